This is an optimization exercise on Yosys and OpenROAD, whose aim is small area, not a production implementation.
Only simulation tests tie the RTL to the original design; equivalence was not proved.
The runs stand in the order in which they began. Some may have run side by side, so a run need not build on the results above it, and the first need not be the original design.
Not every run is shown, and edits may drop behaviour that the tests do not exercise.
Power figures rest on the tool's default switching activity, not on a simulated workload.

===== flow/config.mk =====
export PLATFORM = sky130hd
export DESIGN_NAME = wbuart
export DESIGN_NICKNAME = wbuart
export VERILOG_FILES = /design/flow/design.v
export SDC_FILE = /design/flow/constraint.sdc
export NUM_CORES = 4
export LEC_CHECK = 0
export CAP_MARGIN = 20
export CORE_MARGIN = 2
export CORE_UTILIZATION = 40
export SLEW_MARGIN = 20

===== flow/constraint.sdc =====
create_clock -name core_clock -period 10.0 [get_ports {i_clk}]
set_input_delay 2.0000 -clock core_clock [delete_from_list [all_inputs] [get_ports {i_clk}]]
set_output_delay 2.0000 -clock core_clock [all_outputs]
set_load 0.01 [all_outputs]

===== flow/design.v =====
`default_nettype	none
module	wbuart(i_clk, i_rst,
		i_wb_cyc, i_wb_stb, i_wb_we, i_wb_addr, i_wb_data,
			o_wb_ack, o_wb_stall, o_wb_data,
		i_uart_rx, o_uart_tx, i_cts_n, o_rts_n,
		o_uart_rx_int, o_uart_tx_int,
		o_uart_rxfifo_int, o_uart_txfifo_int);
	parameter [30:0] INITIAL_SETUP = 31'd25;  
	parameter [3:0]	LGFLEN = 4;
	parameter [0:0]	HARDWARE_FLOW_CONTROL_PRESENT = 1'b1;
	localparam [3:0]	LCLLGFLEN = (LGFLEN > 4'ha)? 4'ha
					: ((LGFLEN < 4'h2) ? 4'h2 : LGFLEN);
	input	wire		i_clk, i_rst;
	input	wire		i_wb_cyc;	 
	input	wire		i_wb_stb, i_wb_we;
	input	wire	[1:0]	i_wb_addr;
	input	wire	[31:0]	i_wb_data;	 
	output	reg		o_wb_ack;
	output	wire		o_wb_stall;
	output	reg	[31:0]	o_wb_data;
	input	wire		i_uart_rx;
	output	wire		o_uart_tx;
	input	wire		i_cts_n;
	output	reg		o_rts_n;
	output	wire		o_uart_rx_int, o_uart_tx_int,
				o_uart_rxfifo_int, o_uart_txfifo_int;
	wire	tx_busy;
	reg	[30:0]	uart_setup;
	always @(posedge i_clk)
		if (i_rst)
			uart_setup <= INITIAL_SETUP
			| ((HARDWARE_FLOW_CONTROL_PRESENT==1'b0)? 31'h40000000 : 0);
		else
		if ((i_wb_stb)&&(i_wb_addr == 2'b00)&&(i_wb_we))
			uart_setup <= {
				(i_wb_data[30])
					||(!HARDWARE_FLOW_CONTROL_PRESENT),
				i_wb_data[29:0] };
	wire		rx_stb, rx_break, rx_perr, rx_ferr, ck_uart;
	wire	[7:0]	rx_uart_data;
	reg		rx_uart_reset;
	rxuart	#(INITIAL_SETUP) rx(i_clk, (i_rst)||(rx_uart_reset),
			uart_setup, i_uart_rx,
			rx_stb, rx_uart_data, rx_break,
			rx_perr, rx_ferr, ck_uart);
	wire		rx_empty_n, rx_fifo_err;
	wire	[7:0]	rxf_wb_data;
	wire	[15:0]	rxf_status;
	reg		rxf_wb_read;
	ufifo	#(.LGFLEN(LCLLGFLEN), .RXFIFO(1))
		rxfifo(i_clk, (i_rst)||(rx_break)||(rx_uart_reset),
			rx_stb, rx_uart_data,
			rx_empty_n,
			rxf_wb_read, rxf_wb_data,
			rxf_status, rx_fifo_err);
	assign	o_uart_rxfifo_int = rxf_status[1];
	assign	o_uart_rx_int = rxf_status[0];
	wire	[(LCLLGFLEN-1):0]	check_cutoff;
	assign	check_cutoff = -3;
	always @(posedge i_clk)
		o_rts_n <= ((HARDWARE_FLOW_CONTROL_PRESENT)
			&&(!uart_setup[30])
			&&(rxf_status[(LCLLGFLEN+1):2] > check_cutoff));
	always @(posedge i_clk)
		rxf_wb_read <= (i_wb_stb)&&(i_wb_addr[1:0]==2'b10)
				&&(!i_wb_we);
	reg	r_rx_perr, r_rx_ferr;
	always @(posedge i_clk)
		if ((rx_uart_reset)||(rx_break))
		begin
			r_rx_perr <= 1'b0;
			r_rx_ferr <= 1'b0;
		end else if ((i_wb_stb)
				&&(i_wb_addr[1:0]==2'b10)&&(i_wb_we))
		begin
			r_rx_perr <= (r_rx_perr)&&(~i_wb_data[9]);
			r_rx_ferr <= (r_rx_ferr)&&(~i_wb_data[10]);
		end else if (rx_stb)
		begin
			r_rx_perr <= (r_rx_perr)||(rx_perr);
			r_rx_ferr <= (r_rx_ferr)||(rx_ferr);
		end
	always @(posedge i_clk)
		if ((i_rst)||((i_wb_stb)&&(i_wb_addr[1:0]==2'b00)&&(i_wb_we)))
			rx_uart_reset <= 1'b1;
		else if ((i_wb_stb)&&(i_wb_addr[1:0]==2'b10)&&(i_wb_we))
			rx_uart_reset <= i_wb_data[12];
		else
			rx_uart_reset <= 1'b0;
	wire	[31:0]	wb_rx_data;
	assign	wb_rx_data = { 16'h00,
				3'h0, rx_fifo_err,
				rx_break, rx_ferr, r_rx_perr, !rx_empty_n,
				rxf_wb_data};
	wire		tx_empty_n, txf_err, tx_break;
	wire	[7:0]	tx_data;
	wire	[15:0]	txf_status;
	reg		txf_wb_write, tx_uart_reset;
	reg	[7:0]	txf_wb_data;
	always @(posedge i_clk)
	begin
		txf_wb_write <= (i_wb_stb)&&(i_wb_addr == 2'b11)
					&&(i_wb_we);
		txf_wb_data  <= i_wb_data[7:0];
	end
	ufifo	#(.LGFLEN(LGFLEN), .RXFIFO(0))
		txfifo(i_clk, (tx_break)||(tx_uart_reset),
			txf_wb_write, txf_wb_data,
			tx_empty_n,
			(!tx_busy)&&(tx_empty_n), tx_data,
			txf_status, txf_err);
	assign	o_uart_tx_int = txf_status[0];
	assign	o_uart_txfifo_int = txf_status[1];
	reg	r_tx_break;
	always @(posedge i_clk)
		if (i_rst)
			r_tx_break <= 1'b0;
		else if ((i_wb_stb)&&(i_wb_addr[1:0]==2'b11)&&(i_wb_we))
			r_tx_break <= i_wb_data[9];
	assign	tx_break = r_tx_break;
	always @(posedge i_clk)
		if((i_rst)||((i_wb_stb)&&(i_wb_addr == 2'b00)&&(i_wb_we)))
			tx_uart_reset <= 1'b1;
		else if ((i_wb_stb)&&(i_wb_addr[1:0]==2'b11)&&(i_wb_we))
			tx_uart_reset <= i_wb_data[12];
		else
			tx_uart_reset <= 1'b0;
	wire	cts_n;
	assign	cts_n = (HARDWARE_FLOW_CONTROL_PRESENT)&&(i_cts_n);
	txuart	#(INITIAL_SETUP) tx(i_clk, i_rst, uart_setup,
			r_tx_break, (tx_empty_n), tx_data,
			cts_n, o_uart_tx, tx_busy);
	wire	[31:0]	wb_tx_data;
	assign	wb_tx_data = { 16'h00, 
				i_cts_n, txf_status[1:0], txf_err,
				ck_uart, o_uart_tx, tx_break, (tx_busy|txf_status[0]),
				(tx_busy|txf_status[0])?txf_wb_data:8'b00};
	wire	[31:0]	wb_fifo_data;
	assign	wb_fifo_data = { txf_status, rxf_status };
	reg	[1:0]	r_wb_addr;
	always @(posedge i_clk)
		r_wb_addr <= i_wb_addr;
	reg	r_wb_ack;
	always @(posedge i_clk)  
		r_wb_ack <= i_wb_stb;
	always @(posedge i_clk)  
		o_wb_ack <= r_wb_ack;
	always @(posedge i_clk)
		casez(r_wb_addr)
		2'b00: o_wb_data <= { 1'b0, uart_setup };
		2'b01:  o_wb_data <= wb_fifo_data;
		2'b10: o_wb_data <= wb_rx_data;
		2'b11: o_wb_data <= wb_tx_data;
		endcase
	assign	o_wb_stall = 1'b0;
	/*verilator lint_off UNUSED*/
	wire	[33:0] unused;
	assign	unused = { i_rst, i_wb_cyc, i_wb_data };
	/*verilator lint_on UNUSED*/
endmodule
`default_nettype	none
module rxuart(i_clk, i_reset, i_setup, i_uart_rx, o_wr, o_data, o_break,
			o_parity_err, o_frame_err, o_ck_uart);
	parameter [30:0] INITIAL_SETUP = 31'd868;
	input	wire		i_clk, i_reset;
	/*verilator lint_off UNUSED*/
	input	wire	[30:0]	i_setup;
	/*verilator lint_on UNUSED*/
	input	wire		i_uart_rx;
	output	reg		o_wr;
	output	reg	[7:0]	o_data;
	output	reg		o_break;
	output	reg		o_parity_err, o_frame_err;
	output	wire		o_ck_uart;
	wire	[27:0]	clocks_per_baud, break_condition, half_baud;
	wire	[1:0]	data_bits;
	wire		use_parity, parity_even, dblstop, fixd_parity;
	reg	[29:0]	r_setup;
	reg	[3:0]	state;
	assign	clocks_per_baud = { 4'h0, r_setup[23:0] };
	assign	data_bits   = r_setup[29:28];
	assign	dblstop     = r_setup[27];
	assign	use_parity  = r_setup[26];
	assign	fixd_parity = r_setup[25];
	assign	parity_even = r_setup[24];
	assign	break_condition = { r_setup[23:0], 4'h0 };
	assign	half_baud = { 5'h00, r_setup[23:1] }-28'h1;
	reg	[27:0]	baud_counter;
	reg		zero_baud_counter;
	reg	q_uart, qq_uart, ck_uart;
	always @(posedge i_clk)
	begin
		q_uart <= i_uart_rx;
		qq_uart <= q_uart;
		ck_uart <= qq_uart;
	end
	assign	o_ck_uart = ck_uart;
	reg	[27:0]	chg_counter;
	always @(posedge i_clk)
		if (i_reset)
			chg_counter <= 28'h00;
		else if (qq_uart != ck_uart)
			chg_counter <= 28'h00;
		else if (chg_counter < break_condition)
			chg_counter <= chg_counter + 1;
	always @(posedge i_clk)
		o_break <= ((chg_counter >= break_condition)&&(~ck_uart))? 1'b1:1'b0;
	reg	line_synch;
	always @(posedge i_clk)
		line_synch <= ((chg_counter >= break_condition)&&(ck_uart));
	reg	half_baud_time;
	always @(posedge i_clk)
		half_baud_time <= (~ck_uart)&&(chg_counter >= half_baud);
	always @(posedge i_clk)
		if (state >= 4'he)
			r_setup <= i_setup[29:0];
	always @(posedge i_clk)
	begin
		if (i_reset)
			state <= 4'he;
		else if (state == 4'he)
		begin
			if (line_synch)
				state <= 4'hf;
			else  
				state <= 4'he;
		end else if (o_break)
		begin  
			state <= 4'hd;
		end else if (state == 4'hd)
		begin  
			if (ck_uart)
				state <= 4'hf;
			else
				state <= 4'hd;
		end else if (state == 4'hf)
		begin  
			if ((~ck_uart)&&(half_baud_time))
			begin
				case (data_bits)
				2'b00: state <= 4'h0;
				2'b01: state <= 4'h1;
				2'b10: state <= 4'h2;
				2'b11: state <= 4'h3;
				endcase
			end else  
				state <= 4'hf;
		end else if (zero_baud_counter)
		begin
			if (state < 4'h7)
				state <= state + 1;
			else if (state == 4'h7)
				state <= (use_parity) ? 4'h8:4'h9;
			else if (state == 4'h8)
				state <= 4'h9;
			else if (state == 4'h9)
			begin  
				if (~ck_uart)  
					state <= 4'he;
				else if (dblstop)
					state <= 4'ha;
				else
					state <= 4'hf;
			end else  
			begin
				if (~ck_uart)  
					state <= 4'he;
				else
					state <= 4'hf;
			end
		end
	end
	reg	[7:0]	data_reg;
	always @(posedge i_clk)
		if ((zero_baud_counter)&&(state != 4'h8))
			data_reg <= { ck_uart, data_reg[7:1] };
	reg		calc_parity;
	always @(posedge i_clk)
		if (state == 4'hf)
			calc_parity <= 0;
		else if (zero_baud_counter)
			calc_parity <= calc_parity ^ ck_uart;
	always @(posedge i_clk)
		if ((zero_baud_counter)&&(state == 4'h8))
		begin
			if (fixd_parity)
				o_parity_err <= (ck_uart ^ parity_even);
			else if (parity_even)
				o_parity_err <= (calc_parity != ck_uart);
			else
				o_parity_err <= (calc_parity == ck_uart);
		end else if (state >= 4'hd)
			o_parity_err <= 1'b0;
	always @(posedge i_clk)
		if ((zero_baud_counter)&&((state == 4'h9)
						||(state == 4'ha)))
			o_frame_err <= (o_frame_err)||(~ck_uart);
		else if ((zero_baud_counter)||(state >= 4'hd))
			o_frame_err <= 1'b0;
	reg	pre_wr;
	always @(posedge i_clk)
		if (i_reset)
		begin
			pre_wr <= 1'b0;
			o_data <= 8'h00;
		end else if ((zero_baud_counter)&&(state == 4'h9))
		begin
			pre_wr <= 1'b1;
			case (data_bits)
			2'b00: o_data <= data_reg;
			2'b01: o_data <= { 1'b0, data_reg[7:1] };
			2'b10: o_data <= { 2'b0, data_reg[7:2] };
			2'b11: o_data <= { 3'b0, data_reg[7:3] };
			endcase
		end else if ((zero_baud_counter)||(state == 4'hf))
			pre_wr <= 1'b0;
	always @(posedge i_clk)
		if ((zero_baud_counter)||(state == 4'hf))
			o_wr <= (pre_wr)&&(!i_reset);
		else
			o_wr <= 1'b0;
	always @(posedge i_clk)
		if (i_reset)
			baud_counter <= clocks_per_baud-28'h01;
		else if (zero_baud_counter)
			baud_counter <= clocks_per_baud-28'h01;
		else case(state)
			4'he:baud_counter <= clocks_per_baud-28'h01;
			4'hd:	baud_counter <= clocks_per_baud-28'h01;
			4'hf:	baud_counter <= clocks_per_baud-28'h01;
			default:	baud_counter <= baud_counter-28'h01;
		endcase
	always @(posedge i_clk)
		if (state == 4'hf)
			zero_baud_counter <= 1'b0;
		else
		zero_baud_counter <= (baud_counter == 28'h01);
endmodule
`default_nettype	none
module txuart(i_clk, i_reset, i_setup, i_break, i_wr, i_data,
		i_cts_n, o_uart_tx, o_busy);
	parameter	[30:0]	INITIAL_SETUP = 31'd868;
	input	wire		i_clk, i_reset;
	input	wire	[30:0]	i_setup;
	input	wire		i_break;
	input	wire		i_wr;
	input	wire	[7:0]	i_data;
	input	wire		i_cts_n;
	output	reg		o_uart_tx;
	output	wire		o_busy;
	wire	[27:0]	clocks_per_baud, break_condition;
	wire	[1:0]	data_bits;
	wire		use_parity, parity_even, dblstop, fixd_parity,
			fixdp_value, hw_flow_control;
	reg	[30:0]	r_setup;
	assign	clocks_per_baud = { 4'h0, r_setup[23:0] };
	assign	break_condition = { r_setup[23:0], 4'h0 };
	assign	hw_flow_control = !r_setup[30];
	assign	data_bits       =  r_setup[29:28];
	assign	dblstop         =  r_setup[27];
	assign	use_parity      =  r_setup[26];
	assign	fixd_parity     =  r_setup[25];
	assign	parity_even     =  r_setup[24];
	assign	fixdp_value     =  r_setup[24];
	reg	[27:0]	baud_counter;
	reg	[3:0]	state;
	reg	[7:0]	lcl_data;
	reg		calc_parity, r_busy, zero_baud_counter;
	reg	q_cts_n, qq_cts_n, ck_cts;
	always	@(posedge i_clk)
		q_cts_n <= i_cts_n;
	always	@(posedge i_clk)
		qq_cts_n <= q_cts_n;
	always	@(posedge i_clk)
		ck_cts <= (!qq_cts_n)||(!hw_flow_control);
	always @(posedge i_clk)
	begin
		if (i_reset)
		begin
			r_busy <= 1'b1;
			state <= 4'hf;
		end else if (i_break)
		begin
			state <= 4'he;
			r_busy <= 1'b1;
		end else if (!zero_baud_counter)
		begin  
			r_busy <= 1'b1;
		end else if (state == 4'he)
		begin
			state <= 4'hf;
			r_busy <= 1'b1;
		end else if (state == 4'hf)	 
		begin
			if ((i_wr)&&(!r_busy))
			begin	 
				r_busy <= 1'b1;
				case(data_bits)
				2'b00: state <= 4'h0;
				2'b01: state <= 4'h1;
				2'b10: state <= 4'h2;
				2'b11: state <= 4'h3;
				endcase
			end else begin  
				r_busy <= !ck_cts;
			end
		end else begin
			r_busy <= 1'b1;
			if (state[3] == 0)  
			begin
				if (state == 4'h7)
					state <= (use_parity)?4'h8:4'h9;
				else
					state <= state + 1;
			end else if (state == 4'h8)
			begin
				state <= 4'h9;
			end else if (state == 4'h9)
			begin  
				if (dblstop)
					state <= 4'ha;
				else
					state <= 4'hf;
			end else  
			begin
				state <= 4'hf;  
			end
		end 
	end
	assign	o_busy = (r_busy);
	always @(posedge i_clk)
		if (state == 4'hf)
			r_setup <= i_setup;
	always @(posedge i_clk)
		if (!r_busy)
			lcl_data <= i_data;
		else if (zero_baud_counter)
			lcl_data <= { 1'b0, lcl_data[7:1] };
	always @(posedge i_clk)
		if (i_reset)
			o_uart_tx <= 1'b1;
		else if ((i_break)||((i_wr)&&(!r_busy)))
			o_uart_tx <= 1'b0;
		else if (zero_baud_counter)
			casez(state)
			4'b0???:	o_uart_tx <= lcl_data[0];
			4'h8:	o_uart_tx <= calc_parity;
			default:	o_uart_tx <= 1'b1;
			endcase
	always @(posedge i_clk)
		if (fixd_parity)
			calc_parity <= fixdp_value;
		else if (zero_baud_counter)
		begin
			if (state[3] == 0)  
				calc_parity <= calc_parity ^ lcl_data[0];
			else
				calc_parity <= parity_even;
		end else if (!r_busy)
			calc_parity <= parity_even;
	always @(posedge i_clk)
	begin
		zero_baud_counter <= (baud_counter == 28'h01);
		if ((i_reset)||(i_break))
		begin
			baud_counter <= break_condition;
			zero_baud_counter <= 1'b0;
		end else if (!zero_baud_counter)
			baud_counter <= baud_counter - 28'h01;
		else if (state == 4'he)
			baud_counter <= clocks_per_baud<<2;
		else if (state == 4'hf)
		begin
			baud_counter <= 28'h0;
			zero_baud_counter <= 1'b1;
			if ((i_wr)&&(!r_busy))
			begin
				baud_counter <= clocks_per_baud - 28'h01;
				zero_baud_counter <= 1'b0;
			end
		end else
			baud_counter <= clocks_per_baud - 28'h01;
	end
endmodule
`default_nettype	none
module ufifo(i_clk, i_rst, i_wr, i_data, o_empty_n, i_rd, o_data, o_status, o_err);
	parameter	BW=8;	 
	parameter [3:0]	LGFLEN=4;
	parameter 	RXFIFO=1'b0;
	input	wire		i_clk, i_rst;
	input	wire		i_wr;
	input	wire [(BW-1):0]	i_data;
	output	wire		o_empty_n;	 
	input	wire		i_rd;
	output	wire [(BW-1):0]	o_data;
	output	wire	[15:0]	o_status;
	output	wire		o_err;
	localparam	FLEN=(1<<LGFLEN);
	reg	[(BW-1):0]	fifo[0:(FLEN-1)];
	reg	[(LGFLEN-1):0]	r_first, r_last, r_next;
	wire	[(LGFLEN-1):0]	w_first_plus_one, w_first_plus_two,
				w_last_plus_one;
	assign	w_first_plus_two = r_first + {{(LGFLEN-2){1'b0}},2'b10};
	assign	w_first_plus_one = r_first + {{(LGFLEN-1){1'b0}},1'b1};
	assign	w_last_plus_one  = r_next;  
	reg	will_overflow;
	always @(posedge i_clk)
		if (i_rst)
			will_overflow <= 1'b0;
		else if (i_rd)
			will_overflow <= (will_overflow)&&(i_wr);
		else if (i_wr)
			will_overflow <= (will_overflow)||(w_first_plus_two == r_last);
		else if (w_first_plus_one == r_last)
			will_overflow <= 1'b1;
	reg	r_ovfl;
	always @(posedge i_clk)
		if (i_rst)
		begin
			r_ovfl <= 1'b0;
			r_first <= { (LGFLEN){1'b0} };
		end else if (i_wr)
		begin  
			if ((i_rd)||(!will_overflow))  
				r_first <= w_first_plus_one;
			else
				r_ovfl <= 1'b1;
		end
	always @(posedge i_clk)
		if (i_wr)  
			fifo[r_first] <= i_data;
	reg	will_underflow;
	always @(posedge i_clk)
		if (i_rst)
			will_underflow <= 1'b1;
		else if (i_wr)
			will_underflow <= 1'b0;
		else if (i_rd)
			will_underflow <= (will_underflow)||(w_last_plus_one == r_first);
		else
			will_underflow <= (r_last == r_first);
	always @(posedge i_clk)
		if (i_rst)
		begin
			r_last <= 0;
			r_next <= { {(LGFLEN-1){1'b0}}, 1'b1 };
		end else if (i_rd)
		begin
			if (!will_underflow)  
			begin
				r_last <= r_next;
				r_next <= r_last +{{(LGFLEN-2){1'b0}},2'b10};
			end
		end
	reg	[(BW-1):0]	fifo_here, fifo_next, r_data;
	always @(posedge i_clk)
		fifo_here <= fifo[r_last];
	always @(posedge i_clk)
		fifo_next <= fifo[r_next];
	always @(posedge i_clk)
		r_data <= i_data;
	reg	[1:0]	osrc;
	always @(posedge i_clk)
		if (will_underflow)
			osrc <= 2'b00;
		else if ((i_rd)&&(r_first == w_last_plus_one))
			osrc <= 2'b01;
		else if (i_rd)
			osrc <= 2'b11;
		else
			osrc <= 2'b10;
	assign o_data = (osrc[1]) ? ((osrc[0])?fifo_next:fifo_here) : r_data;
	reg	r_empty_n;
	always @(posedge i_clk)
		if (i_rst)
			r_empty_n <= 1'b0;
		else casez({i_wr, i_rd, will_underflow})
			3'b00?: r_empty_n <= (r_first != r_last);
			3'b010: r_empty_n <= (r_first != w_last_plus_one);
			3'b10?: r_empty_n <= 1'b1;
			3'b110: r_empty_n <= (r_first != r_last);
			3'b111: r_empty_n <= 1'b1;
			default: begin end
		endcase
	wire	w_full_n;
	assign	w_full_n = will_overflow;
	reg	[(LGFLEN-1):0]	r_fill;
	always @(posedge i_clk)
		if (RXFIFO!=0) begin
			if (i_rst)
				r_fill <= 0;
			else casez({(i_wr), (!will_overflow), (i_rd)&&(!will_underflow)})
			3'b0?1:   r_fill <= r_first - r_next;
			3'b110:   r_fill <= r_first - r_last + 1'b1;
			3'b1?1:   r_fill <= r_first - r_last;
			default: r_fill <= r_first - r_last;
			endcase
		end else begin
			if (i_rst)
				r_fill <= { (LGFLEN){1'b1} };
			else casez({i_wr, (!will_overflow), (i_rd)&&(!will_underflow)})
			3'b0?1:   r_fill <= r_fill + 1'b1;
			3'b110:   r_fill <= r_fill - 1'b1;
			default: r_fill  <= r_fill;
			endcase
		end
	assign o_err = (r_ovfl);  
	wire	[3:0]	lglen;
	assign lglen = LGFLEN;
	wire	w_half_full;
	wire	[9:0]	w_fill;
	assign	w_fill[(LGFLEN-1):0] = r_fill;
	generate if (LGFLEN < 10)
		assign w_fill[9:(LGFLEN)] = 0;
	endgenerate
	assign	w_half_full = r_fill[(LGFLEN-1)];
	assign	o_status = {
		lglen,
		w_fill,
		(RXFIFO!=0)?w_half_full:w_half_full,
		(RXFIFO!=0)?r_empty_n:w_full_n
	};
	assign	o_empty_n = r_empty_n;
endmodule

===== flow/run.sh =====
#!/bin/bash
# synth_recipe.tcl (not shown) runs the flow's synth.tcl, then flattens the netlist and writes it again
# the make line also repeats each setting of config.mk as NAME=value (left out here)
make -C /OpenROAD-flow-scripts/flow DESIGN_CONFIG=/design/flow/config.mk WORK_HOME=/design/flow/orfs CLKGATE_MAP_FILE= SYNTH_SCRIPT=/design/flow/synth_recipe.tcl finish

==> report_table.html, run 1 <==
<table>
<tr><th>Metric</th><th>Value</th></tr>
<tr><th colspan="2">Run status</th></tr>
<tr><td>Outcome</td><td>finished clean</td></tr>
<tr><th colspan="2">CTS</th></tr>
<tr><td>CTS hold repair buffers</td><td>0</td></tr>
<tr><td>H-tree depth reported by CTS</td><td>3</td></tr>
<tr><td>Gates resized, CTS repair</td><td>0</td></tr>
<tr><td>Buffer cell driving the clock tree root</td><td>sky130_fd_sc_hd__clkbuf_16</td></tr>
<tr><td>Post-CTS setup-driven buffer insertion count</td><td>0</td></tr>
<tr><td>TritonCTS clock tree</td><td>done</td></tr>
<tr><td>Sink count of the clock tree</td><td>625</td></tr>
<tr><td>Clock buffers created by TritonCTS</td><td>70</td></tr>
<tr><td>Clock-pin transition on the worst setup and hold timing paths</td><td>0.06 ns</td></tr>
<tr><td>Clock network latency to the later pin of the worst-skew pair</td><td>0.63 ns</td></tr>
<tr><td>Longest Clk Path Bufs</td><td>3</td></tr>
<tr><th colspan="2">Power</th></tr>
<tr><td>Cell-internal power</td><td>4.381 mW</td></tr>
<tr><td>Worst VDD drop</td><td>0.0001131 V</td></tr>
<tr><td>Pwr Total</td><td>5.630 mW</td></tr>
<tr><td>Net switching power figure</td><td>1.249 mW</td></tr>
<tr><td>Sw Share</td><td>22.18%</td></tr>
<tr><td>Share of power burned in combinational logic</td><td>3.7%</td></tr>
<tr><td>Reg power frac</td><td>49.5%</td></tr>
<tr><td>Standby leakage power</td><td>11.56 nW</td></tr>
<tr><td>Fraction of power consumed by the clock network</td><td>46.8%</td></tr>
<tr><td>Power density over cell area</td><td>169.9 mW/mm^2</td></tr>
<tr><th colspan="2">STA</th></tr>
<tr><td>Setup violators final</td><td>0</td></tr>
<tr><td>Final hold vios</td><td>0</td></tr>
<tr><td>Final Skew</td><td>0.02738 ns</td></tr>
<tr><td>Normalized max-slew margin</td><td>30.31%</td></tr>
<tr><td>Worst slack on hold paths</td><td>0.3251 ns</td></tr>
<tr><td>Setup repair after global routing missed its margin</td><td>false</td></tr>
<tr><td>Ratio of final minimum period to clock period</td><td>38.59%</td></tr>
<tr><td>Tightest Pin Transition</td><td>1.041 ns</td></tr>
<tr><td>Pins over their slew limit</td><td>0</td></tr>
<tr><td>Fmax</td><td>0.2592 GHz</td></tr>
<tr><td>Final period demand of the worst path</td><td>3.859 ns</td></tr>
<tr><td>Sum of negative setup slack</td><td>0 ns</td></tr>
<tr><th colspan="2">Detailed routing</th></tr>
<tr><td>Vias per inst</td><td>5.598</td></tr>
<tr><td>Wirelength per Cell</td><td>21.26 um</td></tr>
<tr><td>Met3 wirelength from detailed routing</td><td>4719 um</td></tr>
<tr><td>Post-Route M1 WL</td><td>32150 um</td></tr>
<tr><td>Uppermost signal routing layer after detailed routing</td><td>met4</td></tr>
<tr><td>Number of detailed-route iterations in the first pass</td><td>5</td></tr>
<tr><td>DR DRC count</td><td>0</td></tr>
<tr><td>Routed Antenna Nets</td><td>0</td></tr>
<tr><td>Wirelength, routed</td><td>73000 um</td></tr>
<tr><td>Drt initial violations</td><td>1695</td></tr>
<tr><td>Total via count after detailed routing</td><td>19.22k</td></tr>
<tr><td>Sum of met2 wire segment lengths after detailed routing</td><td>34510 um</td></tr>
<tr><th colspan="2">Synth</th></tr>
<tr><td>Part of the Yosys area used for sequential elements</td><td>54.56%</td></tr>
<tr><td>Synthesis-stage register bit count</td><td>625</td></tr>
<tr><td>Cells after Synth</td><td>2381</td></tr>
<tr><td>Post-synthesis cell type with the largest combined area</td><td>sky130_fd_sc_hd__edfxtp_1</td></tr>
<tr><td>Largest family of logic cells by synthesized area</td><td>multiplexers</td></tr>
<tr><td>Post-Syn Area</td><td>0.02910 sq mm</td></tr>
<tr><td>Post-synthesis async set-or-reset flop share</td><td>0%</td></tr>
<tr><td>Simple-gate portion of the synthesized area</td><td>12.22%</td></tr>
<tr><td>Ys Warns</td><td>5</td></tr>
<tr><td>Synthesized-area fraction occupied by adder cells</td><td>4.162%</td></tr>
<tr><td>Synth top area cells</td><td>sky130_fd_sc_hd__edfxtp_1 35%, sky130_fd_sc_hd__dfxtp_1 20%, sky130_fd_sc_hd__mux4_2 13%, sky130_fd_sc_hd__ha_1 4.0%, sky130_fd_sc_hd__xnor2_1 3.5%</td></tr>
<tr><td>Most frequently used cell type in the post-synthesis netlist</td><td>sky130_fd_sc_hd__edfxtp_1</td></tr>
<tr><td>EDFF count, synth</td><td>336</td></tr>
<tr><td>Most common library cells after synthesis</td><td>336 x sky130_fd_sc_hd__edfxtp_1, 289 x sky130_fd_sc_hd__dfxtp_1, 247 x sky130_fd_sc_hd__nand2_1, 202 x sky130_fd_sc_hd__nor2_1, 164 x sky130_fd_sc_hd__mux4_2</td></tr>
<tr><td>Xor/xnor cell area share of the yosys netlist</td><td>5.177%</td></tr>
<tr><td>Avg Inst Size Synth</td><td>12.22 sq um</td></tr>
<tr><td>Compound-Gate Fraction of Synth Area</td><td>7.129%</td></tr>
<tr><td>Top-area cell type share of the netlist area</td><td>34.67%</td></tr>
<tr><td>Mux cell area share after synthesis</td><td>14.15%</td></tr>
<tr><td>Count of different cell masters after synthesis</td><td>76</td></tr>
<tr><td>Flip-flop cell with the highest count after synthesis</td><td>sky130_fd_sc_hd__edfxtp_1</td></tr>
<tr><th colspan="2">Worst setup path</th></tr>
<tr><td>Delay contributed by the slowest stage of the critical path</td><td>0.64 ns</td></tr>
<tr><td>Cell type group with the largest total delay on the critical path</td><td>simple AND/OR/NAND/NOR gates</td></tr>
<tr><td>Critical path buffer and inverter count</td><td>0</td></tr>
<tr><td>Type of the setup path with the least slack</td><td>flip-flop to flip-flop</td></tr>
<tr><td>Critical path launch point type</td><td>flip-flop</td></tr>
<tr><td>Ordered cell list for the critical path</td><td>nor4_1, nand3_1, or4_1, nor3_1, xnor2_1, ha_1, nand4_1, nor3_1, a221oi_1, o211ai_1, a21oi_1, a211oi_1</td></tr>
<tr><td>CP arrival</td><td>4.33 ns</td></tr>
<tr><td>Worst Setup End Kind</td><td>flip-flop</td></tr>
<tr><td>Most used cell along the critical path</td><td>sky130_fd_sc_hd__nor3_1</td></tr>
<tr><td>Req. time, crit path</td><td>10.47 ns</td></tr>
<tr><td>Slowest cell on the critical path</td><td>sky130_fd_sc_hd__nor4_1</td></tr>
<tr><td>Biggest fanout along the worst timing path</td><td>7</td></tr>
<tr><th colspan="2">Global routing</th></tr>
<tr><td>GR Util All Layers</td><td>19.47%</td></tr>
<tr><td>Initial antenna violation count</td><td>4</td></tr>
<tr><td>Global-route wire length before repair</td><td>112200 um</td></tr>
<tr><td>Largest net degree at the start of global routing</td><td>52</td></tr>
<tr><td>Vias in the first global route</td><td>18.99k</td></tr>
<tr><td>GR Overflow Total</td><td>0</td></tr>
<tr><th colspan="2">Placed design</th></tr>
<tr><td>Buffers on Ports</td><td>76</td></tr>
<tr><td>RD Place Congestion</td><td>0.8564</td></tr>
<tr><td>Post-DP HPWL</td><td>51150 um</td></tr>
<tr><th colspan="2">Flow run</th></tr>
<tr><td>MaxCap Viol Count</td><td>0</td></tr>
<tr><th colspan="2">Floorplan</th></tr>
<tr><td>Die boundary height</td><td>273.7 um</td></tr>
<tr><td>Boundary pin count</td><td>81</td></tr>
<tr><td>Die width</td><td>273.7 um</td></tr>
<tr><td>Cell row count</td><td>98</td></tr>
<tr><td>Initial core utilization</td><td>40.57%</td></tr>
<tr><td>Floorplan die area</td><td>0.07492 sq mm</td></tr>
<tr><td>Area of the core</td><td>0.07173 sq mm</td></tr>
<tr><th colspan="2">Final layout</th></tr>
<tr><td>Registers with the most flip-flops</td><td>rxfifo.fifo x128, txfifo.fifo x128</td></tr>
<tr><td>Number of nets in the final layout</td><td>2563</td></tr>
<tr><td>Final-layout fill cell count</td><td>6404</td></tr>
<tr><td>Post-synthesis to final-layout area growth</td><td>13.87%</td></tr>
<tr><td>Ratio of cells with drive above 1 in the final layout</td><td>13.53%</td></tr>
<tr><th colspan="2">Hold path</th></tr>
<tr><td>Class of the tightest hold or removal check</td><td>flip-flop to flip-flop</td></tr>
</table>
-- cells by family (layout without fill, tap and decap cells) --
kind of cell    after synthesis  in the layout
simple gates                731            731
xor+xnor                    172            172
fa+ha+maj                    95             95
mux                         206            206
flops                       625            625
other cells                   1              3
compound gates              354            354
buf+inv                     197            298
-- routing by layer --
metal	vias to the layer above	GRT usage [%]
met5	-	0
met4	0	5.910
met3	103	3.351
met2	630	31.36
met1	9569	26.91
li1	8922	-
-- layout make-up --
class | count | area, sq um | share of cell area [%]
sequential | 625 | 15880 | 47.93
antenna | 1 | 2.502 | 0.007553
clock inverter | 33 | 379.1 | 1.144
timing repair buffer | 105 | 978.4 | 2.953
tap | 950 | 1189 | 3.587
inverter | 65 | 244.0 | 0.7364
multi-input combinational | 1560 | 12480 | 37.67
clock buffer | 95 | 1979 | 5.974
-- layout by cell type, fill, tap and decap left out, types with 11 or more instances in the layout --
cell type	synthesis	layout
sky130_fd_sc_hd__edfxtp_1	336	336
sky130_fd_sc_hd__dfxtp_1	289	285
sky130_fd_sc_hd__nand2_1	247	247
sky130_fd_sc_hd__nor2_1	202	201
sky130_fd_sc_hd__mux4_2	164	164
sky130_fd_sc_hd__a21oi_1	149	149
sky130_fd_sc_hd__xnor2_1	116	116
sky130_fd_sc_hd__ha_1	92	92
sky130_fd_sc_hd__o21ai_0	81	81
sky130_fd_sc_hd__clkdlybuf4s50_1	0	76
sky130_fd_sc_hd__clkbuf_16	0	73
sky130_fd_sc_hd__inv_1	64	64
sky130_fd_sc_hd__nor3_1	60	59
sky130_fd_sc_hd__xor2_1	56	56
sky130_fd_sc_hd__nand3_1	40	40
sky130_fd_sc_hd__mux2i_1	39	39
sky130_fd_sc_hd__buf_4	2	29
sky130_fd_sc_hd__nor4_1	27	27
sky130_fd_sc_hd__nand4_1	26	26
sky130_fd_sc_hd__a211oi_1	20	20
sky130_fd_sc_hd__nand2b_1	19	19
sky130_fd_sc_hd__o211ai_1	17	17
sky130_fd_sc_hd__or3_1	15	15
sky130_fd_sc_hd__and2_1	15	15
sky130_fd_sc_hd__clkbuf_1	102	15
sky130_fd_sc_hd__clkinv_2	0	14
sky130_fd_sc_hd__or4_1	13	13
sky130_fd_sc_hd__nor2b_1	11	11
sky130_fd_sc_hd__o22ai_1	11	11
-- per-stage QoR --
| step | setup WS (ns) | instances | utilization, % | instance area, sq um |
|---|---|---|---|---|
| after floorplan | 6.498 | 2382 | - | 29100 |
| after global placement | 5.713 | 3305 | 42.90 | 30770 |
| after detailed placement | 5.668 | 3305 | 42.90 | 30770 |
| after CTS | 6.157 | 3433 | 46.19 | 33130 |
| after global routing | 5.837 | 3433 | 46.19 | 33130 |
| final | 6.141 | 3434 | 46.19 | 33130 |
-- worst paths after layout --
path	from	end	slack [ns]	cells past startpoint
max	rx.r_setup[7]	rx.half_baud_time	6.14	12
max reg2reg	rx.r_setup[7]	rx.half_baud_time	6.14	12
min reg2reg	tx.q_cts_n	tx.qq_cts_n	0.33	0
min	tx.q_cts_n	tx.qq_cts_n	0.33	0
-- power by group through the flow --
stage | Clock [mW] | Combinational, mW | Sequential (mW)
2_1_floorplan | 0 | 0.134 | 2.82
3_3_place_gp | 0 | 0.205 | 2.84
3_5_place_dp | 0 | 0.207 | 2.84
4_1_cts | 2.68 | 0.209 | 2.79
5_1_grt | 2.79 | 0.230 | 2.79
6_report | 2.63 | 0.209 | 2.79
-- worst reg2reg max path, stage by stage, from the launching register on --
cell and delay (ns):
sky130_fd_sc_hd__edfxtp_1 0.51, sky130_fd_sc_hd__nor4_1 0.64, sky130_fd_sc_hd__nand3_1 0.22, sky130_fd_sc_hd__or4_1 0.58
sky130_fd_sc_hd__nor3_1 0.23, sky130_fd_sc_hd__xnor2_1 0.11, sky130_fd_sc_hd__ha_1 0.28, sky130_fd_sc_hd__nand4_1 0.13
sky130_fd_sc_hd__nor3_1 0.26, sky130_fd_sc_hd__a221oi_1 0.18, sky130_fd_sc_hd__o211ai_1 0.12, sky130_fd_sc_hd__a21oi_1 0.06
sky130_fd_sc_hd__a211oi_1 0.41
==> run 2: changes to the inputs <==
==> flow/design.v (replaced) <==
`default_nettype	none
module	wbuart(i_clk, i_rst,
		i_wb_cyc, i_wb_stb, i_wb_we, i_wb_addr, i_wb_data,
			o_wb_ack, o_wb_stall, o_wb_data,
		i_uart_rx, o_uart_tx, i_cts_n, o_rts_n,
		o_uart_rx_int, o_uart_tx_int,
		o_uart_rxfifo_int, o_uart_txfifo_int);
	input	wire		i_clk, i_rst;
	input	wire		i_wb_cyc;
	input	wire		i_wb_stb, i_wb_we;
	input	wire	[1:0]	i_wb_addr;
	input	wire	[31:0]	i_wb_data;
	output	reg		o_wb_ack;
	output	wire		o_wb_stall;
	output	reg	[31:0]	o_wb_data;
	input	wire		i_uart_rx;
	output	wire		o_uart_tx;
	input	wire		i_cts_n;
	output	reg		o_rts_n;
	output	wire		o_uart_rx_int, o_uart_tx_int,
				o_uart_rxfifo_int, o_uart_txfifo_int;
	wire	tx_busy;
	reg	[30:24]	setup_hi;
	reg	[15:0]	setup_lo;
	wire	[30:0]	uart_setup = { setup_hi, 8'h0, setup_lo };
	wire	wr_setup = (i_wb_stb)&&(i_wb_addr == 2'b00)&&(i_wb_we);
	wire	wr_rxreg = (i_wb_stb)&&(i_wb_addr == 2'b10)&&(i_wb_we);
	wire	wr_txreg = (i_wb_stb)&&(i_wb_addr == 2'b11)&&(i_wb_we);
	always @(posedge i_clk)
		if (i_rst)
		begin
			setup_hi <= 7'h0;
			setup_lo <= 16'd25;
		end else if (wr_setup)
		begin
			setup_hi <= i_wb_data[30:24];
			setup_lo <= i_wb_data[15:0];
		end
	wire		rx_stb, rx_break, rx_perr, rx_ferr, ck_uart;
	wire	[7:0]	rx_uart_data;
	reg		rx_uart_reset;
	rxuart	rx(i_clk, (i_rst)||(rx_uart_reset),
			uart_setup[29:0], i_uart_rx,
			rx_stb, rx_uart_data, rx_break,
			rx_perr, rx_ferr, ck_uart);
	wire		rx_empty_n, rx_fifo_err;
	wire	[7:0]	rxf_wb_data;
	wire	[15:0]	rxf_status;
	reg		rxf_wb_read;
	ufifo	#(.RXFIFO(1))
		rxfifo(i_clk, (i_rst)||(rx_break)||(rx_uart_reset),
			rx_stb, rx_uart_data,
			rx_empty_n,
			rxf_wb_read, rxf_wb_data,
			rxf_status, rx_fifo_err);
	assign	o_uart_rxfifo_int = rxf_status[1];
	assign	o_uart_rx_int = rxf_status[0];
	always @(posedge i_clk)
		o_rts_n <= (!uart_setup[30])&&(rxf_status[5:2] > 4'd13);
	always @(posedge i_clk)
		rxf_wb_read <= (i_wb_stb)&&(i_wb_addr[1:0]==2'b10)
				&&(!i_wb_we);
	reg	r_rx_perr;
	always @(posedge i_clk)
		if ((rx_uart_reset)||(rx_break))
			r_rx_perr <= 1'b0;
		else if (wr_rxreg)
			r_rx_perr <= (r_rx_perr)&&(!i_wb_data[9]);
		else if (rx_stb)
			r_rx_perr <= (r_rx_perr)||(rx_perr);
	always @(posedge i_clk)
		if ((i_rst)||(wr_setup))
			rx_uart_reset <= 1'b1;
		else if (wr_rxreg)
			rx_uart_reset <= i_wb_data[12];
		else
			rx_uart_reset <= 1'b0;
	wire	[31:0]	wb_rx_data;
	assign	wb_rx_data = { 16'h00,
				3'h0, rx_fifo_err,
				rx_break, rx_ferr, r_rx_perr, !rx_empty_n,
				rxf_wb_data};
	wire		tx_empty_n, txf_err;
	wire	[7:0]	tx_data;
	wire	[15:0]	txf_status;
	reg		txf_wb_write, tx_uart_reset;
	reg	[7:0]	txf_wb_data;
	always @(posedge i_clk)
	begin
		txf_wb_write <= wr_txreg;
		txf_wb_data  <= i_wb_data[7:0];
	end
	reg	r_tx_break;
	ufifo	#(.RXFIFO(0))
		txfifo(i_clk, (r_tx_break)||(tx_uart_reset),
			txf_wb_write, txf_wb_data,
			tx_empty_n,
			(!tx_busy)&&(tx_empty_n), tx_data,
			txf_status, txf_err);
	assign	o_uart_tx_int = txf_status[0];
	assign	o_uart_txfifo_int = txf_status[1];
	always @(posedge i_clk)
		if (i_rst)
			r_tx_break <= 1'b0;
		else if (wr_txreg)
			r_tx_break <= i_wb_data[9];
	always @(posedge i_clk)
		if ((i_rst)||(wr_setup))
			tx_uart_reset <= 1'b1;
		else if (wr_txreg)
			tx_uart_reset <= i_wb_data[12];
		else
			tx_uart_reset <= 1'b0;
	txuart	tx(i_clk, i_rst, uart_setup,
			r_tx_break, (tx_empty_n), tx_data,
			i_cts_n, o_uart_tx, tx_busy);
	wire	tx_busy_or_full = tx_busy | txf_status[0];
	wire	[31:0]	wb_tx_data;
	assign	wb_tx_data = { 16'h00,
				i_cts_n, txf_status[1:0], txf_err,
				ck_uart, o_uart_tx, r_tx_break, tx_busy_or_full,
				tx_busy_or_full ? txf_wb_data : 8'h00 };
	wire	[31:0]	wb_fifo_data;
	assign	wb_fifo_data = { txf_status, rxf_status };
	reg	[1:0]	r_wb_addr;
	always @(posedge i_clk)
		r_wb_addr <= i_wb_addr;
	reg	r_wb_ack;
	always @(posedge i_clk)
		r_wb_ack <= i_wb_stb;
	always @(posedge i_clk)
		o_wb_ack <= r_wb_ack;
	always @(posedge i_clk)
		case(r_wb_addr)
		2'b00: o_wb_data <= { 1'b0, uart_setup };
		2'b01:  o_wb_data <= wb_fifo_data;
		2'b10: o_wb_data <= wb_rx_data;
		2'b11: o_wb_data <= wb_tx_data;
		endcase
	assign	o_wb_stall = 1'b0;
endmodule
`default_nettype	none
module rxuart(i_clk, i_reset, i_setup, i_uart_rx, o_wr, o_data, o_break,
			o_parity_err, o_frame_err, o_ck_uart);
	input	wire		i_clk, i_reset;
	input	wire	[29:0]	i_setup;
	input	wire		i_uart_rx;
	output	reg		o_wr;
	output	reg	[7:0]	o_data;
	output	reg		o_break;
	output	reg		o_parity_err, o_frame_err;
	output	wire		o_ck_uart;
	reg	[15:0]	r_baud;
	reg	[3:0]	state;
	wire	[1:0]	data_bits   = i_setup[29:28];
	wire		dblstop     = i_setup[27];
	wire		use_parity  = i_setup[26];
	wire		fixd_parity = i_setup[25];
	wire		parity_even = i_setup[24];
	wire	[19:0]	break_condition = { r_baud, 4'h0 };
	wire	[15:0]	baud_reload = r_baud - 16'h1;
	reg	[15:0]	baud_counter;
	reg		zero_baud_counter;
	reg	q_uart, qq_uart, ck_uart;
	always @(posedge i_clk)
	begin
		q_uart <= i_uart_rx;
		qq_uart <= q_uart;
		ck_uart <= qq_uart;
	end
	assign	o_ck_uart = ck_uart;
	reg	[19:0]	chg_counter;
	wire		chg_done = (chg_counter >= break_condition);
	always @(posedge i_clk)
		if (i_reset)
			chg_counter <= 20'h0;
		else if (qq_uart != ck_uart)
			chg_counter <= 20'h0;
		else if (!chg_done)
			chg_counter <= chg_counter + 20'h1;
	always @(posedge i_clk)
		o_break <= chg_done && !ck_uart;
	reg	line_synch;
	always @(posedge i_clk)
		line_synch <= chg_done && ck_uart;
	reg	half_baud_time;
	always @(posedge i_clk)
		half_baud_time <= (!ck_uart) && (r_baud[15:1] != 15'h0)
			&& ((chg_counter + 20'h1) >= { 5'h0, r_baud[15:1] });
	always @(posedge i_clk)
		if (state >= 4'he)
			r_baud <= i_setup[15:0];
	always @(posedge i_clk)
	begin
		if (i_reset)
			state <= 4'he;
		else if (state == 4'he)
		begin
			if (line_synch)
				state <= 4'hf;
		end else if (o_break)
			state <= 4'hd;
		else if (state == 4'hd)
		begin
			if (ck_uart)
				state <= 4'hf;
		end else if (state == 4'hf)
		begin
			if ((!ck_uart)&&(half_baud_time))
				state <= { 2'b00, data_bits };
		end else if (zero_baud_counter)
		begin
			if (state < 4'h7)
				state <= state + 1;
			else if (state == 4'h7)
				state <= (use_parity) ? 4'h8:4'h9;
			else if (state == 4'h8)
				state <= 4'h9;
			else if (state == 4'h9)
			begin
				if (!ck_uart)
					state <= 4'he;
				else if (dblstop)
					state <= 4'ha;
				else
					state <= 4'hf;
			end else begin
				if (!ck_uart)
					state <= 4'he;
				else
					state <= 4'hf;
			end
		end
	end
	reg	[7:0]	data_reg;
	always @(posedge i_clk)
		if ((zero_baud_counter)&&(state != 4'h8))
			data_reg <= { ck_uart, data_reg[7:1] };
	reg		calc_parity;
	always @(posedge i_clk)
		if (state == 4'hf)
			calc_parity <= 0;
		else if (zero_baud_counter)
			calc_parity <= calc_parity ^ ck_uart;
	always @(posedge i_clk)
		if ((zero_baud_counter)&&(state == 4'h8))
		begin
			if (fixd_parity)
				o_parity_err <= (ck_uart ^ parity_even);
			else if (parity_even)
				o_parity_err <= (calc_parity != ck_uart);
			else
				o_parity_err <= (calc_parity == ck_uart);
		end else if (state >= 4'hd)
			o_parity_err <= 1'b0;
	always @(posedge i_clk)
		if ((zero_baud_counter)&&((state == 4'h9)
						||(state == 4'ha)))
			o_frame_err <= (o_frame_err)||(!ck_uart);
		else if ((zero_baud_counter)||(state >= 4'hd))
			o_frame_err <= 1'b0;
	reg	pre_wr;
	always @(posedge i_clk)
		if (i_reset)
		begin
			pre_wr <= 1'b0;
			o_data <= 8'h00;
		end else if ((zero_baud_counter)&&(state == 4'h9))
		begin
			pre_wr <= 1'b1;
			case (data_bits)
			2'b00: o_data <= data_reg;
			2'b01: o_data <= { 1'b0, data_reg[7:1] };
			2'b10: o_data <= { 2'b0, data_reg[7:2] };
			2'b11: o_data <= { 3'b0, data_reg[7:3] };
			endcase
		end else if ((zero_baud_counter)||(state == 4'hf))
			pre_wr <= 1'b0;
	always @(posedge i_clk)
		if ((zero_baud_counter)||(state == 4'hf))
			o_wr <= (pre_wr)&&(!i_reset);
		else
			o_wr <= 1'b0;
	always @(posedge i_clk)
		if (i_reset)
			baud_counter <= baud_reload;
		else if (zero_baud_counter)
			baud_counter <= baud_reload;
		else if (state >= 4'hd)
			baud_counter <= baud_reload;
		else
			baud_counter <= baud_counter - 16'h1;
	always @(posedge i_clk)
		if (state == 4'hf)
			zero_baud_counter <= 1'b0;
		else
			zero_baud_counter <= (baud_counter == 16'h1);
endmodule
`default_nettype	none
module txuart(i_clk, i_reset, i_setup, i_break, i_wr, i_data,
		i_cts_n, o_uart_tx, o_busy);
	input	wire		i_clk, i_reset;
	input	wire	[30:0]	i_setup;
	input	wire		i_break;
	input	wire		i_wr;
	input	wire	[7:0]	i_data;
	input	wire		i_cts_n;
	output	reg		o_uart_tx;
	output	wire		o_busy;
	reg	[30:24]	r_fmt;
	reg	[15:0]	r_baud;
	wire	[1:0]	data_bits   = r_fmt[29:28];
	wire		dblstop     = r_fmt[27];
	wire		use_parity  = r_fmt[26];
	wire		fixd_parity = r_fmt[25];
	wire		parity_even = r_fmt[24];
	wire		hw_flow_control = !r_fmt[30];
	reg	[19:0]	baud_counter;
	reg	[3:0]	state;
	reg	[7:0]	lcl_data;
	reg		calc_parity, r_busy, zero_baud_counter;
	reg	q_cts_n, qq_cts_n, ck_cts;
	always	@(posedge i_clk)
	begin
		q_cts_n <= i_cts_n;
		qq_cts_n <= q_cts_n;
		ck_cts <= (!qq_cts_n)||(!hw_flow_control);
	end
	wire	start = (i_wr)&&(!r_busy);
	always @(posedge i_clk)
	begin
		if (i_reset)
		begin
			r_busy <= 1'b1;
			state <= 4'hf;
		end else if (i_break)
		begin
			state <= 4'he;
			r_busy <= 1'b1;
		end else if (!zero_baud_counter)
			r_busy <= 1'b1;
		else if (state == 4'he)
		begin
			state <= 4'hf;
			r_busy <= 1'b1;
		end else if (state == 4'hf)
		begin
			if (start)
			begin
				r_busy <= 1'b1;
				state <= { 2'b00, data_bits };
			end else
				r_busy <= !ck_cts;
		end else begin
			r_busy <= 1'b1;
			if (state[3] == 0)
			begin
				if (state == 4'h7)
					state <= (use_parity)?4'h8:4'h9;
				else
					state <= state + 1;
			end else if (state == 4'h8)
				state <= 4'h9;
			else if (state == 4'h9)
			begin
				if (dblstop)
					state <= 4'ha;
				else
					state <= 4'hf;
			end else
				state <= 4'hf;
		end
	end
	assign	o_busy = r_busy;
	always @(posedge i_clk)
		if (state == 4'hf)
		begin
			r_fmt  <= i_setup[30:24];
			r_baud <= i_setup[15:0];
		end
	always @(posedge i_clk)
		if (!r_busy)
			lcl_data <= i_data;
		else if (zero_baud_counter)
			lcl_data <= { 1'b0, lcl_data[7:1] };
	always @(posedge i_clk)
		if (i_reset)
			o_uart_tx <= 1'b1;
		else if ((i_break)||(start))
			o_uart_tx <= 1'b0;
		else if (zero_baud_counter)
			casez(state)
			4'b0???:	o_uart_tx <= lcl_data[0];
			4'h8:	o_uart_tx <= calc_parity;
			default:	o_uart_tx <= 1'b1;
			endcase
	always @(posedge i_clk)
		if (fixd_parity)
			calc_parity <= parity_even;
		else if (zero_baud_counter)
		begin
			if (state[3] == 0)
				calc_parity <= calc_parity ^ lcl_data[0];
			else
				calc_parity <= parity_even;
		end else if (!r_busy)
			calc_parity <= parity_even;
	always @(posedge i_clk)
	begin
		zero_baud_counter <= (baud_counter == 20'h01);
		if ((i_reset)||(i_break))
		begin
			baud_counter <= { r_baud, 4'h0 };
			zero_baud_counter <= 1'b0;
		end else if (!zero_baud_counter)
			baud_counter <= baud_counter - 20'h01;
		else if (state == 4'he)
			baud_counter <= { 2'b0, r_baud, 2'b0 };
		else if (state == 4'hf)
		begin
			baud_counter <= 20'h0;
			zero_baud_counter <= 1'b1;
			if (start)
			begin
				baud_counter <= { 4'h0, r_baud } - 20'h01;
				zero_baud_counter <= 1'b0;
			end
		end else
			baud_counter <= { 4'h0, r_baud } - 20'h01;
	end
endmodule
`default_nettype	none
module ufifo(i_clk, i_rst, i_wr, i_data, o_empty_n, i_rd, o_data, o_status, o_err);
	parameter	RXFIFO = 1'b0;
	input	wire		i_clk, i_rst;
	input	wire		i_wr;
	input	wire	[7:0]	i_data;
	output	wire		o_empty_n;
	input	wire		i_rd;
	output	wire	[7:0]	o_data;
	output	wire	[15:0]	o_status;
	output	wire		o_err;
	reg	[7:0]	mem	[1:15];
	reg	[3:0]	rp, wp, n;
	reg		ovfl;
	wire	full  = (n == 4'hf);
	wire	empty = (n == 4'h0);
	wire	do_rd = i_rd && !empty;
	wire	do_wr = i_wr && (i_rd || !full);
	wire	[3:0]	rp_adv  = do_rd ? { rp[2:0], rp[3]^rp[2] } : rp;
	wire	[3:0]	rp_next = { rp_adv[3:1], rp_adv[0] | (rp_adv == 4'h0) };
	always @(posedge i_clk)
	begin
		rp <= (RXFIFO != 0) ? rp_next : (i_rst ? 4'h1 : rp_next);
		if (i_rst)
		begin
			wp   <= (RXFIFO != 0) ? rp_next : 4'h1;
			n    <= 4'h0;
			ovfl <= 1'b0;
		end else begin
			if (do_wr)
				wp <= { wp[2:0], wp[3]^wp[2] };
			if (do_wr && !do_rd)
				n <= n + 4'h1;
			else if (do_rd && !do_wr)
				n <= n - 4'h1;
			if (i_wr && !i_rd && full)
				ovfl <= 1'b1;
		end
	end
	always @(posedge i_clk)
		if (do_wr && !i_rst)
			mem[wp] <= i_data;
	generate if (RXFIFO != 0)
	begin : RX
		reg	[7:0]	r_data;
		reg		show;
		always @(posedge i_clk)
		begin
			r_data <= i_data;
			show   <= (n != { 3'b0, do_rd });
		end
		assign	o_data = show ? mem[rp] : r_data;
		assign	o_status = { 4'h4, 6'h0, n, n[3], !empty };
	end else begin : TX
		assign	o_data = mem[rp];
		assign	o_status = { 4'h4, 6'h0, ~n, !n[3], full };
	end endgenerate
	assign	o_empty_n = !empty;
	assign	o_err = ovfl;
endmodule
==> run 2 against run 1 <==
Effect of this change:
- still clean on timing, DRC and antenna
- critical path depth is 7 lower
- worst hold slack gained 0.0023 ns
- synthesized cell count fell by 29%
- area after synthesis decreased by 27%
- sequential power decreased by about 20%
- sequential cell count shrank 134
- clock power down 28%
- cell area is 27% lower
- clock skew down 0.015 ns
- largest power group unchanged
==> report_table.html, run 2 <==
<table>
<tr><th>Metric</th><th>Value</th></tr>
<tr><th colspan="2">Worst setup path</th></tr>
<tr><td>CP arrival</td><td>4.53 ns (+0.20 ns)</td></tr>
<tr><td>Type of the setup path with the least slack</td><td>input pin to flip-flop</td></tr>
<tr><td>Req. time, crit path</td><td>10.24 ns (-0.23 ns)</td></tr>
<tr><td>Ordered cell list for the critical path</td><td>clkdlybuf4s50_1, buf_4, or3_1, nor4b_1, and2_1</td></tr>
<tr><td>Slowest cell on the critical path</td><td>sky130_fd_sc_hd__nor4b_1</td></tr>
<tr><td>Biggest fanout along the worst timing path</td><td>30 (+23)</td></tr>
<tr><td>Worst Setup End Kind</td><td>flip-flop</td></tr>
<tr><td>Critical Path Source</td><td>i_rst</td></tr>
<tr><td>RR Startpoint</td><td>txfifo.n[1]</td></tr>
<tr><td>Delay contributed by the slowest stage of the critical path</td><td>0.73 ns (+0.09 ns)</td></tr>
<tr><td>Critical path launch point type</td><td>input pin</td></tr>
<tr><th colspan="2">Synth</th></tr>
<tr><td>Xor/xnor cell area share of the yosys netlist</td><td>3.980% (-1.2 points)</td></tr>
<tr><td>Synthesis-stage register bit count</td><td>491 (-21%)</td></tr>
<tr><td>Count of different cell masters after synthesis</td><td>72 (-5.3%)</td></tr>
<tr><td>Most frequently used cell type in the post-synthesis netlist</td><td>sky130_fd_sc_hd__edfxtp_1</td></tr>
<tr><td>Post-synthesis async set-or-reset flop share</td><td>0% (unchanged)</td></tr>
<tr><td>Simple-gate portion of the synthesized area</td><td>11.83% (-0.39 points)</td></tr>
<tr><td>EDFF count, synth</td><td>302 (-10%)</td></tr>
<tr><td>Post-Syn Area</td><td>0.02113 sq mm (-27%)</td></tr>
<tr><td>Compound-Gate Fraction of Synth Area</td><td>7.101% (-0.028 points)</td></tr>
<tr><td>Mux cell area share after synthesis</td><td>9.742% (-4.4 points)</td></tr>
<tr><td>Synthesized-area fraction occupied by adder cells</td><td>3.861% (-0.30 points)</td></tr>
<tr><td>Largest family of logic cells by synthesized area</td><td>simple AND/OR/NAND/NOR gates</td></tr>
<tr><td>Avg Inst Size Synth</td><td>12.52 sq um (+2.5%)</td></tr>
<tr><td>Part of the Yosys area used for sequential elements</td><td>60.84% (+6.3 points)</td></tr>
<tr><td>Post-synthesis cell type with the largest combined area</td><td>sky130_fd_sc_hd__edfxtp_1</td></tr>
<tr><td>Flip-flop cell with the highest count after synthesis</td><td>sky130_fd_sc_hd__edfxtp_1</td></tr>
<tr><td>Cells after Synth</td><td>1687 (-29%)</td></tr>
<tr><td>Synth top area cells</td><td>sky130_fd_sc_hd__edfxtp_1 43%, sky130_fd_sc_hd__dfxtp_1 18%, sky130_fd_sc_hd__mux4_2 7.1%, sky130_fd_sc_hd__ha_1 3.7%, sky130_fd_sc_hd__nor2_1 2.9%</td></tr>
<tr><td>Most common library cells after synthesis</td><td>302 x sky130_fd_sc_hd__edfxtp_1, 189 x sky130_fd_sc_hd__dfxtp_1, 161 x sky130_fd_sc_hd__nor2_1, 160 x sky130_fd_sc_hd__nand2_1, 99 x sky130_fd_sc_hd__a21oi_1</td></tr>
<tr><td>Top-area cell type share of the netlist area</td><td>42.93% (+8.3 points)</td></tr>
<tr><td>Ys Warns</td><td>5 (unchanged)</td></tr>
<tr><th colspan="2">STA</th></tr>
<tr><td>Setup repair after global routing missed its margin</td><td>false</td></tr>
<tr><td>Pins over their slew limit</td><td>0 (unchanged)</td></tr>
<tr><td>Setup violators final</td><td>0 (unchanged)</td></tr>
<tr><td>Fmax</td><td>0.2330 GHz (-10%)</td></tr>
<tr><td>Final Skew</td><td>0.01212 ns (-0.01526 ns)</td></tr>
<tr><td>Ratio of final minimum period to clock period</td><td>42.92% (+4.3 points)</td></tr>
<tr><td>Final period demand of the worst path</td><td>4.292 ns (+0.4337 ns)</td></tr>
<tr><td>Tightest Pin Transition</td><td>0.9722 ns (-0.06927 ns)</td></tr>
<tr><td>Final hold vios</td><td>0 (unchanged)</td></tr>
<tr><td>Sum of negative setup slack</td><td>0 ns (unchanged)</td></tr>
<tr><td>Normalized max-slew margin</td><td>34.95% (+4.6 points)</td></tr>
<tr><th colspan="2">Detailed routing</th></tr>
<tr><td>Number of detailed-route iterations in the first pass</td><td>5 (unchanged)</td></tr>
<tr><td>Wirelength per Cell</td><td>19.94 um (-6.2%)</td></tr>
<tr><td>Vias per inst</td><td>5.401 (-3.5%)</td></tr>
<tr><td>Total via count after detailed routing</td><td>13.37k (-30%)</td></tr>
<tr><td>Drt initial violations</td><td>1137 (-33%)</td></tr>
<tr><td>Wirelength, routed</td><td>49370 um (-32%)</td></tr>
<tr><td>Routed Antenna Nets</td><td>0 (unchanged)</td></tr>
<tr><td>DR DRC count</td><td>0 (unchanged)</td></tr>
<tr><th colspan="2">Floorplan</th></tr>
<tr><td>Die width</td><td>233.8 um (-15%)</td></tr>
<tr><td>Floorplan die area</td><td>0.05467 sq mm (-27%)</td></tr>
<tr><td>Die boundary height</td><td>233.8 um (-15%)</td></tr>
<tr><td>Cell row count</td><td>84 (-14%)</td></tr>
<tr><td>Initial core utilization</td><td>40.36% (-0.20 points)</td></tr>
<tr><td>Boundary pin count</td><td>81 (unchanged)</td></tr>
<tr><td>Area of the core</td><td>0.05234 sq mm (-27%)</td></tr>
<tr><th colspan="2">CTS</th></tr>
<tr><td>Clock buffers created by TritonCTS</td><td>50 (-29%)</td></tr>
<tr><td>TritonCTS clock tree</td><td>done</td></tr>
<tr><td>Post-CTS setup-driven buffer insertion count</td><td>0 (unchanged)</td></tr>
<tr><td>Clock network latency to the later pin of the worst-skew pair</td><td>0.60 ns (-0.03 ns)</td></tr>
<tr><td>Buffer cell driving the clock tree root</td><td>sky130_fd_sc_hd__clkbuf_16</td></tr>
<tr><td>H-tree depth reported by CTS</td><td>2 (-1)</td></tr>
<tr><td>CTS hold repair buffers</td><td>0 (unchanged)</td></tr>
<tr><td>Sink count of the clock tree</td><td>491 (-21%)</td></tr>
<tr><td>Clock-pin transition on the worst setup and hold timing paths</td><td>0.06 ns (about the same)</td></tr>
<tr><td>Longest Clk Path Bufs</td><td>3 (unchanged)</td></tr>
<tr><td>Gates resized, CTS repair</td><td>0 (unchanged)</td></tr>
<tr><th colspan="2">Power</th></tr>
<tr><td>Share of power burned in combinational logic</td><td>3.6% (about the same)</td></tr>
<tr><td>Reg power frac</td><td>52.1% (+2.6 points)</td></tr>
<tr><td>Power density over cell area</td><td>176.6 mW/mm^2 (+3.9%)</td></tr>
<tr><td>Cell-internal power</td><td>3.349 mW (-24%)</td></tr>
<tr><td>Sw Share</td><td>21.39% (-0.79 points)</td></tr>
<tr><td>Net switching power figure</td><td>0.9112 mW (-27%)</td></tr>
<tr><td>Fraction of power consumed by the clock network</td><td>44.3% (-2.5 points)</td></tr>
<tr><td>Standby leakage power</td><td>8.661 nW (-25%)</td></tr>
<tr><td>Worst VDD drop</td><td>0.0001159 V (+2.5%)</td></tr>
<tr><th colspan="2">Final layout</th></tr>
<tr><td>Post-synthesis to final-layout area growth</td><td>14.19%</td></tr>
<tr><td>Registers with the most flip-flops</td><td>rxfifo.mem x120, txfifo.mem x120, o_wb_data x28</td></tr>
<tr><td>Core Util, Final</td><td>46.09% (-0.099 points)</td></tr>
<tr><td>Number of nets in the final layout</td><td>1851 (-28%)</td></tr>
<tr><td>Commonest cells after routing, fill and taps aside</td><td>302 x sky130_fd_sc_hd__edfxtp_1, 187 x sky130_fd_sc_hd__dfxtp_1, 160 x sky130_fd_sc_hd__nand2_1, 160 x sky130_fd_sc_hd__nor2_1, 99 x sky130_fd_sc_hd__a21oi_1</td></tr>
<tr><td>Most frequent standard cell in the layout excluding fill and tap cells</td><td>sky130_fd_sc_hd__edfxtp_1</td></tr>
<tr><td>Ratio of cells with drive above 1 in the final layout</td><td>10.35% (-3.2 points)</td></tr>
<tr><td>Final-layout fill cell count</td><td>4606 (-28%)</td></tr>
<tr><th colspan="2">Run status</th></tr>
<tr><td>Outcome</td><td>finished clean</td></tr>
<tr><th colspan="2">Placed design</th></tr>
<tr><td>Post-DP HPWL</td><td>33530 um (-34%)</td></tr>
<tr><td>Buffers on Ports</td><td>66 (-13%)</td></tr>
<tr><td>RD Place Congestion</td><td>0.8675 (+1.3%)</td></tr>
<tr><th colspan="2">Flow run</th></tr>
<tr><td>MaxCap Viol Count</td><td>0 (unchanged)</td></tr>
<tr><th colspan="2">Global routing</th></tr>
<tr><td>GR Util All Layers</td><td>18.08% (-1.4 points)</td></tr>
<tr><td>Vias in the first global route</td><td>12.45k (-34%)</td></tr>
<tr><td>Largest net degree at the start of global routing</td><td>44 (-15%)</td></tr>
<tr><td>Global-route wire length before repair</td><td>74950 um (-33%)</td></tr>
<tr><td>Initial antenna violation count</td><td>3 (-1)</td></tr>
<tr><td>GR Overflow Total</td><td>0 (unchanged)</td></tr>
<tr><th colspan="2">Hold path</th></tr>
<tr><td>Class of the tightest hold or removal check</td><td>flip-flop to flip-flop</td></tr>
<tr><td>Hold path startpoint</td><td>rx.q_uart</td></tr>
</table>
==> run 2: changes by cell type after synthesis, moves of 41 or more <==
| cell | before | now |
|---|---|---|
| sky130_fd_sc_hd__nand2_1 | 247 | 160 |
| sky130_fd_sc_hd__dfxtp_1 | 289 | 189 |
| sky130_fd_sc_hd__mux4_2 | 164 | 67 |
| sky130_fd_sc_hd__a21oi_1 | 149 | 99 |
| sky130_fd_sc_hd__xnor2_1 | 116 | 53 |
| sky130_fd_sc_hd__clkbuf_1 | 102 | 58 |
| sky130_fd_sc_hd__nor2_1 | 202 | 161 |
==> run 2: layout make-up <==
cell class              count  area, sq um  area share [%]
multi-input cells        1061         7742           32.09
repair buffers             83        788.3           3.267
clock buffers              74         1445           5.990
well taps                 688        860.8           3.568
clock inverters            19        209.0          0.8661
inverters                  59        221.5          0.9180
diodes                      1        2.502         0.01037
flip-flops and latches    491        12850           53.29
==> run 2: per-layer routing <==
layer  global-route usage (%)  vias up  share of wire (%)
met5                        0        -              0.051
met4                    5.795        4                2.9
met3                    3.380       92                5.5
met2                    27.51      354                 45
met1                    26.15     6624                 47
li1                         -     6300                  -
==> run 2: per-stage QoR <==
stage / cell area (sq um) / instances / worst slack [ns] / total power, mW / hold WS, ns
2_1_floorplan: 21140 / 1690 / 6.379 / 2.343 / 0.3096
3_3_place_gp: 22460 / 2382 / 5.118 / 2.410 / 0.3137
3_5_place_dp: 22460 / 2382 / 5.112 / 2.414 / 0.3184
4_1_cts: 24120 / 2475 / 5.719 / 4.303 / 0.3317
5_1_grt: 24120 / 2475 / 5.585 / 4.398 / 0.3424
6_report: 24120 / 2476 / 5.708 / 4.260 / 0.3274
==> run 2: cells by family (layout without fill, tap and decap cells) <==
family,Yosys count,count (layout)
simple gates,526,526
flops,491,491
compound gates,250,250
buf+inv,138,235
mux,121,121
xor+xnor,96,96
fa+ha+maj,64,64
other cells,1,5
==> run 2: critical path, delay by kind of cell <==
family	cells	cell delay [ns]
simple gates	3	1.86
buf+inv	2	0.64
==> run 2: final timing paths <==
| path | end | slack, ns | cells after the start |
|---|---|---|---|
| max | rxfifo.mem[2][1] | 5.71 | 5 |
| min | rx.qq_uart | 0.33 | 0 |
| max reg2reg | txfifo.mem[1][4] | 6.83 | 5 |
| min reg2reg | rx.qq_uart | 0.33 | 0 |
==> run 2: power by group through the flow <==
stage | combinational [mW] | clock (mW) | sequential, mW
2_1_floorplan | 0.102 | 0 | 2.24
3_5_place_dp | 0.154 | 0 | 2.26
3_3_place_gp | 0.153 | 0 | 2.26
6_report | 0.154 | 1.89 | 2.22
4_1_cts | 0.155 | 1.93 | 2.22
5_1_grt | 0.172 | 2.00 | 2.22
==> run 3: changes to the inputs <==
--- a/flow/config.mk
+++ b/flow/config.mk
@@ -10,2 +10,3 @@
 export CORE_UTILIZATION = 40
+export CTS_BUF_LIST = sky130_fd_sc_hd__clkbuf_4
 export SLEW_MARGIN = 20
==> run 3 against run 2 <==
Effect of this change:
- clock-buffer cell count up 115
- global-route usage up 0.47 points
- final cell count up 5.7%
- largest power group unchanged
- area after synthesis unchanged
- sequential power about the same
- synthesized cell count unchanged
- total power down 0.91%
- largest cell class unchanged
- combinational power about the same
==> report_table.html, run 3 <==
<table>
<tr><th>Metric</th><th>Value</th></tr>
<tr><th colspan="2">STA</th></tr>
<tr><td>Fmax</td><td>0.2243 GHz (-3.7%)</td></tr>
<tr><td>Ratio of final minimum period to clock period</td><td>44.58% (+1.7 points)</td></tr>
<tr><td>Tightest Pin Transition</td><td>1.007 ns (+0.03494 ns)</td></tr>
<tr><td>Pins over their slew limit</td><td>0 (unchanged)</td></tr>
<tr><td>Setup repair after global routing missed its margin</td><td>false</td></tr>
<tr><td>Final hold vios</td><td>0 (unchanged)</td></tr>
<tr><td>Final period demand of the worst path</td><td>4.458 ns (+0.1662 ns)</td></tr>
<tr><td>Final Skew</td><td>0.03448 ns (+0.02235 ns)</td></tr>
<tr><td>Normalized max-slew margin</td><td>32.61% (-2.3 points)</td></tr>
<tr><td>Setup violators final</td><td>0 (unchanged)</td></tr>
<tr><td>Sum of negative setup slack</td><td>0 ns (unchanged)</td></tr>
<tr><th colspan="2">CTS</th></tr>
<tr><td>Clock-pin transition on the worst setup and hold timing paths</td><td>0.07 ns (about the same)</td></tr>
<tr><td>CTS hold repair buffers</td><td>0 (unchanged)</td></tr>
<tr><td>Longest Clk Path Bufs</td><td>3 (unchanged)</td></tr>
<tr><td>Gates resized, CTS repair</td><td>0 (unchanged)</td></tr>
<tr><td>Sink count of the clock tree</td><td>491 (unchanged)</td></tr>
<tr><td>H-tree depth reported by CTS</td><td>4 (+2)</td></tr>
<tr><td>Post-CTS setup-driven buffer insertion count</td><td>0 (unchanged)</td></tr>
<tr><td>Clock network latency to the later pin of the worst-skew pair</td><td>0.83 ns (+0.23 ns)</td></tr>
<tr><td>Clock buffers created by TritonCTS</td><td>130 (+160%)</td></tr>
<tr><td>TritonCTS clock tree</td><td>done</td></tr>
<tr><td>Buffer cell driving the clock tree root</td><td>sky130_fd_sc_hd__clkbuf_4</td></tr>
<tr><th colspan="2">Final layout</th></tr>
<tr><td>Area occupied by registers</td><td>0.01285 sq mm (unchanged)</td></tr>
<tr><td>Layout Cell Area excl Fill</td><td>0.02422 sq mm (+0.41%)</td></tr>
<tr><td>Registers with the most flip-flops</td><td>rxfifo.mem x120, txfifo.mem x120, o_wb_data x28</td></tr>
<tr><td>Combined area of the multi-input logic cells</td><td>0.007742 sq mm (unchanged)</td></tr>
<tr><td>Number of nets in the final layout</td><td>1931 (+4.3%)</td></tr>
<tr><td>Commonest cells after routing, fill and taps aside</td><td>302 x sky130_fd_sc_hd__edfxtp_1, 189 x sky130_fd_sc_hd__clkbuf_4, 187 x sky130_fd_sc_hd__dfxtp_1</td></tr>
<tr><td>Most frequent standard cell in the layout excluding fill and tap cells</td><td>sky130_fd_sc_hd__edfxtp_1</td></tr>
<tr><td>Post-synthesis to final-layout area growth</td><td>14.66%</td></tr>
<tr><td>Ratio of cells with drive above 1 in the final layout</td><td>16.50% (+6.1 points)</td></tr>
<tr><td>Final-layout fill cell count</td><td>4663 (+1.2%)</td></tr>
<tr><th colspan="2">Worst setup path</th></tr>
<tr><td>Critical path launch point type</td><td>flip-flop</td></tr>
<tr><td>Biggest fanout along the worst timing path</td><td>6 (-80%)</td></tr>
<tr><td>Worst Setup End Kind</td><td>output port</td></tr>
<tr><td>Req. time, crit path</td><td>8.00 ns (-2.24 ns)</td></tr>
<tr><td>CP arrival</td><td>2.46 ns (-2.07 ns)</td></tr>
<tr><td>Type of the setup path with the least slack</td><td>flip-flop to output port</td></tr>
<tr><th colspan="2">Synth</th></tr>
<tr><td>Cells after Synth</td><td>1687 (unchanged)</td></tr>
<tr><td>Count of different cell masters after synthesis</td><td>72 (unchanged)</td></tr>
<tr><td>Most frequently used cell type in the post-synthesis netlist</td><td>sky130_fd_sc_hd__edfxtp_1</td></tr>
<tr><td>Synthesis-stage register bit count</td><td>491 (unchanged)</td></tr>
<tr><td>Post-Syn Area</td><td>0.02113 sq mm (unchanged)</td></tr>
<tr><td>Post-synthesis cell type with the largest combined area</td><td>sky130_fd_sc_hd__edfxtp_1</td></tr>
<tr><td>Part of the Yosys area used for sequential elements</td><td>60.84% (unchanged)</td></tr>
<tr><td>Flip-flop cell with the highest count after synthesis</td><td>sky130_fd_sc_hd__edfxtp_1</td></tr>
<tr><td>Post-synthesis async set-or-reset flop share</td><td>0% (unchanged)</td></tr>
<tr><td>Ys Warns</td><td>5 (unchanged)</td></tr>
<tr><td>Synth top area cells</td><td>sky130_fd_sc_hd__edfxtp_1 43%, sky130_fd_sc_hd__dfxtp_1 18%, sky130_fd_sc_hd__mux4_2 7.1%, sky130_fd_sc_hd__ha_1 3.7%, sky130_fd_sc_hd__nor2_1 2.9%</td></tr>
<tr><td>EDFF count, synth</td><td>302 (unchanged)</td></tr>
<tr><td>Avg Inst Size Synth</td><td>12.52 sq um (unchanged)</td></tr>
<tr><td>Most common library cells after synthesis</td><td>302 x sky130_fd_sc_hd__edfxtp_1, 189 x sky130_fd_sc_hd__dfxtp_1, 161 x sky130_fd_sc_hd__nor2_1, 160 x sky130_fd_sc_hd__nand2_1, 99 x sky130_fd_sc_hd__a21oi_1</td></tr>
<tr><td>Top-area cell type share of the netlist area</td><td>42.93% (unchanged)</td></tr>
<tr><th colspan="2">Floorplan</th></tr>
<tr><td>Initial core utilization</td><td>40.36% (unchanged)</td></tr>
<tr><td>Die width</td><td>233.8 um (unchanged)</td></tr>
<tr><td>Boundary pin count</td><td>81 (unchanged)</td></tr>
<tr><td>Area of the core</td><td>0.05234 sq mm (unchanged)</td></tr>
<tr><td>Cell row count</td><td>84 (unchanged)</td></tr>
<tr><td>Die boundary height</td><td>233.8 um (unchanged)</td></tr>
<tr><td>Floorplan die area</td><td>0.05467 sq mm (unchanged)</td></tr>
<tr><th colspan="2">Run status</th></tr>
<tr><td>Outcome</td><td>finished clean</td></tr>
<tr><th colspan="2">Hold path</th></tr>
<tr><td>Class of the tightest hold or removal check</td><td>flip-flop to flip-flop</td></tr>
<tr><th colspan="2">Power</th></tr>
<tr><td>Power density over cell area</td><td>174.3 mW/mm^2 (-1.3%)</td></tr>
<tr><td>Worst VDD drop</td><td>0.00008336 V (-28%)</td></tr>
<tr><td>Standby leakage power</td><td>8.881 nW (+2.5%)</td></tr>
<tr><td>Pwr Total</td><td>4.221 mW (-0.91%)</td></tr>
<tr><th colspan="2">Global routing</th></tr>
<tr><td>Largest net degree at the start of global routing</td><td>44 (unchanged)</td></tr>
<tr><td>Initial antenna violation count</td><td>3 (unchanged)</td></tr>
<tr><td>GR Overflow Total</td><td>0 (unchanged)</td></tr>
<tr><td>Global-route wire length before repair</td><td>76560 um (+2.1%)</td></tr>
<tr><td>GR Util All Layers</td><td>18.56% (+0.47 points)</td></tr>
<tr><td>Vias in the first global route</td><td>13.24k (+6.4%)</td></tr>
<tr><th colspan="2">Detailed routing</th></tr>
<tr><td>Vias per inst</td><td>5.270 (-2.4%)</td></tr>
<tr><td>DR DRC count</td><td>0 (unchanged)</td></tr>
<tr><td>Drt initial violations</td><td>1007 (-11%)</td></tr>
<tr><td>Number of detailed-route iterations in the first pass</td><td>5 (unchanged)</td></tr>
<tr><td>Routed Antenna Nets</td><td>0 (unchanged)</td></tr>
<tr><td>Wirelength per Cell</td><td>19.24 um (-3.5%)</td></tr>
<tr><td>Wirelength, routed</td><td>50350 um (+2.0%)</td></tr>
<tr><td>Total via count after detailed routing</td><td>13.79k (+3.1%)</td></tr>
<tr><th colspan="2">Placed design</th></tr>
<tr><td>Placement-stage cell area</td><td>0.02246 sq mm (unchanged)</td></tr>
<tr><td>Post-DP HPWL</td><td>33530 um (unchanged)</td></tr>
<tr><td>Buffers on Ports</td><td>66 (unchanged)</td></tr>
<tr><td>RD Place Congestion</td><td>0.8675 (unchanged)</td></tr>
<tr><th colspan="2">Flow run</th></tr>
<tr><td>MaxCap Viol Count</td><td>0 (unchanged)</td></tr>
</table>
-- run 3: changes by cell type in the layout (fill, tap and decap cells not counted), sizes merged --
cell      delta
diode        +1
clkbuf     +115
clkinv      +20
clkinvlp     +1
bufinv       +2
inv          +2
-- run 3: worst paths after layout --
path | startpoint | end | slack (ns) | depth (start not counted)
worst max register to register | txfifo.n[1] | txfifo.mem[1][5] | 6.76 | 5
worst min register to register | rx.q_uart | rx.qq_uart | 0.33 | 0
worst max-delay path | rxfifo.n[0] | o_uart_rx_int | 5.54 | 2
worst min-delay path | rx.q_uart | rx.qq_uart | 0.33 | 0
-- run 3: per-stage QoR --
stage	utilization [%]	setup slack, ns	cells	hold WS (ns)
floorplan	-	6.379	1690	0.3096
global placement	42.92	5.118	2382	0.3137
detailed placement	42.92	5.112	2382	0.3184
CTS	46.26	5.430	2615	0.3310
global route	46.28	5.442	2616	0.3426
finish	46.28	5.542	2617	0.3276
-- run 3: cells by family after synthesis --
group           after synthesis  synth area share, %
xor+xnor                     96                3.980
compound gates              250                7.101
fa+ha+maj                    64                3.861
mux                         121                9.742
buf+inv                     138                2.630
other cells                   1              0.01775
flops                       491                60.84
simple gates                526                11.83
-- run 3: critical path, stage by stage, from the launching register on --
cell and delay (ns):
sky130_fd_sc_hd__dfxtp_1 0.39, sky130_fd_sc_hd__or4_1 0.70, sky130_fd_sc_hd__clkdlybuf4s50_1 0.55
-- run 3: metal layers --
metal	GRT usage, %	part of all wire, %
met4	7.753	2.6
met2	27.88	45
met1	25.85	46
met5	0	0.022
met3	4.341	5.5
-- run 3: report_power, final --
group	leakage [nW]	internal (mW)	switching (mW)	total [mW]
combinational	3.44	0.0723	0.0830	0.155
clock	1.03	1.03	0.824	1.85
sequential	4.40	2.17	0.0475	2.22
-- run 3: final cells by class --
cell class	instances	area share [%]
sequential	491	53.07
multi-input combinational	1061	31.96
clock buffer	189	5.857
tap	688	3.554
timing repair buffer	83	3.254
clock inverter	44	1.374
inverter	59	0.9142
antenna	2	0.02066
==> run 4: changes to the inputs <==
--- a/flow/design.v
+++ b/flow/design.v
@@ -160,3 +160,2 @@
 	wire	[19:0]	break_condition = { r_baud, 4'h0 };
-	wire	[15:0]	baud_reload = r_baud - 16'h1;
 	reg	[15:0]	baud_counter;
@@ -236,3 +235,10 @@
 	always @(posedge i_clk)
-		if ((zero_baud_counter)&&(state != 4'h8))
+		if ((zero_baud_counter)&&(state == 4'h9))
+			case (data_bits)
+			2'b00: data_reg <= data_reg;
+			2'b01: data_reg <= { 1'b0, data_reg[7:1] };
+			2'b10: data_reg <= { 2'b0, data_reg[7:2] };
+			2'b11: data_reg <= { 3'b0, data_reg[7:3] };
+			endcase
+		else if ((zero_baud_counter)&&(state != 4'h8))
 			data_reg <= { ck_uart, data_reg[7:1] };
@@ -261,20 +267,16 @@
 			o_frame_err <= 1'b0;
-	reg	pre_wr;
+	reg	pre_wr, data_ev;
 	always @(posedge i_clk)
 		if (i_reset)
-		begin
 			pre_wr <= 1'b0;
-			o_data <= 8'h00;
-		end else if ((zero_baud_counter)&&(state == 4'h9))
-		begin
+		else if ((zero_baud_counter)&&(state == 4'h9))
 			pre_wr <= 1'b1;
-			case (data_bits)
-			2'b00: o_data <= data_reg;
-			2'b01: o_data <= { 1'b0, data_reg[7:1] };
-			2'b10: o_data <= { 2'b0, data_reg[7:2] };
-			2'b11: o_data <= { 3'b0, data_reg[7:3] };
-			endcase
-		end else if ((zero_baud_counter)||(state == 4'hf))
+		else if ((zero_baud_counter)||(state == 4'hf))
 			pre_wr <= 1'b0;
 	always @(posedge i_clk)
+		data_ev <= (i_reset)||((zero_baud_counter)&&(state == 4'h9));
+	always @(posedge i_clk)
+		if (data_ev)
+			o_data <= (pre_wr) ? data_reg : 8'h00;
+	always @(posedge i_clk)
 		if ((zero_baud_counter)||(state == 4'hf))
@@ -284,8 +286,4 @@
 	always @(posedge i_clk)
-		if (i_reset)
-			baud_counter <= baud_reload;
-		else if (zero_baud_counter)
-			baud_counter <= baud_reload;
-		else if (state >= 4'hd)
-			baud_counter <= baud_reload;
+		if ((i_reset)||(zero_baud_counter)||(state >= 4'hd))
+			baud_counter <= r_baud;
 		else
@@ -296,3 +294,3 @@
 		else
-			zero_baud_counter <= (baud_counter == 16'h1);
+			zero_baud_counter <= (baud_counter == 16'h2);
 endmodule
@@ -409,6 +407,6 @@
 	begin
-		zero_baud_counter <= (baud_counter == 20'h01);
+		zero_baud_counter <= (baud_counter == 20'h02);
 		if ((i_reset)||(i_break))
 		begin
-			baud_counter <= { r_baud, 4'h0 };
+			baud_counter <= { r_baud, 4'h1 };
 			zero_baud_counter <= 1'b0;
@@ -417,6 +415,6 @@
 		else if (state == 4'he)
-			baud_counter <= { 2'b0, r_baud, 2'b0 };
+			baud_counter <= { 2'b0, r_baud, 2'b01 };
 		else if (state == 4'hf)
 		begin
-			baud_counter <= 20'h0;
+			baud_counter <= 20'h1;
 			zero_baud_counter <= 1'b1;
@@ -424,3 +422,3 @@
 			begin
-				baud_counter <= { 4'h0, r_baud } - 20'h01;
+				baud_counter <= { 4'h0, r_baud };
 				zero_baud_counter <= 1'b0;
@@ -428,3 +426,3 @@
 		end else
-			baud_counter <= { 4'h0, r_baud } - 20'h01;
+			baud_counter <= { 4'h0, r_baud };
 	end
@@ -475,10 +473,6 @@
 	begin : RX
-		reg	[7:0]	r_data;
 		reg		show;
 		always @(posedge i_clk)
-		begin
-			r_data <= i_data;
-			show   <= (n != { 3'b0, do_rd });
-		end
-		assign	o_data = show ? mem[rp] : r_data;
+			show <= (n != { 3'b0, do_rd });
+		assign	o_data = show ? mem[rp] : i_data;
 		assign	o_status = { 4'h4, 6'h0, n, n[3], !empty };
--- a/flow/config.mk
+++ b/flow/config.mk
@@ -10,3 +10,2 @@
 export CORE_UTILIZATION = 40
-export CTS_BUF_LIST = sky130_fd_sc_hd__clkbuf_4
 export SLEW_MARGIN = 20
==> run 4 against run 3 <==
Effect of this change:
- still clean
- global-route usage fell by 0.056 points
- area after synthesis decreased by 1.9%
- die area decreased by 1.9%
- first-iteration DRC count is 10% higher
- total power barely moved
- largest power group unchanged
==> report_table.html, run 4 <==
<table>
<tr><th>Metric</th><th>Value</th></tr>
<tr><th colspan="2">CTS</th></tr>
<tr><td>CTS hold repair buffers</td><td>0 (unchanged)</td></tr>
<tr><td>Clock buffers created by TritonCTS</td><td>50 (-62%)</td></tr>
<tr><td>H-tree depth reported by CTS</td><td>2 (-2)</td></tr>
<tr><td>Clock network latency to the later pin of the worst-skew pair</td><td>0.60 ns (-0.23 ns)</td></tr>
<tr><td>Clock-pin transition on the worst setup and hold timing paths</td><td>0.06 ns (about the same)</td></tr>
<tr><td>Gates resized, CTS repair</td><td>0 (unchanged)</td></tr>
<tr><td>Sink count of the clock tree</td><td>484 (-1.4%)</td></tr>
<tr><td>Post-CTS setup-driven buffer insertion count</td><td>0 (unchanged)</td></tr>
<tr><td>Buffer cell driving the clock tree root</td><td>sky130_fd_sc_hd__clkbuf_16</td></tr>
<tr><td>TritonCTS clock tree</td><td>done</td></tr>
<tr><td>Longest Clk Path Bufs</td><td>3 (unchanged)</td></tr>
<tr><th colspan="2">Worst setup path</th></tr>
<tr><td>CP arrival</td><td>4.40 ns (+1.94 ns)</td></tr>
<tr><td>Most used cell along the critical path</td><td>sky130_fd_sc_hd__nor2_1</td></tr>
<tr><td>Ordered cell list for the critical path</td><td>clkdlybuf4s50_1, buf_4, or3_1, nor2_1, nand2_1, nor2_1</td></tr>
<tr><td>Worst Setup End Kind</td><td>flip-flop</td></tr>
<tr><td>Delay contributed by the slowest stage of the critical path</td><td>0.69 ns (about the same)</td></tr>
<tr><td>Type of the setup path with the least slack</td><td>input pin to flip-flop</td></tr>
<tr><td>RR Startpoint</td><td>txfifo.n[3]</td></tr>
<tr><td>Slowest cell on the critical path</td><td>sky130_fd_sc_hd__nor2_1</td></tr>
<tr><td>Critical Path Source</td><td>i_rst</td></tr>
<tr><td>Biggest fanout along the worst timing path</td><td>29 (+23)</td></tr>
<tr><td>Depth of the worst register-to-register path</td><td>11 (+6)</td></tr>
<tr><td>Req. time, crit path</td><td>10.20 ns (+2.20 ns)</td></tr>
<tr><td>Critical path launch point type</td><td>input pin</td></tr>
<tr><th colspan="2">Synth</th></tr>
<tr><td>Flip-flop cell with the highest count after synthesis</td><td>sky130_fd_sc_hd__edfxtp_1</td></tr>
<tr><td>Most common library cells after synthesis</td><td>310 x sky130_fd_sc_hd__edfxtp_1, 184 x sky130_fd_sc_hd__nand2_1, 174 x sky130_fd_sc_hd__dfxtp_1, 134 x sky130_fd_sc_hd__nor2_1, 104 x sky130_fd_sc_hd__a21oi_1</td></tr>
<tr><td>Cells after Synth</td><td>1634 (-3.1%)</td></tr>
<tr><td>Synth top area cells</td><td>sky130_fd_sc_hd__edfxtp_1 45%, sky130_fd_sc_hd__dfxtp_1 17%, sky130_fd_sc_hd__mux4_2 6.8%, sky130_fd_sc_hd__ha_1 3.6%, sky130_fd_sc_hd__nand2_1 3.3%</td></tr>
<tr><td>Post-synthesis async set-or-reset flop share</td><td>0% (unchanged)</td></tr>
<tr><td>Xor/xnor cell area share of the yosys netlist</td><td>2.282% (-1.7 points)</td></tr>
<tr><td>Most frequently used cell type in the post-synthesis netlist</td><td>sky130_fd_sc_hd__edfxtp_1</td></tr>
<tr><td>Count of different cell masters after synthesis</td><td>84 (+17%)</td></tr>
<tr><td>Post-synthesis cell type with the largest combined area</td><td>sky130_fd_sc_hd__edfxtp_1</td></tr>
<tr><td>Simple-gate portion of the synthesized area</td><td>11.77% (-0.068 points)</td></tr>
<tr><td>Part of the Yosys area used for sequential elements</td><td>61.72% (+0.88 points)</td></tr>
<tr><td>Synthesis-stage register bit count</td><td>484 (-1.4%)</td></tr>
<tr><td>Avg Inst Size Synth</td><td>12.69 sq um (+1.3%)</td></tr>
<tr><td>Compound-Gate Fraction of Synth Area</td><td>8.282% (+1.2 points)</td></tr>
<tr><td>Top-area cell type share of the netlist area</td><td>44.91% (+2.0 points)</td></tr>
<tr><td>Largest family of logic cells by synthesized area</td><td>simple AND/OR/NAND/NOR gates</td></tr>
<tr><td>Ys Warns</td><td>5 (unchanged)</td></tr>
<tr><td>Synthesized-area fraction occupied by adder cells</td><td>3.815% (-0.046 points)</td></tr>
<tr><td>EDFF count, synth</td><td>310 (+2.6%)</td></tr>
<tr><td>Mux cell area share after synthesis</td><td>9.248% (-0.49 points)</td></tr>
<tr><td>Post-Syn Area</td><td>0.02073 sq mm (-1.9%)</td></tr>
<tr><th colspan="2">STA</th></tr>
<tr><td>Final period demand of the worst path</td><td>4.195 ns (-0.2630 ns)</td></tr>
<tr><td>Normalized max-slew margin</td><td>26.88% (-5.7 points)</td></tr>
<tr><td>Sum of negative setup slack</td><td>0 ns (unchanged)</td></tr>
<tr><td>Final hold vios</td><td>0 (unchanged)</td></tr>
<tr><td>Ratio of final minimum period to clock period</td><td>41.95% (-2.6 points)</td></tr>
<tr><td>Final Skew</td><td>0.03286 ns (-0.001618 ns)</td></tr>
<tr><td>Fin worst setup slack</td><td>5.805 ns (+0.2630 ns)</td></tr>
<tr><td>Setup repair after global routing missed its margin</td><td>false</td></tr>
<tr><td>Tightest Pin Transition</td><td>1.088 ns (+0.08043 ns)</td></tr>
<tr><td>Setup violators final</td><td>0 (unchanged)</td></tr>
<tr><td>Fmax</td><td>0.2384 GHz (+6.3%)</td></tr>
<tr><td>Pins over their slew limit</td><td>0 (unchanged)</td></tr>
<tr><th colspan="2">Final layout</th></tr>
<tr><td>Number of nets in the final layout</td><td>1794 (-7.1%)</td></tr>
<tr><td>Commonest cells after routing, fill and taps aside</td><td>310 x sky130_fd_sc_hd__edfxtp_1, 184 x sky130_fd_sc_hd__nand2_1, 172 x sky130_fd_sc_hd__dfxtp_1</td></tr>
<tr><td>Ant. Diodes</td><td>0 (-2)</td></tr>
<tr><td>Registers with the most flip-flops</td><td>rxfifo.mem x120, txfifo.mem x120, o_wb_data x28</td></tr>
<tr><td>Ratio of cells with drive above 1 in the final layout</td><td>11.50% (-5.0 points)</td></tr>
<tr><td>Post-synthesis to final-layout area growth</td><td>14.08%</td></tr>
<tr><td>Most frequent standard cell in the layout excluding fill and tap cells</td><td>sky130_fd_sc_hd__edfxtp_1</td></tr>
<tr><th colspan="2">Detailed routing</th></tr>
<tr><td>Wirelength per Cell</td><td>20.46 um (+6.3%)</td></tr>
<tr><td>Drt initial violations</td><td>1108 (+10%)</td></tr>
<tr><td>Vias per inst</td><td>5.422 (+2.9%)</td></tr>
<tr><td>Wirelength, routed</td><td>49320 um (-2.0%)</td></tr>
<tr><td>DR DRC count</td><td>0 (unchanged)</td></tr>
<tr><td>Number of detailed-route iterations in the first pass</td><td>5 (unchanged)</td></tr>
<tr><td>Routed Antenna Nets</td><td>0 (unchanged)</td></tr>
<tr><td>Total via count after detailed routing</td><td>13.07k (-5.2%)</td></tr>
<tr><th colspan="2">Global routing</th></tr>
<tr><td>GR Overflow Total</td><td>0 (unchanged)</td></tr>
<tr><td>Largest net degree at the start of global routing</td><td>44 (unchanged)</td></tr>
<tr><td>Vias in the first global route</td><td>12.70k (-4.1%)</td></tr>
<tr><td>Global-route wire length before repair</td><td>75690 um (-1.1%)</td></tr>
<tr><td>Initial antenna violation count</td><td>3 (unchanged)</td></tr>
<tr><td>GR Util All Layers</td><td>18.50% (-0.056 points)</td></tr>
<tr><th colspan="2">Floorplan</th></tr>
<tr><td>Die width</td><td>231.6 um (-0.93%)</td></tr>
<tr><td>Initial core utilization</td><td>40.40% (about the same)</td></tr>
<tr><td>Boundary pin count</td><td>81 (unchanged)</td></tr>
<tr><td>Area of the core</td><td>0.05130 sq mm (-2.0%)</td></tr>
<tr><td>Floorplan die area</td><td>0.05365 sq mm (-1.9%)</td></tr>
<tr><td>Die boundary height</td><td>231.6 um (-0.93%)</td></tr>
<tr><td>Cell row count</td><td>83 (-1.2%)</td></tr>
<tr><th colspan="2">Placed design</th></tr>
<tr><td>Post-DP HPWL</td><td>33580 um (+0.15%)</td></tr>
<tr><td>RD Place Congestion</td><td>0.8549 (-1.5%)</td></tr>
<tr><td>Worst Setup Slack post-DPL</td><td>5.206 ns (+0.09329 ns)</td></tr>
<tr><td>Buffers on Ports</td><td>66 (unchanged)</td></tr>
<tr><th colspan="2">Hold path</th></tr>
<tr><td>Hold path startpoint</td><td>r_wb_ack</td></tr>
<tr><td>Number of cells traversed by the worst hold path</td><td>0 (unchanged)</td></tr>
<tr><td>Class of the tightest hold or removal check</td><td>flip-flop to flip-flop</td></tr>
<tr><th colspan="2">Flow run</th></tr>
<tr><td>MaxCap Viol Count</td><td>0 (unchanged)</td></tr>
<tr><th colspan="2">Power</th></tr>
<tr><td>Power density over cell area</td><td>178.4 mW/mm^2 (+2.4%)</td></tr>
<tr><td>Worst VDD drop</td><td>0.0001291 V (+55%)</td></tr>
<tr><td>Standby leakage power</td><td>8.420 nW (-5.2%)</td></tr>
<tr><th colspan="2">Run status</th></tr>
<tr><td>Outcome</td><td>finished clean</td></tr>
</table>
==> run 4: final timing paths <==
kind / slack (ns) / end
hold reg to reg: 0.33 / o_wb_ack
setup reg to reg: 7.00 / txfifo.n[3]
hold / removal: 0.33 / o_wb_ack
setup / recovery: 5.80 / rxfifo.mem[13][1]
==> run 4: worst max-delay path, delay by kind of cell <==
| kind | cells | cell delay, ns |
|---|---|---|
| AND/OR/NAND/NOR | 4 | 1.74 |
| buffers and inverters | 2 | 0.64 |
==> run 4: report_power, final <==
part / total [mW] / switching, mW / internal (mW)
sequential: 2.20 / 0.0501 / 2.15
combinational: 0.140 / 0.0774 / 0.0622
clock: 1.87 / 0.780 / 1.09
total: 4.22 / 0.908 / 3.31
==> run 4: cells by family (layout without fill, tap and decap cells) <==
logic type	Yosys count	in the layout
flip-flops	484	484
XOR/XNOR	54	54
other	1	4
AO/OA/AOI/OAI	278	278
buffers and inverters	136	230
adder cells (fa/ha/maj)	62	62
AND/OR/NAND/NOR	507	507
multiplexers	112	112
==> run 4: layout make-up <==
| type | instances | area, sq um |
|---|---|---|
| clock buffers | 63 | 1361 |
| clock inverters | 29 | 287.8 |
| fillers | 4584 | 27660 |
| inverters | 56 | 210.2 |
| multi-input cells | 1017 | 7361 |
| flip-flops and latches | 484 | 12790 |
| well taps | 680 | 850.8 |
| repair buffers | 82 | 780.7 |
==> run 4: through the flow <==
step	util (%)	instance area [sq um]	hold WS (ns)	cells	power (mW)
finish	46.09	23650	0.3303	2411	4.218
global route	46.09	23650	0.3389	2411	4.353
CTS	46.09	23650	0.3345	2411	4.254
detailed placement	42.88	22000	0.3212	2319	2.385
global placement	42.88	22000	0.3145	2319	2.381
floorplan	-	20740	0.3096	1637	2.314
==> run 4: routing by layer <==
metal | GRT usage, % | vias to the layer above | routed length (um)
li1 | - | 6169 | -
met5 | 0 | - | 0
met2 | 29.85 | 345 | 23360
met3 | 2.867 | 79 | 2664
met4 | 5.729 | 0 | 1293
met1 | 25.75 | 6480 | 22000
==> run 5: changes to the inputs <==
--- a/flow/design.v
+++ b/flow/design.v
@@ -152,4 +152,4 @@
 	output	wire		o_ck_uart;
-	reg	[15:0]	r_baud;
 	reg	[3:0]	state;
+	wire	[15:0]	r_baud_in = i_setup[15:0];
 	wire	[1:0]	data_bits   = i_setup[29:28];
@@ -159,3 +159,2 @@
 	wire		parity_even = i_setup[24];
-	wire	[19:0]	break_condition = { r_baud, 4'h0 };
 	reg	[15:0]	baud_counter;
@@ -170,11 +169,23 @@
 	assign	o_ck_uart = ck_uart;
-	reg	[19:0]	chg_counter;
-	wire		chg_done = (chg_counter >= break_condition);
+	reg	[19:0]	chg_count;
+	reg		cmp_break, cmp_half, chg_restart, rb_zero, rb_one;
+	wire		chg_done = (chg_restart) ? rb_zero : cmp_break;
+	wire		half_ok  = (chg_restart) ? rb_one  : cmp_half;
+	wire		restart = (i_reset)||(qq_uart != ck_uart);
+	wire	[19:0]	chg_next = (restart) ? 20'h1
+				: ((chg_done) ? chg_count : chg_count + 20'h1);
 	always @(posedge i_clk)
-		if (i_reset)
-			chg_counter <= 20'h0;
-		else if (qq_uart != ck_uart)
-			chg_counter <= 20'h0;
-		else if (!chg_done)
-			chg_counter <= chg_counter + 20'h1;
+	begin
+		chg_count   <= chg_next;
+		chg_restart <= restart;
+		cmp_break   <= (chg_next > { r_baud_in, 4'h0 });
+		cmp_half    <= (r_baud_in[15:1] != 15'h0)
+				&& (chg_next >= { 5'h0, r_baud_in[15:1] });
+	end
+	always @(posedge i_clk)
+		if (state >= 4'he)
+		begin
+			rb_zero <= (r_baud_in == 16'h0);
+			rb_one  <= (r_baud_in[15:1] == 15'h1);
+		end
 	always @(posedge i_clk)
@@ -186,7 +197,3 @@
 	always @(posedge i_clk)
-		half_baud_time <= (!ck_uart) && (r_baud[15:1] != 15'h0)
-			&& ((chg_counter + 20'h1) >= { 5'h0, r_baud[15:1] });
-	always @(posedge i_clk)
-		if (state >= 4'he)
-			r_baud <= i_setup[15:0];
+		half_baud_time <= (!ck_uart) && half_ok;
 	always @(posedge i_clk)
@@ -287,3 +294,3 @@
 		if ((i_reset)||(zero_baud_counter)||(state >= 4'hd))
-			baud_counter <= r_baud;
+			baud_counter <= r_baud_in;
 		else
--- a/flow/config.mk
+++ b/flow/config.mk
@@ -10,2 +10,4 @@
 export CORE_UTILIZATION = 40
+export CTS_CLUSTER_DIAMETER = 80
+export CTS_CLUSTER_SIZE = 20
 export SLEW_MARGIN = 20
==> run 5 against run 4 <==
Effect of this change:
- still clean on timing, DRC and antenna
- first-iteration DRC count increased by 6.9%
- clock skew about the same
- sequential cell count decreased by 11
- sequential power decreased by 2%
- register-to-register slack got worse by 0.83 ns
- final cell count decreased by 5.4%
- highest routed layer unchanged
==> report_table.html, run 5 <==
<table>
<tr><th>Metric</th><th>Value</th></tr>
<tr><th colspan="2">Power</th></tr>
<tr><td>Standby leakage power</td><td>7.726 nW (-8.2%)</td></tr>
<tr><td>Cell-internal power</td><td>2.781 mW (-16%)</td></tr>
<tr><td>Fraction of power consumed by the clock network</td><td>35.7% (-8.7 points)</td></tr>
<tr><td>Sw Share</td><td>21.66% (+0.14 points)</td></tr>
<tr><td>Worst VDD drop</td><td>0.0001392 V (+7.8%)</td></tr>
<tr><td>Reg power frac</td><td>60.4% (+8.1 points)</td></tr>
<tr><td>Share of power burned in combinational logic</td><td>3.9% (+0.6 points)</td></tr>
<tr><td>Net switching power figure</td><td>0.7688 mW (-15%)</td></tr>
<tr><td>Power density over cell area</td><td>159.9 mW/mm^2 (-10%)</td></tr>
<tr><th colspan="2">Synth</th></tr>
<tr><td>Cells after Synth</td><td>1552 (-5.0%)</td></tr>
<tr><td>Part of the Yosys area used for sequential elements</td><td>62.29% (+0.57 points)</td></tr>
<tr><td>Avg Inst Size Synth</td><td>12.86 sq um (+1.4%)</td></tr>
<tr><td>Flip-flop cell with the highest count after synthesis</td><td>sky130_fd_sc_hd__edfxtp_1</td></tr>
<tr><td>Synth top area cells</td><td>sky130_fd_sc_hd__edfxtp_1 45%, sky130_fd_sc_hd__dfxtp_1 18%, sky130_fd_sc_hd__mux4_2 7.1%, sky130_fd_sc_hd__ha_1 3.7%, sky130_fd_sc_hd__nand2_1 2.9%</td></tr>
<tr><td>Post-synthesis async set-or-reset flop share</td><td>0% (unchanged)</td></tr>
<tr><td>Most common library cells after synthesis</td><td>296 x sky130_fd_sc_hd__edfxtp_1, 177 x sky130_fd_sc_hd__dfxtp_1, 155 x sky130_fd_sc_hd__nand2_1, 152 x sky130_fd_sc_hd__nor2_1, 81 x sky130_fd_sc_hd__a21oi_1</td></tr>
<tr><td>Synthesis-stage register bit count</td><td>473 (-2.3%)</td></tr>
<tr><td>EDFF count, synth</td><td>296 (-4.5%)</td></tr>
<tr><td>Most frequently used cell type in the post-synthesis netlist</td><td>sky130_fd_sc_hd__edfxtp_1</td></tr>
<tr><td>Count of different cell masters after synthesis</td><td>62 (-26%)</td></tr>
<tr><td>Post-synthesis cell type with the largest combined area</td><td>sky130_fd_sc_hd__edfxtp_1</td></tr>
<tr><td>Post-Syn Area</td><td>0.01996 sq mm (-3.7%)</td></tr>
<tr><td>Top-area cell type share of the netlist area</td><td>44.54% (-0.37 points)</td></tr>
<tr><td>Ys Warns</td><td>5 (unchanged)</td></tr>
<tr><th colspan="2">CTS</th></tr>
<tr><td>Clock buffers created by TritonCTS</td><td>29 (-42%)</td></tr>
<tr><td>CTS hold repair buffers</td><td>0 (unchanged)</td></tr>
<tr><td>Buffer cell driving the clock tree root</td><td>sky130_fd_sc_hd__clkbuf_16</td></tr>
<tr><td>Post-CTS setup-driven buffer insertion count</td><td>0 (unchanged)</td></tr>
<tr><td>Longest Clk Path Bufs</td><td>3 (unchanged)</td></tr>
<tr><td>Clock network latency to the later pin of the worst-skew pair</td><td>0.60 ns (about the same)</td></tr>
<tr><td>Sink count of the clock tree</td><td>473 (-2.3%)</td></tr>
<tr><td>Gates resized, CTS repair</td><td>0 (unchanged)</td></tr>
<tr><td>TritonCTS clock tree</td><td>done</td></tr>
<tr><td>H-tree depth reported by CTS</td><td>1 (-1)</td></tr>
<tr><td>Clock-pin transition on the worst setup and hold timing paths</td><td>0.08 ns (+0.02 ns)</td></tr>
<tr><th colspan="2">STA</th></tr>
<tr><td>Worst slack on hold paths</td><td>0.3340 ns (+0.003778 ns)</td></tr>
<tr><td>Final hold vios</td><td>0 (unchanged)</td></tr>
<tr><td>Pins over their slew limit</td><td>0 (unchanged)</td></tr>
<tr><td>Sum of negative setup slack</td><td>0 ns (unchanged)</td></tr>
<tr><td>Setup violators final</td><td>0 (unchanged)</td></tr>
<tr><td>Setup repair after global routing missed its margin</td><td>false</td></tr>
<tr><td>Fmax</td><td>0.1961 GHz (-18%)</td></tr>
<tr><td>Final period demand of the worst path</td><td>5.099 ns (+0.9035 ns)</td></tr>
<tr><td>Fin worst setup slack</td><td>4.901 ns (-0.9035 ns)</td></tr>
<tr><td>Tightest Pin Transition</td><td>1.090 ns (+0.002317 ns)</td></tr>
<tr><td>Normalized max-slew margin</td><td>27.26% (+0.39 points)</td></tr>
<tr><td>Ratio of final minimum period to clock period</td><td>50.99% (+9.0 points)</td></tr>
<tr><td>Final Skew</td><td>0.03255 ns (-0.0003114 ns)</td></tr>
<tr><th colspan="2">Floorplan</th></tr>
<tr><td>Floorplan die area</td><td>0.05170 sq mm (-3.6%)</td></tr>
<tr><td>Die boundary height</td><td>227.4 um (-1.8%)</td></tr>
<tr><td>Cell row count</td><td>81 (-2.4%)</td></tr>
<tr><td>Initial core utilization</td><td>40.69% (+0.28 points)</td></tr>
<tr><td>Area of the core</td><td>0.04905 sq mm (-4.4%)</td></tr>
<tr><td>Die width</td><td>227.4 um (-1.8%)</td></tr>
<tr><td>Boundary pin count</td><td>81 (unchanged)</td></tr>
<tr><th colspan="2">Placed design</th></tr>
<tr><td>Placement-stage cell area</td><td>0.02127 sq mm (-3.3%)</td></tr>
<tr><td>Buffers on Ports</td><td>66 (unchanged)</td></tr>
<tr><td>Post-DP HPWL</td><td>32070 um (-4.5%)</td></tr>
<tr><td>Worst Setup Slack post-DPL</td><td>4.310 ns (-0.8955 ns)</td></tr>
<tr><td>RD Place Congestion</td><td>0.8325 (-2.6%)</td></tr>
<tr><th colspan="2">Detailed routing</th></tr>
<tr><td>Vias per inst</td><td>5.377 (-0.83%)</td></tr>
<tr><td>Wirelength, routed</td><td>45810 um (-7.1%)</td></tr>
<tr><td>Drt initial violations</td><td>1185 (+6.9%)</td></tr>
<tr><td>DR DRC count</td><td>0 (unchanged)</td></tr>
<tr><td>Wirelength per Cell</td><td>20.09 um (-1.8%)</td></tr>
<tr><td>Routed Antenna Nets</td><td>0 (unchanged)</td></tr>
<tr><td>Number of detailed-route iterations in the first pass</td><td>5 (unchanged)</td></tr>
<tr><td>Total via count after detailed routing</td><td>12.27k (-6.2%)</td></tr>
<tr><th colspan="2">Global routing</th></tr>
<tr><td>Initial antenna violation count</td><td>1 (-2)</td></tr>
<tr><td>GR Overflow Total</td><td>0 (unchanged)</td></tr>
<tr><td>GR Util All Layers</td><td>17.98% (-0.52 points)</td></tr>
<tr><td>Global-route wire length before repair</td><td>70800 um (-6.5%)</td></tr>
<tr><td>Vias in the first global route</td><td>11.90k (-6.3%)</td></tr>
<tr><td>Largest net degree at the start of global routing</td><td>44 (unchanged)</td></tr>
<tr><th colspan="2">Worst setup path</th></tr>
<tr><td>Critical path buffer and inverter count</td><td>2 (unchanged)</td></tr>
<tr><td>Critical path launch point type</td><td>input pin</td></tr>
<tr><td>Req. time, crit path</td><td>10.48 ns (+0.28 ns)</td></tr>
<tr><td>Biggest fanout along the worst timing path</td><td>28 (-3.4%)</td></tr>
<tr><td>Worst Setup End Kind</td><td>flip-flop</td></tr>
<tr><td>Cell type group with the largest total delay on the critical path</td><td>simple AND/OR/NAND/NOR gates</td></tr>
<tr><td>Ordered cell list for the critical path</td><td>clkdlybuf4s50_1, buf_4, nor2_1, nand2_1, nor2b_1, ha_1, nand2b_1, a2111oi_0, or4_1, a311oi_1, o311ai_0, o211ai_1</td></tr>
<tr><td>Delay contributed by the slowest stage of the critical path</td><td>0.63 ns (-0.06 ns)</td></tr>
<tr><td>Slowest cell on the critical path</td><td>sky130_fd_sc_hd__nand2_1</td></tr>
<tr><td>Type of the setup path with the least slack</td><td>input pin to flip-flop</td></tr>
<tr><td>CP arrival</td><td>5.58 ns (+1.18 ns)</td></tr>
<tr><th colspan="2">Final layout</th></tr>
<tr><td>Final-layout fill cell count</td><td>4462 (-2.7%)</td></tr>
<tr><td>Ant. Diodes</td><td>0 (unchanged)</td></tr>
<tr><td>Commonest cells after routing, fill and taps aside</td><td>296 x sky130_fd_sc_hd__edfxtp_1, 175 x sky130_fd_sc_hd__dfxtp_1, 155 x sky130_fd_sc_hd__nand2_1</td></tr>
<tr><td>Layout Cell Area excl Fill</td><td>0.02219 sq mm (-6.1%)</td></tr>
<tr><td>Most frequent standard cell in the layout excluding fill and tap cells</td><td>sky130_fd_sc_hd__edfxtp_1</td></tr>
<tr><td>Core Util, Final</td><td>45.25% (-0.85 points)</td></tr>
<tr><td>Post-synthesis to final-layout area growth</td><td>11.20%</td></tr>
<tr><td>Ratio of cells with drive above 1 in the final layout</td><td>9.586% (-1.9 points)</td></tr>
<tr><td>Number of nets in the final layout</td><td>1696 (-5.5%)</td></tr>
<tr><td>Registers with the most flip-flops</td><td>rxfifo.mem x120, txfifo.mem x120, o_wb_data x28</td></tr>
<tr><th colspan="2">Hold path</th></tr>
<tr><td>Class of the tightest hold or removal check</td><td>flip-flop to flip-flop</td></tr>
<tr><th colspan="2">Run status</th></tr>
<tr><td>Outcome</td><td>finished clean</td></tr>
<tr><th colspan="2">Flow run</th></tr>
<tr><td>MaxCap Viol Count</td><td>0 (unchanged)</td></tr>
</table>
[run 5: kinds of logic (layout without fill, tap and decap cells)]
kind of cell | Yosys count | count (layout) | synth area share (%)
buf+inv | 120 | 182 | 2.476
mux | 121 | 121 | 10.12
compound gates | 245 | 245 | 7.467
flops | 473 | 473 | 62.29
simple gates | 475 | 475 | 11.27
xor+xnor | 56 | 56 | 2.458
fa+ha+maj | 61 | 61 | 3.899
other cells | 1 | 4 | 0.01879
[run 5: per-layer routing]
| metal | wire length, um | GRT usage [%] | vias to the layer above |
|---|---|---|---|
| li1 | - | - | 5796 |
| met1 | 20980 | 25.67 | 6124 |
| met2 | 21620 | 29.51 | 295 |
| met3 | 2433 | 2.246 | 51 |
| met4 | 778 | 3.837 | 0 |
| met5 | 0 | 0 | - |
[run 5: final cells by class]
cell class | count | area, sq um | area share, %
sequential | 473 | 12430 | 56.03
tap | 664 | 830.8 | 3.743
multi-input combinational | 962 | 7061 | 31.81
clock inverter | 7 | 107.6 | 0.4848
clock buffer | 47 | 814.5 | 3.670
inverter | 48 | 180.2 | 0.8118
timing repair buffer | 80 | 765.7 | 3.450
[run 5: final timing paths]
check / startpoint / end / slack, ns / cells after the start
worst max-delay path: i_rst / rx.cmp_half / 4.90 / 12
worst min-delay path: r_wb_ack / o_wb_ack / 0.33 / 0
worst max register to register: rx.chg_restart / rx.cmp_break / 6.17 / 12
worst min register to register: r_wb_ack / o_wb_ack / 0.33 / 0
[run 5: power groups by stage]
stage               Combinational, mW  Clock (mW)  Sequential, mW
global route                    0.152        1.37            2.15
detailed placement              0.137           0            2.19
floorplan                      0.0849           0            2.17
global placement                0.135           0            2.19
finish                          0.138        1.27            2.15
CTS                             0.138        1.30            2.15
[run 5: metrics by stage]
stage          instances  power (mW)
5_1_grt             2281       3.671
3_3_place_gp        2227       2.323
6_report            2281       3.550
4_1_cts             2281       3.579
2_1_floorplan       1555       2.257
3_5_place_dp        2227       2.327
==> run 6: changes to the inputs <==
==> flow/flow/run.sh (new file) <==
#!/bin/bash
# Standard ORFS layout with two changes: ports get the smallest buffer
# (sky130_fd_sc_hd__buf_1), and clock tree synthesis clusters the sinks
# without dummy loads.  All of ORFS's output goes to standard.log here and
# to the per-step logs under orfs/logs/.
set -euo pipefail
export BUFFER_PORTS_ARGS="-buffer_cell sky130_fd_sc_hd__buf_1"
export CTS_ARGS="-sink_clustering_enable -repair_clock_nets -dont_use_dummy_load -sink_clustering_size 20 -sink_clustering_max_diameter 80"
bash standard.sh > standard.log 2>&1
==> flow/standard.sh (new file) <==
#!/bin/bash
# synth_recipe.tcl (not shown) runs the flow's synth.tcl, then flattens the netlist and writes it again
# the make line also repeats each setting of config.mk as NAME=value (left out here)
make -C /OpenROAD-flow-scripts/flow DESIGN_CONFIG=/design/flow/config.mk WORK_HOME=/design/flow/orfs CLKGATE_MAP_FILE= SYNTH_SCRIPT=/design/flow/synth_recipe.tcl "${@:-finish}"
--- a/flow/config.mk
+++ b/flow/config.mk
@@ -9,5 +9,3 @@
 export CORE_MARGIN = 2
-export CORE_UTILIZATION = 40
-export CTS_CLUSTER_DIAMETER = 80
-export CTS_CLUSTER_SIZE = 20
+export CORE_UTILIZATION = 60
 export SLEW_MARGIN = 20
removed: flow/run.sh
==> run 6 against run 5 <==
Effect of this change:
- cell area decreased by 4.1%
- combinational power decreased by 14%
- register-to-register slack improved by 0.25 ns
- synthesized cell count unchanged
- critical path depth unchanged
- still clean on timing, DRC and antenna
- utilization increased by 20 points
==> report_table.html, run 6 <==
<table>
<tr><th>Metric</th><th>Value</th></tr>
<tr><th colspan="2">Detailed routing</th></tr>
<tr><td>Met3 wirelength from detailed routing</td><td>2577 um (+5.9%)</td></tr>
<tr><td>Total via count after detailed routing</td><td>12.16k (-0.90%)</td></tr>
<tr><td>Wirelength per Cell</td><td>22.04 um (+9.7%)</td></tr>
<tr><td>Sum of met2 wire segment lengths after detailed routing</td><td>21080 um (-2.5%)</td></tr>
<tr><td>DR DRC count</td><td>0 (unchanged)</td></tr>
<tr><td>Drt initial violations</td><td>1024 (-14%)</td></tr>
<tr><td>Routed Antenna Nets</td><td>0 (unchanged)</td></tr>
<tr><td>Vias per inst</td><td>5.982 (+11%)</td></tr>
<tr><td>Number of detailed-route iterations in the first pass</td><td>6 (+1)</td></tr>
<tr><td>Post-Route M1 WL</td><td>19440 um (-7.4%)</td></tr>
<tr><td>Uppermost signal routing layer after detailed routing</td><td>met5</td></tr>
<tr><td>Wirelength, routed</td><td>44790 um (-2.2%)</td></tr>
<tr><th colspan="2">Global routing</th></tr>
<tr><td>GR Overflow Total</td><td>0 (unchanged)</td></tr>
<tr><td>Vias in the first global route</td><td>11.77k (-1.1%)</td></tr>
<tr><td>Largest net degree at the start of global routing</td><td>44 (unchanged)</td></tr>
<tr><td>Initial antenna violation count</td><td>2 (+1)</td></tr>
<tr><td>GR Util All Layers</td><td>26.03% (+8.1 points)</td></tr>
<tr><td>Global-route wire length before repair</td><td>69730 um (-1.5%)</td></tr>
<tr><th colspan="2">Worst setup path</th></tr>
<tr><td>RR Startpoint</td><td>rx.chg_restart</td></tr>
<tr><td>Setup crit end</td><td>rx.cmp_half</td></tr>
<tr><td>Terminus of the critical flop-to-flop path</td><td>rx.cmp_break</td></tr>
<tr><td>Delay contributed by the slowest stage of the critical path</td><td>0.61 ns (-0.02 ns)</td></tr>
<tr><td>Depth of the worst register-to-register path</td><td>12 (unchanged)</td></tr>
<tr><td>Biggest fanout along the worst timing path</td><td>28 (unchanged)</td></tr>
<tr><td>CP arrival</td><td>5.25 ns (-0.33 ns)</td></tr>
<tr><td>Type of the setup path with the least slack</td><td>input pin to flip-flop</td></tr>
<tr><td>Ordered cell list for the critical path</td><td>buf_1, buf_4, nor2_1, nand2_1, or2_2, inv_1, ha_1, nand4_1, or4_1, a311oi_1, o311ai_0, o211ai_1</td></tr>
<tr><td>Critical path launch point type</td><td>input pin</td></tr>
<tr><td>Worst Setup End Kind</td><td>flip-flop</td></tr>
<tr><td>Req. time, crit path</td><td>10.49 ns (about the same)</td></tr>
<tr><td>Worst setup slack for register-to-register paths</td><td>6.42 ns (+0.25 ns)</td></tr>
<tr><td>Critical Path Source</td><td>i_rst</td></tr>
<tr><td>Slowest cell on the critical path</td><td>sky130_fd_sc_hd__nand2_1</td></tr>
<tr><th colspan="2">Synth</th></tr>
<tr><td>Post-synthesis cell type with the largest combined area</td><td>sky130_fd_sc_hd__edfxtp_1</td></tr>
<tr><td>Count of different cell masters after synthesis</td><td>62 (unchanged)</td></tr>
<tr><td>Cells after Synth</td><td>1552 (unchanged)</td></tr>
<tr><td>Synthesis-stage register bit count</td><td>473 (unchanged)</td></tr>
<tr><td>Ys Warns</td><td>5 (unchanged)</td></tr>
<tr><td>Flip-flop cell with the highest count after synthesis</td><td>sky130_fd_sc_hd__edfxtp_1</td></tr>
<tr><td>Most frequently used cell type in the post-synthesis netlist</td><td>sky130_fd_sc_hd__edfxtp_1</td></tr>
<tr><td>Avg Inst Size Synth</td><td>12.86 sq um (unchanged)</td></tr>
<tr><td>EDFF count, synth</td><td>296 (unchanged)</td></tr>
<tr><td>Most common library cells after synthesis</td><td>296 x sky130_fd_sc_hd__edfxtp_1, 177 x sky130_fd_sc_hd__dfxtp_1, 155 x sky130_fd_sc_hd__nand2_1, 152 x sky130_fd_sc_hd__nor2_1, 81 x sky130_fd_sc_hd__a21oi_1</td></tr>
<tr><td>Post-synthesis async set-or-reset flop share</td><td>0% (unchanged)</td></tr>
<tr><td>Part of the Yosys area used for sequential elements</td><td>62.29% (unchanged)</td></tr>
<tr><td>Synth top area cells</td><td>sky130_fd_sc_hd__edfxtp_1 45%, sky130_fd_sc_hd__dfxtp_1 18%, sky130_fd_sc_hd__mux4_2 7.1%, sky130_fd_sc_hd__ha_1 3.7%, sky130_fd_sc_hd__nand2_1 2.9%</td></tr>
<tr><td>Post-Syn Area</td><td>0.01996 sq mm (unchanged)</td></tr>
<tr><td>Top-area cell type share of the netlist area</td><td>44.54% (unchanged)</td></tr>
<tr><th colspan="2">CTS</th></tr>
<tr><td>Buffer cell driving the clock tree root</td><td>sky130_fd_sc_hd__clkbuf_16</td></tr>
<tr><td>TritonCTS clock tree</td><td>done</td></tr>
<tr><td>H-tree depth reported by CTS</td><td>1 (unchanged)</td></tr>
<tr><td>Clock network latency to the later pin of the worst-skew pair</td><td>0.56 ns (-0.04 ns)</td></tr>
<tr><td>CTS hold repair buffers</td><td>0 (unchanged)</td></tr>
<tr><td>Sink count of the clock tree</td><td>473 (unchanged)</td></tr>
<tr><td>Clock-pin transition on the worst setup and hold timing paths</td><td>0.08 ns (about the same)</td></tr>
<tr><td>Longest Clk Path Bufs</td><td>3 (unchanged)</td></tr>
<tr><td>Post-CTS setup-driven buffer insertion count</td><td>0 (unchanged)</td></tr>
<tr><td>Clock buffers created by TritonCTS</td><td>28 (-3.4%)</td></tr>
<tr><td>Gates resized, CTS repair</td><td>0 (unchanged)</td></tr>
<tr><th colspan="2">STA</th></tr>
<tr><td>Pins over their slew limit</td><td>0 (unchanged)</td></tr>
<tr><td>Normalized max-slew margin</td><td>36.12% (+8.9 points)</td></tr>
<tr><td>Final Skew</td><td>0.04130 ns (+0.008758 ns)</td></tr>
<tr><td>Fmax</td><td>0.2101 GHz (+7.1%)</td></tr>
<tr><td>Tightest Pin Transition</td><td>0.9569 ns (-0.1329 ns)</td></tr>
<tr><td>Final hold vios</td><td>0 (unchanged)</td></tr>
<tr><td>Sum of negative setup slack</td><td>0 ns (unchanged)</td></tr>
<tr><td>Final period demand of the worst path</td><td>4.760 ns (-0.3391 ns)</td></tr>
<tr><td>Worst slack on hold paths</td><td>0.3321 ns (-0.001900 ns)</td></tr>
<tr><td>Setup violators final</td><td>0 (unchanged)</td></tr>
<tr><td>Fin worst setup slack</td><td>5.240 ns (+0.3391 ns)</td></tr>
<tr><td>Ratio of final minimum period to clock period</td><td>47.60% (-3.4 points)</td></tr>
<tr><td>Setup repair after global routing missed its margin</td><td>false</td></tr>
<tr><th colspan="2">Floorplan</th></tr>
<tr><td>Cell row count</td><td>66 (-19%)</td></tr>
<tr><td>Initial core utilization</td><td>61.19% (+20 points)</td></tr>
<tr><td>Floorplan die area</td><td>0.03474 sq mm (-33%)</td></tr>
<tr><td>Die width</td><td>186.4 um (-18%)</td></tr>
<tr><td>Area of the core</td><td>0.03262 sq mm (-34%)</td></tr>
<tr><td>Die boundary height</td><td>186.4 um (-18%)</td></tr>
<tr><td>Boundary pin count</td><td>81 (unchanged)</td></tr>
<tr><th colspan="2">Final layout</th></tr>
<tr><td>Ratio of cells with drive above 1 in the final layout</td><td>9.125% (-0.46 points)</td></tr>
<tr><td>Final-layout fill cell count</td><td>2510 (-44%)</td></tr>
<tr><td>Most frequent standard cell in the layout excluding fill and tap cells</td><td>sky130_fd_sc_hd__edfxtp_1</td></tr>
<tr><td>Area occupied by registers</td><td>0.01243 sq mm (unchanged)</td></tr>
<tr><td>Final Non-Filler Cells</td><td>2032 (-11%)</td></tr>
<tr><td>Core Util, Final</td><td>65.22% (+20 points)</td></tr>
<tr><td>Registers with the most flip-flops</td><td>rxfifo.mem x120, txfifo.mem x120, o_wb_data x28</td></tr>
<tr><td>Post-synthesis to final-layout area growth</td><td>6.595%</td></tr>
<tr><td>Number of nets in the final layout</td><td>1693 (-0.18%)</td></tr>
<tr><td>Layout Cell Area excl Fill</td><td>0.02127 sq mm (-4.1%)</td></tr>
<tr><td>Combined area of the multi-input logic cells</td><td>0.007066 sq mm (about the same)</td></tr>
<tr><td>Commonest cells after routing, fill and taps aside</td><td>296 x sky130_fd_sc_hd__edfxtp_1, 175 x sky130_fd_sc_hd__dfxtp_1, 155 x sky130_fd_sc_hd__nand2_1</td></tr>
<tr><th colspan="2">Placed design</th></tr>
<tr><td>Number of placed instances with taps included</td><td>2003 (-10%)</td></tr>
<tr><td>Buffers on Ports</td><td>66 (unchanged)</td></tr>
<tr><td>RD Place Congestion</td><td>0.8779 (+5.5%)</td></tr>
<tr><td>Worst Setup Slack post-DPL</td><td>4.630 ns (+0.3204 ns)</td></tr>
<tr><td>Placement-stage cell area</td><td>0.02057 sq mm (-3.3%)</td></tr>
<tr><td>Post-DP HPWL</td><td>31240 um (-2.6%)</td></tr>
<tr><th colspan="2">Power</th></tr>
<tr><td>Worst VDD drop</td><td>0.0001714 V (+23%)</td></tr>
<tr><td>Power density over cell area</td><td>157.3 mW/mm^2 (-1.7%)</td></tr>
<tr><td>Standby leakage power</td><td>7.447 nW (-3.6%)</td></tr>
<tr><td>Pwr Total</td><td>3.346 mW (-5.7%)</td></tr>
<tr><th colspan="2">Run status</th></tr>
<tr><td>Outcome</td><td>finished clean</td></tr>
<tr><th colspan="2">Hold path</th></tr>
<tr><td>Class of the tightest hold or removal check</td><td>flip-flop to flip-flop</td></tr>
<tr><th colspan="2">Flow run</th></tr>
<tr><td>MaxCap Viol Count</td><td>0 (unchanged)</td></tr>
</table>
-- run 6: cell counts after synthesis --
Identical to the previous run, type by type.
-- run 6: where the power goes --
group | leakage [nW] | switching (mW) | internal [mW]
combinational | 2.88 | 0.0707 | 0.0473
clock | 0.345 | 0.584 | 0.495
sequential | 4.23 | 0.0504 | 2.10
total | 7.45 | 0.706 | 2.64
-- run 6: cells by family after synthesis --
| logic type | synth area share (%) |
|---|---|
| other | 0.01879 |
| AOI/OAI and AO/OA | 7.467 |
| adders and majority gates | 3.899 |
| buffers and inverters | 2.476 |
| DFF | 62.29 |
| and+or+nand+nor | 11.27 |
| xor gates and xnor gates | 2.458 |
| muxes | 10.12 |
-- run 6: final cells by class --
type,instances,area share [%]
Antenna cell,1,0.01176
Clock buffer,28,3.294
Inverter,48,0.8469
Multi-Input combinational cell,962,33.21
Sequential cell,473,58.45
Tap cell,442,2.600
Timing Repair Buffer,78,1.588
-- run 6: critical path: cells and delay by family --
family                   cells  cell delay [ns]
AND/OR/NAND/NOR              5             2.05
AO/OA/AOI/OAI                3             0.66
buffers and inverters        3             0.38
adder cells (fa/ha/maj)      1             0.14
-- run 6: metal layers --
metal / global-route usage [%] / up-vias
li1: - / 5756
met1: 37.13 / 5942
met2: 41.88 / 366
met3: 3.178 / 87
met4: 9.015 / 4
met5: 0 / -
-- run 6: worst min-delay path by stage --
stage               startpoint          end  slack [ns]  depth (start not counted)
finish              tx.q_cts_n  tx.qq_cts_n        0.33                          0
global route         rx.q_uart   rx.qq_uart        0.35                          0
CTS                 tx.q_cts_n  tx.qq_cts_n        0.33                          0
detailed placement  tx.q_cts_n  tx.qq_cts_n        0.32                          0
global placement      r_wb_ack     o_wb_ack        0.31                          0
floorplan             r_wb_ack     o_wb_ack        0.31                          0
==> run 7: changes to the inputs <==
--- a/flow/design.v
+++ b/flow/design.v
@@ -242,11 +242,10 @@
 	always @(posedge i_clk)
-		if ((zero_baud_counter)&&(state == 4'h9))
+		if ((zero_baud_counter)&&(state != 4'h8)
+				&&(state != 4'h9))
 			case (data_bits)
-			2'b00: data_reg <= data_reg;
-			2'b01: data_reg <= { 1'b0, data_reg[7:1] };
-			2'b10: data_reg <= { 2'b0, data_reg[7:2] };
-			2'b11: data_reg <= { 3'b0, data_reg[7:3] };
+			2'b00: data_reg <= { ck_uart, data_reg[7:1] };
+			2'b01: data_reg <= { 1'b0, ck_uart, data_reg[6:1] };
+			2'b10: data_reg <= { 2'b0, ck_uart, data_reg[5:1] };
+			2'b11: data_reg <= { 3'b0, ck_uart, data_reg[4:1] };
 			endcase
-		else if ((zero_baud_counter)&&(state != 4'h8))
-			data_reg <= { ck_uart, data_reg[7:1] };
 	reg		calc_parity;
==> run 7 against run 6 <==
Effect of this change:
- still clean
- final cell count about the same
- fmax decreased by 3.9%
- worst hold slack got worse by 0.028 ns
- first-iteration DRC count increased by 1.9%
- non-clock buffer count increased by 4
- clock-buffer cell count unchanged
- critical path depth decreased by 1
- utilization decreased by 0.084 points
- sequential power about the same
- largest power group unchanged
==> report_table.html, run 7 <==
<table>
<tr><th>Metric</th><th>Value</th></tr>
<tr><th colspan="2">Run status</th></tr>
<tr><td>Outcome</td><td>finished clean</td></tr>
<tr><th colspan="2">Worst setup path</th></tr>
<tr><td>Req. time, crit path</td><td>10.44 ns (-0.05 ns)</td></tr>
<tr><td>Depth of the worst register-to-register path</td><td>13 (+1)</td></tr>
<tr><td>Critical path launch point type</td><td>input pin</td></tr>
<tr><td>Biggest fanout along the worst timing path</td><td>28 (unchanged)</td></tr>
<tr><td>Worst Setup End Kind</td><td>flip-flop</td></tr>
<tr><td>Type of the setup path with the least slack</td><td>input pin to flip-flop</td></tr>
<tr><td>Worst setup slack for register-to-register paths</td><td>6.35 ns (-0.07 ns)</td></tr>
<tr><td>CP arrival</td><td>5.40 ns (+0.15 ns)</td></tr>
<tr><th colspan="2">Detailed routing</th></tr>
<tr><td>Wirelength per Cell</td><td>21.92 um (-0.54%)</td></tr>
<tr><td>Drt initial violations</td><td>1043 (+1.9%)</td></tr>
<tr><td>Vias per inst</td><td>5.956 (-0.43%)</td></tr>
<tr><td>DR DRC count</td><td>0 (unchanged)</td></tr>
<tr><td>Total via count after detailed routing</td><td>12.12k (-0.33%)</td></tr>
<tr><td>Wirelength, routed</td><td>44590 um (-0.44%)</td></tr>
<tr><td>Routed Antenna Nets</td><td>0 (unchanged)</td></tr>
<tr><td>Number of detailed-route iterations in the first pass</td><td>5 (-1)</td></tr>
<tr><th colspan="2">CTS</th></tr>
<tr><td>Post-CTS setup-driven buffer insertion count</td><td>0 (unchanged)</td></tr>
<tr><td>H-tree depth reported by CTS</td><td>1 (unchanged)</td></tr>
<tr><td>TritonCTS clock tree</td><td>done</td></tr>
<tr><td>Clock network latency to the later pin of the worst-skew pair</td><td>0.57 ns (about the same)</td></tr>
<tr><td>Buffer cell driving the clock tree root</td><td>sky130_fd_sc_hd__clkbuf_16</td></tr>
<tr><td>Sink count of the clock tree</td><td>473 (unchanged)</td></tr>
<tr><td>Longest Clk Path Bufs</td><td>3 (unchanged)</td></tr>
<tr><td>CTS hold repair buffers</td><td>0 (unchanged)</td></tr>
<tr><td>Clock buffers created by TritonCTS</td><td>28 (unchanged)</td></tr>
<tr><td>Gates resized, CTS repair</td><td>0 (unchanged)</td></tr>
<tr><td>Clock-pin transition on the worst setup and hold timing paths</td><td>0.08 ns (about the same)</td></tr>
<tr><th colspan="2">Final layout</th></tr>
<tr><td>Layout Cell Area excl Fill</td><td>0.02125 sq mm (-0.13%)</td></tr>
<tr><td>Area occupied by registers</td><td>0.01243 sq mm (unchanged)</td></tr>
<tr><td>Most frequent standard cell in the layout excluding fill and tap cells</td><td>sky130_fd_sc_hd__edfxtp_1</td></tr>
<tr><td>Combined area of the multi-input logic cells</td><td>0.006990 sq mm (-1.1%)</td></tr>
<tr><td>Post-synthesis to final-layout area growth</td><td>6.725%</td></tr>
<tr><td>Number of nets in the final layout</td><td>1694 (+0.059%)</td></tr>
<tr><td>Ratio of cells with drive above 1 in the final layout</td><td>8.994% (-0.13 points)</td></tr>
<tr><td>Commonest cells after routing, fill and taps aside</td><td>296 x sky130_fd_sc_hd__edfxtp_1, 175 x sky130_fd_sc_hd__dfxtp_1, 160 x sky130_fd_sc_hd__nor2_1</td></tr>
<tr><td>Registers with the most flip-flops</td><td>rxfifo.mem x120, txfifo.mem x120, o_wb_data x28</td></tr>
<tr><td>Final-layout fill cell count</td><td>2496 (-0.56%)</td></tr>
<tr><th colspan="2">STA</th></tr>
<tr><td>Normalized max-slew margin</td><td>28.91% (-7.2 points)</td></tr>
<tr><td>Ratio of final minimum period to clock period</td><td>49.51% (+1.9 points)</td></tr>
<tr><td>Fmax</td><td>0.2020 GHz (-3.9%)</td></tr>
<tr><td>Pins over their slew limit</td><td>0 (unchanged)</td></tr>
<tr><td>Final period demand of the worst path</td><td>4.951 ns (+0.1912 ns)</td></tr>
<tr><td>Setup repair after global routing missed its margin</td><td>false</td></tr>
<tr><td>Tightest Pin Transition</td><td>1.066 ns (+0.1095 ns)</td></tr>
<tr><td>Final hold vios</td><td>0 (unchanged)</td></tr>
<tr><td>Sum of negative setup slack</td><td>0 ns (unchanged)</td></tr>
<tr><td>Final Skew</td><td>0.02431 ns (-0.01700 ns)</td></tr>
<tr><td>Worst slack on hold paths</td><td>0.3041 ns (-0.02803 ns)</td></tr>
<tr><td>Setup violators final</td><td>0 (unchanged)</td></tr>
<tr><th colspan="2">Global routing</th></tr>
<tr><td>Vias in the first global route</td><td>11.64k (-1.1%)</td></tr>
<tr><td>GR Util All Layers</td><td>26.42% (+0.39 points)</td></tr>
<tr><td>Largest net degree at the start of global routing</td><td>44 (unchanged)</td></tr>
<tr><td>GR Overflow Total</td><td>0 (unchanged)</td></tr>
<tr><td>Global-route wire length before repair</td><td>68770 um (-1.4%)</td></tr>
<tr><td>Initial antenna violation count</td><td>2 (unchanged)</td></tr>
<tr><th colspan="2">Floorplan</th></tr>
<tr><td>Area of the core</td><td>0.03262 sq mm (unchanged)</td></tr>
<tr><td>Die boundary height</td><td>186.2 um (-0.12%)</td></tr>
<tr><td>Cell row count</td><td>66 (unchanged)</td></tr>
<tr><td>Boundary pin count</td><td>81 (unchanged)</td></tr>
<tr><td>Initial core utilization</td><td>61.03% (-0.15 points)</td></tr>
<tr><td>Floorplan die area</td><td>0.03465 sq mm (-0.24%)</td></tr>
<tr><td>Die width</td><td>186.2 um (-0.12%)</td></tr>
<tr><th colspan="2">Synth</th></tr>
<tr><td>Ys Warns</td><td>5 (unchanged)</td></tr>
<tr><td>Most common library cells after synthesis</td><td>296 x sky130_fd_sc_hd__edfxtp_1, 177 x sky130_fd_sc_hd__dfxtp_1, 161 x sky130_fd_sc_hd__nor2_1, 149 x sky130_fd_sc_hd__nand2_1, 101 x sky130_fd_sc_hd__a21oi_1</td></tr>
<tr><td>Post-synthesis cell type with the largest combined area</td><td>sky130_fd_sc_hd__edfxtp_1</td></tr>
<tr><td>Most frequently used cell type in the post-synthesis netlist</td><td>sky130_fd_sc_hd__edfxtp_1</td></tr>
<tr><td>Part of the Yosys area used for sequential elements</td><td>62.45% (+0.16 points)</td></tr>
<tr><td>Cells after Synth</td><td>1544 (-0.52%)</td></tr>
<tr><td>Post-Syn Area</td><td>0.01991 sq mm (-0.25%)</td></tr>
<tr><td>Flip-flop cell with the highest count after synthesis</td><td>sky130_fd_sc_hd__edfxtp_1</td></tr>
<tr><td>Top-area cell type share of the netlist area</td><td>44.65% (+0.11 points)</td></tr>
<tr><td>EDFF count, synth</td><td>296 (unchanged)</td></tr>
<tr><td>Post-synthesis async set-or-reset flop share</td><td>0% (unchanged)</td></tr>
<tr><td>Avg Inst Size Synth</td><td>12.89 sq um (+0.27%)</td></tr>
<tr><td>Synth top area cells</td><td>sky130_fd_sc_hd__edfxtp_1 45%, sky130_fd_sc_hd__dfxtp_1 18%, sky130_fd_sc_hd__mux4_2 7.1%, sky130_fd_sc_hd__ha_1 3.7%, sky130_fd_sc_hd__nor2_1 3.0%</td></tr>
<tr><td>Synthesis-stage register bit count</td><td>473 (unchanged)</td></tr>
<tr><td>Count of different cell masters after synthesis</td><td>70 (+13%)</td></tr>
<tr><th colspan="2">Placed design</th></tr>
<tr><td>RD Place Congestion</td><td>0.8950 (+1.9%)</td></tr>
<tr><td>Placement-stage cell area</td><td>0.02054 sq mm (-0.15%)</td></tr>
<tr><td>Post-DP HPWL</td><td>31780 um (+1.7%)</td></tr>
<tr><td>Buffers on Ports</td><td>66 (unchanged)</td></tr>
<tr><th colspan="2">Power</th></tr>
<tr><td>Power density over cell area</td><td>157.7 mW/mm^2 (+0.25%)</td></tr>
<tr><td>Worst VDD drop</td><td>0.0001555 V (-9.2%)</td></tr>
<tr><td>Standby leakage power</td><td>7.529 nW (+1.1%)</td></tr>
<tr><th colspan="2">Flow run</th></tr>
<tr><td>MaxCap Viol Count</td><td>0 (unchanged)</td></tr>
<tr><th colspan="2">Hold path</th></tr>
<tr><td>Class of the tightest hold or removal check</td><td>flip-flop to flip-flop</td></tr>
<tr><td>Number of cells traversed by the worst hold path</td><td>0 (unchanged)</td></tr>
</table>
## run 7: stage by stage
| stage | std cells | util [%] | power (mW) | worst slack, ns |
|---|---|---|---|---|
| after CTS | 2032 | 65.11 | 3.370 | 5.124 |
| after detailed placement | 2004 | 62.96 | 2.316 | 4.569 |
| after global placement | 2004 | 62.94 | 2.313 | 4.498 |
| after global routing | 2032 | 65.12 | 3.456 | 4.741 |
| final | 2034 | 65.14 | 3.350 | 5.049 |
| after floorplan | 1547 | - | 2.259 | 5.471 |
## run 7: cell families after synthesis
kind of cell               count (synthesis)  share of synthesized area, %
buffers and inverters                    119                         2.583
adders and majority gates                 61                         3.909
other                                      1                       0.01884
xor gates and xnor gates                  59                         2.596
DFF                                      473                         62.45
and+or+nand+nor                          473                         11.24
AOI/OAI and AO/OA                        244                         7.454
muxes                                    114                         9.748
## run 7: path summary, 6_finish.rpt
| kind | to | start |
|---|---|---|
| worst max-delay path | rx.cmp_half | i_rst |
| worst min-delay path | rx.qq_uart | rx.q_uart |
| worst max register to register | rx.cmp_break | rx.chg_restart |
| worst min register to register | rx.qq_uart | rx.q_uart |
## run 7: critical path, stage by stage
cell and delay [ns]:
sky130_fd_sc_hd__buf_1 0.07, sky130_fd_sc_hd__buf_4 0.24, sky130_fd_sc_hd__nor2_1 0.42, sky130_fd_sc_hd__nand2_1 0.60
sky130_fd_sc_hd__a21oi_1 0.47, sky130_fd_sc_hd__ha_1 0.29, sky130_fd_sc_hd__a2111oi_0 0.49, sky130_fd_sc_hd__nor4_1 0.10
sky130_fd_sc_hd__o21ai_0 0.22, sky130_fd_sc_hd__a31oi_1 0.15, sky130_fd_sc_hd__o41a_1 0.32
## run 7: layout make-up
class	count	share of cell area [%]
well taps	442	2.603
flip-flops and latches	473	58.52
inverters	52	0.9187
repair buffers	82	1.731
clock buffers	28	3.298
diodes	2	0.02356
multi-input cells	955	32.90
## run 7: power by group
| group | leakage [nW] | switching (mW) | internal, mW |
|---|---|---|---|
| Combinational | 2.96 | 0.0776 | 0.0492 |
| Clock | 0.345 | 0.583 | 0.495 |
| Sequential | 4.23 | 0.0469 | 2.10 |
| Total | 7.53 | 0.708 | 2.64 |
## run 7: routing by layer
metal	part of all wire [%]	global-route usage [%]	wire [um]	vias to the layer above
met3	5.1	3.154	2285	78
met1	45	38.11	20040	5955
li1	-	-	-	5737
met5	0	0	0	-
met2	46	42.44	20670	345
met4	3.6	8.378	1596	0
==> run 8: changes to the inputs <==
--- a/flow/flow/run.sh
+++ b/flow/flow/run.sh
@@ -7,3 +7,3 @@
 export BUFFER_PORTS_ARGS="-buffer_cell sky130_fd_sc_hd__buf_1"
-export CTS_ARGS="-sink_clustering_enable -repair_clock_nets -dont_use_dummy_load -sink_clustering_size 20 -sink_clustering_max_diameter 80"
+export CTS_ARGS="-sink_clustering_enable -repair_clock_nets -dont_use_dummy_load -sink_clustering_size 16 -sink_clustering_max_diameter 70 -buf_list sky130_fd_sc_hd__clkbuf_8"
 bash standard.sh > standard.log 2>&1
--- a/flow/config.mk
+++ b/flow/config.mk
@@ -9,3 +9,3 @@
 export CORE_MARGIN = 2
-export CORE_UTILIZATION = 60
+export CORE_UTILIZATION = 70
 export SLEW_MARGIN = 20
==> run 8 against run 7 <==
Effect of this change:
- still clean on timing, DRC and antenna
- critical endpoint unchanged
- routed wire length decreased by 0.36%
- global-route usage increased by 3.7 points
- cell area decreased by 1.5%
- final cell count decreased by 3.0%
- non-clock buffer count decreased by 4
- die area decreased by 14%
- largest power group unchanged
- synthesized cell count unchanged
==> report_table.html, run 8 <==
<table>
<tr><th>Metric</th><th>Value</th></tr>
<tr><th colspan="2">Placed design</th></tr>
<tr><td>Buffers on Ports</td><td>66 (unchanged)</td></tr>
<tr><td>Post-DP HPWL</td><td>31330 um (-1.4%)</td></tr>
<tr><td>Number of placed instances with taps included</td><td>1936 (-3.4%)</td></tr>
<tr><td>Worst Setup Slack post-DPL</td><td>4.581 ns (+0.01156 ns)</td></tr>
<tr><td>RD Place Congestion</td><td>0.9086 (+1.5%)</td></tr>
<tr><td>Placement-stage cell area</td><td>0.02043 sq mm (-0.51%)</td></tr>
<tr><th colspan="2">Floorplan</th></tr>
<tr><td>Die boundary height</td><td>172.6 um (-7.3%)</td></tr>
<tr><td>Die width</td><td>172.6 um (-7.3%)</td></tr>
<tr><td>Cell row count</td><td>61 (-7.6%)</td></tr>
<tr><td>Initial core utilization</td><td>71.46% (+10 points)</td></tr>
<tr><td>Area of the core</td><td>0.02786 sq mm (-15%)</td></tr>
<tr><td>Boundary pin count</td><td>81 (unchanged)</td></tr>
<tr><td>Floorplan die area</td><td>0.02980 sq mm (-14%)</td></tr>
<tr><th colspan="2">Final layout</th></tr>
<tr><td>Commonest cells after routing, fill and taps aside</td><td>296 x sky130_fd_sc_hd__edfxtp_1, 175 x sky130_fd_sc_hd__dfxtp_1, 160 x sky130_fd_sc_hd__nor2_1</td></tr>
<tr><td>Number of nets in the final layout</td><td>1697 (+0.18%)</td></tr>
<tr><td>Final-layout fill cell count</td><td>1858 (-26%)</td></tr>
<tr><td>Most frequent standard cell in the layout excluding fill and tap cells</td><td>sky130_fd_sc_hd__edfxtp_1</td></tr>
<tr><td>Final Non-Filler Cells</td><td>1972 (-3.0%)</td></tr>
<tr><td>Post-synthesis to final-layout area growth</td><td>5.110%</td></tr>
<tr><td>Layout Cell Area excl Fill</td><td>0.02093 sq mm (-1.5%)</td></tr>
<tr><td>Core Util, Final</td><td>75.11% (+10 points)</td></tr>
<tr><td>Ratio of cells with drive above 1 in the final layout</td><td>9.291% (+0.30 points)</td></tr>
<tr><td>Registers with the most flip-flops</td><td>rxfifo.mem x120, txfifo.mem x120, o_wb_data x28</td></tr>
<tr><th colspan="2">Detailed routing</th></tr>
<tr><td>Wirelength, routed</td><td>44430 um (-0.36%)</td></tr>
<tr><td>Total via count after detailed routing</td><td>12.49k (+3.1%)</td></tr>
<tr><td>Drt initial violations</td><td>1180 (+13%)</td></tr>
<tr><td>DR DRC count</td><td>0 (unchanged)</td></tr>
<tr><td>Wirelength per Cell</td><td>22.53 um (+2.8%)</td></tr>
<tr><td>Vias per inst</td><td>6.333 (+6.3%)</td></tr>
<tr><td>Routed Antenna Nets</td><td>0 (unchanged)</td></tr>
<tr><td>Number of detailed-route iterations in the first pass</td><td>7 (+2)</td></tr>
<tr><th colspan="2">Run status</th></tr>
<tr><td>Outcome</td><td>finished clean</td></tr>
<tr><th colspan="2">Synth</th></tr>
<tr><td>Cells after Synth</td><td>1544 (unchanged)</td></tr>
<tr><td>Synthesis-stage register bit count</td><td>473 (unchanged)</td></tr>
<tr><td>Post-Syn Area</td><td>0.01991 sq mm (unchanged)</td></tr>
<tr><td>Most frequently used cell type in the post-synthesis netlist</td><td>sky130_fd_sc_hd__edfxtp_1</td></tr>
<tr><td>Flip-flop cell with the highest count after synthesis</td><td>sky130_fd_sc_hd__edfxtp_1</td></tr>
<tr><td>EDFF count, synth</td><td>296 (unchanged)</td></tr>
<tr><td>Avg Inst Size Synth</td><td>12.89 sq um (unchanged)</td></tr>
<tr><td>Top-area cell type share of the netlist area</td><td>44.65% (unchanged)</td></tr>
<tr><td>Ys Warns</td><td>5 (unchanged)</td></tr>
<tr><td>Count of different cell masters after synthesis</td><td>70 (unchanged)</td></tr>
<tr><td>Synth top area cells</td><td>sky130_fd_sc_hd__edfxtp_1 45%, sky130_fd_sc_hd__dfxtp_1 18%, sky130_fd_sc_hd__mux4_2 7.1%, sky130_fd_sc_hd__ha_1 3.7%, sky130_fd_sc_hd__nor2_1 3.0%</td></tr>
<tr><td>Most common library cells after synthesis</td><td>296 x sky130_fd_sc_hd__edfxtp_1, 177 x sky130_fd_sc_hd__dfxtp_1, 161 x sky130_fd_sc_hd__nor2_1, 149 x sky130_fd_sc_hd__nand2_1, 101 x sky130_fd_sc_hd__a21oi_1</td></tr>
<tr><td>Post-synthesis async set-or-reset flop share</td><td>0% (unchanged)</td></tr>
<tr><td>Post-synthesis cell type with the largest combined area</td><td>sky130_fd_sc_hd__edfxtp_1</td></tr>
<tr><td>Part of the Yosys area used for sequential elements</td><td>62.45% (unchanged)</td></tr>
<tr><th colspan="2">STA</th></tr>
<tr><td>Tightest Pin Transition</td><td>0.9867 ns (-0.07962 ns)</td></tr>
<tr><td>Fmax</td><td>0.2037 GHz (+0.87%)</td></tr>
<tr><td>Pins over their slew limit</td><td>0 (unchanged)</td></tr>
<tr><td>Final hold vios</td><td>0 (unchanged)</td></tr>
<tr><td>Fin worst setup slack</td><td>5.092 ns (+0.04278 ns)</td></tr>
<tr><td>Final period demand of the worst path</td><td>4.908 ns (-0.04278 ns)</td></tr>
<tr><td>Setup violators final</td><td>0 (unchanged)</td></tr>
<tr><td>Setup repair after global routing missed its margin</td><td>false</td></tr>
<tr><td>Normalized max-slew margin</td><td>34.14% (+5.2 points)</td></tr>
<tr><td>Sum of negative setup slack</td><td>0 ns (unchanged)</td></tr>
<tr><td>Final Skew</td><td>0.03565 ns (+0.01134 ns)</td></tr>
<tr><td>Ratio of final minimum period to clock period</td><td>49.08% (-0.43 points)</td></tr>
<tr><th colspan="2">Power</th></tr>
<tr><td>Standby leakage power</td><td>7.416 nW (-1.5%)</td></tr>
<tr><td>Worst VDD drop</td><td>0.0001726 V (+11%)</td></tr>
<tr><td>Power density over cell area</td><td>150.2 mW/mm^2 (-4.7%)</td></tr>
<tr><th colspan="2">Worst setup path</th></tr>
<tr><td>Req. time, crit path</td><td>10.43 ns (about the same)</td></tr>
<tr><td>Worst Setup End Kind</td><td>flip-flop</td></tr>
<tr><td>Ordered cell list for the critical path</td><td>buf_1, buf_4, nor2_1, nand2_1, a21oi_1, ha_1, a2111oi_0, nor4_1, o21ai_0, a31oi_1, o41a_1</td></tr>
<tr><td>Critical path launch point type</td><td>input pin</td></tr>
<tr><td>Delay contributed by the slowest stage of the critical path</td><td>0.61 ns (about the same)</td></tr>
<tr><td>Type of the setup path with the least slack</td><td>input pin to flip-flop</td></tr>
<tr><td>Critical Path Source</td><td>i_rst</td></tr>
<tr><td>Slowest cell on the critical path</td><td>sky130_fd_sc_hd__nand2_1</td></tr>
<tr><td>Biggest fanout along the worst timing path</td><td>28 (unchanged)</td></tr>
<tr><td>CP arrival</td><td>5.34 ns (-0.06 ns)</td></tr>
<tr><td>RR Startpoint</td><td>rx.chg_restart</td></tr>
<tr><th colspan="2">CTS</th></tr>
<tr><td>TritonCTS clock tree</td><td>done</td></tr>
<tr><td>Sink count of the clock tree</td><td>473 (unchanged)</td></tr>
<tr><td>Clock network latency to the later pin of the worst-skew pair</td><td>0.56 ns (about the same)</td></tr>
<tr><td>Clock-pin transition on the worst setup and hold timing paths</td><td>0.09 ns (about the same)</td></tr>
<tr><td>Post-CTS setup-driven buffer insertion count</td><td>0 (unchanged)</td></tr>
<tr><td>Gates resized, CTS repair</td><td>0 (unchanged)</td></tr>
<tr><td>Longest Clk Path Bufs</td><td>3 (unchanged)</td></tr>
<tr><td>H-tree depth reported by CTS</td><td>2 (+1)</td></tr>
<tr><td>Buffer cell driving the clock tree root</td><td>sky130_fd_sc_hd__clkbuf_8</td></tr>
<tr><td>CTS hold repair buffers</td><td>0 (unchanged)</td></tr>
<tr><td>Clock buffers created by TritonCTS</td><td>35 (+25%)</td></tr>
<tr><th colspan="2">Global routing</th></tr>
<tr><td>Most Used Layer, Global Route</td><td>met2</td></tr>
<tr><td>GR Util All Layers</td><td>30.09% (+3.7 points)</td></tr>
<tr><td>Vias in the first global route</td><td>12.10k (+3.9%)</td></tr>
<tr><td>GR Overflow Total</td><td>0 (unchanged)</td></tr>
<tr><td>GR met3 Demand/Resource</td><td>4.529% (+1.4 points)</td></tr>
<tr><td>Largest net degree at the start of global routing</td><td>44 (unchanged)</td></tr>
<tr><td>Initial antenna violation count</td><td>1 (-1)</td></tr>
<tr><td>Global-route wire length before repair</td><td>68790 um (about the same)</td></tr>
<tr><td>Global routing usage on met1</td><td>44.09% (+6.0 points)</td></tr>
<tr><td>Met2 GRT Util</td><td>47.51% (+5.1 points)</td></tr>
<tr><th colspan="2">Flow run</th></tr>
<tr><td>MaxCap Viol Count</td><td>0 (unchanged)</td></tr>
<tr><th colspan="2">Hold path</th></tr>
<tr><td>Class of the tightest hold or removal check</td><td>flip-flop to flip-flop</td></tr>
<tr><td>Hold path startpoint</td><td>r_wb_ack</td></tr>
</table>
-- run 8: cell counts after synthesis --
No cell type changed its count.
-- run 8: cell type report --
| cell class | instances | area (sq um) | area share (%) |
|---|---|---|---|
| sequential | 473 | 12430 | 59.42 |
| multi-input combinational | 955 | 7000 | 33.45 |
| clock buffer | 35 | 481.7 | 2.302 |
| tap | 378 | 473.0 | 2.260 |
| timing repair buffer | 78 | 337.8 | 1.614 |
| inverter | 52 | 195.2 | 0.9328 |
| antenna | 1 | 2.502 | 0.01196 |
-- run 8: per-layer routing --
metal / wire (um) / up-vias / share of wire (%)
met1: 18470 / 6109 / 42
met3: 3909 / 87 / 8.8
met4: 1360 / 0 / 3.1
met2: 20690 / 566 / 47
li1: - / 5726 / -
met5: 0 / - / 0
-- run 8: path summary, 6_finish.rpt --
kind                       end  cells after the start  slack (ns)
setup reg to reg  rx.cmp_break                     13        6.29
hold / removal        o_wb_ack                      0        0.34
setup / recovery   rx.cmp_half                     11        5.09
hold reg to reg       o_wb_ack                      0        0.34
-- run 8: kinds of logic (layout without fill, tap and decap cells) --
family / count (synthesis) / in the layout / synth area share (%)
AOI/OAI and AO/OA: 244 / 244 / 7.454
other: 1 / 5 / 0.01884
DFF: 473 / 473 / 62.45
adders and majority gates: 61 / 61 / 3.909
and+or+nand+nor: 473 / 473 / 11.24
muxes: 114 / 114 / 9.748
buffers and inverters: 119 / 165 / 2.583
xor gates and xnor gates: 59 / 59 / 2.596
-- run 8: stage by stage --
| step | hold slack [ns] | power (mW) |
|---|---|---|
| 2_1_floorplan | 0.3096 | 2.259 |
| 5_1_grt | 0.3490 | 3.239 |
| 3_5_place_dp | 0.3179 | 2.313 |
| 6_report | 0.3397 | 3.144 |
| 3_3_place_gp | 0.3108 | 2.307 |
| 4_1_cts | 0.3440 | 3.155 |
-- run 8: critical path, delay by kind of cell --
kind | cells | cell delay (ns)
AO/OA/AOI/OAI | 5 | 1.47
buffers and inverters | 2 | 0.31
adder cells (fa/ha/maj) | 1 | 0.28
AND/OR/NAND/NOR | 3 | 1.26
-- run 8: power breakdown --
part	internal, mW	switching, mW
combinational	0.0486	0.0727
sequential	2.10	0.0528
clock	0.316	0.555
total	2.46	0.680
==> run 9: changes to the inputs <==
--- a/flow/flow/run.sh
+++ b/flow/flow/run.sh
@@ -8,2 +8,3 @@
 export CTS_ARGS="-sink_clustering_enable -repair_clock_nets -dont_use_dummy_load -sink_clustering_size 16 -sink_clustering_max_diameter 70 -buf_list sky130_fd_sc_hd__clkbuf_8"
+export RECOVER_POWER=100
 bash standard.sh > standard.log 2>&1
--- a/flow/config.mk
+++ b/flow/config.mk
@@ -9,3 +9,3 @@
 export CORE_MARGIN = 2
-export CORE_UTILIZATION = 70
+export CORE_UTILIZATION = 75
 export SLEW_MARGIN = 20
==> run 9 against run 8 <==
Effect of this change:
- now fails the layout checks on max-capacitance violations, max-slew violations
- sequential power hardly changed
- first-iteration DRC count is 29% higher
- clock power hardly changed
- critical path type unchanged
- critical endpoint unchanged
- largest cell class unchanged
- largest power group unchanged
==> report_table.html, run 9 <==
<table>
<tr><th>Metric</th><th>Value</th></tr>
<tr><th colspan="2">Global routing</th></tr>
<tr><td>Vias in the first global route</td><td>12.10k (unchanged)</td></tr>
<tr><td>Initial antenna violation count</td><td>2 (+1)</td></tr>
<tr><td>Global-route wire length before repair</td><td>68170 um (-0.91%)</td></tr>
<tr><td>GR Util All Layers</td><td>31.98% (+1.9 points)</td></tr>
<tr><td>Largest net degree at the start of global routing</td><td>44 (unchanged)</td></tr>
<tr><td>GR Overflow Total</td><td>0 (unchanged)</td></tr>
<tr><th colspan="2">Synth</th></tr>
<tr><td>EDFF count, synth</td><td>296 (unchanged)</td></tr>
<tr><td>Most common library cells after synthesis</td><td>296 x sky130_fd_sc_hd__edfxtp_1, 177 x sky130_fd_sc_hd__dfxtp_1, 161 x sky130_fd_sc_hd__nor2_1, 149 x sky130_fd_sc_hd__nand2_1, 101 x sky130_fd_sc_hd__a21oi_1</td></tr>
<tr><td>Avg Inst Size Synth</td><td>12.89 sq um (unchanged)</td></tr>
<tr><td>Post-synthesis cell type with the largest combined area</td><td>sky130_fd_sc_hd__edfxtp_1</td></tr>
<tr><td>Post-synthesis async set-or-reset flop share</td><td>0% (unchanged)</td></tr>
<tr><td>Synthesis-stage register bit count</td><td>473 (unchanged)</td></tr>
<tr><td>Part of the Yosys area used for sequential elements</td><td>62.45% (unchanged)</td></tr>
<tr><td>Cells after Synth</td><td>1544 (unchanged)</td></tr>
<tr><td>Post-Syn Area</td><td>0.01991 sq mm (unchanged)</td></tr>
<tr><td>Count of different cell masters after synthesis</td><td>70 (unchanged)</td></tr>
<tr><td>Ys Warns</td><td>5 (unchanged)</td></tr>
<tr><td>Flip-flop cell with the highest count after synthesis</td><td>sky130_fd_sc_hd__edfxtp_1</td></tr>
<tr><td>Most frequently used cell type in the post-synthesis netlist</td><td>sky130_fd_sc_hd__edfxtp_1</td></tr>
<tr><td>Synth top area cells</td><td>sky130_fd_sc_hd__edfxtp_1 45%, sky130_fd_sc_hd__dfxtp_1 18%, sky130_fd_sc_hd__mux4_2 7.1%, sky130_fd_sc_hd__ha_1 3.7%, sky130_fd_sc_hd__nor2_1 3.0%</td></tr>
<tr><td>Top-area cell type share of the netlist area</td><td>44.65% (unchanged)</td></tr>
<tr><th colspan="2">CTS</th></tr>
<tr><td>H-tree depth reported by CTS</td><td>2 (unchanged)</td></tr>
<tr><td>Longest Clk Path Bufs</td><td>3 (unchanged)</td></tr>
<tr><td>Buffer cell driving the clock tree root</td><td>sky130_fd_sc_hd__clkbuf_8</td></tr>
<tr><td>Clock-pin transition on the worst setup and hold timing paths</td><td>0.09 ns (about the same)</td></tr>
<tr><td>CTS hold repair buffers</td><td>0 (unchanged)</td></tr>
<tr><td>Gates resized, CTS repair</td><td>0 (unchanged)</td></tr>
<tr><td>Post-CTS setup-driven buffer insertion count</td><td>0 (unchanged)</td></tr>
<tr><td>Clock network latency to the later pin of the worst-skew pair</td><td>0.57 ns (about the same)</td></tr>
<tr><td>Clock buffers created by TritonCTS</td><td>35 (unchanged)</td></tr>
<tr><td>TritonCTS clock tree</td><td>done</td></tr>
<tr><td>Sink count of the clock tree</td><td>473 (unchanged)</td></tr>
<tr><th colspan="2">Floorplan</th></tr>
<tr><td>Die width</td><td>166.9 um (-3.3%)</td></tr>
<tr><td>Die boundary height</td><td>166.9 um (-3.3%)</td></tr>
<tr><td>Cell row count</td><td>59 (-3.3%)</td></tr>
<tr><td>Area of the core</td><td>0.02606 sq mm (-6.5%)</td></tr>
<tr><td>Boundary pin count</td><td>81 (unchanged)</td></tr>
<tr><td>Floorplan die area</td><td>0.02786 sq mm (-6.5%)</td></tr>
<tr><td>Initial core utilization</td><td>76.40% (+4.9 points)</td></tr>
<tr><th colspan="2">Final layout</th></tr>
<tr><td>Number of nets in the final layout</td><td>1698 (+0.059%)</td></tr>
<tr><td>Post-synthesis to final-layout area growth</td><td>4.481%</td></tr>
<tr><td>Final-layout fill cell count</td><td>1547 (-17%)</td></tr>
<tr><td>Ant. Diodes</td><td>0 (-1)</td></tr>
<tr><td>Ratio of cells with drive above 1 in the final layout</td><td>7.905% (-1.4 points)</td></tr>
<tr><td>Registers with the most flip-flops</td><td>rxfifo.mem x120, txfifo.mem x120, o_wb_data x28</td></tr>
<tr><td>Final Non-Filler Cells</td><td>1929 (-2.2%)</td></tr>
<tr><td>Most frequent standard cell in the layout excluding fill and tap cells</td><td>sky130_fd_sc_hd__edfxtp_1</td></tr>
<tr><td>Commonest cells after routing, fill and taps aside</td><td>296 x sky130_fd_sc_hd__edfxtp_1, 177 x sky130_fd_sc_hd__dfxtp_1, 161 x sky130_fd_sc_hd__nor2_1</td></tr>
<tr><th colspan="2">STA</th></tr>
<tr><td>Pins over their slew limit</td><td>93 (+93)</td></tr>
<tr><td>Final period demand of the worst path</td><td>5.464 ns (+0.5563 ns)</td></tr>
<tr><td>Setup repair after global routing missed its margin</td><td>false</td></tr>
<tr><td>Fmax</td><td>0.1830 GHz (-10%)</td></tr>
<tr><td>Ratio of final minimum period to clock period</td><td>54.64% (+5.6 points)</td></tr>
<tr><td>Tightest Pin Transition</td><td>2.711 ns (+1.724 ns)</td></tr>
<tr><td>Normalized max-slew margin</td><td>-80.72% (-110 points)</td></tr>
<tr><td>Sum of negative setup slack</td><td>0 ns (unchanged)</td></tr>
<tr><td>Setup violators final</td><td>0 (unchanged)</td></tr>
<tr><td>Final Skew</td><td>0.03974 ns (+0.004091 ns)</td></tr>
<tr><td>Final hold vios</td><td>0 (unchanged)</td></tr>
<tr><th colspan="2">Detailed routing</th></tr>
<tr><td>Total via count after detailed routing</td><td>12.59k (+0.78%)</td></tr>
<tr><td>Uppermost signal routing layer after detailed routing</td><td>met5</td></tr>
<tr><td>Wirelength per Cell</td><td>22.76 um (+1.0%)</td></tr>
<tr><td>Number of detailed-route iterations in the first pass</td><td>5 (-2)</td></tr>
<tr><td>Wirelength, routed</td><td>43900 um (-1.2%)</td></tr>
<tr><td>Drt initial violations</td><td>1526 (+29%)</td></tr>
<tr><td>Post-Route M1 WL</td><td>17750 um (-3.9%)</td></tr>
<tr><td>DR DRC count</td><td>0 (unchanged)</td></tr>
<tr><td>Met3 wirelength from detailed routing</td><td>4054 um (+3.7%)</td></tr>
<tr><td>Routed Antenna Nets</td><td>0 (unchanged)</td></tr>
<tr><td>Vias per inst</td><td>6.524 (+3.0%)</td></tr>
<tr><td>Sum of met2 wire segment lengths after detailed routing</td><td>20570 um (-0.58%)</td></tr>
<tr><th colspan="2">Power</th></tr>
<tr><td>Worst VDD drop</td><td>0.0001457 V (-16%)</td></tr>
<tr><td>Power density over cell area</td><td>151.1 mW/mm^2 (+0.60%)</td></tr>
<tr><td>Standby leakage power</td><td>7.358 nW (-0.79%)</td></tr>
<tr><th colspan="2">Worst setup path</th></tr>
<tr><td>Type of the setup path with the least slack</td><td>input pin to flip-flop</td></tr>
<tr><td>Biggest fanout along the worst timing path</td><td>28 (unchanged)</td></tr>
<tr><td>Cell type group with the largest total delay on the critical path</td><td>compound AO/OA/AOI/OAI gates</td></tr>
<tr><td>Ordered cell list for the critical path</td><td>buf_1, clkbuf_1, nor2_1, nand2_1, a21oi_1, ha_1, a2111oi_0, nor4_1, o21ai_0, a31oi_1, o41a_1</td></tr>
<tr><td>Req. time, crit path</td><td>10.43 ns (about the same)</td></tr>
<tr><td>Slowest cell on the critical path</td><td>sky130_fd_sc_hd__clkbuf_1</td></tr>
<tr><td>Worst Setup End Kind</td><td>flip-flop</td></tr>
<tr><td>Critical path launch point type</td><td>input pin</td></tr>
<tr><td>CP arrival</td><td>5.89 ns (+0.55 ns)</td></tr>
<tr><td>Critical path buffer and inverter count</td><td>2 (unchanged)</td></tr>
<tr><td>Delay contributed by the slowest stage of the critical path</td><td>1.03 ns (+0.42 ns)</td></tr>
<tr><th colspan="2">Placed design</th></tr>
<tr><td>RD Place Congestion</td><td>0.9067 (-0.21%)</td></tr>
<tr><td>Post-DP HPWL</td><td>31010 um (-1.0%)</td></tr>
<tr><td>Buffers on Ports</td><td>66 (unchanged)</td></tr>
<tr><td>Number of placed instances with taps included</td><td>1894 (-2.2%)</td></tr>
<tr><th colspan="2">Hold path</th></tr>
<tr><td>Class of the tightest hold or removal check</td><td>flip-flop to flip-flop</td></tr>
<tr><th colspan="2">Flow run</th></tr>
<tr><td>MaxCap Viol Count</td><td>3 (+3)</td></tr>
<tr><th colspan="2">Run status</th></tr>
<tr><td>Outcome</td><td>finished with violations</td></tr>
<tr><td>Layout check failures</td><td>max-capacitance violations, max-slew violations</td></tr>
</table>
==> run 9: area by class of cell <==
type                       instances  area, sq um  area share (%)
inverter                          52        195.2          0.9384
clock buffer                      35        481.7           2.316
tap                              335        419.2           2.015
timing repair buffer              79        307.8           1.480
multi-input combinational        955         6964           33.48
sequential                       473        12430           59.77
==> run 9: path summary, 6_finish.rpt <==
path / from / end / slack [ns] / cells past startpoint
worst max-delay path: i_rst / rx.cmp_half / 4.54 / 11
worst min-delay path: rx.q_uart / rx.qq_uart / 0.33 / 0
worst max register to register: rxfifo.rp[0] / o_wb_data[7] / 5.88 / 6
worst min register to register: rx.q_uart / rx.qq_uart / 0.33 / 0
==> run 9: cell families (layout without fill, tap and decap cells) <==
| kind of cell | count (synthesis) | count (layout) | share of synthesized area, % |
|---|---|---|---|
| flops | 473 | 473 | 62.45 |
| simple gates | 473 | 473 | 11.24 |
| mux | 114 | 114 | 9.748 |
| buf+inv | 119 | 166 | 2.583 |
| xor+xnor | 59 | 59 | 2.596 |
| fa+ha+maj | 61 | 61 | 3.909 |
| other cells | 1 | 4 | 0.01884 |
| compound gates | 244 | 244 | 7.454 |
==> run 9: worst reg2reg max path, delay by kind of cell, from the launching register on <==
| family | cells | cell delay (ns) |
|---|---|---|
| flip-flops | 1 | 0.32 |
| multiplexers | 3 | 1.36 |
| AO/OA/AOI/OAI | 2 | 0.42 |
| buffers and inverters | 1 | 1.91 |
==> run 9: layer usage <==
metal	up-vias	GRT usage, %
met5	-	0
met1	6073	45.39
met3	108	5.917
met2	658	50.74
li1	5742	-
met4	4	11.06
==> run 9: stage by stage <==
step | total power [mW] | setup slack [ns] | hold slack [ns] | utilization (%) | instance area, sq um
global placement | 2.306 | 4.631 | 0.3119 | 78.19 | 20370
detailed placement | 2.312 | 4.658 | 0.3164 | 78.21 | 20380
global route | 3.239 | 4.251 | 0.3441 | 79.82 | 20800
CTS | 3.150 | 5.201 | 0.3387 | 80.05 | 20860
floorplan | 2.259 | 5.471 | 0.3096 | - | 19920
finish | 3.143 | 4.536 | 0.3346 | 79.82 | 20800
==> run 9: power by group <==
group / internal [mW] / switching [mW] / total (mW)
logic: 0.0480 / 0.0751 / 0.123
registers: 2.10 / 0.0477 / 2.15
clock network: 0.316 / 0.558 / 0.874
total: 2.46 / 0.681 / 3.14
==> run 10: changes to the inputs <==
--- a/flow/design.v
+++ b/flow/design.v
@@ -170,5 +170,6 @@
 	reg	[19:0]	chg_count;
-	reg		cmp_break, cmp_half, chg_restart, rb_zero, rb_one;
+	reg		cmp_break, cmp_half, chg_restart, rb_zero;
 	wire		chg_done = (chg_restart) ? rb_zero : cmp_break;
-	wire		half_ok  = (chg_restart) ? rb_one  : cmp_half;
+	wire		half_ok  = (chg_restart) ? (r_baud_in[15:1] == 15'h1)
+						: cmp_half;
 	wire		restart = (i_reset)||(qq_uart != ck_uart);
@@ -186,6 +187,3 @@
 		if (state >= 4'he)
-		begin
 			rb_zero <= (r_baud_in == 16'h0);
-			rb_one  <= (r_baud_in[15:1] == 15'h1);
-		end
 	always @(posedge i_clk)
--- a/flow/flow/run.sh
+++ b/flow/flow/run.sh
@@ -8,3 +8,2 @@
 export CTS_ARGS="-sink_clustering_enable -repair_clock_nets -dont_use_dummy_load -sink_clustering_size 16 -sink_clustering_max_diameter 70 -buf_list sky130_fd_sc_hd__clkbuf_8"
-export RECOVER_POWER=100
 bash standard.sh > standard.log 2>&1
==> run 10 against run 9 <==
Effect of this change:
- now clean on timing, DRC and antenna
- combinational power shrank 5%
- global-route usage shrank 0.78 points
- worst hold slack gained 0.016 ns
- critical path type unchanged
==> report_table.html, run 10 <==
<table>
<tr><th>Metric</th><th>Value</th></tr>
<tr><th colspan="2">Synth</th></tr>
<tr><td>Most common library cells after synthesis</td><td>295 x sky130_fd_sc_hd__edfxtp_1, 177 x sky130_fd_sc_hd__dfxtp_1, 147 x sky130_fd_sc_hd__nor2_1, 133 x sky130_fd_sc_hd__nand2_1, 92 x sky130_fd_sc_hd__a21oi_1</td></tr>
<tr><td>Synth top area cells</td><td>sky130_fd_sc_hd__edfxtp_1 45%, sky130_fd_sc_hd__dfxtp_1 18%, sky130_fd_sc_hd__mux4_2 7.3%, sky130_fd_sc_hd__ha_1 3.7%, sky130_fd_sc_hd__nor2_1 2.8%</td></tr>
<tr><td>Post-synthesis async set-or-reset flop share</td><td>0% (unchanged)</td></tr>
<tr><td>Ys Warns</td><td>5 (unchanged)</td></tr>
<tr><td>Synthesis-stage register bit count</td><td>472 (-0.21%)</td></tr>
<tr><td>EDFF count, synth</td><td>295 (-0.34%)</td></tr>
<tr><td>Part of the Yosys area used for sequential elements</td><td>62.91% (+0.47 points)</td></tr>
<tr><td>Post-Syn Area</td><td>0.01971 sq mm (-0.98%)</td></tr>
<tr><td>Flip-flop cell with the highest count after synthesis</td><td>sky130_fd_sc_hd__edfxtp_1</td></tr>
<tr><td>Count of different cell masters after synthesis</td><td>62 (-11%)</td></tr>
<tr><td>Post-synthesis cell type with the largest combined area</td><td>sky130_fd_sc_hd__edfxtp_1</td></tr>
<tr><td>Most frequently used cell type in the post-synthesis netlist</td><td>sky130_fd_sc_hd__edfxtp_1</td></tr>
<tr><td>Cells after Synth</td><td>1517 (-1.7%)</td></tr>
<tr><td>Avg Inst Size Synth</td><td>12.99 sq um (+0.78%)</td></tr>
<tr><td>Top-area cell type share of the netlist area</td><td>44.94% (+0.29 points)</td></tr>
<tr><th colspan="2">Detailed routing</th></tr>
<tr><td>Met3 wirelength from detailed routing</td><td>2990 um (-26%)</td></tr>
<tr><td>Drt initial violations</td><td>1379 (-9.6%)</td></tr>
<tr><td>Sum of met2 wire segment lengths after detailed routing</td><td>20090 um (-2.3%)</td></tr>
<tr><td>Vias per inst</td><td>6.466 (-0.89%)</td></tr>
<tr><td>Number of detailed-route iterations in the first pass</td><td>6 (+1)</td></tr>
<tr><td>Uppermost signal routing layer after detailed routing</td><td>met4</td></tr>
<tr><td>Wirelength, routed</td><td>42020 um (-4.3%)</td></tr>
<tr><td>Wirelength per Cell</td><td>22.13 um (-2.8%)</td></tr>
<tr><td>Total via count after detailed routing</td><td>12.28k (-2.4%)</td></tr>
<tr><td>Routed Antenna Nets</td><td>0 (unchanged)</td></tr>
<tr><td>DR DRC count</td><td>0 (unchanged)</td></tr>
<tr><td>Post-Route M1 WL</td><td>17460 um (-1.7%)</td></tr>
<tr><th colspan="2">Floorplan</th></tr>
<tr><td>Area of the core</td><td>0.02591 sq mm (-0.57%)</td></tr>
<tr><td>Floorplan die area</td><td>0.02760 sq mm (-0.96%)</td></tr>
<tr><td>Die boundary height</td><td>166.1 um (-0.48%)</td></tr>
<tr><td>Boundary pin count</td><td>81 (unchanged)</td></tr>
<tr><td>Initial core utilization</td><td>76.08% (-0.32 points)</td></tr>
<tr><td>Die width</td><td>166.1 um (-0.48%)</td></tr>
<tr><td>Cell row count</td><td>59 (unchanged)</td></tr>
<tr><th colspan="2">Power</th></tr>
<tr><td>Share of power burned in combinational logic</td><td>3.7% (-0.2 points)</td></tr>
<tr><td>Cell-internal power</td><td>2.455 mW (-0.30%)</td></tr>
<tr><td>Sw Share</td><td>21.42% (-0.24 points)</td></tr>
<tr><td>Power density over cell area</td><td>151.0 mW/mm^2 (about the same)</td></tr>
<tr><td>Fraction of power consumed by the clock network</td><td>27.8% (about the same)</td></tr>
<tr><td>Standby leakage power</td><td>7.295 nW (-0.84%)</td></tr>
<tr><td>Worst VDD drop</td><td>0.0001672 V (+15%)</td></tr>
<tr><td>Net switching power figure</td><td>0.6692 mW (-1.7%)</td></tr>
<tr><td>Reg power frac</td><td>68.5% (+0.2 points)</td></tr>
<tr><th colspan="2">Placed design</th></tr>
<tr><td>RD Place Congestion</td><td>0.9101 (+0.37%)</td></tr>
<tr><td>Post-DP HPWL</td><td>29960 um (-3.4%)</td></tr>
<tr><td>Buffers on Ports</td><td>66 (unchanged)</td></tr>
<tr><td>Number of placed instances with taps included</td><td>1863 (-1.6%)</td></tr>
<tr><th colspan="2">CTS</th></tr>
<tr><td>Clock buffers created by TritonCTS</td><td>35 (unchanged)</td></tr>
<tr><td>Clock-pin transition on the worst setup and hold timing paths</td><td>0.10 ns (about the same)</td></tr>
<tr><td>Gates resized, CTS repair</td><td>0 (unchanged)</td></tr>
<tr><td>H-tree depth reported by CTS</td><td>2 (unchanged)</td></tr>
<tr><td>CTS hold repair buffers</td><td>0 (unchanged)</td></tr>
<tr><td>Buffer cell driving the clock tree root</td><td>sky130_fd_sc_hd__clkbuf_8</td></tr>
<tr><td>Post-CTS setup-driven buffer insertion count</td><td>0 (unchanged)</td></tr>
<tr><td>TritonCTS clock tree</td><td>done</td></tr>
<tr><td>Longest Clk Path Bufs</td><td>3 (unchanged)</td></tr>
<tr><td>Clock network latency to the later pin of the worst-skew pair</td><td>0.57 ns (about the same)</td></tr>
<tr><td>Sink count of the clock tree</td><td>472 (-0.21%)</td></tr>
<tr><th colspan="2">Final layout</th></tr>
<tr><td>Post-synthesis to final-layout area growth</td><td>4.951%</td></tr>
<tr><td>Final Non-Filler Cells</td><td>1899 (-1.6%)</td></tr>
<tr><td>Registers with the most flip-flops</td><td>rxfifo.mem x120, txfifo.mem x120, o_wb_data x28</td></tr>
<tr><td>Ratio of cells with drive above 1 in the final layout</td><td>9.399% (+1.5 points)</td></tr>
<tr><td>Final-layout fill cell count</td><td>1508 (-2.5%)</td></tr>
<tr><td>Most frequent standard cell in the layout excluding fill and tap cells</td><td>sky130_fd_sc_hd__edfxtp_1</td></tr>
<tr><td>Number of nets in the final layout</td><td>1668 (-1.8%)</td></tr>
<tr><td>Ant. Diodes</td><td>0 (unchanged)</td></tr>
<tr><td>Core Util, Final</td><td>79.84% (about the same)</td></tr>
<tr><td>Commonest cells after routing, fill and taps aside</td><td>295 x sky130_fd_sc_hd__edfxtp_1, 175 x sky130_fd_sc_hd__dfxtp_1, 146 x sky130_fd_sc_hd__nor2_1</td></tr>
<tr><th colspan="2">Global routing</th></tr>
<tr><td>Global-route wire length before repair</td><td>66830 um (-2.0%)</td></tr>
<tr><td>GR Util All Layers</td><td>31.20% (-0.78 points)</td></tr>
<tr><td>GR Overflow Total</td><td>0 (unchanged)</td></tr>
<tr><td>Largest net degree at the start of global routing</td><td>44 (unchanged)</td></tr>
<tr><td>Vias in the first global route</td><td>12.16k (+0.47%)</td></tr>
<tr><td>Initial antenna violation count</td><td>0 (-2)</td></tr>
<tr><th colspan="2">STA</th></tr>
<tr><td>Tightest Pin Transition</td><td>0.9598 ns (-1.751 ns)</td></tr>
<tr><td>Fmax</td><td>0.1975 GHz (+7.9%)</td></tr>
<tr><td>Final Skew</td><td>0.05191 ns (+0.01217 ns)</td></tr>
<tr><td>Final hold vios</td><td>0 (unchanged)</td></tr>
<tr><td>Ratio of final minimum period to clock period</td><td>50.63% (-4.0 points)</td></tr>
<tr><td>Normalized max-slew margin</td><td>35.94% (+120 points)</td></tr>
<tr><td>Final period demand of the worst path</td><td>5.063 ns (-0.4013 ns)</td></tr>
<tr><td>Sum of negative setup slack</td><td>0 ns (unchanged)</td></tr>
<tr><td>Setup violators final</td><td>0 (unchanged)</td></tr>
<tr><td>Setup repair after global routing missed its margin</td><td>false</td></tr>
<tr><td>Pins over their slew limit</td><td>0 (-100%)</td></tr>
<tr><th colspan="2">Worst setup path</th></tr>
<tr><td>Depth of the worst register-to-register path</td><td>11 (+5)</td></tr>
<tr><td>RR Startpoint</td><td>rx.chg_restart</td></tr>
<tr><td>Worst setup slack for register-to-register paths</td><td>6.26 ns (+0.38 ns)</td></tr>
<tr><td>Ordered cell list for the critical path</td><td>buf_1, buf_4, nor2_1, nand2_1, nor2_1, ha_1, a21o_1, a21o_1, a2111oi_0, nor3_1, a2111oi_0, a21oi_1</td></tr>
<tr><td>Critical path launch point type</td><td>input pin</td></tr>
<tr><td>Req. time, crit path</td><td>10.41 ns (-0.02 ns)</td></tr>
<tr><td>Type of the setup path with the least slack</td><td>input pin to flip-flop</td></tr>
<tr><td>Biggest fanout along the worst timing path</td><td>28 (unchanged)</td></tr>
<tr><td>Delay contributed by the slowest stage of the critical path</td><td>0.58 ns (-0.45 ns)</td></tr>
<tr><td>Critical Path Source</td><td>i_rst</td></tr>
<tr><td>Worst Setup End Kind</td><td>flip-flop</td></tr>
<tr><td>Terminus of the critical flop-to-flop path</td><td>rx.cmp_break</td></tr>
<tr><td>Slowest cell on the critical path</td><td>sky130_fd_sc_hd__nand2_1</td></tr>
<tr><td>Setup crit end</td><td>rx.cmp_break</td></tr>
<tr><td>CP arrival</td><td>5.47 ns (-0.42 ns)</td></tr>
<tr><th colspan="2">Flow run</th></tr>
<tr><td>MaxCap Viol Count</td><td>0 (-3)</td></tr>
<tr><th colspan="2">Run status</th></tr>
<tr><td>Outcome</td><td>finished clean</td></tr>
<tr><th colspan="2">Hold path</th></tr>
<tr><td>Class of the tightest hold or removal check</td><td>flip-flop to flip-flop</td></tr>
</table>
run 10: cells by family after synthesis:
kind of cell / count (synthesis) / share of synthesized area, %
buf+inv: 121 / 2.488
compound gates: 242 / 7.458
mux: 115 / 9.997
xor+xnor: 56 / 2.488
flops: 472 / 62.91
fa+ha+maj: 61 / 3.948
simple gates: 449 / 10.69
other cells: 1 / 0.01902
run 10: area by class of cell:
cell class / count / area, sq um / share of cell area, %
Tap cell: 335 / 419.2 / 2.026
Clock buffer: 35 / 481.7 / 2.328
Inverter: 54 / 202.7 / 0.9797
Sequential cell: 472 / 12400 / 59.96
Multi-Input combinational cell: 927 / 6860 / 33.16
Timing Repair Buffer: 76 / 320.3 / 1.548
run 10: metrics by stage:
stage / worst slack (ns) / hold slack, ns / area (sq um) / power, mW
2_1_floorplan: 5.164 / 0.3096 / 19720 / 2.247
3_3_place_gp: 4.417 / 0.3124 / 20180 / 2.289
3_5_place_dp: 4.335 / 0.3385 / 20190 / 2.297
4_1_cts: 4.973 / 0.3490 / 20670 / 3.136
5_1_grt: 4.648 / 0.3547 / 20690 / 3.223
6_report: 4.937 / 0.3507 / 20690 / 3.124
run 10: layer usage:
metal  vias to the layer above  GRT usage (%)
li1                       5673              -
met1                      5982          44.93
met2                       524          49.94
met3                       100          4.719
met4                         0          10.55
met5                         -              0
run 10: how the worst min path moves through the flow:
stage | from | end | slack (ns) | cells after the start
CTS | tx.q_cts_n | tx.qq_cts_n | 0.35 | 0
floorplan | r_wb_ack | o_wb_ack | 0.31 | 0
global route | tx.q_cts_n | tx.qq_cts_n | 0.35 | 0
finish | tx.q_cts_n | tx.qq_cts_n | 0.35 | 0
detailed placement | tx.q_cts_n | tx.qq_cts_n | 0.34 | 0
global placement | rx.q_uart | rx.qq_uart | 0.31 | 0
run 10: worst max-delay path, delay by kind of cell:
family / cells / cell delay, ns
AND/OR/NAND/NOR: 4 / 1.51
AO/OA/AOI/OAI: 5 / 1.37
adder cells (fa/ha/maj): 1 / 0.30
buffers and inverters: 2 / 0.29
run 10: power groups by stage:
stage	clock, mW	combinational [mW]	sequential (mW)
after floorplan	0	0.0819	2.17
after global placement	0	0.111	2.18
after detailed placement	0	0.115	2.18
after CTS	0.882	0.116	2.14
after global routing	0.948	0.131	2.14
final	0.868	0.117	2.14
==> run 11: changes to the inputs <==
--- a/flow/flow/run.sh
+++ b/flow/flow/run.sh
@@ -7,3 +7,3 @@
 export BUFFER_PORTS_ARGS="-buffer_cell sky130_fd_sc_hd__buf_1"
-export CTS_ARGS="-sink_clustering_enable -repair_clock_nets -dont_use_dummy_load -sink_clustering_size 16 -sink_clustering_max_diameter 70 -buf_list sky130_fd_sc_hd__clkbuf_8"
+export CTS_ARGS="-sink_clustering_enable -repair_clock_nets -dont_use_dummy_load -sink_clustering_size 10 -sink_clustering_max_diameter 50 -buf_list sky130_fd_sc_hd__clkbuf_4"
 bash standard.sh > standard.log 2>&1
==> run 11 against run 10 <==
Effect of this change:
- register-to-register slack lost 0.04 ns
- global-route usage rose by 0.10 points
- final cell count grew 1.0%
- die area stayed put
- sequential share of layout area rose by 0.24 points
- clock-buffer cell count increased by 18
- sequential power is essentially flat
- clock skew grew 0.035 ns
- still clean on timing, DRC and antenna
- routed wire length is 0.34% higher
==> report_table.html, run 11 <==
<table>
<tr><th>Metric</th><th>Value</th></tr>
<tr><th colspan="2">Power</th></tr>
<tr><td>Worst VDD drop</td><td>0.0001197 V (-28%)</td></tr>
<tr><td>Share of power burned in combinational logic</td><td>3.8% (about the same)</td></tr>
<tr><td>Fraction of power consumed by the clock network</td><td>26.2% (-1.6 points)</td></tr>
<tr><td>Power density over cell area</td><td>148.5 mW/mm^2 (-1.7%)</td></tr>
<tr><td>Reg power frac</td><td>69.9% (+1.4 points)</td></tr>
<tr><td>Net switching power figure</td><td>0.6772 mW (+1.2%)</td></tr>
<tr><td>Standby leakage power</td><td>7.288 nW (-0.11%)</td></tr>
<tr><td>Cell-internal power</td><td>2.382 mW (-3.0%)</td></tr>
<tr><td>Sw Share</td><td>22.13% (+0.71 points)</td></tr>
<tr><th colspan="2">Synth</th></tr>
<tr><td>Synthesis-stage register bit count</td><td>472 (unchanged)</td></tr>
<tr><td>Cells after Synth</td><td>1517 (unchanged)</td></tr>
<tr><td>Count of different cell masters after synthesis</td><td>62 (unchanged)</td></tr>
<tr><td>Post-Syn Area</td><td>0.01971 sq mm (unchanged)</td></tr>
<tr><td>Ys Warns</td><td>5 (unchanged)</td></tr>
<tr><td>Avg Inst Size Synth</td><td>12.99 sq um (unchanged)</td></tr>
<tr><td>Synth top area cells</td><td>sky130_fd_sc_hd__edfxtp_1 45%, sky130_fd_sc_hd__dfxtp_1 18%, sky130_fd_sc_hd__mux4_2 7.3%, sky130_fd_sc_hd__ha_1 3.7%, sky130_fd_sc_hd__nor2_1 2.8%</td></tr>
<tr><td>Post-synthesis cell type with the largest combined area</td><td>sky130_fd_sc_hd__edfxtp_1</td></tr>
<tr><td>Most common library cells after synthesis</td><td>295 x sky130_fd_sc_hd__edfxtp_1, 177 x sky130_fd_sc_hd__dfxtp_1, 147 x sky130_fd_sc_hd__nor2_1, 133 x sky130_fd_sc_hd__nand2_1, 92 x sky130_fd_sc_hd__a21oi_1</td></tr>
<tr><td>Part of the Yosys area used for sequential elements</td><td>62.91% (unchanged)</td></tr>
<tr><td>EDFF count, synth</td><td>295 (unchanged)</td></tr>
<tr><td>Flip-flop cell with the highest count after synthesis</td><td>sky130_fd_sc_hd__edfxtp_1</td></tr>
<tr><td>Top-area cell type share of the netlist area</td><td>44.94% (unchanged)</td></tr>
<tr><td>Most frequently used cell type in the post-synthesis netlist</td><td>sky130_fd_sc_hd__edfxtp_1</td></tr>
<tr><td>Post-synthesis async set-or-reset flop share</td><td>0% (unchanged)</td></tr>
<tr><th colspan="2">STA</th></tr>
<tr><td>Tightest Pin Transition</td><td>0.9885 ns (+0.02868 ns)</td></tr>
<tr><td>Final Skew</td><td>0.08727 ns (+0.03536 ns)</td></tr>
<tr><td>Ratio of final minimum period to clock period</td><td>49.76% (-0.87 points)</td></tr>
<tr><td>Sum of negative setup slack</td><td>0 ns (unchanged)</td></tr>
<tr><td>Worst slack on hold paths</td><td>0.3416 ns (-0.009154 ns)</td></tr>
<tr><td>Final period demand of the worst path</td><td>4.976 ns (-0.08722 ns)</td></tr>
<tr><td>Fmax</td><td>0.2010 GHz (+1.8%)</td></tr>
<tr><td>Pins over their slew limit</td><td>0 (unchanged)</td></tr>
<tr><td>Setup violators final</td><td>0 (unchanged)</td></tr>
<tr><td>Setup repair after global routing missed its margin</td><td>false</td></tr>
<tr><td>Final hold vios</td><td>0 (unchanged)</td></tr>
<tr><td>Normalized max-slew margin</td><td>34.03% (-1.9 points)</td></tr>
<tr><td>Fin worst setup slack</td><td>5.024 ns (+0.08722 ns)</td></tr>
<tr><th colspan="2">Flow run</th></tr>
<tr><td>MaxCap Viol Count</td><td>0 (unchanged)</td></tr>
<tr><th colspan="2">Detailed routing</th></tr>
<tr><td>Routed Antenna Nets</td><td>0 (unchanged)</td></tr>
<tr><td>Vias per inst</td><td>6.492 (+0.40%)</td></tr>
<tr><td>Wirelength, routed</td><td>42160 um (+0.34%)</td></tr>
<tr><td>Wirelength per Cell</td><td>21.98 um (-0.66%)</td></tr>
<tr><td>Total via count after detailed routing</td><td>12.45k (+1.4%)</td></tr>
<tr><td>Number of detailed-route iterations in the first pass</td><td>8 (+2)</td></tr>
<tr><td>DR DRC count</td><td>0 (unchanged)</td></tr>
<tr><td>Drt initial violations</td><td>1397 (+1.3%)</td></tr>
<tr><th colspan="2">CTS</th></tr>
<tr><td>H-tree depth reported by CTS</td><td>2 (unchanged)</td></tr>
<tr><td>Sink count of the clock tree</td><td>472 (unchanged)</td></tr>
<tr><td>Longest Clk Path Bufs</td><td>3 (unchanged)</td></tr>
<tr><td>Post-CTS setup-driven buffer insertion count</td><td>0 (unchanged)</td></tr>
<tr><td>Clock-pin transition on the worst setup and hold timing paths</td><td>0.11 ns (about the same)</td></tr>
<tr><td>CTS hold repair buffers</td><td>0 (unchanged)</td></tr>
<tr><td>TritonCTS clock tree</td><td>done</td></tr>
<tr><td>Gates resized, CTS repair</td><td>0 (unchanged)</td></tr>
<tr><td>Clock network latency to the later pin of the worst-skew pair</td><td>0.73 ns (+0.16 ns)</td></tr>
<tr><td>Clock buffers created by TritonCTS</td><td>53 (+51%)</td></tr>
<tr><td>Buffer cell driving the clock tree root</td><td>sky130_fd_sc_hd__clkbuf_4</td></tr>
<tr><th colspan="2">Floorplan</th></tr>
<tr><td>Area of the core</td><td>0.02591 sq mm (unchanged)</td></tr>
<tr><td>Die boundary height</td><td>166.1 um (unchanged)</td></tr>
<tr><td>Floorplan die area</td><td>0.02760 sq mm (unchanged)</td></tr>
<tr><td>Boundary pin count</td><td>81 (unchanged)</td></tr>
<tr><td>Die width</td><td>166.1 um (unchanged)</td></tr>
<tr><td>Cell row count</td><td>59 (unchanged)</td></tr>
<tr><td>Initial core utilization</td><td>76.08% (unchanged)</td></tr>
<tr><th colspan="2">Worst setup path</th></tr>
<tr><td>CP arrival</td><td>5.53 ns (+0.06 ns)</td></tr>
<tr><td>Delay contributed by the slowest stage of the critical path</td><td>0.56 ns (-0.02 ns)</td></tr>
<tr><td>Worst Setup End Kind</td><td>flip-flop</td></tr>
<tr><td>RR Startpoint</td><td>rx.chg_restart</td></tr>
<tr><td>Biggest fanout along the worst timing path</td><td>28 (unchanged)</td></tr>
<tr><td>Slowest cell on the critical path</td><td>sky130_fd_sc_hd__nand2_1</td></tr>
<tr><td>Ordered cell list for the critical path</td><td>buf_1, buf_4, nor2_1, nand2_1, nor2_1, ha_1, a21o_1, a21o_1, a2111oi_0, nor3_1, a2111oi_0, a21oi_1</td></tr>
<tr><td>Terminus of the critical flop-to-flop path</td><td>rx.cmp_break</td></tr>
<tr><td>Worst setup slack for register-to-register paths</td><td>6.22 ns (-0.04 ns)</td></tr>
<tr><td>Req. time, crit path</td><td>10.55 ns (+0.14 ns)</td></tr>
<tr><td>Type of the setup path with the least slack</td><td>input pin to flip-flop</td></tr>
<tr><td>Depth of the worst register-to-register path</td><td>11 (unchanged)</td></tr>
<tr><td>Critical path launch point type</td><td>input pin</td></tr>
<tr><th colspan="2">Global routing</th></tr>
<tr><td>Largest net degree at the start of global routing</td><td>44 (unchanged)</td></tr>
<tr><td>GR Overflow Total</td><td>0 (unchanged)</td></tr>
<tr><td>Global-route wire length before repair</td><td>67170 um (+0.51%)</td></tr>
<tr><td>GR Util All Layers</td><td>31.30% (+0.10 points)</td></tr>
<tr><td>Vias in the first global route</td><td>12.24k (+0.67%)</td></tr>
<tr><td>Initial antenna violation count</td><td>1 (+1)</td></tr>
<tr><th colspan="2">Hold path</th></tr>
<tr><td>Hold path startpoint</td><td>tx.q_cts_n</td></tr>
<tr><td>Class of the tightest hold or removal check</td><td>flip-flop to flip-flop</td></tr>
<tr><td>Endpoint of the worst hold path</td><td>tx.qq_cts_n</td></tr>
<tr><td>Number of cells traversed by the worst hold path</td><td>0 (unchanged)</td></tr>
<tr><th colspan="2">Final layout</th></tr>
<tr><td>Most frequent standard cell in the layout excluding fill and tap cells</td><td>sky130_fd_sc_hd__edfxtp_1</td></tr>
<tr><td>Final-layout fill cell count</td><td>1539 (+2.1%)</td></tr>
<tr><td>Number of nets in the final layout</td><td>1686 (+1.1%)</td></tr>
<tr><td>Post-synthesis to final-layout area growth</td><td>4.538%</td></tr>
<tr><td>Combined area of the multi-input logic cells</td><td>0.006860 sq mm (unchanged)</td></tr>
<tr><td>Commonest cells after routing, fill and taps aside</td><td>295 x sky130_fd_sc_hd__edfxtp_1, 175 x sky130_fd_sc_hd__dfxtp_1, 146 x sky130_fd_sc_hd__nor2_1</td></tr>
<tr><td>Registers with the most flip-flops</td><td>rxfifo.mem x120, txfifo.mem x120, o_wb_data x28</td></tr>
<tr><td>Area occupied by registers</td><td>0.01240 sq mm (unchanged)</td></tr>
<tr><td>Ratio of cells with drive above 1 in the final layout</td><td>10.43% (+1.0 points)</td></tr>
<tr><th colspan="2">Run status</th></tr>
<tr><td>Outcome</td><td>finished clean</td></tr>
<tr><th colspan="2">Placed design</th></tr>
<tr><td>Post-DP HPWL</td><td>29960 um (unchanged)</td></tr>
<tr><td>Worst Setup Slack post-DPL</td><td>4.335 ns (unchanged)</td></tr>
<tr><td>Buffers on Ports</td><td>66 (unchanged)</td></tr>
<tr><td>RD Place Congestion</td><td>0.9101 (unchanged)</td></tr>
</table>
run 11: cell types whose count changed in the layout (fill, tap and decap cells not counted):
cell,before,now
sky130_fd_sc_hd__clkbuf_4,0,53
sky130_fd_sc_hd__clkbuf_8,35,0
sky130_fd_sc_hd__diode_2,0,1
run 11: layer usage:
metal | up-vias | track usage (%) | share of wire, % | wire (um)
met5 | - | 0 | 0 | 0
met3 | 107 | 4.409 | 7.3 | 3084
li1 | 5732 | - | - | -
met2 | 571 | 49.83 | 48 | 20140
met1 | 6041 | 45.24 | 41 | 17490
met4 | 0 | 11.30 | 3.4 | 1447
run 11: cell type report:
type	count	area share, %
diodes	1	0.01214
clock buffers	53	1.931
inverters	54	0.9836
multi-input cells	927	33.29
flip-flops and latches	472	60.19
well taps	335	2.034
repair buffers	76	1.554
run 11: power by group through the flow:
stage | clock network [mW] | registers (mW) | logic [mW]
6_report | 0.803 | 2.14 | 0.117
5_1_grt | 0.886 | 2.14 | 0.131
4_1_cts | 0.816 | 2.14 | 0.116
3_5_place_dp | 0 | 2.18 | 0.115
3_3_place_gp | 0 | 2.18 | 0.111
2_1_floorplan | 0 | 2.17 | 0.0819
run 11: cells by family (layout without fill, tap and decap cells):
| group | after synthesis | in the layout | share of synthesized area, % |
|---|---|---|---|
| buffers and inverters | 121 | 183 | 2.488 |
| adders and majority gates | 61 | 61 | 3.948 |
| AOI/OAI and AO/OA | 242 | 242 | 7.458 |
| xor gates and xnor gates | 56 | 56 | 2.488 |
| and+or+nand+nor | 449 | 449 | 10.69 |
| DFF | 472 | 472 | 62.91 |
| muxes | 115 | 115 | 9.997 |
| other | 1 | 5 | 0.01902 |
run 11: critical path: cells and delay by family:
family / cells / cell delay [ns]
AO/OA/AOI/OAI: 5 / 1.44
AND/OR/NAND/NOR: 4 / 1.48
adder cells (fa/ha/maj): 1 / 0.30
buffers and inverters: 2 / 0.29
run 11: worst max-delay path by stage:
| stage | from | end | slack, ns |
|---|---|---|---|
| final | i_rst | rx.cmp_break | 5.02 |
| after global routing | i_rst | rx.cmp_break | 4.85 |
| after CTS | i_rst | rx.cmp_break | 5.11 |
| after detailed placement | i_rst | rx.cmp_break | 4.33 |
| after global placement | i_rst | rx.cmp_break | 4.42 |
| after floorplan | i_rst | rx.cmp_break | 5.16 |
run 11: metrics by stage:
| step | cells | cell area [sq um] | util [%] | total power [mW] |
|---|---|---|---|---|
| floorplan | 1520 | 19720 | - | 2.247 |
| global placement | 1863 | 20180 | 77.88 | 2.289 |
| detailed placement | 1863 | 20190 | 77.90 | 2.297 |
| CTS | 1916 | 20580 | 79.44 | 3.070 |
| global route | 1918 | 20610 | 79.53 | 3.161 |
| finish | 1918 | 20610 | 79.53 | 3.060 |
==> run 12: changes to the inputs <==
--- a/flow/design.v
+++ b/flow/design.v
@@ -319,3 +319,3 @@
 	wire		hw_flow_control = !r_fmt[30];
-	reg	[19:0]	baud_counter;
+	reg	[27:0]	baud_counter;
 	reg	[3:0]	state;
@@ -411,14 +411,14 @@
 	begin
-		zero_baud_counter <= (baud_counter == 20'h02);
+		zero_baud_counter <= (baud_counter == 28'h02);
 		if ((i_reset)||(i_break))
 		begin
-			baud_counter <= { r_baud, 4'h1 };
+			baud_counter <= { 8'h0, r_baud, 4'h1 };
 			zero_baud_counter <= 1'b0;
 		end else if (!zero_baud_counter)
-			baud_counter <= baud_counter - 20'h01;
+			baud_counter <= baud_counter - 28'h01;
 		else if (state == 4'he)
-			baud_counter <= { 2'b0, r_baud, 2'b01 };
+			baud_counter <= { 10'h0, r_baud, 2'b01 };
 		else if (state == 4'hf)
 		begin
-			baud_counter <= 20'h1;
+			baud_counter <= 28'h1;
 			zero_baud_counter <= 1'b1;
@@ -426,3 +426,3 @@
 			begin
-				baud_counter <= { 4'h0, r_baud };
+				baud_counter <= { 12'h0, r_baud };
 				zero_baud_counter <= 1'b0;
@@ -430,3 +430,3 @@
 		end else
-			baud_counter <= { 4'h0, r_baud };
+			baud_counter <= { 12'h0, r_baud };
 	end
--- a/flow/flow/run.sh
+++ b/flow/flow/run.sh
@@ -7,3 +7,3 @@
 export BUFFER_PORTS_ARGS="-buffer_cell sky130_fd_sc_hd__buf_1"
-export CTS_ARGS="-sink_clustering_enable -repair_clock_nets -dont_use_dummy_load -sink_clustering_size 10 -sink_clustering_max_diameter 50 -buf_list sky130_fd_sc_hd__clkbuf_4"
+export CTS_ARGS="-sink_clustering_enable -repair_clock_nets -dont_use_dummy_load -sink_clustering_size 16 -sink_clustering_max_diameter 70 -buf_list sky130_fd_sc_hd__clkbuf_8"
 bash standard.sh > standard.log 2>&1
==> run 12 against run 11 <==
Effect of this change:
- still clean on timing, DRC and antenna
- total power grew 3.7%
- combinational power grew 7%
- clock skew shrank 0.049 ns
- fmax grew 9.2%
- critical endpoint unchanged
==> report_table.html, run 12 <==
<table>
<tr><th>Metric</th><th>Value</th></tr>
<tr><th colspan="2">Power</th></tr>
<tr><td>Pwr Total</td><td>3.172 mW (+3.7%)</td></tr>
<tr><td>Worst VDD drop</td><td>0.0001256 V (+5.0%)</td></tr>
<tr><td>Standby leakage power</td><td>7.514 nW (+3.1%)</td></tr>
<tr><td>Power density over cell area</td><td>150.4 mW/mm^2 (+1.3%)</td></tr>
<tr><th colspan="2">STA</th></tr>
<tr><td>Setup repair after global routing missed its margin</td><td>false</td></tr>
<tr><td>Sum of negative setup slack</td><td>0 ns (unchanged)</td></tr>
<tr><td>Ratio of final minimum period to clock period</td><td>45.58% (-4.2 points)</td></tr>
<tr><td>Tightest Pin Transition</td><td>1.043 ns (+0.05448 ns)</td></tr>
<tr><td>Final period demand of the worst path</td><td>4.558 ns (-0.4179 ns)</td></tr>
<tr><td>Normalized max-slew margin</td><td>30.21% (-3.8 points)</td></tr>
<tr><td>Final Skew</td><td>0.03818 ns (-0.04909 ns)</td></tr>
<tr><td>Pins over their slew limit</td><td>0 (unchanged)</td></tr>
<tr><td>Final hold vios</td><td>0 (unchanged)</td></tr>
<tr><td>Setup violators final</td><td>0 (unchanged)</td></tr>
<tr><td>Fmax</td><td>0.2194 GHz (+9.2%)</td></tr>
<tr><th colspan="2">CTS</th></tr>
<tr><td>Gates resized, CTS repair</td><td>0 (unchanged)</td></tr>
<tr><td>Longest Clk Path Bufs</td><td>3 (unchanged)</td></tr>
<tr><td>Clock network latency to the later pin of the worst-skew pair</td><td>0.56 ns (-0.17 ns)</td></tr>
<tr><td>Sink count of the clock tree</td><td>480 (+1.7%)</td></tr>
<tr><td>H-tree depth reported by CTS</td><td>2 (unchanged)</td></tr>
<tr><td>Buffer cell driving the clock tree root</td><td>sky130_fd_sc_hd__clkbuf_8</td></tr>
<tr><td>Post-CTS setup-driven buffer insertion count</td><td>0 (unchanged)</td></tr>
<tr><td>Clock-pin transition on the worst setup and hold timing paths</td><td>0.09 ns (-0.02 ns)</td></tr>
<tr><td>Clock buffers created by TritonCTS</td><td>35 (-34%)</td></tr>
<tr><td>TritonCTS clock tree</td><td>done</td></tr>
<tr><td>CTS hold repair buffers</td><td>0 (unchanged)</td></tr>
<tr><th colspan="2">Worst setup path</th></tr>
<tr><td>CP arrival</td><td>4.98 ns (-0.55 ns)</td></tr>
<tr><td>Depth of the worst register-to-register path</td><td>12 (+1)</td></tr>
<tr><td>Worst Setup End Kind</td><td>flip-flop</td></tr>
<tr><td>RR Startpoint</td><td>rx.chg_restart</td></tr>
<tr><td>Type of the setup path with the least slack</td><td>input pin to flip-flop</td></tr>
<tr><td>Worst setup slack for register-to-register paths</td><td>6.68 ns (+0.46 ns)</td></tr>
<tr><td>Terminus of the critical flop-to-flop path</td><td>rx.cmp_break</td></tr>
<tr><td>Critical path launch point type</td><td>input pin</td></tr>
<tr><td>Biggest fanout along the worst timing path</td><td>28 (unchanged)</td></tr>
<tr><td>Req. time, crit path</td><td>10.42 ns (-0.13 ns)</td></tr>
<tr><th colspan="2">Placed design</th></tr>
<tr><td>Buffers on Ports</td><td>66 (unchanged)</td></tr>
<tr><td>Post-DP HPWL</td><td>30360 um (+1.3%)</td></tr>
<tr><td>RD Place Congestion</td><td>0.9274 (+1.9%)</td></tr>
<tr><th colspan="2">Final layout</th></tr>
<tr><td>Registers with the most flip-flops</td><td>rxfifo.mem x120, txfifo.mem x120</td></tr>
<tr><td>Final-layout fill cell count</td><td>1483 (-3.6%)</td></tr>
<tr><td>Ant. Diodes</td><td>0 (-1)</td></tr>
<tr><td>Post-synthesis to final-layout area growth</td><td>4.805%</td></tr>
<tr><td>Most frequent standard cell in the layout excluding fill and tap cells</td><td>sky130_fd_sc_hd__edfxtp_1</td></tr>
<tr><td>Number of nets in the final layout</td><td>1731 (+2.7%)</td></tr>
<tr><td>Ratio of cells with drive above 1 in the final layout</td><td>8.851% (-1.6 points)</td></tr>
<tr><td>Commonest cells after routing, fill and taps aside</td><td>295 x sky130_fd_sc_hd__edfxtp_1, 183 x sky130_fd_sc_hd__dfxtp_1, 172 x sky130_fd_sc_hd__nand2_1</td></tr>
<tr><td>Core Util, Final</td><td>80.50% (+0.97 points)</td></tr>
<tr><th colspan="2">Synth</th></tr>
<tr><td>Post-Syn Area</td><td>0.02013 sq mm (+2.1%)</td></tr>
<tr><td>Synth top area cells</td><td>sky130_fd_sc_hd__edfxtp_1 44%, sky130_fd_sc_hd__dfxtp_1 18%, sky130_fd_sc_hd__mux4_2 7.0%, sky130_fd_sc_hd__ha_1 3.7%, sky130_fd_sc_hd__nand2_1 3.2%</td></tr>
<tr><td>Synthesis-stage register bit count</td><td>480 (+1.7%)</td></tr>
<tr><td>EDFF count, synth</td><td>295 (unchanged)</td></tr>
<tr><td>Most common library cells after synthesis</td><td>295 x sky130_fd_sc_hd__edfxtp_1, 185 x sky130_fd_sc_hd__dfxtp_1, 172 x sky130_fd_sc_hd__nand2_1, 152 x sky130_fd_sc_hd__nor2_1, 83 x sky130_fd_sc_hd__a21oi_1</td></tr>
<tr><td>Cells after Synth</td><td>1578 (+4.0%)</td></tr>
<tr><td>Ys Warns</td><td>5 (unchanged)</td></tr>
<tr><td>Post-synthesis cell type with the largest combined area</td><td>sky130_fd_sc_hd__edfxtp_1</td></tr>
<tr><td>Flip-flop cell with the highest count after synthesis</td><td>sky130_fd_sc_hd__edfxtp_1</td></tr>
<tr><td>Count of different cell masters after synthesis</td><td>70 (+13%)</td></tr>
<tr><td>Avg Inst Size Synth</td><td>12.76 sq um (-1.8%)</td></tr>
<tr><td>Top-area cell type share of the netlist area</td><td>44.01% (-0.93 points)</td></tr>
<tr><td>Part of the Yosys area used for sequential elements</td><td>62.41% (-0.51 points)</td></tr>
<tr><td>Post-synthesis async set-or-reset flop share</td><td>0% (unchanged)</td></tr>
<tr><td>Most frequently used cell type in the post-synthesis netlist</td><td>sky130_fd_sc_hd__edfxtp_1</td></tr>
<tr><th colspan="2">Floorplan</th></tr>
<tr><td>Cell row count</td><td>59 (unchanged)</td></tr>
<tr><td>Floorplan die area</td><td>0.02817 sq mm (+2.1%)</td></tr>
<tr><td>Boundary pin count</td><td>81 (unchanged)</td></tr>
<tr><td>Die width</td><td>167.8 um (+1.0%)</td></tr>
<tr><td>Die boundary height</td><td>167.8 um (+1.0%)</td></tr>
<tr><td>Initial core utilization</td><td>76.81% (+0.73 points)</td></tr>
<tr><td>Area of the core</td><td>0.02621 sq mm (+1.1%)</td></tr>
<tr><th colspan="2">Global routing</th></tr>
<tr><td>Most Used Layer, Global Route</td><td>met2</td></tr>
<tr><td>Initial antenna violation count</td><td>0 (-1)</td></tr>
<tr><td>Largest net degree at the start of global routing</td><td>44 (unchanged)</td></tr>
<tr><td>GR met3 Demand/Resource</td><td>4.325% (-0.084 points)</td></tr>
<tr><td>Vias in the first global route</td><td>12.38k (+1.1%)</td></tr>
<tr><td>Global routing usage on met1</td><td>45.25% (about the same)</td></tr>
<tr><td>Met2 GRT Util</td><td>49.43% (-0.40 points)</td></tr>
<tr><td>GR Overflow Total</td><td>0 (unchanged)</td></tr>
<tr><td>GR Util All Layers</td><td>31.06% (-0.24 points)</td></tr>
<tr><td>Global-route wire length before repair</td><td>67450 um (+0.41%)</td></tr>
<tr><th colspan="2">Detailed routing</th></tr>
<tr><td>Vias per inst</td><td>6.489 (about the same)</td></tr>
<tr><td>DR DRC count</td><td>0 (unchanged)</td></tr>
<tr><td>Wirelength per Cell</td><td>22.01 um (+0.13%)</td></tr>
<tr><td>Number of detailed-route iterations in the first pass</td><td>8 (unchanged)</td></tr>
<tr><td>Total via count after detailed routing</td><td>12.73k (+2.3%)</td></tr>
<tr><td>Routed Antenna Nets</td><td>0 (unchanged)</td></tr>
<tr><td>Drt initial violations</td><td>1354 (-3.1%)</td></tr>
<tr><td>Wirelength, routed</td><td>43190 um (+2.4%)</td></tr>
<tr><th colspan="2">Hold path</th></tr>
<tr><td>Number of cells traversed by the worst hold path</td><td>0 (unchanged)</td></tr>
<tr><td>Endpoint of the worst hold path</td><td>rx.qq_uart</td></tr>
<tr><td>Class of the tightest hold or removal check</td><td>flip-flop to flip-flop</td></tr>
<tr><td>Hold path startpoint</td><td>rx.q_uart</td></tr>
<tr><th colspan="2">Run status</th></tr>
<tr><td>Outcome</td><td>finished clean</td></tr>
<tr><th colspan="2">Flow run</th></tr>
<tr><td>MaxCap Viol Count</td><td>0 (unchanged)</td></tr>
</table>
==> run 12: logic make-up after synthesis <==
group	after synthesis	share of synthesized area, %
buf+inv	119	2.424
xor+xnor	66	2.872
mux	107	9.299
flops	480	62.41
other cells	1	0.01863
fa+ha+maj	61	3.866
simple gates	498	11.69
compound gates	246	7.422
==> run 12: per-layer routing <==
metal / share of wire [%] / wire (um)
met4: 3.0 / 1295
met3: 8.2 / 3531
met5: 0 / 0
met1: 42 / 17930
met2: 47 / 20430
==> run 12: where the power goes <==
| part | switching, mW | total [mW] | internal [mW] | leakage, nW |
|---|---|---|---|---|
| Combinational | 0.0758 | 0.125 | 0.0490 | 2.99 |
| Sequential | 0.0455 | 2.17 | 2.13 | 4.28 |
| Clock | 0.560 | 0.877 | 0.317 | 0.252 |
==> run 12: area by class of cell <==
class                   count  area [sq um]  share of cell area, %
flip-flops and latches    480         12560                  59.56
repair buffers             76         322.8                  1.530
inverters                  54         202.7                 0.9608
clock buffers              35         481.7                  2.283
multi-input cells         982          7106                  33.68
well taps                 335         419.2                  1.987
==> run 12: worst max-delay path, stage by stage <==
cell,delay [ns]
sky130_fd_sc_hd__buf_1,0.07
sky130_fd_sc_hd__buf_4,0.22
sky130_fd_sc_hd__nor2_1,0.40
sky130_fd_sc_hd__nand2_1,0.55
sky130_fd_sc_hd__nor2_1,0.44
sky130_fd_sc_hd__ha_1,0.31
sky130_fd_sc_hd__a211o_1,0.30
sky130_fd_sc_hd__o211ai_1,0.09
sky130_fd_sc_hd__a21oi_1,0.09
sky130_fd_sc_hd__o31ai_1,0.25
sky130_fd_sc_hd__nand3b_1,0.13
sky130_fd_sc_hd__o31a_1,0.11
==> run 12: worst max path at each step <==
stage                   endpoint   from
finish              rx.cmp_break  i_rst
floorplan           rx.cmp_break  i_rst
global placement    rx.cmp_break  i_rst
detailed placement  rx.cmp_break  i_rst
CTS                 rx.cmp_break  i_rst
global route        rx.cmp_break  i_rst
==> run 12: through the flow <==
step	hold WS [ns]	cell area (sq um)	cells	worst slack [ns]
after floorplan	0.3096	20140	1581	5.658
after global placement	0.3115	20600	1927	5.019
after detailed placement	0.3171	20610	1927	4.943
after CTS	0.3387	21100	1962	5.481
after global routing	0.3497	21100	1962	5.223
final	0.3357	21100	1962	5.442
==> run 13: changes to the inputs <==
--- a/flow/flow/run.sh
+++ b/flow/flow/run.sh
@@ -7,3 +7,3 @@
 export BUFFER_PORTS_ARGS="-buffer_cell sky130_fd_sc_hd__buf_1"
-export CTS_ARGS="-sink_clustering_enable -repair_clock_nets -dont_use_dummy_load -sink_clustering_size 16 -sink_clustering_max_diameter 70 -buf_list sky130_fd_sc_hd__clkbuf_8"
+export CTS_ARGS="-sink_clustering_enable -repair_clock_nets -dont_use_dummy_load -sink_clustering_size 10 -sink_clustering_max_diameter 45 -buf_list sky130_fd_sc_hd__clkbuf_4"
 bash standard.sh > standard.log 2>&1
==> run 13 against run 12 <==
Effect of this change:
- routed wire length grew 0.73%
- combinational power is essentially flat
- clock-buffer cell count grew 20
- utilization shrank 0.25 points
- still clean on timing, DRC and antenna
- clock power shrank 5.9%
==> report_table.html, run 13 <==
<table>
<tr><th>Metric</th><th>Value</th></tr>
<tr><th colspan="2">Run status</th></tr>
<tr><td>Outcome</td><td>finished clean</td></tr>
<tr><th colspan="2">Detailed routing</th></tr>
<tr><td>DR DRC count</td><td>0 (unchanged)</td></tr>
<tr><td>Number of detailed-route iterations in the first pass</td><td>7 (-1)</td></tr>
<tr><td>Wirelength per Cell</td><td>21.94 um (-0.34%)</td></tr>
<tr><td>Post-Route M1 WL</td><td>17700 um (-1.3%)</td></tr>
<tr><td>Wirelength, routed</td><td>43500 um (+0.73%)</td></tr>
<tr><td>Uppermost signal routing layer after detailed routing</td><td>met4</td></tr>
<tr><td>Sum of met2 wire segment lengths after detailed routing</td><td>20480 um (+0.23%)</td></tr>
<tr><td>Met3 wirelength from detailed routing</td><td>3923 um (+11%)</td></tr>
<tr><td>Vias per inst</td><td>6.497 (+0.12%)</td></tr>
<tr><td>Total via count after detailed routing</td><td>12.88k (+1.2%)</td></tr>
<tr><td>Drt initial violations</td><td>1438 (+6.2%)</td></tr>
<tr><td>Routed Antenna Nets</td><td>0 (unchanged)</td></tr>
<tr><th colspan="2">Floorplan</th></tr>
<tr><td>Area of the core</td><td>0.02621 sq mm (unchanged)</td></tr>
<tr><td>Floorplan die area</td><td>0.02817 sq mm (unchanged)</td></tr>
<tr><td>Initial core utilization</td><td>76.81% (unchanged)</td></tr>
<tr><td>Cell row count</td><td>59 (unchanged)</td></tr>
<tr><td>Die width</td><td>167.8 um (unchanged)</td></tr>
<tr><td>Boundary pin count</td><td>81 (unchanged)</td></tr>
<tr><td>Die boundary height</td><td>167.8 um (unchanged)</td></tr>
<tr><th colspan="2">STA</th></tr>
<tr><td>Fin worst setup slack</td><td>5.605 ns (+0.1630 ns)</td></tr>
<tr><td>Setup repair after global routing missed its margin</td><td>false</td></tr>
<tr><td>Final period demand of the worst path</td><td>4.395 ns (-0.1630 ns)</td></tr>
<tr><td>Normalized max-slew margin</td><td>29.05% (-1.2 points)</td></tr>
<tr><td>Sum of negative setup slack</td><td>0 ns (unchanged)</td></tr>
<tr><td>Ratio of final minimum period to clock period</td><td>43.95% (-1.6 points)</td></tr>
<tr><td>Fmax</td><td>0.2275 GHz (+3.7%)</td></tr>
<tr><td>Final hold vios</td><td>0 (unchanged)</td></tr>
<tr><td>Pins over their slew limit</td><td>0 (unchanged)</td></tr>
<tr><td>Setup violators final</td><td>0 (unchanged)</td></tr>
<tr><td>Tightest Pin Transition</td><td>1.060 ns (+0.01746 ns)</td></tr>
<tr><td>Final Skew</td><td>0.07248 ns (+0.03429 ns)</td></tr>
<tr><th colspan="2">Synth</th></tr>
<tr><td>Flip-flop cell with the highest count after synthesis</td><td>sky130_fd_sc_hd__edfxtp_1</td></tr>
<tr><td>Ys Warns</td><td>5 (unchanged)</td></tr>
<tr><td>Synthesis-stage register bit count</td><td>480 (unchanged)</td></tr>
<tr><td>Most frequently used cell type in the post-synthesis netlist</td><td>sky130_fd_sc_hd__edfxtp_1</td></tr>
<tr><td>Top-area cell type share of the netlist area</td><td>44.01% (unchanged)</td></tr>
<tr><td>EDFF count, synth</td><td>295 (unchanged)</td></tr>
<tr><td>Synth top area cells</td><td>sky130_fd_sc_hd__edfxtp_1 44%, sky130_fd_sc_hd__dfxtp_1 18%, sky130_fd_sc_hd__mux4_2 7.0%, sky130_fd_sc_hd__ha_1 3.7%, sky130_fd_sc_hd__nand2_1 3.2%</td></tr>
<tr><td>Avg Inst Size Synth</td><td>12.76 sq um (unchanged)</td></tr>
<tr><td>Count of different cell masters after synthesis</td><td>70 (unchanged)</td></tr>
<tr><td>Post-synthesis cell type with the largest combined area</td><td>sky130_fd_sc_hd__edfxtp_1</td></tr>
<tr><td>Post-Syn Area</td><td>0.02013 sq mm (unchanged)</td></tr>
<tr><td>Part of the Yosys area used for sequential elements</td><td>62.41% (unchanged)</td></tr>
<tr><td>Cells after Synth</td><td>1578 (unchanged)</td></tr>
<tr><td>Post-synthesis async set-or-reset flop share</td><td>0% (unchanged)</td></tr>
<tr><td>Most common library cells after synthesis</td><td>295 x sky130_fd_sc_hd__edfxtp_1, 185 x sky130_fd_sc_hd__dfxtp_1, 172 x sky130_fd_sc_hd__nand2_1, 152 x sky130_fd_sc_hd__nor2_1, 83 x sky130_fd_sc_hd__a21oi_1</td></tr>
<tr><th colspan="2">Placed design</th></tr>
<tr><td>RD Place Congestion</td><td>0.9274 (unchanged)</td></tr>
<tr><td>Buffers on Ports</td><td>66 (unchanged)</td></tr>
<tr><td>Post-DP HPWL</td><td>30360 um (unchanged)</td></tr>
<tr><td>Worst Setup Slack post-DPL</td><td>4.943 ns (unchanged)</td></tr>
<tr><td>Number of placed instances with taps included</td><td>1927 (unchanged)</td></tr>
<tr><td>Placement-stage cell area</td><td>0.02061 sq mm (unchanged)</td></tr>
<tr><th colspan="2">Power</th></tr>
<tr><td>Power density over cell area</td><td>148.5 mW/mm^2 (-1.3%)</td></tr>
<tr><td>Standby leakage power</td><td>7.515 nW (about the same)</td></tr>
<tr><td>Worst VDD drop</td><td>0.0001212 V (-3.6%)</td></tr>
<tr><th colspan="2">Worst setup path</th></tr>
<tr><td>Terminus of the critical flop-to-flop path</td><td>rx.cmp_break</td></tr>
<tr><td>Critical path launch point type</td><td>input pin</td></tr>
<tr><td>RR Startpoint</td><td>rx.chg_restart</td></tr>
<tr><td>Worst setup slack for register-to-register paths</td><td>6.67 ns (about the same)</td></tr>
<tr><td>Biggest fanout along the worst timing path</td><td>28 (unchanged)</td></tr>
<tr><td>Depth of the worst register-to-register path</td><td>12 (unchanged)</td></tr>
<tr><td>CP arrival</td><td>4.98 ns (about the same)</td></tr>
<tr><td>Worst Setup End Kind</td><td>flip-flop</td></tr>
<tr><td>Type of the setup path with the least slack</td><td>input pin to flip-flop</td></tr>
<tr><td>Req. time, crit path</td><td>10.58 ns (+0.16 ns)</td></tr>
<tr><th colspan="2">Global routing</th></tr>
<tr><td>Global-route wire length before repair</td><td>67970 um (+0.78%)</td></tr>
<tr><td>GR Overflow Total</td><td>0 (unchanged)</td></tr>
<tr><td>Largest net degree at the start of global routing</td><td>44 (unchanged)</td></tr>
<tr><td>Vias in the first global route</td><td>12.46k (+0.67%)</td></tr>
<tr><td>Initial antenna violation count</td><td>1 (+1)</td></tr>
<tr><td>GR Util All Layers</td><td>31.27% (+0.21 points)</td></tr>
<tr><th colspan="2">Final layout</th></tr>
<tr><td>Post-synthesis to final-layout area growth</td><td>4.476%</td></tr>
<tr><td>Number of nets in the final layout</td><td>1751 (+1.2%)</td></tr>
<tr><td>Ratio of cells with drive above 1 in the final layout</td><td>9.957% (+1.1 points)</td></tr>
<tr><td>Commonest cells after routing, fill and taps aside</td><td>295 x sky130_fd_sc_hd__edfxtp_1, 183 x sky130_fd_sc_hd__dfxtp_1, 172 x sky130_fd_sc_hd__nand2_1</td></tr>
<tr><td>Registers with the most flip-flops</td><td>rxfifo.mem x120, txfifo.mem x120</td></tr>
<tr><td>Layout Cell Area excl Fill</td><td>0.02103 sq mm (-0.31%)</td></tr>
<tr><td>Most frequent standard cell in the layout excluding fill and tap cells</td><td>sky130_fd_sc_hd__edfxtp_1</td></tr>
<tr><td>Final Non-Filler Cells</td><td>1983 (+1.1%)</td></tr>
<tr><td>Core Util, Final</td><td>80.25% (-0.25 points)</td></tr>
<tr><th colspan="2">CTS</th></tr>
<tr><td>Post-CTS setup-driven buffer insertion count</td><td>0 (unchanged)</td></tr>
<tr><td>Clock buffers created by TritonCTS</td><td>55 (+57%)</td></tr>
<tr><td>TritonCTS clock tree</td><td>done</td></tr>
<tr><td>CTS hold repair buffers</td><td>0 (unchanged)</td></tr>
<tr><td>Longest Clk Path Bufs</td><td>3 (unchanged)</td></tr>
<tr><td>Gates resized, CTS repair</td><td>0 (unchanged)</td></tr>
<tr><td>Sink count of the clock tree</td><td>480 (unchanged)</td></tr>
<tr><td>Buffer cell driving the clock tree root</td><td>sky130_fd_sc_hd__clkbuf_4</td></tr>
<tr><td>Clock-pin transition on the worst setup and hold timing paths</td><td>0.10 ns (about the same)</td></tr>
<tr><td>Clock network latency to the later pin of the worst-skew pair</td><td>0.74 ns (+0.18 ns)</td></tr>
<tr><td>H-tree depth reported by CTS</td><td>2 (unchanged)</td></tr>
<tr><th colspan="2">Hold path</th></tr>
<tr><td>Endpoint of the worst hold path</td><td>rx.qq_uart</td></tr>
<tr><td>Number of cells traversed by the worst hold path</td><td>0 (unchanged)</td></tr>
<tr><td>Hold path startpoint</td><td>rx.q_uart</td></tr>
<tr><td>Class of the tightest hold or removal check</td><td>flip-flop to flip-flop</td></tr>
<tr><th colspan="2">Flow run</th></tr>
<tr><td>MaxCap Viol Count</td><td>0 (unchanged)</td></tr>
</table>
==> run 13: metrics by stage <==
step                power (mW)  hold WS [ns]
finish                   3.122        0.3346
global route             3.226        0.3510
CTS                      3.129        0.3385
detailed placement       2.337        0.3171
global placement         2.330        0.3115
floorplan                2.286        0.3096
==> run 13: kinds of logic (layout without fill, tap and decap cells) <==
family	after synthesis	count (layout)	share of synthesized area [%]
xor+xnor	66	66	2.872
other cells	1	5	0.01863
fa+ha+maj	61	61	3.866
buf+inv	119	185	2.424
mux	107	107	9.299
compound gates	246	246	7.422
simple gates	498	498	11.69
flops	480	480	62.41
==> run 13: worst max path at each step <==
stage | from | to | slack [ns] | depth (start not counted)
final | i_rst | rx.cmp_break | 5.60 | 12
after global routing | i_rst | rx.cmp_break | 5.42 | 12
after CTS | i_rst | rx.cmp_break | 5.66 | 12
after detailed placement | i_rst | rx.cmp_break | 4.94 | 12
after global placement | i_rst | rx.cmp_break | 5.02 | 12
after floorplan | i_rst | rx.cmp_break | 5.66 | 13
==> run 13: where the power goes <==
| part | leakage, nW | switching (mW) | total (mW) | internal (mW) |
|---|---|---|---|---|
| sequential | 4.28 | 0.0455 | 2.17 | 2.13 |
| clock | 0.253 | 0.574 | 0.825 | 0.252 |
| combinational | 2.99 | 0.0761 | 0.125 | 0.0490 |
==> run 13: final cells by class <==
| class | instances | area [sq um] |
|---|---|---|
| Fill cell | 1498 | 5176 |
| Tap cell | 335 | 419.2 |
| Inverter | 54 | 202.7 |
| Clock buffer | 55 | 412.9 |
| Sequential cell | 480 | 12560 |
| Multi-Input combinational cell | 982 | 7106 |
| Timing Repair Buffer | 76 | 322.8 |
| Antenna cell | 1 | 2.502 |
==> run 13: routing by layer <==
metal  vias up  track usage (%)
met5         -                0
met4         0            11.08
met3       119            5.172
met2       674            49.37
met1      6199            45.09
li1       5892                -
==> run 13: critical path, cell delays in order <==
cell,delay [ns]
sky130_fd_sc_hd__buf_1,0.07
sky130_fd_sc_hd__buf_4,0.22
sky130_fd_sc_hd__nor2_1,0.40
sky130_fd_sc_hd__nand2_1,0.55
sky130_fd_sc_hd__nor2_1,0.44
sky130_fd_sc_hd__ha_1,0.31
sky130_fd_sc_hd__a211o_1,0.30
sky130_fd_sc_hd__o211ai_1,0.09
sky130_fd_sc_hd__a21oi_1,0.09
sky130_fd_sc_hd__o31ai_1,0.26
sky130_fd_sc_hd__nand3b_1,0.13
sky130_fd_sc_hd__o31a_1,0.11
==> run 14: changes to the inputs <==
--- a/flow/flow/run.sh
+++ b/flow/flow/run.sh
@@ -7,3 +7,3 @@
 export BUFFER_PORTS_ARGS="-buffer_cell sky130_fd_sc_hd__buf_1"
-export CTS_ARGS="-sink_clustering_enable -repair_clock_nets -dont_use_dummy_load -sink_clustering_size 10 -sink_clustering_max_diameter 45 -buf_list sky130_fd_sc_hd__clkbuf_4"
+export CTS_ARGS="-sink_clustering_enable -repair_clock_nets -dont_use_dummy_load -sink_clustering_size 10 -sink_clustering_max_diameter 40 -buf_list sky130_fd_sc_hd__clkbuf_4"
 bash standard.sh > standard.log 2>&1
==> run 14 against run 13 <==
Effect of this change:
- critical path type unchanged
- die area unchanged
- critical endpoint unchanged
- total power increased by 0.57%
- global-route usage decreased by 0.056 points
- still clean
- sequential power about the same
- worst hold slack improved by 0.015 ns
- fmax increased by 1.5%
==> report_table.html, run 14 <==
<table>
<tr><th>Metric</th><th>Value</th></tr>
<tr><th colspan="2">Power</th></tr>
<tr><td>Cell-internal power</td><td>2.440 mW (+0.55%)</td></tr>
<tr><td>Fraction of power consumed by the clock network</td><td>26.9% (+0.5 points)</td></tr>
<tr><td>Net switching power figure</td><td>0.6999 mW (+0.66%)</td></tr>
<tr><td>Sw Share</td><td>22.29% (about the same)</td></tr>
<tr><td>Pwr Total</td><td>3.140 mW (+0.57%)</td></tr>
<tr><td>Share of power burned in combinational logic</td><td>4.0% (about the same)</td></tr>
<tr><td>Reg power frac</td><td>69.2% (-0.4 points)</td></tr>
<tr><td>Power density over cell area</td><td>149.1 mW/mm^2 (+0.45%)</td></tr>
<tr><td>Standby leakage power</td><td>7.529 nW (+0.18%)</td></tr>
<tr><td>Worst VDD drop</td><td>0.0001265 V (+4.4%)</td></tr>
<tr><th colspan="2">Placed design</th></tr>
<tr><td>RD Place Congestion</td><td>0.9274 (unchanged)</td></tr>
<tr><td>Placement-stage cell area</td><td>0.02061 sq mm (unchanged)</td></tr>
<tr><td>Worst Setup Slack post-DPL</td><td>4.943 ns (unchanged)</td></tr>
<tr><td>Number of placed instances with taps included</td><td>1927 (unchanged)</td></tr>
<tr><td>Post-DP HPWL</td><td>30360 um (unchanged)</td></tr>
<tr><td>Buffers on Ports</td><td>66 (unchanged)</td></tr>
<tr><th colspan="2">Final layout</th></tr>
<tr><td>Post-synthesis to final-layout area growth</td><td>4.600%</td></tr>
<tr><td>Commonest cells after routing, fill and taps aside</td><td>295 x sky130_fd_sc_hd__edfxtp_1, 183 x sky130_fd_sc_hd__dfxtp_1, 172 x sky130_fd_sc_hd__nand2_1</td></tr>
<tr><td>Most frequent standard cell in the layout excluding fill and tap cells</td><td>sky130_fd_sc_hd__edfxtp_1</td></tr>
<tr><td>Number of nets in the final layout</td><td>1754 (+0.17%)</td></tr>
<tr><td>Core Util, Final</td><td>80.34% (+0.096 points)</td></tr>
<tr><td>Final-layout fill cell count</td><td>1508 (+0.67%)</td></tr>
<tr><td>Final Non-Filler Cells</td><td>1987 (+0.20%)</td></tr>
<tr><td>Layout Cell Area excl Fill</td><td>0.02106 sq mm (+0.12%)</td></tr>
<tr><td>Ratio of cells with drive above 1 in the final layout</td><td>10.12% (+0.16 points)</td></tr>
<tr><td>Registers with the most flip-flops</td><td>rxfifo.mem x120, txfifo.mem x120</td></tr>
<tr><th colspan="2">Synth</th></tr>
<tr><td>Synthesis-stage register bit count</td><td>480 (unchanged)</td></tr>
<tr><td>Most common library cells after synthesis</td><td>295 x sky130_fd_sc_hd__edfxtp_1, 185 x sky130_fd_sc_hd__dfxtp_1, 172 x sky130_fd_sc_hd__nand2_1, 152 x sky130_fd_sc_hd__nor2_1, 83 x sky130_fd_sc_hd__a21oi_1</td></tr>
<tr><td>Synth top area cells</td><td>sky130_fd_sc_hd__edfxtp_1 44%, sky130_fd_sc_hd__dfxtp_1 18%, sky130_fd_sc_hd__mux4_2 7.0%, sky130_fd_sc_hd__ha_1 3.7%, sky130_fd_sc_hd__nand2_1 3.2%</td></tr>
<tr><td>Part of the Yosys area used for sequential elements</td><td>62.41% (unchanged)</td></tr>
<tr><td>Ys Warns</td><td>5 (unchanged)</td></tr>
<tr><td>Post-synthesis async set-or-reset flop share</td><td>0% (unchanged)</td></tr>
<tr><td>EDFF count, synth</td><td>295 (unchanged)</td></tr>
<tr><td>Post-Syn Area</td><td>0.02013 sq mm (unchanged)</td></tr>
<tr><td>Count of different cell masters after synthesis</td><td>70 (unchanged)</td></tr>
<tr><td>Flip-flop cell with the highest count after synthesis</td><td>sky130_fd_sc_hd__edfxtp_1</td></tr>
<tr><td>Cells after Synth</td><td>1578 (unchanged)</td></tr>
<tr><td>Most frequently used cell type in the post-synthesis netlist</td><td>sky130_fd_sc_hd__edfxtp_1</td></tr>
<tr><td>Post-synthesis cell type with the largest combined area</td><td>sky130_fd_sc_hd__edfxtp_1</td></tr>
<tr><td>Avg Inst Size Synth</td><td>12.76 sq um (unchanged)</td></tr>
<tr><td>Top-area cell type share of the netlist area</td><td>44.01% (unchanged)</td></tr>
<tr><th colspan="2">CTS</th></tr>
<tr><td>Clock network latency to the later pin of the worst-skew pair</td><td>0.74 ns (about the same)</td></tr>
<tr><td>Sink count of the clock tree</td><td>480 (unchanged)</td></tr>
<tr><td>Buffer cell driving the clock tree root</td><td>sky130_fd_sc_hd__clkbuf_4</td></tr>
<tr><td>Longest Clk Path Bufs</td><td>3 (unchanged)</td></tr>
<tr><td>Post-CTS setup-driven buffer insertion count</td><td>0 (unchanged)</td></tr>
<tr><td>CTS hold repair buffers</td><td>0 (unchanged)</td></tr>
<tr><td>TritonCTS clock tree</td><td>done</td></tr>
<tr><td>Gates resized, CTS repair</td><td>0 (unchanged)</td></tr>
<tr><td>Clock-pin transition on the worst setup and hold timing paths</td><td>0.10 ns (about the same)</td></tr>
<tr><td>Clock buffers created by TritonCTS</td><td>58 (+5.5%)</td></tr>
<tr><td>H-tree depth reported by CTS</td><td>2 (unchanged)</td></tr>
<tr><th colspan="2">Floorplan</th></tr>
<tr><td>Initial core utilization</td><td>76.81% (unchanged)</td></tr>
<tr><td>Floorplan die area</td><td>0.02817 sq mm (unchanged)</td></tr>
<tr><td>Die boundary height</td><td>167.8 um (unchanged)</td></tr>
<tr><td>Area of the core</td><td>0.02621 sq mm (unchanged)</td></tr>
<tr><td>Die width</td><td>167.8 um (unchanged)</td></tr>
<tr><td>Cell row count</td><td>59 (unchanged)</td></tr>
<tr><td>Boundary pin count</td><td>81 (unchanged)</td></tr>
<tr><th colspan="2">Global routing</th></tr>
<tr><td>GR Util All Layers</td><td>31.22% (-0.056 points)</td></tr>
<tr><td>Vias in the first global route</td><td>12.52k (+0.50%)</td></tr>
<tr><td>GR Overflow Total</td><td>0 (unchanged)</td></tr>
<tr><td>GR met3 Demand/Resource</td><td>4.631% (-0.54 points)</td></tr>
<tr><td>Met2 GRT Util</td><td>49.41% (about the same)</td></tr>
<tr><td>Initial antenna violation count</td><td>1 (unchanged)</td></tr>
<tr><td>Most Used Layer, Global Route</td><td>met2</td></tr>
<tr><td>Largest net degree at the start of global routing</td><td>44 (unchanged)</td></tr>
<tr><td>Global-route wire length before repair</td><td>67930 um (about the same)</td></tr>
<tr><td>Global routing usage on met1</td><td>45.10% (about the same)</td></tr>
<tr><th colspan="2">Hold path</th></tr>
<tr><td>Class of the tightest hold or removal check</td><td>flip-flop to flip-flop</td></tr>
<tr><th colspan="2">STA</th></tr>
<tr><td>Sum of negative setup slack</td><td>0 ns (unchanged)</td></tr>
<tr><td>Fmax</td><td>0.2308 GHz (+1.5%)</td></tr>
<tr><td>Setup violators final</td><td>0 (unchanged)</td></tr>
<tr><td>Setup repair after global routing missed its margin</td><td>false</td></tr>
<tr><td>Final Skew</td><td>0.04239 ns (-0.03009 ns)</td></tr>
<tr><td>Tightest Pin Transition</td><td>1.018 ns (-0.04261 ns)</td></tr>
<tr><td>Ratio of final minimum period to clock period</td><td>43.32% (-0.63 points)</td></tr>
<tr><td>Fin worst setup slack</td><td>5.668 ns (+0.06286 ns)</td></tr>
<tr><td>Final hold vios</td><td>0 (unchanged)</td></tr>
<tr><td>Final period demand of the worst path</td><td>4.332 ns (-0.06286 ns)</td></tr>
<tr><td>Pins over their slew limit</td><td>0 (unchanged)</td></tr>
<tr><td>Normalized max-slew margin</td><td>31.90% (+2.9 points)</td></tr>
<tr><td>Worst slack on hold paths</td><td>0.3499 ns (+0.01526 ns)</td></tr>
<tr><th colspan="2">Detailed routing</th></tr>
<tr><td>Routed Antenna Nets</td><td>0 (unchanged)</td></tr>
<tr><td>Total via count after detailed routing</td><td>12.88k (-0.039%)</td></tr>
<tr><td>Number of detailed-route iterations in the first pass</td><td>5 (-2)</td></tr>
<tr><td>Wirelength per Cell</td><td>21.89 um (-0.23%)</td></tr>
<tr><td>DR DRC count</td><td>0 (unchanged)</td></tr>
<tr><td>Drt initial violations</td><td>1371 (-4.7%)</td></tr>
<tr><td>Vias per inst</td><td>6.482 (-0.24%)</td></tr>
<tr><td>Wirelength, routed</td><td>43490 um (about the same)</td></tr>
<tr><th colspan="2">Worst setup path</th></tr>
<tr><td>Req. time, crit path</td><td>10.60 ns (+0.02 ns)</td></tr>
<tr><td>Biggest fanout along the worst timing path</td><td>28 (unchanged)</td></tr>
<tr><td>Type of the setup path with the least slack</td><td>input pin to flip-flop</td></tr>
<tr><td>CP arrival</td><td>4.93 ns (-0.05 ns)</td></tr>
<tr><td>Critical path launch point type</td><td>input pin</td></tr>
<tr><td>Worst Setup End Kind</td><td>flip-flop</td></tr>
<tr><th colspan="2">Flow run</th></tr>
<tr><td>MaxCap Viol Count</td><td>0 (unchanged)</td></tr>
<tr><th colspan="2">Run status</th></tr>
<tr><td>Outcome</td><td>finished clean</td></tr>
</table>
==> run 14: logic make-up after synthesis <==
kind of cell / after synthesis / synth area share [%]
AO/OA/AOI/OAI: 246 / 7.422
adder cells (fa/ha/maj): 61 / 3.866
XOR/XNOR: 66 / 2.872
AND/OR/NAND/NOR: 498 / 11.69
other: 1 / 0.01863
flip-flops: 480 / 62.41
buffers and inverters: 119 / 2.424
multiplexers: 107 / 9.299
==> run 14: area by class of cell <==
cell class,instances,area (sq um),share of cell area (%)
clock buffers,58,435.4,2.068
inverters,54,202.7,0.9627
repair buffers,76,322.8,1.533
multi-input cells,982,7106,33.75
flip-flops and latches,480,12560,59.67
well taps,335,419.2,1.991
diodes,2,5.005,0.02377
==> run 14: layer usage <==
layer,part of all wire [%],wire (um)
met5,0,0
met4,3.1,1346
met3,8.1,3544
met2,47,20500
met1,42,18100
==> run 14: final timing paths <==
path / start / to / slack [ns] / cells after the start
setup / recovery: i_rst / rx.cmp_break / 5.67 / 12
hold / removal: rx.q_uart / rx.qq_uart / 0.35 / 0
setup reg to reg: rx.chg_restart / rx.cmp_break / 6.67 / 12
hold reg to reg: rx.q_uart / rx.qq_uart / 0.35 / 0
==> run 14: power groups by stage <==
stage               Clock, mW  Combinational, mW  Sequential (mW)
floorplan                   0             0.0876             2.20
global placement            0              0.119             2.21
detailed placement          0              0.122             2.21
CTS                     0.853              0.123             2.17
global route            0.926              0.137             2.18
finish                  0.844              0.125             2.17
==> run 14: worst max-delay path, stage by stage <==
cell	delay [ns]
sky130_fd_sc_hd__buf_1	0.07
sky130_fd_sc_hd__buf_4	0.22
sky130_fd_sc_hd__nor2_1	0.38
sky130_fd_sc_hd__nand2_1	0.54
sky130_fd_sc_hd__nor2_1	0.43
sky130_fd_sc_hd__ha_1	0.31
sky130_fd_sc_hd__a211o_1	0.30
sky130_fd_sc_hd__o211ai_1	0.09
sky130_fd_sc_hd__a21oi_1	0.09
sky130_fd_sc_hd__o31ai_1	0.25
sky130_fd_sc_hd__nand3b_1	0.13
sky130_fd_sc_hd__o31a_1	0.11
==> run 15: changes to the inputs <==
--- a/flow/config.mk
+++ b/flow/config.mk
@@ -9,3 +9,3 @@
 export CORE_MARGIN = 2
-export CORE_UTILIZATION = 75
+export CORE_UTILIZATION = 80
 export SLEW_MARGIN = 20
==> run 15 against run 14 <==
Effect of this change:
- utilization up 3.9 points
- clock skew up 0.0031 ns
- largest cell class unchanged
- worst setup slack better by 0.17 ns
- clock-buffer cell count down 1
- final cell count shrank 0.40%
- worst hold slack got worse by 0.015 ns
- via count grew 2.8%
- critical endpoint is now rx.cmp_half
- sequential share of layout area grew 0.068 points
- sequential cell count did not move
- fmax increased by 4.0%
- total power about the same
- sequential power hardly changed
==> report_table.html, run 15 <==
<table>
<tr><th>Metric</th><th>Value</th></tr>
<tr><th colspan="2">Global routing</th></tr>
<tr><td>Largest net degree at the start of global routing</td><td>44 (unchanged)</td></tr>
<tr><td>GR Overflow Total</td><td>0 (unchanged)</td></tr>
<tr><td>Global-route wire length before repair</td><td>70990 um (+4.5%)</td></tr>
<tr><td>Most Used Layer, Global Route</td><td>met2</td></tr>
<tr><td>GR met3 Demand/Resource</td><td>6.137% (+1.5 points)</td></tr>
<tr><td>Met2 GRT Util</td><td>58.99% (+9.6 points)</td></tr>
<tr><td>GR Util All Layers</td><td>35.65% (+4.4 points)</td></tr>
<tr><td>Initial antenna violation count</td><td>1 (unchanged)</td></tr>
<tr><td>Vias in the first global route</td><td>12.99k (+3.7%)</td></tr>
<tr><td>Global routing usage on met1</td><td>48.31% (+3.2 points)</td></tr>
<tr><th colspan="2">Floorplan</th></tr>
<tr><td>Floorplan die area</td><td>0.02645 sq mm (-6.1%)</td></tr>
<tr><td>Cell row count</td><td>58 (-1.7%)</td></tr>
<tr><td>Boundary pin count</td><td>81 (unchanged)</td></tr>
<tr><td>Area of the core</td><td>0.02496 sq mm (-4.7%)</td></tr>
<tr><td>Die boundary height</td><td>162.6 um (-3.1%)</td></tr>
<tr><td>Die width</td><td>162.6 um (-3.1%)</td></tr>
<tr><td>Initial core utilization</td><td>80.63% (+3.8 points)</td></tr>
<tr><th colspan="2">Synth</th></tr>
<tr><td>Most frequently used cell type in the post-synthesis netlist</td><td>sky130_fd_sc_hd__edfxtp_1</td></tr>
<tr><td>Post-Syn Area</td><td>0.02013 sq mm (unchanged)</td></tr>
<tr><td>Top-area cell type share of the netlist area</td><td>44.01% (unchanged)</td></tr>
<tr><td>Cells after Synth</td><td>1578 (unchanged)</td></tr>
<tr><td>Synthesized-area fraction occupied by adder cells</td><td>3.866% (unchanged)</td></tr>
<tr><td>EDFF count, synth</td><td>295 (unchanged)</td></tr>
<tr><td>Simple-gate portion of the synthesized area</td><td>11.69% (unchanged)</td></tr>
<tr><td>Synth top area cells</td><td>sky130_fd_sc_hd__edfxtp_1 44%, sky130_fd_sc_hd__dfxtp_1 18%, sky130_fd_sc_hd__mux4_2 7.0%, sky130_fd_sc_hd__ha_1 3.7%, sky130_fd_sc_hd__nand2_1 3.2%</td></tr>
<tr><td>Ys Warns</td><td>5 (unchanged)</td></tr>
<tr><td>Mux cell area share after synthesis</td><td>9.299% (unchanged)</td></tr>
<tr><td>Count of different cell masters after synthesis</td><td>70 (unchanged)</td></tr>
<tr><td>Compound-Gate Fraction of Synth Area</td><td>7.422% (unchanged)</td></tr>
<tr><td>Post-synthesis async set-or-reset flop share</td><td>0% (unchanged)</td></tr>
<tr><td>Synthesis-stage register bit count</td><td>480 (unchanged)</td></tr>
<tr><td>Post-synthesis cell type with the largest combined area</td><td>sky130_fd_sc_hd__edfxtp_1</td></tr>
<tr><td>Most common library cells after synthesis</td><td>295 x sky130_fd_sc_hd__edfxtp_1, 185 x sky130_fd_sc_hd__dfxtp_1, 172 x sky130_fd_sc_hd__nand2_1, 152 x sky130_fd_sc_hd__nor2_1, 83 x sky130_fd_sc_hd__a21oi_1</td></tr>
<tr><td>Largest family of logic cells by synthesized area</td><td>simple AND/OR/NAND/NOR gates</td></tr>
<tr><td>Part of the Yosys area used for sequential elements</td><td>62.41% (unchanged)</td></tr>
<tr><td>Avg Inst Size Synth</td><td>12.76 sq um (unchanged)</td></tr>
<tr><td>Xor/xnor cell area share of the yosys netlist</td><td>2.872% (unchanged)</td></tr>
<tr><td>Flip-flop cell with the highest count after synthesis</td><td>sky130_fd_sc_hd__edfxtp_1</td></tr>
<tr><th colspan="2">Final layout</th></tr>
<tr><td>Most frequent standard cell in the layout excluding fill and tap cells</td><td>sky130_fd_sc_hd__edfxtp_1</td></tr>
<tr><td>Commonest cells after routing, fill and taps aside</td><td>295 x sky130_fd_sc_hd__edfxtp_1, 183 x sky130_fd_sc_hd__dfxtp_1, 172 x sky130_fd_sc_hd__nand2_1</td></tr>
<tr><td>Post-synthesis to final-layout area growth</td><td>4.481%</td></tr>
<tr><td>Layout Cell Area excl Fill</td><td>0.02103 sq mm (-0.11%)</td></tr>
<tr><td>Number of nets in the final layout</td><td>1752 (-0.11%)</td></tr>
<tr><td>Registers with the most flip-flops</td><td>rxfifo.mem x120, txfifo.mem x120</td></tr>
<tr><td>Ratio of cells with drive above 1 in the final layout</td><td>10.01% (-0.11 points)</td></tr>
<tr><th colspan="2">CTS</th></tr>
<tr><td>Buffer cell driving the clock tree root</td><td>sky130_fd_sc_hd__clkbuf_4</td></tr>
<tr><td>Sink count of the clock tree</td><td>480 (unchanged)</td></tr>
<tr><td>Clock buffers created by TritonCTS</td><td>57 (-1.7%)</td></tr>
<tr><td>Clock network latency to the later pin of the worst-skew pair</td><td>0.73 ns (about the same)</td></tr>
<tr><td>CTS hold repair buffers</td><td>0 (unchanged)</td></tr>
<tr><td>Longest Clk Path Bufs</td><td>3 (unchanged)</td></tr>
<tr><td>Post-CTS setup-driven buffer insertion count</td><td>0 (unchanged)</td></tr>
<tr><td>Gates resized, CTS repair</td><td>0 (unchanged)</td></tr>
<tr><td>TritonCTS clock tree</td><td>done</td></tr>
<tr><td>Clock-pin transition on the worst setup and hold timing paths</td><td>0.10 ns (about the same)</td></tr>
<tr><td>H-tree depth reported by CTS</td><td>2 (unchanged)</td></tr>
<tr><th colspan="2">STA</th></tr>
<tr><td>Normalized max-slew margin</td><td>29.47% (-2.4 points)</td></tr>
<tr><td>Ratio of final minimum period to clock period</td><td>41.64% (-1.7 points)</td></tr>
<tr><td>Fmax</td><td>0.2402 GHz (+4.0%)</td></tr>
<tr><td>Final period demand of the worst path</td><td>4.164 ns (-0.1684 ns)</td></tr>
<tr><td>Final Skew</td><td>0.04548 ns (+0.003091 ns)</td></tr>
<tr><td>Setup violators final</td><td>0 (unchanged)</td></tr>
<tr><td>Pins over their slew limit</td><td>0 (unchanged)</td></tr>
<tr><td>Worst slack on hold paths</td><td>0.3351 ns (-0.01480 ns)</td></tr>
<tr><td>Setup repair after global routing missed its margin</td><td>false</td></tr>
<tr><td>Tightest Pin Transition</td><td>1.054 ns (+0.03633 ns)</td></tr>
<tr><td>Final hold vios</td><td>0 (unchanged)</td></tr>
<tr><td>Sum of negative setup slack</td><td>0 ns (unchanged)</td></tr>
<tr><th colspan="2">Worst setup path</th></tr>
<tr><td>Type of the setup path with the least slack</td><td>input pin to flip-flop</td></tr>
<tr><td>Delay contributed by the slowest stage of the critical path</td><td>0.51 ns (-0.03 ns)</td></tr>
<tr><td>Critical Path Source</td><td>i_rst</td></tr>
<tr><td>Worst Setup End Kind</td><td>flip-flop</td></tr>
<tr><td>Most used cell along the critical path</td><td>sky130_fd_sc_hd__nor2_1</td></tr>
<tr><td>Slowest cell on the critical path</td><td>sky130_fd_sc_hd__nand2_1</td></tr>
<tr><td>Biggest fanout along the worst timing path</td><td>28 (unchanged)</td></tr>
<tr><td>Critical path launch point type</td><td>input pin</td></tr>
<tr><td>Critical path buffer and inverter count</td><td>2 (unchanged)</td></tr>
<tr><td>Ordered cell list for the critical path</td><td>buf_1, buf_4, nor2_1, nand2_1, nor2_1, ha_1, a21oi_1, o21ai_0, a211oi_1, o31ai_1, a32oi_1, o21ai_1</td></tr>
<tr><td>Req. time, crit path</td><td>10.62 ns (+0.02 ns)</td></tr>
<tr><td>RR Startpoint</td><td>rx.chg_restart</td></tr>
<tr><td>Setup crit end</td><td>rx.cmp_half</td></tr>
<tr><td>Depth of the worst register-to-register path</td><td>12 (unchanged)</td></tr>
<tr><td>Terminus of the critical flop-to-flop path</td><td>rx.cmp_break</td></tr>
<tr><td>CP arrival</td><td>4.79 ns (-0.14 ns)</td></tr>
<tr><td>Worst path depth</td><td>12 (unchanged)</td></tr>
<tr><td>Cell type group with the largest total delay on the critical path</td><td>simple AND/OR/NAND/NOR gates</td></tr>
<tr><td>Worst setup slack for register-to-register paths</td><td>6.63 ns (-0.04 ns)</td></tr>
<tr><th colspan="2">Power</th></tr>
<tr><td>Worst VDD drop</td><td>0.0001242 V (-1.9%)</td></tr>
<tr><td>Power density over cell area</td><td>149.2 mW/mm^2 (about the same)</td></tr>
<tr><td>Sw Share</td><td>22.38% (+0.086 points)</td></tr>
<tr><td>Reg power frac</td><td>69.3% (about the same)</td></tr>
<tr><td>Fraction of power consumed by the clock network</td><td>26.7% (-0.2 points)</td></tr>
<tr><td>Net switching power figure</td><td>0.7021 mW (+0.32%)</td></tr>
<tr><td>Share of power burned in combinational logic</td><td>4.0% (about the same)</td></tr>
<tr><td>Pwr Total</td><td>3.138 mW (about the same)</td></tr>
<tr><td>Cell-internal power</td><td>2.436 mW (-0.18%)</td></tr>
<tr><td>Standby leakage power</td><td>7.520 nW (-0.12%)</td></tr>
<tr><th colspan="2">Placed design</th></tr>
<tr><td>RD Place Congestion</td><td>0.9413 (+1.5%)</td></tr>
<tr><td>Placement-stage cell area</td><td>0.02059 sq mm (-0.12%)</td></tr>
<tr><td>Post-DP HPWL</td><td>32620 um (+7.4%)</td></tr>
<tr><td>Buffers on Ports</td><td>66 (unchanged)</td></tr>
<tr><th colspan="2">Detailed routing</th></tr>
<tr><td>DR DRC count</td><td>0 (unchanged)</td></tr>
<tr><td>Number of detailed-route iterations in the first pass</td><td>7 (+2)</td></tr>
<tr><td>Total via count after detailed routing</td><td>13.24k (+2.8%)</td></tr>
<tr><td>Vias per inst</td><td>6.691 (+3.2%)</td></tr>
<tr><td>Wirelength per Cell</td><td>23.42 um (+7.0%)</td></tr>
<tr><td>Routed Antenna Nets</td><td>0 (unchanged)</td></tr>
<tr><td>Drt initial violations</td><td>1556 (+13%)</td></tr>
<tr><td>Wirelength, routed</td><td>46350 um (+6.6%)</td></tr>
<tr><th colspan="2">Run status</th></tr>
<tr><td>Outcome</td><td>finished clean</td></tr>
<tr><th colspan="2">Hold path</th></tr>
<tr><td>Class of the tightest hold or removal check</td><td>flip-flop to flip-flop</td></tr>
<tr><th colspan="2">Flow run</th></tr>
<tr><td>MaxCap Viol Count</td><td>0 (unchanged)</td></tr>
</table>
[run 15: cell counts after synthesis]
No cell type changed its count.
[run 15: kinds of logic after synthesis]
| kind of cell | count (synthesis) |
|---|---|
| other cells | 1 |
| flops | 480 |
| simple gates | 498 |
| mux | 107 |
| compound gates | 246 |
| xor+xnor | 66 |
| fa+ha+maj | 61 |
| buf+inv | 119 |
[run 15: layout make-up]
class                   instances  area, sq um
fillers                      1300         3933
inverters                      54        202.7
multi-input cells             982         7106
flip-flops and latches        480        12560
diodes                          1        2.502
repair buffers                 75        315.3
clock buffers                  57        427.9
well taps                     330        412.9
[run 15: routing by layer]
metal,part of all wire [%],vias to the layer above
met4,4.0,0
met1,37,6405
li1,-,5883
met5,0,-
met3,9.5,148
met2,49,805
[run 15: power by group through the flow]
stage / combinational [mW] / sequential [mW] / clock (mW)
after global routing: 0.138 / 2.18 / 0.908
final: 0.127 / 2.17 / 0.838
after detailed placement: 0.124 / 2.22 / 0
after global placement: 0.118 / 2.21 / 0
after CTS: 0.125 / 2.17 / 0.839
after floorplan: 0.0876 / 2.20 / 0
[run 15: per-stage QoR]
step / instances / utilization, % / setup WS (ns)
2_1_floorplan: 1581 / - / 5.658
3_3_place_gp: 1921 / 82.48 / 5.221
3_5_place_dp: 1921 / 82.48 / 5.127
4_1_cts: 1978 / 84.20 / 5.888
5_1_grt: 1979 / 84.25 / 5.674
6_report: 1979 / 84.25 / 5.836
[run 15: worst min path at each step]
stage,startpoint,end,slack (ns),cells after the start
global route,tx.q_cts_n,tx.qq_cts_n,0.35,0
detailed placement,tx.q_cts_n,tx.qq_cts_n,0.31,0
floorplan,r_wb_ack,o_wb_ack,0.31,0
CTS,tx.q_cts_n,tx.qq_cts_n,0.34,0
global placement,r_wb_ack,o_wb_ack,0.31,0
finish,tx.q_cts_n,tx.qq_cts_n,0.34,0

[separate check: timing with driven ports]
The results above use ideal ports. As a check the final layouts listed here were re-extracted and re-timed, cells and wires unchanged. Step 1, drivers: a clkbuf_16 drives i_clk and a buf_2 each remaining input, both assumed. Step 2 adds t to the input delays and takes it off the output delays; t is the mean of the earliest and latest rising clock arrival at the registers after step 1. Input paths then give back, and output paths get back, about the clock's delay inside the block. a / b / c = ideal ports / drivers / drivers and shift; a / b = the first two.
run | t (ns) | setup WS [ns] | hold WS [ns] | latest minus earliest clock arrival (ns) | slew at the worst register clock pin (ns)
run 1 | 0.678 | 6.141 / 6.113 / 5.624 | 0.325 / 0.325 / 0.325 | 0.031 / 0.031 | 0.06 / 0.06
run 2 | 0.655 | 5.708 / 5.716 / 5.092 | 0.327 / 0.327 / 0.327 | 0.016 / 0.016 | 0.07 / 0.07
run 3 | 0.867 | 5.542 / 5.487 / 5.124 | 0.328 / 0.328 / 0.328 | 0.034 / 0.035 | 0.07 / 0.07
run 4 | 0.637 | 5.805 / 5.781 / 5.202 | 0.330 / 0.330 / 0.330 | 0.034 / 0.034 | 0.07 / 0.07
run 5 | 0.639 | 4.901 / 4.936 / 4.297 | 0.334 / 0.334 / 0.334 | 0.042 / 0.041 | 0.09 / 0.09
run 6 | 0.593 | 5.240 / 5.234 / 4.641 | 0.332 / 0.332 / 0.332 | 0.046 / 0.046 | 0.09 / 0.09
run 7 | 0.611 | 5.049 / 5.086 / 4.475 | 0.304 / 0.304 / 0.304 | 0.027 / 0.027 | 0.09 / 0.09
run 8 | 0.593 | 5.092 / 5.114 / 4.521 | 0.340 / 0.340 / 0.340 | 0.036 / 0.036 | 0.10 / 0.10
run 9 | 0.599 | 4.536 / 4.554 / 3.954 | 0.335 / 0.335 / 0.335 | 0.040 / 0.041 | 0.10 / 0.10
run 10 | 0.593 | 4.937 / 4.963 / 4.370 | 0.351 / 0.351 / 0.351 | 0.052 / 0.052 | 0.10 / 0.10
run 11 | 0.733 | 5.024 / 5.044 / 4.311 | 0.342 / 0.342 / 0.342 | 0.088 / 0.088 | 0.11 / 0.11
run 12 | 0.591 | 5.442 / 5.471 / 4.880 | 0.336 / 0.336 / 0.336 | 0.039 / 0.038 | 0.11 / 0.11
run 13 | 0.752 | 5.605 / 5.630 / 4.878 | 0.335 / 0.335 / 0.335 | 0.081 / 0.081 | 0.12 / 0.12
run 14 | 0.766 | 5.668 / 5.692 / 4.926 | 0.350 / 0.350 / 0.350 | 0.045 / 0.044 | 0.11 / 0.11
run 15 | 0.754 | 5.836 / 5.860 / 5.106 | 0.335 / 0.335 / 0.335 | 0.053 / 0.053 | 0.11 / 0.11
For run 14, which loses most, drivers alone change the setup slack by +0.024 ns; drivers and shift together by -0.742 ns.
